Source: an optimization exercise on an open RTL-to-GDS flow (aim: small area). Production flows keep margins and buffers that such runs may drop. Where RTL was checked, it was by simulation tests only, not by an equivalence proof against the original. The runs stand in the order in which they began. Some may have run side by side, so a run need not build on the results above it, and the first need not be the original design. Some runs may be left out. An edit can pass the tests and still lose a function that they never use. For runs 3 to 10 and 12 to 14, only the layout was checked, not whether the RTL still works. Power is estimated from default activity; no workload was simulated.

File: flow/design.v
module uart_rx #(
    parameter CLOCKS_PER_PULSE = 4 ,  
              BITS_PER_WORD = 8,  
              W_OUT = 24  
) (
    input clk,rst_n,rx,
    output reg m_valid,
    output reg [W_OUT-1:0] m_data 
);
    localparam  IDLE    = 2'b00, 
                START   = 2'b01, 
                DATA    = 2'b10, 
                STOP    = 2'b11;
  	reg [1:0] state; 
    localparam NUM_WORDS = W_OUT / BITS_PER_WORD;
    reg[$clog2(CLOCKS_PER_PULSE)-1:0] c_clocks;
    reg[$clog2(BITS_PER_WORD)-1:0] c_bits;
    reg[$clog2(NUM_WORDS)-1:0] c_words;
    always @(posedge clk or negedge rst_n) begin
        if (!rst_n) begin
            {c_words,c_bits,c_clocks,m_valid,m_data} <= 1'b0;
            state <= IDLE;
        end else begin
            m_valid <= 0;
            case(state)
                IDLE: if(rx == 0)
                    state <= START;
                START: if(c_clocks == CLOCKS_PER_PULSE/2 - 1) begin
                        c_clocks <= 0;
                        state <= DATA;
                    end else begin
                        c_clocks <= c_clocks + 1;
                    end
              DATA:   if(c_clocks == CLOCKS_PER_PULSE-1)begin
                            c_clocks <= 0;
                            m_data <= {rx, m_data[W_OUT-1:1]};  
                            if(c_bits == BITS_PER_WORD-1) begin
                                c_bits <= 0;
                                state <= STOP;  
                                if(c_words == NUM_WORDS - 1) begin
                                    m_valid <= 1;  
                                    c_words <= 0;  
                                end else c_words <= c_words + 1;  
                            end else c_bits <= c_bits + 1;  
                        end else c_clocks <= c_clocks + 1;  
                STOP: if(c_clocks == CLOCKS_PER_PULSE - 1) begin
                        c_clocks <= 0;
                        state <= IDLE;  
                    end else c_clocks <= c_clocks + 1;
            endcase
        end
    end        
endmodule
module pwm_9ch #(
    parameter RESOLUTION = 16
)(
    input  wire                 clk,
    input  wire                 rst_n,
    input  wire [RESOLUTION-1:0] duty0,
    input  wire [RESOLUTION-1:0] duty1,
    input  wire [RESOLUTION-1:0] duty2,
    input  wire [RESOLUTION-1:0] duty3,
    input  wire [RESOLUTION-1:0] duty4,
    input  wire [RESOLUTION-1:0] duty5,
    input  wire [RESOLUTION-1:0] duty6,
    input  wire [RESOLUTION-1:0] duty7,
    input  wire [RESOLUTION-1:0] duty8,
    output reg  [8:0]           pwm_out
);
    reg [RESOLUTION-1:0] counter;
    always @(posedge clk or negedge rst_n) begin
        if (!rst_n)
            counter <= {RESOLUTION{1'b0}};
        else
            counter <= counter + 1;
    end
    always @(posedge clk or negedge rst_n) begin
        if (!rst_n) begin
            pwm_out <= 9'b0;
        end else begin
            pwm_out[0] <= (counter < duty0);
            pwm_out[1] <= (counter < duty1);
            pwm_out[2] <= (counter < duty2);
            pwm_out[3] <= (counter < duty3);
            pwm_out[4] <= (counter < duty4);
            pwm_out[5] <= (counter < duty5);
            pwm_out[6] <= (counter < duty6);
            pwm_out[7] <= (counter < duty7);
            pwm_out[8] <= (counter < duty8);
        end
    end
endmodule
module sev_seg_decorder(
    input [3:0] digit,
    output reg [6:0] seg
);
    always @(*)begin
        case(digit)
           4'd0: seg  = 7'b1000000;  
            4'd1: seg  = 7'b1111001;  
            4'd2: seg  = 7'b0100100;  
            4'd3: seg  = 7'b0110000;  
            4'd4: seg  = 7'b0011001;  
            4'd5: seg  = 7'b0010010;  
            4'd6: seg  = 7'b0000010;  
            4'd7: seg  = 7'b1111000;  
            4'd8: seg  = 7'b0000000;  
            4'd9: seg  = 7'b0010000;  
            4'd10: seg = 7'b0001000;  
            4'd11: seg = 7'b0000011;  
            4'd12: seg = 7'b1000110;  
            4'd13: seg = 7'b0100001;  
            4'd14: seg = 7'b0000110;  
            4'd15: seg = 7'b0001110;  
            default: seg = 7'b0111111;  
        endcase 
        end
endmodule
module uart_pwm_data_store #(
    parameter WIDTH = 16,
    parameter CHANNELS = 9
)(
    input  wire              clk,
    input  wire              rst_n,
    input  wire              rx_valid,
    input  wire [WIDTH-1:0]  rx_data,
    output reg  [3:0]        pkt_count,
    output reg [WIDTH-1:0] duty0,
    output reg [WIDTH-1:0] duty1,
    output reg [WIDTH-1:0] duty2,
    output reg [WIDTH-1:0] duty3,
    output reg [WIDTH-1:0] duty4,
    output reg [WIDTH-1:0] duty5,
    output reg [WIDTH-1:0] duty6,
    output reg [WIDTH-1:0] duty7,
    output reg [WIDTH-1:0] duty8
);
    reg [WIDTH-1:0] duty_reg [0:CHANNELS-1];
    integer k;
    always @(posedge clk or negedge rst_n) begin
        if (!rst_n) begin
            pkt_count <= 4'd0;
            for (k = 0; k < CHANNELS; k = k + 1)
                duty_reg[k] <= {WIDTH{1'b0}};
            duty0 <= 0; duty1 <= 0; duty2 <= 0;
            duty3 <= 0; duty4 <= 0; duty5 <= 0;
            duty6 <= 0; duty7 <= 0; duty8 <= 0;
        end else if (rx_valid) begin
            duty_reg[pkt_count] <= rx_data;
            duty0 <= duty_reg[0];
            duty1 <= duty_reg[1];
            duty2 <= duty_reg[2];
            duty3 <= duty_reg[3];
            duty4 <= duty_reg[4];
            duty5 <= duty_reg[5];
            duty6 <= duty_reg[6];
            duty7 <= duty_reg[7];
            duty8 <= duty_reg[8];
            if (pkt_count == CHANNELS-1)
                pkt_count <= 4'd0;
            else
                pkt_count <= pkt_count + 1;
        end
    end
endmodule
module uart_pwm_top (
    input  wire        clk,         
    input  wire        rst_n,       
    input  wire        uart_rx,     
    output wire [8:0]  pwm_out,     
    output wire [6:0] seg0,
    output wire [6:0] seg1,
    output wire [6:0] seg2,
    output wire [6:0] seg3,
    output wire [3:0] pkt_count
);
    wire        rx_valid;
    wire [15:0] rx_data;
    uart_rx #(.CLOCKS_PER_PULSE(434),  
              .BITS_PER_WORD(8), 
              .W_OUT(16) 
    ) uart_rx_inst (
        .clk(clk),
        .rst_n(rst_n),
        .rx(uart_rx),
        .m_data(rx_data),
        .m_valid(rx_valid)
    );
    wire [15:0] duty0, duty1, duty2, duty3, duty4, duty5, duty6, duty7, duty8;
    uart_pwm_data_store #(
        .WIDTH(16),
        .CHANNELS(9)
    ) data_store_inst (
        .clk(clk),
        .rst_n(rst_n),
        .rx_valid(rx_valid),
        .rx_data(rx_data),
        .pkt_count(pkt_count),
        .duty0(duty0), .duty1(duty1), .duty2(duty2),
        .duty3(duty3), .duty4(duty4), .duty5(duty5),
        .duty6(duty6), .duty7(duty7), .duty8(duty8)
    );
    pwm_9ch #(
        .RESOLUTION(16)
    ) pwm_inst (
        .clk(clk),
        .rst_n(rst_n),
        .duty0(duty0),
        .duty1(duty1),
        .duty2(duty2),
        .duty3(duty3),
        .duty4(duty4),
        .duty5(duty5),
        .duty6(duty6),
        .duty7(duty7),
        .duty8(duty8),
        .pwm_out(pwm_out)
    );
    wire [3:0] digit0 = rx_data[3:0];     
    wire [3:0] digit1 = rx_data[7:4];
    wire [3:0] digit2 = rx_data[11:8];
    wire [3:0] digit3 = rx_data[15:12];   
    sev_seg_decorder seg_inst0 (.digit(digit0), .seg(seg0));
    sev_seg_decorder seg_inst1 (.digit(digit1), .seg(seg1));
    sev_seg_decorder seg_inst2 (.digit(digit2), .seg(seg2));
    sev_seg_decorder seg_inst3 (.digit(digit3), .seg(seg3));
endmodule
File: flow/run.sh
#!/bin/bash
# synth_recipe.tcl (not shown) runs the flow's synth.tcl, then flattens the netlist and writes it again
# the make line also repeats each setting of config.mk as NAME=value (left out here)
make -C /OpenROAD-flow-scripts/flow DESIGN_CONFIG=/design/flow/config.mk WORK_HOME=/design/flow/orfs CLKGATE_MAP_FILE= SYNTH_SCRIPT=/design/flow/synth_recipe.tcl finish
File: flow/config.mk
export PLATFORM = sky130hd
export DESIGN_NAME = uart_pwm_top
export DESIGN_NICKNAME = uart_pwm_top
export VERILOG_FILES = /design/flow/design.v
export SDC_FILE = /design/flow/constraint.sdc
export NUM_CORES = 4
export LEC_CHECK = 0
export CAP_MARGIN = 20
export CORE_MARGIN = 2
export CORE_UTILIZATION = 40
export SLEW_MARGIN = 20
File: flow/constraint.sdc
create_clock -name core_clock -period 20.0 [get_ports {clk}]
set_input_delay 4.0000 -clock core_clock [delete_from_list [all_inputs] [get_ports {clk}]]
set_output_delay 4.0000 -clock core_clock [all_outputs]
set_load 0.01 [all_outputs]
==> impl_metrics.prom, run 1 <==
# TYPE chip_impl_metric gauge
chip_impl_info{name="run_status",value="no timing/DRC/antenna violations"} 1
chip_impl_metric{name="internal-power",unit="µW"} 1170
chip_impl_metric{name="total_global_routing_track_utilization",unit="%"} 19.8
chip_impl_metric{name="fin_worst_hold_slack",unit="ps"} 478
chip_impl_metric{name="grt_antenna_before_repair",unit=""} 0
chip_impl_info{name="timing.critical_path.from_type",value="flop"} 1
chip_impl_metric{name="die_h",unit="µm"} 212
chip_impl_metric{name="ioPinCount",unit=""} 44
chip_impl_metric{name="antenna-diode-count",unit=""} 0
chip_impl_metric{name="ys_warn_count",unit=""} 5
chip_impl_info{name="worstHoldPathType",value="flop to flop"} 1
chip_impl_metric{name="postSynth.asyncResetShare",unit="%"} 100
chip_impl_metric{name="combPwrFrac",unit="%"} 4.4
chip_impl_metric{name="dpl.hpwl",unit="µm"} 28600
chip_impl_metric{name="cts_made_buffers",unit=""} 39
chip_impl_metric{name="insertion_delay",unit="ps"} 530
chip_impl_metric{name="ir_worst_vdd",unit="mV"} 0.0551
chip_impl_metric{name="die_x",unit="µm"} 212
chip_impl_metric{name="postCtsResizedCells",unit=""} 0
chip_impl_metric{name="power_switching_share",unit="%"} 22.0
chip_impl_metric{name="nets_in_the_synthesized_netlist",unit=""} 1840
chip_impl_info{name="worst_setup_path_category",value="flop to primary output"} 1
chip_impl_metric{name="placer_congestion_estimate",unit=""} 0.794
chip_impl_metric{name="fraction_of_synthesized_cell_area_in_xor_and_xnor_cells",unit="%"} 1.00
chip_impl_metric{name="gr-total-overflow",unit=""} 0
chip_impl_metric{name="worst_slew_margin_rel",unit="%"} 32.6
chip_impl_metric{name="layout-drive-gt1-share",unit="%"} 10.9
chip_impl_info{name="ordered_cell_list_for_the_critical_path",value="clkinv_1 -> ha_1 -> mux2i_1 -> o21ai_0 -> clkdlybuf4s50_1"} 1
chip_impl_metric{name="wl",unit="µm"} 42600
chip_impl_metric{name="share_clk_of_total_power",unit="%"} 47.0
chip_impl_metric{name="depth_of_the_cts_h_tree",unit=""} 2
chip_impl_metric{name="largest_reg_flops",unit=""} 144
chip_impl_metric{name="netSwitchingPower",unit="µW"} 330
chip_impl_metric{name="dpl-instance-area",unit="µm²"} 18200
chip_impl_metric{name="fillCellCount",unit=""} 3992
chip_impl_metric{name="cpPeakStageDelay",unit="ps"} 660
chip_impl_metric{name="syn_inst",unit=""} 1664
chip_impl_metric{name="worst-path-max-fanout",unit=""} 12
chip_impl_metric{name="initial_utilization",unit="%"} 40.4
chip_impl_metric{name="synth.area.mux_share",unit="%"} 7.74
chip_impl_info{name="largest_family_of_logic_cells_by_synthesized_area",value="adder cells"} 1
chip_impl_metric{name="cts.path.max_buffers",unit=""} 3
chip_impl_metric{name="buffer_ports.inserted",unit=""} 43
chip_impl_metric{name="drt_first_pass_iters",unit=""} 5
chip_impl_metric{name="routed_via_density",unit=""} 5.19
chip_impl_metric{name="design.core.area",unit="µm²"} 42900
chip_impl_metric{name="grt_max_degree",unit=""} 240
chip_impl_metric{name="violation_count_after_the_first_detailed_routing_iteration",unit=""} 894
chip_impl_metric{name="synthesis.area",unit="µm²"} 17300
chip_impl_metric{name="cts_hold_buffers",unit=""} 0
chip_impl_metric{name="sequential_power_share",unit="%"} 48.6
chip_impl_metric{name="worst-slew-pin-transition",unit="ps"} 1010
chip_impl_metric{name="path_clk_slew",unit="ps"} 60
chip_impl_metric{name="worst-endpoint-arrival",unit="ps"} 3070
chip_impl_info{name="cts_tree",value="done"} 1
chip_impl_info{name="worst_setup_path_end_kind",value="primary output"} 1
chip_impl_metric{name="synthDistinctLibCells",unit=""} 56
chip_impl_info{name="worst_path_dominant_cell_family",value="buffers and inverters"} 1
chip_impl_metric{name="worst_clock_skew",unit="ps"} 11.0
chip_impl_info{name="clockRootBuffer",value="sky130_fd_sc_hd__clkbuf_16"} 1
chip_impl_metric{name="syn_area_per_cell",unit="µm²"} 10.4
chip_impl_metric{name="finalInstanceArea",unit="µm²"} 19500
chip_impl_metric{name="syn_to_final_growth",unit="%"} 12.7
chip_impl_info{name="worst_path_max_delay_cell",value="sky130_fd_sc_hd__clkdlybuf4s50_1"} 1
chip_impl_metric{name="period_minus_slack",unit="ps"} 7070
chip_impl_metric{name="fp.dieArea",unit="µm²"} 45000
chip_impl_metric{name="ant_nets",unit=""} 0
chip_impl_metric{name="clkSinkCount",unit=""} 349
chip_impl_metric{name="yosys.area_share.adder",unit="%"} 12.5
chip_impl_metric{name="cp_data_required_time",unit="ps"} 16000
chip_impl_metric{name="setup-tns-final",unit="ps"} 0
chip_impl_metric{name="detail_route.wl_per_cell",unit="µm"} 18.6
chip_impl_metric{name="post_route_drc_violation_count",unit=""} 0
chip_impl_metric{name="post_cts.repair.setup_buffers",unit=""} 0
chip_impl_metric{name="postSynthRegisterBits",unit=""} 349
chip_impl_info{name="synth_ff_type",value="sky130_fd_sc_hd__dfrtp_1"} 1
chip_impl_metric{name="portion_of_the_clock_cycle_consumed_by_the_worst_path_in_the_final_layout",unit="%"} 35.4
chip_impl_metric{name="sequential_element_share_of_the_synthesized_area",unit="%"} 50.4
chip_impl_metric{name="final_nets",unit=""} 1860
chip_impl_metric{name="report.final.hold_viol_count",unit=""} 0
chip_impl_info{name="grt_setup_unrepaired",value="false"} 1
chip_impl_metric{name="post_synth_and_or_nand_nor_area_fraction",unit="%"} 10.6
chip_impl_metric{name="total_leakage_power",unit="µW"} 0.00933
chip_impl_metric{name="max_freq",unit="GHz"} 0.141
chip_impl_metric{name="reg2reg_setup_slack",unit="ps"} 17510
chip_impl_metric{name="floorplan.rows",unit=""} 76
chip_impl_metric{name="vias",unit=""} 11900
chip_impl_metric{name="first_pass_grt_wire_length",unit="µm"} 68300
chip_impl_metric{name="synth_edf_count",unit=""} 0
chip_impl_metric{name="timing.critical_path.buf_inv",unit=""} 2
chip_impl_metric{name="timing.final.setup_violations",unit=""} 0
chip_impl_metric{name="synth_compound_gate_area_share",unit="%"} 12.3
chip_impl_metric{name="report.final.slew_viol_count",unit=""} 0
chip_impl_metric{name="power_per_standard_cell_area",unit="nW/µm²"} 76.8
chip_impl_metric{name="max_cap_viol_count",unit=""} 0
chip_impl_metric{name="first_global_vias",unit=""} 11900
final timing paths:
kind	from	to	depth (start not counted)
min in group asynchronous	rst_n	pwm_inst.pwm_out[3]	1
max in group asynchronous	rst_n	uart_rx_inst.m_valid	3
worst max register to register	pwm_inst.counter[1]	pwm_inst.pwm_out[5]	5
worst max-delay path	uart_rx_inst.m_data[8]	seg2[1]	5
worst min register to register	data_store_inst.duty_reg[5][5]	data_store_inst.duty_reg[5][5]	2
worst min-delay path	data_store_inst.duty_reg[5][5]	data_store_inst.duty_reg[5][5]	2
synthesized netlist by cell type (all sizes together) (10+ instances only):
cell / number / area, µm²
nor3: 32 / 160
a21oi: 49 / 245
a21o: 56 / 420
nor2: 38 / 145
mux2i: 10 / 113
buf: 24 / 159
nand3: 12 / 60.1
nand4: 35 / 219
dfrtp: 349 / 8730
clkbuf: 51 / 191
inv: 157 / 589
nand2b: 16 / 103
ha: 173 / 2160
o21ai: 226 / 1130
nor2b: 10 / 62.6
mux2: 99 / 1140
nand2: 240 / 918
xnor2: 12 / 113
per-stage QoR:
stage               cells  power (µW)  setup WS [ps]  utilization, %
detailed placement   2228         807          13550            42.5
global placement     2228         805          13580            42.5
CTS                  2293        1520          12970            45.5
global route         2293        1560          12810            45.5
finish               2293        1500          12930            45.5
floorplan            1664         781          14470               -
power by group through the flow:
stage               registers, µW  clock network (µW)  logic (µW)
finish                        729                 705        65.3
global route                  730                 752        76.8
CTS                           729                 721        66.2
detailed placement            741                   0        65.9
global placement              741                   0        64.2
floorplan                     737                   0        43.3
final cells by class:
cell class	instances	area [µm²]	area share [%]
sequential	349	8740	44.8
multi-input combinational	1080	7640	39.1
clock buffer	60	1250	6.39
tap	585	732	3.75
inverter	160	601	3.08
timing repair buffer	54	534	2.74
clock inverter	5	27.5	0.141
worst register-to-register path: cells and delay by family (launching register included):
kind | cells | cell delay (ps)
AND/OR/NAND/NOR | 1 | 420
AO/OA/AOI/OAI | 3 | 880
adder cells (fa/ha/maj) | 1 | 350
flip-flops | 1 | 690
routing by layer:
layer	track usage (%)	vias up	wire, µm	share of wire (%)
li1	-	5714	-	-
met1	28.5	5863	20600	48
met2	30.7	251	19000	44
met3	3.19	64	1930	4.5
met4	6.41	0	1180	2.8
met5	0	-	0	0
kinds of logic after synthesis:
| kind of cell | after synthesis |
|---|---|
| adders and majority gates | 173 |
| DFF | 349 |
| AOI/OAI and AO/OA | 371 |
| and+or+nand+nor | 404 |
| xor gates and xnor gates | 19 |
| buffers and inverters | 235 |
| muxes | 113 |
cell usage in the layout (no fill, tap or decap), drive strengths merged, types with 8 or more instances in the layout:
| cell | n |
|---|---|
| nor2 | 38 |
| clkdlybuf4s50 | 42 |
| mux2i | 10 |
| xnor2 | 12 |
| nor3 | 32 |
| clkbuf | 60 |
| mux2 | 99 |
| a21o | 56 |
| nand4 | 35 |
| nor2b | 10 |
| a21oi | 49 |
| o22ai | 8 |
| ha | 173 |
| nand2 | 240 |
| a221o | 9 |
| dfrtp | 349 |
| buf | 12 |
| nand3 | 12 |
| o21ai | 226 |
| inv | 157 |
| nand2b | 16 |
==> inputs of run 2 (changes only) <==
==> flow/design.v (replaced) <==
module uart_rx #(
    parameter CLOCKS_PER_PULSE = 4 ,  
              BITS_PER_WORD = 8,  
              W_OUT = 24  
) (
    input clk,rst_n,rx,
    output reg m_valid,
    output reg [W_OUT-1:0] m_data 
);
    localparam  IDLE    = 2'b00, 
                START   = 2'b01, 
                DATA    = 2'b10, 
                STOP    = 2'b11;
  	reg [1:0] state; 
    localparam NUM_WORDS = W_OUT / BITS_PER_WORD;
    reg[$clog2(CLOCKS_PER_PULSE)-1:0] c_clocks;
    reg[$clog2(BITS_PER_WORD)-1:0] c_bits;
    reg[$clog2(NUM_WORDS)-1:0] c_words;
    always @(posedge clk or negedge rst_n) begin
        if (!rst_n) begin
            {c_words,c_bits,c_clocks,m_valid,m_data} <= 1'b0;
            state <= IDLE;
        end else begin
            m_valid <= 0;
            case(state)
                IDLE: if(rx == 0)
                    state <= START;
                START: if(c_clocks == CLOCKS_PER_PULSE/2 - 1) begin
                        c_clocks <= 0;
                        state <= DATA;
                    end else begin
                        c_clocks <= c_clocks + 1;
                    end
              DATA:   if(c_clocks == CLOCKS_PER_PULSE-1)begin
                            c_clocks <= 0;
                            m_data <= {rx, m_data[W_OUT-1:1]};  
                            if(c_bits == BITS_PER_WORD-1) begin
                                c_bits <= 0;
                                state <= STOP;  
                                if(c_words == NUM_WORDS - 1) begin
                                    m_valid <= 1;  
                                    c_words <= 0;  
                                end else c_words <= c_words + 1;  
                            end else c_bits <= c_bits + 1;  
                        end else c_clocks <= c_clocks + 1;  
                STOP: if(c_clocks == CLOCKS_PER_PULSE - 1) begin
                        c_clocks <= 0;
                        state <= IDLE;  
                    end else c_clocks <= c_clocks + 1;
            endcase
        end
    end        
endmodule
module pwm_9ch (
    input  wire        clk,
    input  wire        rst_n,
    input  wire        rx_valid,
    input  wire [15:0] rx_data,
    output reg  [3:0]  pkt_count,
    output reg  [8:0]  pwm_out
);
    reg [15:0] counter;
    reg [15:0] pend;
    reg [15:0] duty [0:8];
    reg        f1, f2, upd;
    always @(posedge clk or negedge rst_n) begin
        if (!rst_n) begin
            counter   <= 16'd0;
            pkt_count <= 4'd0;
            f1        <= 1'b1;
            f2        <= 1'b1;
            upd       <= 1'b0;
        end else begin
            counter <= counter + 16'd1;
            upd     <= rx_valid;
            if (rx_valid) begin
                if (pkt_count == 4'd8) begin
                    pkt_count <= 4'd0;
                    f1        <= 1'b0;
                end else begin
                    pkt_count <= pkt_count + 4'd1;
                end
                if (!f1 && pkt_count == 4'd0)
                    f2 <= 1'b0;
            end
        end
    end
    always @(posedge clk)
        if (upd)
            pend <= rx_data;
    wire cnt_zero = (counter == 16'd0);
    wire lt_pend  = (counter < pend);
    genvar k;
    generate
        for (k = 0; k < 9; k = k + 1) begin : ch
            wire load = rx_valid && (pkt_count == ((k + 1) % 9));
            wire fix  = upd && (pkt_count == ((k + 2) % 9));
            wire zero;
            if (k == 8) begin : z8
                assign zero = f2;
            end else begin : zk
                assign zero = f1 && (pkt_count < (k + 2));
            end
            always @(posedge clk)
                if (load)
                    duty[k] <= pend;
            always @(posedge clk or negedge rst_n) begin
                if (!rst_n)
                    pwm_out[k] <= 1'b0;
                else if (fix)
                    pwm_out[k] <= !zero && lt_pend;
                else
                    pwm_out[k] <= !zero && (cnt_zero || pwm_out[k]) && (counter != duty[k]);
            end
        end
    endgenerate
endmodule
module sev_seg_decorder(
    input [3:0] digit,
    output reg [6:0] seg
);
    always @(*)begin
        case(digit)
           4'd0: seg  = 7'b1000000;  
            4'd1: seg  = 7'b1111001;  
            4'd2: seg  = 7'b0100100;  
            4'd3: seg  = 7'b0110000;  
            4'd4: seg  = 7'b0011001;  
            4'd5: seg  = 7'b0010010;  
            4'd6: seg  = 7'b0000010;  
            4'd7: seg  = 7'b1111000;  
            4'd8: seg  = 7'b0000000;  
            4'd9: seg  = 7'b0010000;  
            4'd10: seg = 7'b0001000;  
            4'd11: seg = 7'b0000011;  
            4'd12: seg = 7'b1000110;  
            4'd13: seg = 7'b0100001;  
            4'd14: seg = 7'b0000110;  
            4'd15: seg = 7'b0001110;  
            default: seg = 7'b0111111;  
        endcase 
        end
endmodule
module uart_pwm_top (
    input  wire       clk,
    input  wire       rst_n,
    input  wire       uart_rx,
    output wire [8:0] pwm_out,
    output wire [6:0] seg0,
    output wire [6:0] seg1,
    output wire [6:0] seg2,
    output wire [6:0] seg3,
    output wire [3:0] pkt_count
);
    wire        rx_valid;
    wire [15:0] rx_data;
    uart_rx #(.CLOCKS_PER_PULSE(434), .BITS_PER_WORD(8), .W_OUT(16)) uart_rx_inst (
        .clk(clk), .rst_n(rst_n), .rx(uart_rx),
        .m_data(rx_data), .m_valid(rx_valid)
    );
    pwm_9ch pwm_inst (
        .clk(clk), .rst_n(rst_n),
        .rx_valid(rx_valid), .rx_data(rx_data),
        .pkt_count(pkt_count), .pwm_out(pwm_out)
    );
    sev_seg_decorder seg_inst0 (.digit(rx_data[3:0]),   .seg(seg0));
    sev_seg_decorder seg_inst1 (.digit(rx_data[7:4]),   .seg(seg1));
    sev_seg_decorder seg_inst2 (.digit(rx_data[11:8]),  .seg(seg2));
    sev_seg_decorder seg_inst3 (.digit(rx_data[15:12]), .seg(seg3));
endmodule
==> run 2 against run 1 <==
  * Final cell count shrank 45%
  * Via count shrank 44%
  * Global-route usage shrank 1.4 points
  * Synthesized cell count shrank 48%
  * Still clean
  * Count of clock-buffer cells in the layout shrank 28
  * Fmax grew 9.5%
  * Die area shrank 36%
  * Hold slack lost 14 ps
  * Sequential share of layout area grew 6.2 points
  * Worst setup slack gained 620 ps
==> impl_metrics.prom, run 2 <==
# TYPE chip_impl_metric gauge
chip_impl_metric{name="multi_input_gate_area",unit="µm²"} 4210
chip_impl_info{name="worst_setup_path_end_kind",value="primary output"} 1
chip_impl_metric{name="fillCellCount",unit=""} 2389
chip_impl_metric{name="cp_data_required_time",unit="ps"} 16000
chip_impl_metric{name="cpPeakStageDelay",unit="ps"} 540
chip_impl_info{name="clockRootBuffer",value="sky130_fd_sc_hd__clkbuf_16"} 1
chip_impl_metric{name="synthDistinctLibCells",unit=""} 58
chip_impl_metric{name="first_pass_grt_wire_length",unit="µm"} 39700
chip_impl_metric{name="floorplan.rows",unit=""} 60
chip_impl_metric{name="timing.final.setup_violations",unit=""} 0
chip_impl_info{name="ordered_cell_list_for_the_critical_path",value="inv_1 -> ha_1 -> nor2b_1 -> or3b_1 -> o21ai_1 -> clkdlybuf4s50_1"} 1
chip_impl_metric{name="sequential_element_share_of_the_synthesized_area",unit="%"} 58.6
chip_impl_metric{name="report.final.hold_viol_count",unit=""} 0
chip_impl_metric{name="worst-path-max-fanout",unit=""} 7
chip_impl_info{name="netlist_top_cells_area",value="sky130_fd_sc_hd__edfxtp_1 44%, sky130_fd_sc_hd__dfrtp_1 14%, sky130_fd_sc_hd__xnor2_1 7.1%"} 1
chip_impl_metric{name="postSynthRegisterBits",unit=""} 224
chip_impl_info{name="worstHoldPathType",value="flop to flop"} 1
chip_impl_metric{name="initial_utilization",unit="%"} 40.7
chip_impl_info{name="mostFrequentLayoutCells",value="160 x sky130_fd_sc_hd__edfxtp_1, 89 x sky130_fd_sc_hd__xnor2_1, 72 x sky130_fd_sc_hd__xor2_1"} 1
chip_impl_metric{name="largest_reg_flops",unit=""} 144
chip_impl_metric{name="vias",unit=""} 6711
chip_impl_info{name="run_status",value="no timing/DRC/antenna violations"} 1
chip_impl_metric{name="die_x",unit="µm"} 169
chip_impl_metric{name="ant_nets",unit=""} 0
chip_impl_metric{name="post_route_drc_violation_count",unit=""} 0
chip_impl_metric{name="layout-drive-gt1-share",unit="%"} 6.79
chip_impl_metric{name="path_clk_slew",unit="ps"} 60
chip_impl_metric{name="portion_of_the_clock_cycle_consumed_by_the_worst_path_in_the_final_layout",unit="%"} 32.3
chip_impl_metric{name="grt_antenna_before_repair",unit=""} 0
chip_impl_metric{name="post_cts.repair.setup_buffers",unit=""} 0
chip_impl_metric{name="insertion_delay",unit="ps"} 520
chip_impl_metric{name="routed_via_density",unit=""} 5.29
chip_impl_metric{name="max_cap_viol_count",unit=""} 0
chip_impl_metric{name="synth_largest_type_area_fraction",unit="%"} 43.9
chip_impl_info{name="worst_path_max_delay_cell",value="sky130_fd_sc_hd__clkdlybuf4s50_1"} 1
chip_impl_metric{name="worst_clock_skew",unit="ps"} 17.3
chip_impl_metric{name="cp_num_cells",unit=""} 6
chip_impl_info{name="synth_most_common_cell",value="sky130_fd_sc_hd__edfxtp_1"} 1
chip_impl_info{name="netlist.top_cell.by_area",value="sky130_fd_sc_hd__edfxtp_1"} 1
chip_impl_metric{name="clkSinkCount",unit=""} 224
chip_impl_metric{name="grt_max_degree",unit=""} 65
chip_impl_metric{name="depth_of_the_cts_h_tree",unit=""} 1
chip_impl_metric{name="syn_area_per_cell",unit="µm²"} 12.7
chip_impl_metric{name="ioPinCount",unit=""} 44
chip_impl_metric{name="min_path_cells",unit=""} 1
chip_impl_metric{name="worst-slew-pin-transition",unit="ps"} 1100
chip_impl_info{name="grt_setup_unrepaired",value="false"} 1
chip_impl_info{name="timing.critical_path.from_type",value="flop"} 1
chip_impl_metric{name="detail_route.wl_per_cell",unit="µm"} 20.4
chip_impl_metric{name="rr_worst_depth",unit=""} 6
chip_impl_metric{name="buffer_ports.inserted",unit=""} 43
chip_impl_metric{name="fp.dieArea",unit="µm²"} 28700
chip_impl_metric{name="place.detailed.instances",unit=""} 1225
chip_impl_metric{name="postSynth.asyncResetShare",unit="%"} 28.6
chip_impl_metric{name="max_freq",unit="GHz"} 0.155
chip_impl_metric{name="final_std_cells_w_o_fill",unit=""} 1269
chip_impl_metric{name="antenna-diode-count",unit=""} 0
chip_impl_metric{name="synth_edf_count",unit=""} 160
chip_impl_metric{name="area.sequential",unit="µm²"} 6410
chip_impl_metric{name="syn_inst",unit=""} 864
chip_impl_metric{name="nets_in_the_synthesized_netlist",unit=""} 921
chip_impl_metric{name="worst_slew_margin_rel",unit="%"} 26.4
chip_impl_metric{name="design.core.area",unit="µm²"} 26900
chip_impl_metric{name="die_h",unit="µm"} 169
chip_impl_metric{name="setup-tns-final",unit="ps"} 0
chip_impl_metric{name="gr-total-overflow",unit=""} 0
chip_impl_metric{name="violation_count_after_the_first_detailed_routing_iteration",unit=""} 529
chip_impl_info{name="worst_path_dominant_cell_family",value="buffers and inverters"} 1
chip_impl_metric{name="cts.path.max_buffers",unit=""} 3
chip_impl_metric{name="drt_first_pass_iters",unit=""} 5
chip_impl_metric{name="synthesis.area",unit="µm²"} 10900
chip_impl_metric{name="cts_made_buffers",unit=""} 24
chip_impl_info{name="synth.cells.most_frequent",value="160 x sky130_fd_sc_hd__edfxtp_1, 89 x sky130_fd_sc_hd__xnor2_1, 72 x sky130_fd_sc_hd__xor2_1"} 1
chip_impl_metric{name="report.final.slew_viol_count",unit=""} 0
chip_impl_metric{name="first_global_vias",unit=""} 6565
chip_impl_metric{name="total_global_routing_track_utilization",unit="%"} 18.4
chip_impl_metric{name="pre_cts_slack",unit="ps"} 14070
chip_impl_metric{name="placer_congestion_estimate",unit=""} 0.770
chip_impl_metric{name="final_nets",unit=""} 967
chip_impl_metric{name="period_minus_slack",unit="ps"} 6460
chip_impl_metric{name="dpl.hpwl",unit="µm"} 16100
chip_impl_metric{name="cts_hold_buffers",unit=""} 0
chip_impl_metric{name="syn_to_final_growth",unit="%"} 15.0
chip_impl_metric{name="ys_warn_count",unit=""} 4
chip_impl_metric{name="post-route-worst-setup-slack",unit="ps"} 13540
chip_impl_metric{name="wl",unit="µm"} 25900
chip_impl_info{name="cts_tree",value="done"} 1
chip_impl_info{name="worst_setup_path_category",value="flop to primary output"} 1
chip_impl_info{name="mostFrequentLayoutCell",value="sky130_fd_sc_hd__edfxtp_1"} 1
chip_impl_metric{name="postCtsResizedCells",unit=""} 0
chip_impl_info{name="synth_ff_type",value="sky130_fd_sc_hd__edfxtp_1"} 1
chip_impl_metric{name="worst-endpoint-arrival",unit="ps"} 2460
chip_impl_metric{name="timing.critical_path.buf_inv",unit=""} 2
## run 2: cell count changes after synthesis, moves of 52 or more
cell	change
sky130_fd_sc_hd__a21o_1	-52
sky130_fd_sc_hd__dfrtp_1	-287
sky130_fd_sc_hd__edfxtp_1	+160
sky130_fd_sc_hd__ha_1	-119
sky130_fd_sc_hd__inv_1	-114
sky130_fd_sc_hd__mux2_2	-83
sky130_fd_sc_hd__nand2_1	-182
sky130_fd_sc_hd__o21ai_0	-191
sky130_fd_sc_hd__xnor2_1	+78
sky130_fd_sc_hd__xor2_1	+65
## run 2: path summary, 6_finish.rpt
| kind | startpoint | endpoint | slack [ps] |
|---|---|---|---|
| max in group asynchronous | rst_n | pwm_inst.pwm_out[3] | 15790 |
| min reg2reg | uart_rx_inst.c_words | uart_rx_inst.c_words | 460 |
| min in group asynchronous | rst_n | pwm_inst.counter[9] | 3590 |
| max | uart_rx_inst.m_data[1] | seg0[0] | 13540 |
| min | uart_rx_inst.c_words | uart_rx_inst.c_words | 460 |
| max reg2reg | pwm_inst.counter[14] | pwm_inst.pwm_out[8] | 17160 |
## run 2: logic make-up (layout without fill, tap and decap cells)
| kind of cell | after synthesis | after routing | synth area share (%) |
|---|---|---|---|
| buffers and inverters | 84 | 148 | 2.94 |
| flip-flops | 224 | 224 | 58.6 |
| adder cells (fa/ha/maj) | 54 | 54 | 6.18 |
| AO/OA/AOI/OAI | 103 | 103 | 6.27 |
| multiplexers | 26 | 26 | 2.90 |
| AND/OR/NAND/NOR | 212 | 212 | 10.2 |
| XOR/XNOR | 161 | 161 | 12.9 |
## run 2: metal layers
layer  global-route usage, %  share of wire (%)
met1                    26.1                 45
met2                    29.6                 47
met3                    2.68                5.1
met4                    5.17                2.2
met5                       0                  0
## run 2: final cells by class
class | instances | area share [%]
multi-input cells | 556 | 33.5
clock inverters | 12 | 1.30
repair buffers | 60 | 4.42
flip-flops and latches | 224 | 50.9
well taps | 341 | 3.39
clock buffers | 32 | 5.17
inverters | 44 | 1.31
## run 2: per-stage QoR
step | util (%) | hold slack, ps | instance area [µm²]
final | 46.8 | 464 | 12600
after global routing | 46.8 | 498 | 12600
after CTS | 46.8 | 467 | 12600
after detailed placement | 43.8 | 454 | 11800
after global placement | 43.8 | 452 | 11800
after floorplan | - | 410 | 10900
Power of run 2 is not shown: the default activity estimate is doubtful for this run.
==> inputs of run 3 (changes only) <==
==> flow/design.v (replaced) <==
module uart_rx (
    input  wire        clk,
    input  wire        rst_n,
    input  wire        rx,
    output wire        m_valid,
    output reg  [15:0] m_data
);
    localparam IDLE = 2'b00, START = 2'b01, DATA = 2'b10, STOP = 2'b11;
    reg [1:0] state;
    reg [8:0] c_clocks;
    reg [2:0] c_bits;
    reg       c_words;
    wire c_zero = (c_clocks == 9'd0);
    always @(posedge clk or negedge rst_n) begin
        if (!rst_n) begin
            state    <= IDLE;
            c_clocks <= 9'd0;
            c_bits   <= 3'd0;
            c_words  <= 1'b0;
            m_data   <= 16'd0;
        end else begin
            case (state)
                IDLE: if (!rx) begin
                        state    <= START;
                        c_clocks <= 9'd216;
                    end
                START: if (c_zero) begin
                        state    <= DATA;
                        c_clocks <= 9'd433;
                    end else c_clocks <= c_clocks - 9'd1;
                DATA: if (c_zero) begin
                        c_clocks <= 9'd433;
                        m_data   <= {rx, m_data[15:1]};
                        c_bits   <= c_bits + 3'd1;
                        if (c_bits == 3'd7) begin
                            state   <= STOP;
                            c_words <= !c_words;
                        end
                    end else c_clocks <= c_clocks - 9'd1;
                STOP: if (c_zero) state <= IDLE;
                      else c_clocks <= c_clocks - 9'd1;
            endcase
        end
    end
    assign m_valid = (state == STOP) && (c_clocks == 9'd433) && !c_words;
endmodule
module pwm_9ch (
    input  wire        clk,
    input  wire        rst_n,
    input  wire        rx_valid,
    input  wire [15:0] rx_data,
    output reg  [3:0]  pkt_count,
    output reg  [8:0]  pwm_out
);
    reg [15:0] counter;
    reg [15:0] pend;
    reg [15:0] slot [0:8];
    reg [3:0]  ph;
    reg        f1, f2, ip;
    wire [8:0] phs, qs;
    genvar j;
    generate
        for (j = 0; j < 9; j = j + 1) begin : dec
            assign phs[j] = (ph == j);
            assign qs[j]  = (pkt_count == ((j + 2) % 9));
        end
    endgenerate
    wire inj = ip && |(phs & {qs[0], qs[1], qs[2], qs[3], qs[4], qs[5], qs[6], qs[7], qs[8]});
    always @(posedge clk or negedge rst_n) begin
        if (!rst_n) begin
            counter   <= 16'd0;
            pkt_count <= 4'd0;
            f1        <= 1'b1;
            f2        <= 1'b1;
            ip        <= 1'b0;
        end else begin
            counter <= counter + 16'd1;
            if (rx_valid) begin
                ip <= 1'b1;
                if (pkt_count == 4'd8) begin
                    pkt_count <= 4'd0;
                    f1        <= 1'b0;
                end else begin
                    pkt_count <= pkt_count + 4'd1;
                end
                if (!f1 && pkt_count == 4'd0)
                    f2 <= 1'b0;
            end else if (inj) begin
                ip <= 1'b0;
            end
        end
    end
    always @(posedge clk)
        ph <= (ph == 4'd8) ? 4'd0 : ph + 4'd1;
    always @(posedge clk) begin
        slot[0] <= inj ? pend : slot[8];
        if (inj)
            pend <= rx_data;
    end
    genvar s;
    generate
        for (s = 1; s < 9; s = s + 1) begin : ring
            always @(posedge clk)
                slot[s] <= slot[s - 1];
        end
    endgenerate
    wire [8:0] eq;
    generate
        for (s = 0; s < 9; s = s + 1) begin : cmp
            assign eq[s] = (counter == slot[s]);
        end
    endgenerate
    wire cnt_zero = (counter == 16'd0);
    wire lt_pend  = (counter < pend);
    genvar k;
    generate
        for (k = 0; k < 9; k = k + 1) begin : ch
            wire win = ip && qs[k];
            wire zero;
            if (k == 8) begin : z8
                assign zero = f2;
            end else begin : zk
                assign zero = f1 && (pkt_count < (k + 2));
            end
            wire [8:0] eqr = {eq, eq} >> k;
            wire hit = |(phs & eqr);
            always @(posedge clk or negedge rst_n) begin
                if (!rst_n)
                    pwm_out[k] <= 1'b0;
                else if (win)
                    pwm_out[k] <= !zero && lt_pend;
                else
                    pwm_out[k] <= !zero && (cnt_zero || pwm_out[k]) && !hit;
            end
        end
    endgenerate
endmodule
module sev_seg_decorder(
    input [3:0] digit,
    output reg [6:0] seg
);
    always @(*)begin
        case(digit)
           4'd0: seg  = 7'b1000000;  
            4'd1: seg  = 7'b1111001;  
            4'd2: seg  = 7'b0100100;  
            4'd3: seg  = 7'b0110000;  
            4'd4: seg  = 7'b0011001;  
            4'd5: seg  = 7'b0010010;  
            4'd6: seg  = 7'b0000010;  
            4'd7: seg  = 7'b1111000;  
            4'd8: seg  = 7'b0000000;  
            4'd9: seg  = 7'b0010000;  
            4'd10: seg = 7'b0001000;  
            4'd11: seg = 7'b0000011;  
            4'd12: seg = 7'b1000110;  
            4'd13: seg = 7'b0100001;  
            4'd14: seg = 7'b0000110;  
            4'd15: seg = 7'b0001110;  
            default: seg = 7'b0111111;  
        endcase 
        end
endmodule
module uart_pwm_top (
    input  wire       clk,
    input  wire       rst_n,
    input  wire       uart_rx,
    output wire [8:0] pwm_out,
    output wire [6:0] seg0,
    output wire [6:0] seg1,
    output wire [6:0] seg2,
    output wire [6:0] seg3,
    output wire [3:0] pkt_count
);
    wire        rx_valid;
    wire [15:0] rx_data;
    uart_rx uart_rx_inst (
        .clk(clk), .rst_n(rst_n), .rx(uart_rx),
        .m_data(rx_data), .m_valid(rx_valid)
    );
    pwm_9ch pwm_inst (
        .clk(clk), .rst_n(rst_n),
        .rx_valid(rx_valid), .rx_data(rx_data),
        .pkt_count(pkt_count), .pwm_out(pwm_out)
    );
    sev_seg_decorder seg_inst0 (.digit(rx_data[3:0]),   .seg(seg0));
    sev_seg_decorder seg_inst1 (.digit(rx_data[7:4]),   .seg(seg1));
    sev_seg_decorder seg_inst2 (.digit(rx_data[11:8]),  .seg(seg2));
    sev_seg_decorder seg_inst3 (.digit(rx_data[15:12]), .seg(seg3));
endmodule
==> run 3 against run 2 <==
  * Utilization shrank 0.57 points
  * Cell area shrank 4.2%
  * Wire length shrank 8.0%
  * Fmax shrank 3.5%
  * Non-clock buffer count shrank 12
  * Still clean on timing, DRC and antenna
  * Final cell count grew 7.8%
  * Flip-flop and latch count grew 3
==> impl_metrics.prom, run 3 <==
# TYPE chip_impl_metric gauge
chip_impl_info{name="run_status",value="no timing/DRC/antenna violations"} 1
chip_impl_metric{name="multi_input_gate_area",unit="µm²"} 5130
chip_impl_metric{name="reg2reg_setup_slack",unit="ps"} 15890
chip_impl_info{name="worst_path_max_delay_cell",value="sky130_fd_sc_hd__clkdlybuf4s50_1"} 1
chip_impl_info{name="mostFrequentLayoutCells",value="158 x sky130_fd_sc_hd__xnor2_1, 148 x sky130_fd_sc_hd__dfxtp_1, 61 x sky130_fd_sc_hd__dfrtp_1"} 1
chip_impl_info{name="synth_most_common_cell",value="sky130_fd_sc_hd__xnor2_1"} 1
chip_impl_metric{name="gr-total-overflow",unit=""} 0
chip_impl_metric{name="synth_largest_type_area_fraction",unit="%"} 27.9
chip_impl_metric{name="synthesis.area",unit="µm²"} 10600
chip_impl_metric{name="syn_inst",unit=""} 998
chip_impl_metric{name="largest_reg_flops",unit=""} 144
chip_impl_metric{name="buffer_ports.inserted",unit=""} 43
chip_impl_metric{name="path_clk_slew",unit="ps"} 60
chip_impl_metric{name="ioPinCount",unit=""} 44
chip_impl_metric{name="postSynthRegisterBits",unit=""} 227
chip_impl_metric{name="period_minus_slack",unit="ps"} 6690
chip_impl_info{name="critical_path.reg2reg.startpoint",value="pwm_inst.ph[2]"} 1
chip_impl_metric{name="worst-path-max-fanout",unit=""} 7
chip_impl_metric{name="ys_warn_count",unit=""} 4
chip_impl_metric{name="max_freq",unit="GHz"} 0.150
chip_impl_metric{name="setup-tns-final",unit="ps"} 0
chip_impl_metric{name="cts.path.max_buffers",unit=""} 3
chip_impl_metric{name="die_x",unit="µm"} 167
chip_impl_info{name="timing.critical_path.from_type",value="flop"} 1
chip_impl_metric{name="worst_clock_skew",unit="ps"} 10.3
chip_impl_metric{name="report.final.hold_viol_count",unit=""} 0
chip_impl_metric{name="postCtsResizedCells",unit=""} 0
chip_impl_metric{name="design.core.area",unit="µm²"} 26100
chip_impl_metric{name="sequential_element_share_of_the_synthesized_area",unit="%"} 47.2
chip_impl_metric{name="area.sequential",unit="µm²"} 5020
chip_impl_metric{name="ant_nets",unit=""} 0
chip_impl_metric{name="portion_of_the_clock_cycle_consumed_by_the_worst_path_in_the_final_layout",unit="%"} 33.4
chip_impl_metric{name="rr_worst_depth",unit=""} 7
chip_impl_metric{name="initial_utilization",unit="%"} 40.8
chip_impl_metric{name="max_cap_viol_count",unit=""} 0
chip_impl_metric{name="first_pass_grt_wire_length",unit="µm"} 39400
chip_impl_info{name="ordered_cell_list_for_the_critical_path",value="inv_1 -> ha_1 -> nor2b_1 -> or3b_2 -> o21ai_0 -> clkdlybuf4s50_1"} 1
chip_impl_metric{name="worst-slew-pin-transition",unit="ps"} 1110
chip_impl_metric{name="post_cts.repair.setup_buffers",unit=""} 0
chip_impl_metric{name="vias",unit=""} 7132
chip_impl_metric{name="depth_of_the_cts_h_tree",unit=""} 1
chip_impl_metric{name="nets_in_the_synthesized_netlist",unit=""} 1060
chip_impl_info{name="worst_setup_path_end_kind",value="primary output"} 1
chip_impl_metric{name="grt_max_degree",unit=""} 64
chip_impl_metric{name="worst_slew_margin_rel",unit="%"} 25.4
chip_impl_metric{name="min_path_cells",unit=""} 0
chip_impl_metric{name="fp.dieArea",unit="µm²"} 27900
chip_impl_metric{name="layout-drive-gt1-share",unit="%"} 9.59
chip_impl_metric{name="cpPeakStageDelay",unit="ps"} 610
chip_impl_metric{name="postSynth.asyncResetShare",unit="%"} 27.8
chip_impl_metric{name="clkSinkCount",unit=""} 227
chip_impl_metric{name="cp_data_required_time",unit="ps"} 16000
chip_impl_metric{name="cts_hold_buffers",unit=""} 0
chip_impl_metric{name="first_global_vias",unit=""} 7287
chip_impl_info{name="holdPathEnd",value="pwm_inst.slot[2][13]"} 1
chip_impl_metric{name="die_h",unit="µm"} 167
chip_impl_info{name="netlist_top_cells_area",value="sky130_fd_sc_hd__dfxtp_1 28%, sky130_fd_sc_hd__dfrtp_1 14%, sky130_fd_sc_hd__xnor2_1 13%"} 1
chip_impl_metric{name="insertion_delay",unit="ps"} 520
chip_impl_info{name="worstHoldPathType",value="flop to flop"} 1
chip_impl_metric{name="wl",unit="µm"} 23800
chip_impl_info{name="cts_tree",value="done"} 1
chip_impl_info{name="clockRootBuffer",value="sky130_fd_sc_hd__clkbuf_16"} 1
chip_impl_info{name="worst_setup_path_category",value="flop to primary output"} 1
chip_impl_info{name="netlist.top_cell.by_area",value="sky130_fd_sc_hd__dfxtp_1"} 1
chip_impl_metric{name="placer_congestion_estimate",unit=""} 0.826
chip_impl_metric{name="syn_area_per_cell",unit="µm²"} 10.7
chip_impl_metric{name="routed_via_density",unit=""} 5.21
chip_impl_metric{name="synth_edf_count",unit=""} 16
chip_impl_metric{name="violation_count_after_the_first_detailed_routing_iteration",unit=""} 574
chip_impl_metric{name="fillCellCount",unit=""} 2395
chip_impl_metric{name="drt_first_pass_iters",unit=""} 5
chip_impl_metric{name="dpl.hpwl",unit="µm"} 16800
chip_impl_metric{name="syn_to_final_growth",unit="%"} 13.3
chip_impl_info{name="mostFrequentLayoutCell",value="sky130_fd_sc_hd__xnor2_1"} 1
chip_impl_metric{name="detail_route.wl_per_cell",unit="µm"} 17.4
chip_impl_metric{name="final_nets",unit=""} 1075
chip_impl_metric{name="post_route_drc_violation_count",unit=""} 0
chip_impl_metric{name="cts_made_buffers",unit=""} 25
chip_impl_metric{name="timing.final.setup_violations",unit=""} 0
chip_impl_info{name="source_of_the_worst_hold_timing_path",value="pwm_inst.slot[1][13]"} 1
chip_impl_metric{name="synthDistinctLibCells",unit=""} 65
chip_impl_info{name="grt_setup_unrepaired",value="false"} 1
chip_impl_metric{name="report.final.slew_viol_count",unit=""} 0
chip_impl_info{name="synth_ff_type",value="sky130_fd_sc_hd__dfxtp_1"} 1
chip_impl_metric{name="floorplan.rows",unit=""} 59
chip_impl_info{name="reg2reg_to",value="pwm_inst.pend[2]"} 1
chip_impl_metric{name="total_global_routing_track_utilization",unit="%"} 17.4
chip_impl_metric{name="fin_worst_hold_slack",unit="ps"} 359
chip_impl_metric{name="grt_antenna_before_repair",unit=""} 1
chip_impl_info{name="synth.cells.most_frequent",value="158 x sky130_fd_sc_hd__xnor2_1, 148 x sky130_fd_sc_hd__dfxtp_1, 61 x sky130_fd_sc_hd__dfrtp_1"} 1
chip_impl_metric{name="worst-endpoint-arrival",unit="ps"} 2690
==> run 3: final cells by class <==
cell class | count | area share, %
diodes | 1 | 0.0208
clock buffers | 36 | 5.78
clock inverters | 10 | 1.13
inverters | 47 | 1.46
multi-input cells | 664 | 42.6
flip-flops and latches | 227 | 41.7
well taps | 335 | 3.48
repair buffers | 48 | 3.84
==> run 3: critical path: cells and delay by family (launching register included) <==
kind	cells	cell delay (ps)
AO/OA/AOI/OAI	1	160
adder cells (fa/ha/maj)	1	260
buffers and inverters	2	780
flip-flops	1	450
AND/OR/NAND/NOR	2	530
==> run 3: routing by layer <==
| layer | GRT usage (%) | vias up | part of all wire [%] |
|---|---|---|---|
| li1 | - | 3526 | - |
| met1 | 24.9 | 3412 | 49 |
| met4 | 4.84 | 0 | 2.9 |
| met3 | 2.35 | 45 | 3.7 |
| met5 | 0 | - | 0 |
| met2 | 27.6 | 149 | 45 |
==> run 3: worst max path at each step <==
stage | to | startpoint | cells after the start | slack, ps
floorplan | seg1[0] | uart_rx_inst.m_data[5] | 5 | 14590
global placement | seg3[0] | uart_rx_inst.m_data[13] | 6 | 13870
CTS | seg3[0] | uart_rx_inst.m_data[13] | 6 | 13280
detailed placement | seg3[0] | uart_rx_inst.m_data[13] | 6 | 13840
global route | seg3[0] | uart_rx_inst.m_data[13] | 6 | 13150
finish | seg3[0] | uart_rx_inst.m_data[13] | 6 | 13310
==> run 3: metrics by stage <==
stage                     worst slack (ps)  std cells  utilization, %  area, µm²
after CTS                            13280       1367            46.2      12000
after global routing                 13150       1367            46.2      12000
after floorplan                      14590        998               -      10600
after detailed placement             13840       1321            43.0      11200
after global placement               13870       1321            43.0      11200
final                                13310       1368            46.2      12000
==> run 3: cell families after synthesis <==
logic type                 count (synthesis)  share of synthesized area (%)
AOI/OAI and AO/OA                        161                           10.4
adders and majority gates                 59                           6.94
and+or+nand+nor                          230                           11.8
buffers and inverters                    107                           4.51
xor gates and xnor gates                 161                           13.3
muxes                                     53                           5.81
DFF                                      227                           47.2
Power of run 3 is not shown: the default activity estimate is doubtful for this run.
==> inputs of run 4 (changes only) <==
--- a/flow/design.v
+++ b/flow/design.v
@@ -137,28 +137,14 @@
 endmodule
 module sev_seg_decorder(
-    input [3:0] digit,
-    output reg [6:0] seg
+    input  [3:0] digit,
+    output [6:0] seg
 );
-    always @(*)begin
-        case(digit)
-           4'd0: seg  = 7'b1000000;  
-            4'd1: seg  = 7'b1111001;  
-            4'd2: seg  = 7'b0100100;  
-            4'd3: seg  = 7'b0110000;  
-            4'd4: seg  = 7'b0011001;  
-            4'd5: seg  = 7'b0010010;  
-            4'd6: seg  = 7'b0000010;  
-            4'd7: seg  = 7'b1111000;  
-            4'd8: seg  = 7'b0000000;  
-            4'd9: seg  = 7'b0010000;  
-            4'd10: seg = 7'b0001000;  
-            4'd11: seg = 7'b0000011;  
-            4'd12: seg = 7'b1000110;  
-            4'd13: seg = 7'b0100001;  
-            4'd14: seg = 7'b0000110;  
-            4'd15: seg = 7'b0001110;  
-            default: seg = 7'b0111111;  
-        endcase 
-        end
+  assign seg[0] = (~digit[3]&~digit[2]&~digit[1]&digit[0]) | (~digit[3]&digit[2]&~digit[1]&~digit[0]) | (digit[3]&digit[2]&~digit[1]&digit[0]) | (digit[3]&~digit[2]&digit[1]&digit[0]);
+  assign seg[1] = (~digit[3]&digit[2]&~digit[1]&digit[0]) | (digit[3]&digit[2]&~digit[0]) | (digit[2]&digit[1]&~digit[0]) | (digit[3]&digit[1]&digit[0]);
+  assign seg[2] = (digit[3]&digit[2]&digit[1]) | (~digit[3]&~digit[2]&digit[1]&~digit[0]) | (digit[3]&digit[2]&~digit[0]);
+  assign seg[3] = (~digit[3]&~digit[2]&~digit[1]&digit[0]) | (~digit[3]&digit[2]&~digit[1]&~digit[0]) | (digit[3]&~digit[2]&digit[1]&~digit[0]) | (digit[2]&digit[1]&digit[0]);
+  assign seg[4] = (~digit[3]&digit[0]) | (~digit[2]&~digit[1]&digit[0]) | (~digit[3]&digit[2]&~digit[1]);
+  assign seg[5] = (~digit[3]&~digit[2]&digit[0]) | (~digit[3]&~digit[2]&digit[1]) | (digit[3]&digit[2]&~digit[1]&digit[0]) | (~digit[3]&digit[1]&digit[0]);
+  assign seg[6] = (~digit[3]&~digit[2]&~digit[1]) | (digit[3]&digit[2]&~digit[1]&~digit[0]) | (~digit[3]&digit[2]&digit[1]&digit[0]);
 endmodule
 module uart_pwm_top (
==> run 4 against run 3 <==
  * Still clean on timing, DRC and antenna
  * Cell area shrank 0.86%
  * Count of clock-buffer cells in the layout shrank 4
  * Highest routed layer unchanged
  * Sequential share of layout area grew 0.36 points
  * Hold slack lost 21 ps
==> impl_metrics.prom, run 4 <==
# TYPE chip_impl_metric gauge
chip_impl_info{name="run_status",value="no timing/DRC/antenna violations"} 1
chip_impl_metric{name="wl",unit="µm"} 23700
chip_impl_metric{name="worst_slew_margin_rel",unit="%"} 36.8
chip_impl_metric{name="buffer_ports.inserted",unit=""} 43
chip_impl_info{name="synth_most_common_cell",value="sky130_fd_sc_hd__dfxtp_1"} 1
chip_impl_info{name="mostFrequentLayoutCells",value="148 x sky130_fd_sc_hd__dfxtp_1, 141 x sky130_fd_sc_hd__xnor2_1, 67 x sky130_fd_sc_hd__nand2_1"} 1
chip_impl_metric{name="worst-path-max-fanout",unit=""} 16
chip_impl_metric{name="routed_via_density",unit=""} 5.24
chip_impl_metric{name="clkSinkCount",unit=""} 227
chip_impl_metric{name="post_route_drc_violation_count",unit=""} 0
chip_impl_info{name="worst_setup_path_end_kind",value="primary output"} 1
chip_impl_metric{name="sequential_element_share_of_the_synthesized_area",unit="%"} 47.3
chip_impl_metric{name="cts_made_buffers",unit=""} 25
chip_impl_metric{name="ant_nets",unit=""} 0
chip_impl_info{name="synth_ff_type",value="sky130_fd_sc_hd__dfxtp_1"} 1
chip_impl_info{name="timing.critical_path.from_type",value="flop"} 1
chip_impl_metric{name="post_cts.repair.setup_buffers",unit=""} 0
chip_impl_metric{name="grt_max_degree",unit=""} 64
chip_impl_metric{name="design.core.area",unit="µm²"} 26100
chip_impl_metric{name="cp_data_required_time",unit="ps"} 16000
chip_impl_metric{name="dpl.hpwl",unit="µm"} 16600
chip_impl_metric{name="layout-drive-gt1-share",unit="%"} 9.32
chip_impl_info{name="cts_tree",value="done"} 1
chip_impl_metric{name="synthesis.area",unit="µm²"} 10600
chip_impl_metric{name="ys_warn_count",unit=""} 3
chip_impl_metric{name="first_pass_grt_wire_length",unit="µm"} 38500
chip_impl_metric{name="drt_first_pass_iters",unit=""} 5
chip_impl_metric{name="depth_of_the_cts_h_tree",unit=""} 1
chip_impl_metric{name="max_cap_viol_count",unit=""} 0
chip_impl_metric{name="die_x",unit="µm"} 167
chip_impl_metric{name="largest_reg_flops",unit=""} 144
chip_impl_metric{name="synthDistinctLibCells",unit=""} 73
chip_impl_metric{name="synth_largest_type_area_fraction",unit="%"} 27.9
chip_impl_metric{name="gr-total-overflow",unit=""} 0
chip_impl_metric{name="syn_to_final_growth",unit="%"} 12.5
chip_impl_metric{name="worst-endpoint-arrival",unit="ps"} 2420
chip_impl_metric{name="synth_edf_count",unit=""} 16
chip_impl_info{name="clockRootBuffer",value="sky130_fd_sc_hd__clkbuf_16"} 1
chip_impl_info{name="mostFrequentLayoutCell",value="sky130_fd_sc_hd__dfxtp_1"} 1
chip_impl_metric{name="max_freq",unit="GHz"} 0.156
chip_impl_metric{name="report.final.hold_viol_count",unit=""} 0
chip_impl_metric{name="violation_count_after_the_first_detailed_routing_iteration",unit=""} 542
chip_impl_metric{name="worst-slew-pin-transition",unit="ps"} 946
chip_impl_metric{name="cpPeakStageDelay",unit="ps"} 620
chip_impl_metric{name="report.final.slew_viol_count",unit=""} 0
chip_impl_metric{name="fp.dieArea",unit="µm²"} 27900
chip_impl_metric{name="postCtsResizedCells",unit=""} 0
chip_impl_metric{name="syn_area_per_cell",unit="µm²"} 10.3
chip_impl_metric{name="ioPinCount",unit=""} 44
chip_impl_info{name="ordered_cell_list_for_the_critical_path",value="inv_1 -> or3_1 -> o21ai_0 -> a22o_1 -> clkdlybuf4s50_1"} 1
chip_impl_metric{name="die_h",unit="µm"} 167
chip_impl_metric{name="grt_antenna_before_repair",unit=""} 0
chip_impl_metric{name="nets_in_the_synthesized_netlist",unit=""} 1064
chip_impl_metric{name="timing.critical_path.buf_inv",unit=""} 2
chip_impl_metric{name="postSynth.asyncResetShare",unit="%"} 27.8
chip_impl_info{name="netlist.top_cell.by_area",value="sky130_fd_sc_hd__dfxtp_1"} 1
chip_impl_metric{name="placer_congestion_estimate",unit=""} 0.870
chip_impl_metric{name="timing.final.setup_violations",unit=""} 0
chip_impl_info{name="synth.cells.most_frequent",value="148 x sky130_fd_sc_hd__dfxtp_1, 141 x sky130_fd_sc_hd__xnor2_1, 67 x sky130_fd_sc_hd__nand2_1"} 1
chip_impl_metric{name="worst_clock_skew",unit="ps"} 27.2
chip_impl_info{name="netlist_top_cells_area",value="sky130_fd_sc_hd__dfxtp_1 28%, sky130_fd_sc_hd__dfrtp_1 14%, sky130_fd_sc_hd__xnor2_1 12%"} 1
chip_impl_info{name="worst_setup_path_category",value="flop to primary output"} 1
chip_impl_metric{name="final_nets",unit=""} 1070
chip_impl_info{name="worst_path_dominant_cell_family",value="buffers and inverters"} 1
chip_impl_metric{name="portion_of_the_clock_cycle_consumed_by_the_worst_path_in_the_final_layout",unit="%"} 32.1
chip_impl_metric{name="cts.path.max_buffers",unit=""} 3
chip_impl_metric{name="postSynthRegisterBits",unit=""} 227
chip_impl_metric{name="period_minus_slack",unit="ps"} 6420
chip_impl_info{name="grt_setup_unrepaired",value="false"} 1
chip_impl_metric{name="detail_route.wl_per_cell",unit="µm"} 17.1
chip_impl_metric{name="syn_inst",unit=""} 1027
chip_impl_metric{name="first_global_vias",unit=""} 7204
chip_impl_metric{name="vias",unit=""} 7269
chip_impl_metric{name="initial_utilization",unit="%"} 40.8
chip_impl_metric{name="path_clk_slew",unit="ps"} 60
chip_impl_metric{name="cts_hold_buffers",unit=""} 0
chip_impl_info{name="worst_path_max_delay_cell",value="sky130_fd_sc_hd__dfrtp_1"} 1
chip_impl_metric{name="floorplan.rows",unit=""} 59
chip_impl_metric{name="insertion_delay",unit="ps"} 540
chip_impl_info{name="worstHoldPathType",value="flop to flop"} 1
chip_impl_metric{name="total_global_routing_track_utilization",unit="%"} 17.1
chip_impl_metric{name="setup-tns-final",unit="ps"} 0
run 4: cell types whose count changed in the layout (fill, tap and decap cells not counted), sizes merged, moves of 15 or more:
cell,before,now
mux2i,19,4
xor2,3,22
o21ai,36,64
a21oi,30,48
nand2,48,67
ha,59,34
run 4: cells by family (layout without fill, tap and decap cells):
family,after synthesis,in the layout,share of synthesized area [%]
xor gates and xnor gates,166,166,13.9
other,0,1,0
buffers and inverters,114,138,5.71
AOI/OAI and AO/OA,207,207,12.5
DFF,227,227,47.3
adders and majority gates,34,34,4.01
muxes,33,33,3.77
and+or+nand+nor,246,246,12.8
run 4: final cells by class:
| type | count | area [µm²] |
|---|---|---|
| antenna | 1 | 2.50 |
| inverter | 47 | 176 |
| fill | 2463 | 14100 |
| timing repair buffer | 46 | 445 |
| clock buffer | 32 | 723 |
| clock inverter | 13 | 164 |
| tap | 335 | 419 |
| sequential | 227 | 5020 |
| multi-input combinational | 686 | 4990 |
run 4: through the flow:
step	hold WS (ps)	worst slack (ps)	utilization, %	area [µm²]	cells
2_1_floorplan	349	14720	-	10600	1027
3_3_place_gp	352	14190	42.4	11100	1340
6_report	338	13580	45.8	11900	1387
5_1_grt	350	13420	45.8	11900	1386
4_1_cts	339	13590	45.8	11900	1385
3_5_place_dp	354	14150	42.4	11100	1340
run 4: final timing paths:
check / from / cells past startpoint / slack, ps / end
min in group asynchronous: rst_n / 2 / 3660 / pwm_inst.pwm_out[1]
worst max register to register: pwm_inst.ph[2] / 7 / 16810 / pwm_inst.slot[0][15]
max in group asynchronous: rst_n / 2 / 15760 / pwm_inst.counter[15]
worst min-delay path: pwm_inst.slot[0][11] / 0 / 340 / pwm_inst.slot[1][11]
worst max-delay path: uart_rx_inst.m_data[15] / 5 / 13580 / seg3[0]
worst min register to register: pwm_inst.slot[0][11] / 0 / 340 / pwm_inst.slot[1][11]
run 4: metal layers:
metal | global-route usage [%] | up-vias | part of all wire [%]
met5 | 0 | - | 0
met2 | 27.2 | 193 | 46
met1 | 23.9 | 3443 | 48
met3 | 2.26 | 45 | 4.1
met4 | 5.62 | 0 | 2.6
li1 | - | 3588 | -
Power of run 4 is not shown: the default activity estimate is doubtful for this run.
==> inputs of run 5 (changes only) <==
--- a/flow/config.mk
+++ b/flow/config.mk
@@ -9,3 +9,4 @@
 export CORE_MARGIN = 2
 export CORE_UTILIZATION = 40
+export CTS_BUF_LIST = sky130_fd_sc_hd__clkbuf_2
 export SLEW_MARGIN = 20
==> run 5 against run 4 <==
  * Cell area down 3.0%
  * Hold slack worse by 57 ps
  * Clock skew up 74 ps
  * Register-to-register slack barely moved
  * First-iteration DRC count decreased by 4.6%
  * Utilization fell by 1.4 points
  * Critical path depth stayed put
  * Sequential share of layout area grew 1.3 points
  * Area after synthesis stayed put
  * Count of clock-buffer cells in the layout is 57 higher
  * Critical path type unchanged
==> impl_metrics.prom, run 5 <==
# TYPE chip_impl_metric gauge
chip_impl_info{name="run_status",value="no timing/DRC/antenna violations"} 1
chip_impl_metric{name="die_h",unit="µm"} 167
chip_impl_metric{name="report.final.hold_viol_count",unit=""} 0
chip_impl_metric{name="worst_slew_margin_rel",unit="%"} 35.1
chip_impl_info{name="grt_setup_unrepaired",value="false"} 1
chip_impl_metric{name="pre_cts_slack",unit="ps"} 14150
chip_impl_metric{name="worst_clock_skew",unit="ps"} 101
chip_impl_metric{name="ant_nets",unit=""} 0
chip_impl_metric{name="portion_of_the_clock_cycle_consumed_by_the_worst_path_in_the_final_layout",unit="%"} 33.7
chip_impl_info{name="mostFrequentLayoutCell",value="sky130_fd_sc_hd__dfxtp_1"} 1
chip_impl_metric{name="grt_max_degree",unit=""} 64
chip_impl_metric{name="cp_data_required_time",unit="ps"} 16000
chip_impl_metric{name="postSynth.asyncResetShare",unit="%"} 27.8
chip_impl_info{name="netlist_top_cells_area",value="sky130_fd_sc_hd__dfxtp_1 28%, sky130_fd_sc_hd__dfrtp_1 14%, sky130_fd_sc_hd__xnor2_1 12%"} 1
chip_impl_metric{name="postSynthRegisterBits",unit=""} 227
chip_impl_info{name="synth.cells.most_frequent",value="148 x sky130_fd_sc_hd__dfxtp_1, 141 x sky130_fd_sc_hd__xnor2_1, 67 x sky130_fd_sc_hd__nand2_1"} 1
chip_impl_metric{name="post-route-worst-setup-slack",unit="ps"} 13260
chip_impl_metric{name="fp.dieArea",unit="µm²"} 27900
chip_impl_info{name="reg2reg_to",value="pwm_inst.slot[0][15]"} 1
chip_impl_metric{name="setup-tns-final",unit="ps"} 0
chip_impl_info{name="critical_path.reg2reg.startpoint",value="pwm_inst.ph[2]"} 1
chip_impl_metric{name="initial_utilization",unit="%"} 40.8
chip_impl_info{name="worstHoldPathType",value="flop to flop"} 1
chip_impl_info{name="netlist.top_cell.by_area",value="sky130_fd_sc_hd__dfxtp_1"} 1
chip_impl_metric{name="design.core.area",unit="µm²"} 26100
chip_impl_metric{name="violation_count_after_the_first_detailed_routing_iteration",unit=""} 517
chip_impl_metric{name="cts_made_buffers",unit=""} 56
chip_impl_metric{name="gr-total-overflow",unit=""} 0
chip_impl_metric{name="max_freq",unit="GHz"} 0.148
chip_impl_metric{name="synth.area.mux_share",unit="%"} 3.77
chip_impl_info{name="mostFrequentLayoutCells",value="148 x sky130_fd_sc_hd__dfxtp_1, 141 x sky130_fd_sc_hd__xnor2_1, 89 x sky130_fd_sc_hd__clkbuf_2"} 1
chip_impl_metric{name="yosys.area_share.adder",unit="%"} 4.01
chip_impl_metric{name="synth_largest_type_area_fraction",unit="%"} 27.9
chip_impl_metric{name="syn_area_per_cell",unit="µm²"} 10.3
chip_impl_info{name="largest_family_of_logic_cells_by_synthesized_area",value="XOR/XNOR gates"} 1
chip_impl_metric{name="detail_route.wl_per_cell",unit="µm"} 16.5
chip_impl_metric{name="syn_to_final_growth",unit="%"} 9.10
chip_impl_metric{name="syn_inst",unit=""} 1027
chip_impl_info{name="cts_tree",value="done"} 1
chip_impl_metric{name="post_route_drc_violation_count",unit=""} 0
chip_impl_metric{name="synthDistinctLibCells",unit=""} 73
chip_impl_metric{name="final_core_util",unit="%"} 44.5
chip_impl_metric{name="post_cts.repair.setup_buffers",unit=""} 0
chip_impl_metric{name="synth_compound_gate_area_share",unit="%"} 12.5
chip_impl_metric{name="first_global_vias",unit=""} 7467
chip_impl_info{name="synth_most_common_cell",value="sky130_fd_sc_hd__dfxtp_1"} 1
chip_impl_metric{name="fillCellCount",unit=""} 2545
chip_impl_metric{name="dpl-instance-area",unit="µm²"} 11100
chip_impl_metric{name="reg2reg_setup_slack",unit="ps"} 16800
chip_impl_metric{name="synth_edf_count",unit=""} 16
chip_impl_metric{name="floorplan.rows",unit=""} 59
chip_impl_metric{name="worst-endpoint-arrival",unit="ps"} 2740
chip_impl_metric{name="synthesis.area",unit="µm²"} 10600
chip_impl_metric{name="routed_via_density",unit=""} 5.18
chip_impl_metric{name="finalInstanceArea",unit="µm²"} 11600
chip_impl_info{name="source_of_the_worst_hold_timing_path",value="pwm_inst.slot[2][11]"} 1
chip_impl_metric{name="sequential_element_share_of_the_synthesized_area",unit="%"} 47.3
chip_impl_info{name="worst_setup_path_end_kind",value="primary output"} 1
chip_impl_metric{name="dpl.hpwl",unit="µm"} 16600
chip_impl_metric{name="nets_in_the_synthesized_netlist",unit=""} 1064
chip_impl_metric{name="insertion_delay",unit="ps"} 900
chip_impl_metric{name="ioPinCount",unit=""} 44
chip_impl_metric{name="depth_of_the_cts_h_tree",unit=""} 2
chip_impl_metric{name="layout-drive-gt1-share",unit="%"} 13.4
chip_impl_metric{name="final_nets",unit=""} 1101
chip_impl_info{name="clockRootBuffer",value="sky130_fd_sc_hd__clkbuf_2"} 1
chip_impl_metric{name="min_path_cells",unit=""} 0
chip_impl_info{name="holdPathEnd",value="pwm_inst.slot[3][11]"} 1
chip_impl_info{name="synth_ff_type",value="sky130_fd_sc_hd__dfxtp_1"} 1
chip_impl_metric{name="post_synth_and_or_nand_nor_area_fraction",unit="%"} 12.8
chip_impl_metric{name="vias",unit=""} 7485
chip_impl_metric{name="worst-path-max-fanout",unit=""} 16
chip_impl_metric{name="buffer_ports.inserted",unit=""} 43
chip_impl_metric{name="clkSinkCount",unit=""} 227
chip_impl_metric{name="grt_antenna_before_repair",unit=""} 1
chip_impl_metric{name="report.final.slew_viol_count",unit=""} 0
chip_impl_metric{name="rr_worst_depth",unit=""} 7
chip_impl_info{name="timing.critical_path.from_type",value="flop"} 1
chip_impl_metric{name="total_global_routing_track_utilization",unit="%"} 17.3
chip_impl_metric{name="drt_first_pass_iters",unit=""} 5
chip_impl_metric{name="largest_reg_flops",unit=""} 144
chip_impl_metric{name="period_minus_slack",unit="ps"} 6740
chip_impl_metric{name="fraction_of_synthesized_cell_area_in_xor_and_xnor_cells",unit="%"} 13.9
chip_impl_metric{name="first_pass_grt_wire_length",unit="µm"} 38900
chip_impl_metric{name="worst-slew-pin-transition",unit="ps"} 971
chip_impl_info{name="worst_setup_path_category",value="flop to primary output"} 1
chip_impl_metric{name="wl",unit="µm"} 23800
chip_impl_metric{name="timing.final.setup_violations",unit=""} 0
chip_impl_metric{name="cts.path.max_buffers",unit=""} 3
chip_impl_metric{name="max_cap_viol_count",unit=""} 0
chip_impl_metric{name="postCtsResizedCells",unit=""} 0
chip_impl_metric{name="die_x",unit="µm"} 167
chip_impl_metric{name="path_clk_slew",unit="ps"} 120
chip_impl_metric{name="cts_hold_buffers",unit=""} 0
chip_impl_metric{name="placer_congestion_estimate",unit=""} 0.870
chip_impl_metric{name="ys_warn_count",unit=""} 3
==> run 5: cell count changes in the layout (fill, tap and decap cells not counted), moves of 2 or more <==
cell,change
sky130_fd_sc_hd__clkinv_1,+9
sky130_fd_sc_hd__bufinv_16,-3
sky130_fd_sc_hd__clkbuf_8,-5
sky130_fd_sc_hd__clkinv_2,-2
sky130_fd_sc_hd__clkbuf_2,+89
sky130_fd_sc_hd__inv_4,-2
sky130_fd_sc_hd__clkbuf_16,-26
==> run 5: cell type report <==
type                            count  area (µm²)  share of cell area (%)
Clock buffer                       89         445                    3.84
Tap cell                          335         419                    3.62
Clock inverter                     15        82.6                   0.713
Inverter                           47         176                    1.52
Antenna cell                        1        2.50                  0.0216
Multi-Input combinational cell    686        4990                    43.1
Timing Repair Buffer               46         445                    3.84
Sequential cell                   227        5020                    43.3
==> run 5: worst max path at each step <==
stage	from	end	slack (ps)	cells past startpoint
2_1_floorplan	uart_rx_inst.m_data[1]	seg0[0]	14720	5
3_3_place_gp	uart_rx_inst.m_data[7]	seg1[0]	14190	5
3_5_place_dp	uart_rx_inst.m_data[15]	seg3[0]	14150	5
4_1_cts	uart_rx_inst.m_data[3]	seg0[0]	13170	5
5_1_grt	uart_rx_inst.m_data[7]	seg1[0]	13010	5
6_report	uart_rx_inst.m_data[3]	seg0[0]	13260	5
==> run 5: cell families (layout without fill, tap and decap cells) <==
kind of cell	Yosys count	after routing
AO/OA/AOI/OAI	207	207
XOR/XNOR	166	166
multiplexers	33	33
other	0	1
AND/OR/NAND/NOR	246	246
buffers and inverters	114	197
flip-flops	227	227
adder cells (fa/ha/maj)	34	34
==> run 5: worst max-delay path, stage by stage, from the launching register on <==
cell                              delay [ps]
sky130_fd_sc_hd__dfrtp_1                 640
sky130_fd_sc_hd__inv_1                   130
sky130_fd_sc_hd__or3_1                   350
sky130_fd_sc_hd__o21ai_0                  80
sky130_fd_sc_hd__a22o_1                  150
sky130_fd_sc_hd__clkdlybuf4s50_1         520
==> run 5: through the flow <==
stage | std cells | hold WS [ps]
after floorplan | 1027 | 349
after global placement | 1340 | 352
after detailed placement | 1340 | 354
after CTS | 1444 | 290
after global routing | 1446 | 296
final | 1446 | 282
==> run 5: routing by layer <==
metal  share of wire, %  routed length, µm  up-vias  track usage [%]
met4                2.5                602        0             6.97
met5                  0                  0        -                0
li1                   -                  -     3689                -
met2                 46              10900      216             27.2
met3                4.2               1010       48             3.28
met1                 47              11300     3532             23.5
Power of run 5 is not shown: the default activity estimate is doubtful for this run.
==> inputs of run 6 (changes only) <==
==> flow/flow/run.sh (new file) <==
#!/bin/bash
# Layout flow: the standard flow (standard.sh), with two changes.
#  1. Synthesis runs ORFS's own scripts, except that ABC maps for area
#     (flow/abc_area.script in place of abc_speed.script) and Yosys's
#     adder extraction is off (ADDER_MAP_FILE empty), so ABC sees all the
#     logic. Registers are mapped before ABC, exactly as in the standard
#     synthesis.
#  2. Ports are buffered with sky130_fd_sc_hd__buf_1.
# Each step's full output goes to its own log file in this folder.
set -euo pipefail
W=$(pwd)

mkdir -p "$W/scripts_area"
for f in "$FLOW_HOME"/scripts/*; do
  ln -sf "$f" "$W/scripts_area/"
done
rm -f "$W/scripts_area/abc_speed.script"
cp "$W/flow/abc_area.script" "$W/scripts_area/abc_speed.script"

bash standard.sh "SCRIPTS_DIR=$W/scripts_area" "ADDER_MAP_FILE=" synth > "$W/synth.log" 2>&1

bash standard.sh "BUFFER_PORTS_ARGS=-buffer_cell sky130_fd_sc_hd__buf_1" finish > "$W/layout.log" 2>&1
==> flow/flow/abc_area.script (new file) <==
&get -n
&st
&dch
&nf -a -R 1000
&put
topo
dnsize
==> flow/standard.sh (new file) <==
#!/bin/bash
# synth_recipe.tcl (not shown) runs the flow's synth.tcl, then flattens the netlist and writes it again
# the make line also repeats each setting of config.mk as NAME=value (left out here)
make -C /OpenROAD-flow-scripts/flow DESIGN_CONFIG=/design/flow/config.mk WORK_HOME=/design/flow/orfs CLKGATE_MAP_FILE= SYNTH_SCRIPT=/design/flow/synth_recipe.tcl "${@:-finish}"
--- a/flow/config.mk
+++ b/flow/config.mk
@@ -9,4 +9,3 @@
 export CORE_MARGIN = 2
 export CORE_UTILIZATION = 40
-export CTS_BUF_LIST = sky130_fd_sc_hd__clkbuf_2
 export SLEW_MARGIN = 20
removed: flow/run.sh
==> run 6 against run 5 <==
  * Cell area is 6.1% lower
  * Global-route usage decreased by 0.37 points
  * Wire length shrank 14%
  * Fmax rose by 11%
  * First-iteration DRC count shrank 17%
  * Via count is 8.9% lower
  * Largest cell class unchanged
  * Highest routed layer unchanged
==> impl_metrics.prom, run 6 <==
# TYPE chip_impl_metric gauge
chip_impl_metric{name="post_cts.repair.setup_buffers",unit=""} 0
chip_impl_metric{name="clkSinkCount",unit=""} 227
chip_impl_metric{name="max_cap_viol_count",unit=""} 0
chip_impl_metric{name="synth_compound_gate_area_share",unit="%"} 10.4
chip_impl_metric{name="final_nets",unit=""} 989
chip_impl_metric{name="max_freq",unit="GHz"} 0.164
chip_impl_metric{name="worst-path-max-fanout",unit=""} 12
chip_impl_metric{name="design.core.area",unit="µm²"} 22800
chip_impl_metric{name="synthDistinctLibCells",unit=""} 48
chip_impl_metric{name="postSynthRegisterBits",unit=""} 227
chip_impl_metric{name="worst_clock_skew",unit="ps"} 6.41
chip_impl_metric{name="grt_max_degree",unit=""} 64
chip_impl_metric{name="first_global_vias",unit=""} 6432
chip_impl_metric{name="ioPinCount",unit=""} 44
chip_impl_metric{name="synth_largest_type_area_fraction",unit="%"} 31.7
chip_impl_metric{name="cts.path.max_buffers",unit=""} 3
chip_impl_metric{name="timing.final.setup_violations",unit=""} 0
chip_impl_metric{name="finalInstanceArea",unit="µm²"} 10900
chip_impl_metric{name="depth_of_the_cts_h_tree",unit=""} 1
chip_impl_metric{name="postSynth.asyncResetShare",unit="%"} 27.8
chip_impl_metric{name="cts_made_buffers",unit=""} 24
chip_impl_metric{name="syn_to_final_growth",unit="%"} 16.6
chip_impl_info{name="largest_family_of_logic_cells_by_synthesized_area",value="XOR/XNOR gates"} 1
chip_impl_metric{name="setup-tns-final",unit="ps"} 0
chip_impl_info{name="netlist.top_cell.by_area",value="sky130_fd_sc_hd__dfxtp_1"} 1
chip_impl_info{name="crit_start",value="uart_rx_inst.m_data[14]"} 1
chip_impl_metric{name="grt_antenna_before_repair",unit=""} 0
chip_impl_metric{name="synth_edf_count",unit=""} 16
chip_impl_metric{name="worst-endpoint-arrival",unit="ps"} 2090
chip_impl_metric{name="period_minus_slack",unit="ps"} 6090
chip_impl_metric{name="fraction_of_synthesized_cell_area_in_xor_and_xnor_cells",unit="%"} 16.5
chip_impl_metric{name="insertion_delay",unit="ps"} 510
chip_impl_info{name="netlist_top_cells_area",value="sky130_fd_sc_hd__dfxtp_1 32%, sky130_fd_sc_hd__dfrtp_1 16%, sky130_fd_sc_hd__xnor2_1 11%"} 1
chip_impl_info{name="synth_most_common_cell",value="sky130_fd_sc_hd__dfxtp_1"} 1
chip_impl_info{name="worst_setup_path_end_kind",value="primary output"} 1
chip_impl_info{name="mostFrequentLayoutCell",value="sky130_fd_sc_hd__dfxtp_1"} 1
chip_impl_metric{name="wl",unit="µm"} 20600
chip_impl_metric{name="buffer_ports.inserted",unit=""} 43
chip_impl_metric{name="yosys.area_share.adder",unit="%"} 0.107
chip_impl_metric{name="synth.area.mux_share",unit="%"} 2.17
chip_impl_info{name="synth.cells.most_frequent",value="148 x sky130_fd_sc_hd__dfxtp_1, 122 x sky130_fd_sc_hd__xnor2_1, 109 x sky130_fd_sc_hd__nand2_1"} 1
chip_impl_info{name="reg2reg_to",value="pwm_inst.pwm_out[1]"} 1
chip_impl_metric{name="largest_reg_flops",unit=""} 144
chip_impl_metric{name="initial_utilization",unit="%"} 41.0
chip_impl_info{name="synth_ff_type",value="sky130_fd_sc_hd__dfxtp_1"} 1
chip_impl_metric{name="antenna-diode-count",unit=""} 0
chip_impl_metric{name="total_global_routing_track_utilization",unit="%"} 17.0
chip_impl_metric{name="ant_nets",unit=""} 0
chip_impl_info{name="clockRootBuffer",value="sky130_fd_sc_hd__clkbuf_16"} 1
chip_impl_metric{name="postCtsResizedCells",unit=""} 0
chip_impl_metric{name="die_x",unit="µm"} 157
chip_impl_info{name="mostFrequentLayoutCells",value="148 x sky130_fd_sc_hd__dfxtp_1, 122 x sky130_fd_sc_hd__xnor2_1, 109 x sky130_fd_sc_hd__nand2_1"} 1
chip_impl_metric{name="report.final.slew_viol_count",unit=""} 0
chip_impl_metric{name="reg2reg_setup_slack",unit="ps"} 16720
chip_impl_metric{name="fp.dieArea",unit="µm²"} 24600
chip_impl_metric{name="dpl.hpwl",unit="µm"} 14100
chip_impl_info{name="source_of_the_worst_hold_timing_path",value="pwm_inst.slot[1][5]"} 1
chip_impl_metric{name="violation_count_after_the_first_detailed_routing_iteration",unit=""} 430
chip_impl_info{name="run_status",value="no timing/DRC/antenna violations"} 1
chip_impl_metric{name="syn_area_per_cell",unit="µm²"} 10.3
chip_impl_metric{name="drt_first_pass_iters",unit=""} 5
chip_impl_metric{name="portion_of_the_clock_cycle_consumed_by_the_worst_path_in_the_final_layout",unit="%"} 30.5
chip_impl_metric{name="nets_in_the_synthesized_netlist",unit=""} 907
chip_impl_info{name="cts_tree",value="done"} 1
chip_impl_info{name="timing.critical_path.from_type",value="flop"} 1
chip_impl_metric{name="dpl-instance-area",unit="µm²"} 9990
chip_impl_metric{name="worst-slew-pin-transition",unit="ps"} 1190
chip_impl_info{name="holdPathEnd",value="pwm_inst.slot[2][5]"} 1
chip_impl_metric{name="layout-drive-gt1-share",unit="%"} 5.78
chip_impl_info{name="grt_setup_unrepaired",value="false"} 1
chip_impl_metric{name="gr-total-overflow",unit=""} 0
chip_impl_metric{name="path_clk_slew",unit="ps"} 60
chip_impl_info{name="worstHoldPathType",value="flop to flop"} 1
chip_impl_metric{name="sequential_element_share_of_the_synthesized_area",unit="%"} 53.8
chip_impl_metric{name="min_path_cells",unit=""} 0
chip_impl_metric{name="placer_congestion_estimate",unit=""} 0.837
chip_impl_metric{name="post_route_drc_violation_count",unit=""} 0
chip_impl_metric{name="rr_worst_depth",unit=""} 9
chip_impl_metric{name="cts_hold_buffers",unit=""} 0
chip_impl_metric{name="post_synth_and_or_nand_nor_area_fraction",unit="%"} 16.2
chip_impl_metric{name="synthesis.area",unit="µm²"} 9330
chip_impl_metric{name="syn_inst",unit=""} 904
chip_impl_metric{name="report.final.hold_viol_count",unit=""} 0
chip_impl_metric{name="detail_route.wl_per_cell",unit="µm"} 15.6
chip_impl_metric{name="first_pass_grt_wire_length",unit="µm"} 33300
chip_impl_info{name="worst_setup_path_category",value="flop to primary output"} 1
chip_impl_metric{name="ys_warn_count",unit=""} 3
chip_impl_metric{name="floorplan.rows",unit=""} 55
chip_impl_metric{name="cp_data_required_time",unit="ps"} 16000
chip_impl_info{name="critical_path.reg2reg.startpoint",value="pwm_inst.counter[13]"} 1
chip_impl_metric{name="routed_via_density",unit=""} 5.18
chip_impl_metric{name="vias",unit=""} 6817
chip_impl_metric{name="worst_slew_margin_rel",unit="%"} 19.7
chip_impl_metric{name="die_h",unit="µm"} 157
==> run 6: cell count changes in the layout (fill, tap and decap cells not counted), sizes merged, moves of 18 or more <==
cell / delta
a21oi: -18
nor2: +22
o21ai: -25
buf: +52
clkbuf: -52
clkdlybuf4s50: -42
xor2: +32
xnor2: -22
nand2: +42
inv: -47
ha: -34
==> run 6: how the worst max path moves through the flow <==
| stage | to | slack [ps] | depth (start not counted) |
|---|---|---|---|
| 6_report | seg3[3] | 13910 | 5 |
| 5_1_grt | seg3[3] | 13750 | 5 |
| 4_1_cts | seg3[3] | 13880 | 5 |
| 3_5_place_dp | seg3[3] | 14440 | 5 |
| 3_3_place_gp | seg0[3] | 14500 | 5 |
| 2_1_floorplan | seg1[3] | 14680 | 4 |
==> run 6: layout make-up <==
type | instances | area (µm²)
Clock buffer | 37 | 806
Clock inverter | 7 | 90.1
Fill cell | 2153 | 11900
Inverter | 18 | 67.6
Multi-Input combinational cell | 659 | 4250
Sequential cell | 227 | 5020
Tap cell | 313 | 392
Timing Repair Buffer | 56 | 260
==> run 6: critical path, stage by stage, from the launching register on <==
cell	delay, ps
sky130_fd_sc_hd__dfrtp_1	530
sky130_fd_sc_hd__or3b_1	420
sky130_fd_sc_hd__nor2b_1	170
sky130_fd_sc_hd__a21o_1	190
sky130_fd_sc_hd__o311ai_0	80
sky130_fd_sc_hd__buf_1	190
==> run 6: cell families (layout without fill, tap and decap cells) <==
group | Yosys count | after routing
simple gates | 317 | 317
flops | 227 | 227
xor+xnor | 176 | 176
compound gates | 147 | 147
mux | 18 | 18
buf+inv | 18 | 118
fa+ha+maj | 1 | 1
==> run 6: per-layer routing <==
metal	part of all wire, %	GRT usage (%)	up-vias
li1	-	-	3397
met1	48	23.9	3258
met2	46	27.1	134
met3	4.3	2.60	28
met4	1.8	4.67	0
met5	0	0	-
==> run 6: stage by stage <==
| stage | hold WS, ps | instances | utilization (%) | setup slack (ps) |
|---|---|---|---|---|
| finish | 360 | 1317 | 47.8 | 13910 |
| global route | 363 | 1317 | 47.8 | 13750 |
| CTS | 352 | 1317 | 47.8 | 13880 |
| detailed placement | 354 | 1273 | 43.8 | 14440 |
| global placement | 351 | 1273 | 43.8 | 14500 |
| floorplan | 349 | 904 | - | 14680 |
Power of run 6 is not shown: the default activity estimate is doubtful for this run.
==> inputs of run 7 (changes only) <==
--- a/flow/flow/run.sh
+++ b/flow/flow/run.sh
@@ -20,3 +20,4 @@
 bash standard.sh "SCRIPTS_DIR=$W/scripts_area" "ADDER_MAP_FILE=" synth > "$W/synth.log" 2>&1
 
-bash standard.sh "BUFFER_PORTS_ARGS=-buffer_cell sky130_fd_sc_hd__buf_1" finish > "$W/layout.log" 2>&1
+bash standard.sh "BUFFER_PORTS_ARGS=-buffer_cell sky130_fd_sc_hd__buf_1" \
+  "CTS_ARGS=-sink_clustering_enable -repair_clock_nets -buf_list sky130_fd_sc_hd__clkbuf_4 -dont_use_dummy_load" finish > "$W/layout.log" 2>&1
==> run 7 against run 6 <==
  * Still clean
  * Clock skew up 86 ps
  * Flip-flop and latch count did not move
  * Critical path depth unchanged
  * Hold slack got worse by 75 ps
  * Critical endpoint unchanged
  * Largest cell class unchanged
==> impl_metrics.prom, run 7 <==
# TYPE chip_impl_metric gauge
chip_impl_info{name="run_status",value="no timing/DRC/antenna violations"} 1
chip_impl_info{name="mostFrequentLayoutCell",value="sky130_fd_sc_hd__dfxtp_1"} 1
chip_impl_metric{name="worst-endpoint-arrival",unit="ps"} 2240
chip_impl_metric{name="report.final.slew_viol_count",unit=""} 0
chip_impl_metric{name="drt_first_pass_iters",unit=""} 5
chip_impl_metric{name="fp.dieArea",unit="µm²"} 24600
chip_impl_metric{name="worst_slew_margin_rel",unit="%"} 23.0
chip_impl_metric{name="final_nets",unit=""} 1023
chip_impl_metric{name="post_cts.repair.setup_buffers",unit=""} 0
chip_impl_metric{name="postSynth.asyncResetShare",unit="%"} 27.8
chip_impl_metric{name="routed-wl-met2",unit="µm"} 9510
chip_impl_metric{name="path_clk_slew",unit="ps"} 60
chip_impl_info{name="clockRootBuffer",value="sky130_fd_sc_hd__clkbuf_4"} 1
chip_impl_info{name="synth.cells.most_frequent",value="148 x sky130_fd_sc_hd__dfxtp_1, 122 x sky130_fd_sc_hd__xnor2_1, 109 x sky130_fd_sc_hd__nand2_1"} 1
chip_impl_metric{name="ioPinCount",unit=""} 44
chip_impl_metric{name="design.core.area",unit="µm²"} 22800
chip_impl_metric{name="layout-drive-gt1-share",unit="%"} 7.37
chip_impl_metric{name="cts_hold_buffers",unit=""} 0
chip_impl_metric{name="floorplan.rows",unit=""} 55
chip_impl_metric{name="die_h",unit="µm"} 157
chip_impl_metric{name="grt_max_degree",unit=""} 64
chip_impl_info{name="netlist_top_cells_area",value="sky130_fd_sc_hd__dfxtp_1 32%, sky130_fd_sc_hd__dfrtp_1 16%, sky130_fd_sc_hd__xnor2_1 11%"} 1
chip_impl_metric{name="max_cap_viol_count",unit=""} 0
chip_impl_metric{name="postSynthRegisterBits",unit=""} 227
chip_impl_info{name="top_routing_layer_in_use",value="met4"} 1
chip_impl_metric{name="fillCellCount",unit=""} 2227
chip_impl_metric{name="violation_count_after_the_first_detailed_routing_iteration",unit=""} 406
chip_impl_metric{name="multi_input_gate_area",unit="µm²"} 4250
chip_impl_metric{name="fin_worst_hold_slack",unit="ps"} 285
chip_impl_metric{name="routed_via_density",unit=""} 5.20
chip_impl_info{name="grt_setup_unrepaired",value="false"} 1
chip_impl_metric{name="postCtsResizedCells",unit=""} 0
chip_impl_metric{name="gr-total-overflow",unit=""} 0
chip_impl_metric{name="largest_reg_flops",unit=""} 144
chip_impl_metric{name="dpl-instance-area",unit="µm²"} 9990
chip_impl_metric{name="buffer_ports.inserted",unit=""} 43
chip_impl_metric{name="dpl.hpwl",unit="µm"} 14100
chip_impl_metric{name="met3WireLength",unit="µm"} 970
chip_impl_metric{name="synthDistinctLibCells",unit=""} 48
chip_impl_metric{name="worst-path-max-fanout",unit=""} 12
chip_impl_metric{name="synthesis.area",unit="µm²"} 9330
chip_impl_metric{name="period_minus_slack",unit="ps"} 6240
chip_impl_metric{name="first_pass_grt_wire_length",unit="µm"} 33300
chip_impl_info{name="cts_tree",value="done"} 1
chip_impl_metric{name="initial_utilization",unit="%"} 41.0
chip_impl_metric{name="timing.final.setup_violations",unit=""} 0
chip_impl_metric{name="report.final.hold_viol_count",unit=""} 0
chip_impl_info{name="netlist.top_cell.by_area",value="sky130_fd_sc_hd__dfxtp_1"} 1
chip_impl_metric{name="first_global_vias",unit=""} 6640
chip_impl_info{name="worst_setup_path_category",value="flop to primary output"} 1
chip_impl_metric{name="worst-slew-pin-transition",unit="ps"} 1150
chip_impl_metric{name="setup-tns-final",unit="ps"} 0
chip_impl_metric{name="total_global_routing_track_utilization",unit="%"} 17.1
chip_impl_info{name="timing.critical_path.from_type",value="flop"} 1
chip_impl_info{name="synth_ff_type",value="sky130_fd_sc_hd__dfxtp_1"} 1
chip_impl_info{name="worstHoldPathType",value="flop to flop"} 1
chip_impl_info{name="synth_most_common_cell",value="sky130_fd_sc_hd__dfxtp_1"} 1
chip_impl_metric{name="cp_data_required_time",unit="ps"} 16000
chip_impl_metric{name="grt_antenna_before_repair",unit=""} 1
chip_impl_metric{name="area.sequential",unit="µm²"} 5020
chip_impl_metric{name="max_freq",unit="GHz"} 0.160
chip_impl_metric{name="detail_route.wl_per_cell",unit="µm"} 15.4
chip_impl_metric{name="clkSinkCount",unit=""} 227
chip_impl_metric{name="syn_area_per_cell",unit="µm²"} 10.3
chip_impl_metric{name="portion_of_the_clock_cycle_consumed_by_the_worst_path_in_the_final_layout",unit="%"} 31.2
chip_impl_metric{name="syn_inst",unit=""} 904
chip_impl_metric{name="die_x",unit="µm"} 157
chip_impl_metric{name="synth_largest_type_area_fraction",unit="%"} 31.7
chip_impl_info{name="mostFrequentLayoutCells",value="148 x sky130_fd_sc_hd__dfxtp_1, 122 x sky130_fd_sc_hd__xnor2_1, 109 x sky130_fd_sc_hd__nand2_1"} 1
chip_impl_metric{name="placer_congestion_estimate",unit=""} 0.837
chip_impl_metric{name="insertion_delay",unit="ps"} 690
chip_impl_info{name="worst_setup_path_end_kind",value="primary output"} 1
chip_impl_metric{name="ant_nets",unit=""} 0
chip_impl_metric{name="finalInstanceArea",unit="µm²"} 10400
chip_impl_metric{name="vias",unit=""} 6920
chip_impl_metric{name="nets_in_the_synthesized_netlist",unit=""} 907
chip_impl_metric{name="cpPeakStageDelay",unit="ps"} 520
chip_impl_info{name="worst_path_max_delay_cell",value="sky130_fd_sc_hd__dfrtp_1"} 1
chip_impl_metric{name="sequential_element_share_of_the_synthesized_area",unit="%"} 53.8
chip_impl_metric{name="syn_to_final_growth",unit="%"} 11.7
chip_impl_metric{name="m1WireLength",unit="µm"} 9610
chip_impl_metric{name="cts.path.max_buffers",unit=""} 3
chip_impl_metric{name="wl",unit="µm"} 20500
chip_impl_info{name="ordered_cell_list_for_the_critical_path",value="or3b_1 -> nor2b_1 -> a21o_1 -> o311ai_0 -> buf_1"} 1
chip_impl_metric{name="reg2reg_setup_slack",unit="ps"} 16710
chip_impl_metric{name="ys_warn_count",unit=""} 3
chip_impl_metric{name="post_route_drc_violation_count",unit=""} 0
chip_impl_metric{name="synth_edf_count",unit=""} 16
chip_impl_metric{name="worst_clock_skew",unit="ps"} 92.2
chip_impl_metric{name="depth_of_the_cts_h_tree",unit=""} 2
chip_impl_metric{name="cts_made_buffers",unit=""} 58
run 7: cell counts after synthesis:
No cell type changed its count.
run 7: worst paths after layout:
kind / from / endpoint / depth (start not counted)
max in group asynchronous: rst_n / pwm_inst.counter[0] / 2
min: pwm_inst.slot[0][0] / pwm_inst.slot[1][0] / 0
max reg2reg: pwm_inst.counter[13] / pwm_inst.pwm_out[5] / 9
max: uart_rx_inst.m_data[14] / seg3[3] / 5
min in group asynchronous: rst_n / pwm_inst.counter[1] / 2
min reg2reg: pwm_inst.slot[0][0] / pwm_inst.slot[1][0] / 0
run 7: critical path, delay by kind of cell, from the launching register on:
family | cells | cell delay [ps]
buf+inv | 1 | 190
simple gates | 2 | 590
flops | 1 | 520
compound gates | 2 | 270
run 7: area by class of cell:
cell class	count	share of cell area, %
Antenna cell	1	0.0240
Sequential cell	227	48.2
Inverter	18	0.648
Clock buffer	58	4.18
Tap cell	313	3.76
Multi-Input combinational cell	659	40.7
Timing Repair Buffer	56	2.50
run 7: metrics by stage:
stage / util (%) / cells / setup WS, ps
detailed placement: 43.8 / 1273 / 14440
global placement: 43.8 / 1273 / 14500
global route: 45.8 / 1332 / 13580
CTS: 45.8 / 1331 / 13690
floorplan: - / 904 / 14680
finish: 45.8 / 1332 / 13760
run 7: kinds of logic after synthesis:
kind of cell | count (synthesis) | synth area share [%]
AO/OA/AOI/OAI | 147 | 10.4
XOR/XNOR | 176 | 16.5
adder cells (fa/ha/maj) | 1 | 0.107
buffers and inverters | 18 | 0.724
flip-flops | 227 | 53.8
multiplexers | 18 | 2.17
AND/OR/NAND/NOR | 317 | 16.2
run 7: per-layer routing:
layer  track usage [%]  vias to the layer above
li1                  -                     3461
met1              23.2                     3266
met2              27.1                      157
met3              3.57                       36
met4              5.99                        0
met5                 0                        -
Power of run 7 is not shown: the default activity estimate is doubtful for this run.
==> inputs of run 8 (changes only) <==
--- a/flow/flow/run.sh
+++ b/flow/flow/run.sh
@@ -21,3 +21,3 @@
 
 bash standard.sh "BUFFER_PORTS_ARGS=-buffer_cell sky130_fd_sc_hd__buf_1" \
-  "CTS_ARGS=-sink_clustering_enable -repair_clock_nets -buf_list sky130_fd_sc_hd__clkbuf_4 -dont_use_dummy_load" finish > "$W/layout.log" 2>&1
+  "CTS_ARGS=-sink_clustering_enable -repair_clock_nets -buf_list sky130_fd_sc_hd__clkbuf_2 -dont_use_dummy_load" finish > "$W/layout.log" 2>&1
==> run 8 against run 7 <==
  * Still clean on timing, DRC and antenna
  * Via count shrank 0.46%
  * First-iteration DRC count down 3.0%
  * Critical path depth unchanged
  * Synthesized cell count did not move
  * Cell area decreased by 1.4%
  * Flip-flop and latch count unchanged
  * Die area unchanged
  * Register-to-register slack lost 70 ps
  * Hold slack worse by 41 ps
  * Clock skew up 52 ps
  * Final cell count unchanged
  * Critical path type unchanged
  * Critical endpoint unchanged
==> impl_metrics.prom, run 8 <==
# TYPE chip_impl_metric gauge
chip_impl_metric{name="report.final.slew_viol_count",unit=""} 0
chip_impl_metric{name="insertion_delay",unit="ps"} 850
chip_impl_metric{name="ys_warn_count",unit=""} 3
chip_impl_metric{name="synthDistinctLibCells",unit=""} 48
chip_impl_metric{name="setup-tns-final",unit="ps"} 0
chip_impl_metric{name="floorplan.rows",unit=""} 55
chip_impl_metric{name="yosys.area_share.adder",unit="%"} 0.107
chip_impl_metric{name="worst_slew_margin_rel",unit="%"} 19.7
chip_impl_metric{name="synth_edf_count",unit=""} 16
chip_impl_metric{name="pre_cts_slack",unit="ps"} 14440
chip_impl_metric{name="largest_reg_flops",unit=""} 144
chip_impl_metric{name="routed_via_density",unit=""} 5.17
chip_impl_info{name="mostFrequentLayoutCell",value="sky130_fd_sc_hd__dfxtp_1"} 1
chip_impl_metric{name="syn_area_per_cell",unit="µm²"} 10.3
chip_impl_info{name="reg2reg_to",value="pwm_inst.pwm_out[5]"} 1
chip_impl_metric{name="wl",unit="µm"} 20500
chip_impl_info{name="grt_setup_unrepaired",value="false"} 1
chip_impl_metric{name="worst_clock_skew",unit="ps"} 144
chip_impl_metric{name="sequential_element_share_of_the_synthesized_area",unit="%"} 53.8
chip_impl_metric{name="nets_in_the_synthesized_netlist",unit=""} 907
chip_impl_metric{name="final_nets",unit=""} 1023
chip_impl_metric{name="clkSinkCount",unit=""} 227
chip_impl_metric{name="period_minus_slack",unit="ps"} 6420
chip_impl_metric{name="vias",unit=""} 6888
chip_impl_metric{name="worst-slew-pin-transition",unit="ps"} 1200
chip_impl_metric{name="dpl.hpwl",unit="µm"} 14100
chip_impl_metric{name="max_cap_viol_count",unit=""} 0
chip_impl_metric{name="fraction_of_synthesized_cell_area_in_xor_and_xnor_cells",unit="%"} 16.5
chip_impl_info{name="synth_ff_type",value="sky130_fd_sc_hd__dfxtp_1"} 1
chip_impl_metric{name="rr_worst_depth",unit=""} 9
chip_impl_metric{name="syn_inst",unit=""} 904
chip_impl_info{name="crit_start",value="uart_rx_inst.m_data[14]"} 1
chip_impl_info{name="critical_path.reg2reg.startpoint",value="pwm_inst.counter[13]"} 1
chip_impl_metric{name="first_pass_grt_wire_length",unit="µm"} 33300
chip_impl_metric{name="post_cts.repair.setup_buffers",unit=""} 0
chip_impl_info{name="grt_busiest_layer",value="met2"} 1
chip_impl_metric{name="synth_largest_type_area_fraction",unit="%"} 31.7
chip_impl_info{name="source_of_the_worst_hold_timing_path",value="pwm_inst.slot[0][0]"} 1
chip_impl_info{name="holdPathEnd",value="pwm_inst.slot[1][0]"} 1
chip_impl_metric{name="violation_count_after_the_first_detailed_routing_iteration",unit=""} 394
chip_impl_metric{name="post_route_drc_violation_count",unit=""} 0
chip_impl_metric{name="total_global_routing_track_utilization",unit="%"} 17.1
chip_impl_metric{name="final_core_util",unit="%"} 45.1
chip_impl_metric{name="layout-drive-gt1-share",unit="%"} 7.37
chip_impl_metric{name="worst-path-max-fanout",unit=""} 12
chip_impl_info{name="worst_setup_path_end_kind",value="primary output"} 1
chip_impl_metric{name="grt_max_degree",unit=""} 64
chip_impl_metric{name="placer_congestion_estimate",unit=""} 0.837
chip_impl_metric{name="drt_first_pass_iters",unit=""} 5
chip_impl_info{name="synth.cells.most_frequent",value="148 x sky130_fd_sc_hd__dfxtp_1, 122 x sky130_fd_sc_hd__xnor2_1, 109 x sky130_fd_sc_hd__nand2_1"} 1
chip_impl_metric{name="postSynth.asyncResetShare",unit="%"} 27.8
chip_impl_metric{name="postCtsResizedCells",unit=""} 0
chip_impl_info{name="largest_family_of_logic_cells_by_synthesized_area",value="XOR/XNOR gates"} 1
chip_impl_metric{name="initial_utilization",unit="%"} 41.0
chip_impl_metric{name="final_std_cells_w_o_fill",unit=""} 1332
chip_impl_metric{name="met2_usage",unit="%"} 27.1
chip_impl_metric{name="fp.dieArea",unit="µm²"} 24600
chip_impl_metric{name="cts_hold_buffers",unit=""} 0
chip_impl_metric{name="detail_route.wl_per_cell",unit="µm"} 15.4
chip_impl_metric{name="groute.layer.met3.usage",unit="%"} 3.57
chip_impl_metric{name="max_freq",unit="GHz"} 0.156
chip_impl_info{name="worstHoldPathType",value="flop to flop"} 1
chip_impl_metric{name="synth.area.mux_share",unit="%"} 2.17
chip_impl_metric{name="use_met1",unit="%"} 23.2
chip_impl_metric{name="synthesis.area",unit="µm²"} 9330
chip_impl_metric{name="place.detailed.instances",unit=""} 1273
chip_impl_metric{name="portion_of_the_clock_cycle_consumed_by_the_worst_path_in_the_final_layout",unit="%"} 32.1
chip_impl_info{name="cts_tree",value="done"} 1
chip_impl_metric{name="die_x",unit="µm"} 157
chip_impl_info{name="run_status",value="no timing/DRC/antenna violations"} 1
chip_impl_metric{name="depth_of_the_cts_h_tree",unit=""} 2
chip_impl_metric{name="postSynthRegisterBits",unit=""} 227
chip_impl_metric{name="gr-total-overflow",unit=""} 0
chip_impl_metric{name="cp_data_required_time",unit="ps"} 16000
chip_impl_metric{name="path_clk_slew",unit="ps"} 80
chip_impl_metric{name="report.final.hold_viol_count",unit=""} 0
chip_impl_metric{name="grt_antenna_before_repair",unit=""} 1
chip_impl_metric{name="post_synth_and_or_nand_nor_area_fraction",unit="%"} 16.2
chip_impl_metric{name="first_global_vias",unit=""} 6628
chip_impl_metric{name="design.core.area",unit="µm²"} 22800
chip_impl_metric{name="post-route-worst-setup-slack",unit="ps"} 13580
chip_impl_metric{name="ioPinCount",unit=""} 44
chip_impl_metric{name="worst-endpoint-arrival",unit="ps"} 2420
chip_impl_metric{name="syn_to_final_growth",unit="%"} 10.1
chip_impl_metric{name="die_h",unit="µm"} 157
chip_impl_metric{name="cts.path.max_buffers",unit=""} 3
chip_impl_info{name="mostFrequentLayoutCells",value="148 x sky130_fd_sc_hd__dfxtp_1, 122 x sky130_fd_sc_hd__xnor2_1, 109 x sky130_fd_sc_hd__nand2_1"} 1
chip_impl_metric{name="reg2reg_setup_slack",unit="ps"} 16640
chip_impl_info{name="netlist_top_cells_area",value="sky130_fd_sc_hd__dfxtp_1 32%, sky130_fd_sc_hd__dfrtp_1 16%, sky130_fd_sc_hd__xnor2_1 11%"} 1
chip_impl_metric{name="buffer_ports.inserted",unit=""} 43
chip_impl_info{name="netlist.top_cell.by_area",value="sky130_fd_sc_hd__dfxtp_1"} 1
chip_impl_metric{name="cts_made_buffers",unit=""} 58
chip_impl_info{name="worst_setup_path_category",value="flop to primary output"} 1
chip_impl_metric{name="ant_nets",unit=""} 0
chip_impl_metric{name="synth_compound_gate_area_share",unit="%"} 10.4
chip_impl_info{name="clockRootBuffer",value="sky130_fd_sc_hd__clkbuf_2"} 1
chip_impl_info{name="synth_most_common_cell",value="sky130_fd_sc_hd__dfxtp_1"} 1
chip_impl_metric{name="timing.final.setup_violations",unit=""} 0
chip_impl_info{name="timing.critical_path.from_type",value="flop"} 1
chip_impl_metric{name="min_path_cells",unit=""} 0
==> run 8: cell counts after synthesis <==
Identical to the previous run, type by type.
==> run 8: cell type report <==
cell class | count | area (µm²)
antenna | 1 | 2.50
clock buffer | 58 | 290
fill | 2241 | 12500
inverter | 18 | 67.6
multi-input combinational | 659 | 4250
sequential | 227 | 5020
tap | 313 | 392
timing repair buffer | 56 | 260
==> run 8: logic make-up after synthesis <==
kind of cell / after synthesis
adders and majority gates: 1
AOI/OAI and AO/OA: 147
and+or+nand+nor: 317
xor gates and xnor gates: 176
buffers and inverters: 18
muxes: 18
DFF: 227
==> run 8: worst max path at each step <==
| stage | end | cells after the start |
|---|---|---|
| 5_1_grt | seg3[3] | 5 |
| 3_5_place_dp | seg3[3] | 5 |
| 2_1_floorplan | seg1[3] | 4 |
| 3_3_place_gp | seg0[3] | 5 |
| 6_report | seg3[3] | 5 |
| 4_1_cts | seg3[3] | 5 |
==> run 8: routing by layer <==
layer  routed length (µm)  part of all wire (%)  vias to the layer above
li1                     -                     -                     3460
met2                 9490                    46                      146
met5                    0                     0                        -
met3                  908                   4.4                       36
met1                 9680                    47                     3246
met4                  424                   2.1                        0
==> run 8: stage by stage <==
| stage | hold WS [ps] | instance area (µm²) |
|---|---|---|
| finish | 245 | 10300 |
| global route | 231 | 10300 |
| CTS | 233 | 10300 |
| detailed placement | 354 | 9990 |
| global placement | 351 | 9990 |
| floorplan | 349 | 9330 |
==> run 8: worst max-delay path, stage by stage, from the launching register on <==
cell                       delay (ps)
sky130_fd_sc_hd__dfrtp_1          530
sky130_fd_sc_hd__or3b_1           420
sky130_fd_sc_hd__nor2b_1          170
sky130_fd_sc_hd__a21o_1           190
sky130_fd_sc_hd__o311ai_0          80
sky130_fd_sc_hd__buf_1            190
Power of run 8 is not shown: the default activity estimate is doubtful for this run.
==> inputs of run 9 (changes only) <==
--- a/flow/design.v
+++ b/flow/design.v
@@ -6,42 +6,34 @@
     output reg  [15:0] m_data
 );
-    localparam IDLE = 2'b00, START = 2'b01, DATA = 2'b10, STOP = 2'b11;
-    reg [1:0] state;
+    reg [3:0] phase;
     reg [8:0] c_clocks;
-    reg [2:0] c_bits;
     reg       c_words;
+    wire idle   = (phase == 4'b0001);
     wire c_zero = (c_clocks == 9'd0);
     always @(posedge clk or negedge rst_n) begin
         if (!rst_n) begin
-            state    <= IDLE;
-            c_clocks <= 9'd0;
-            c_bits   <= 3'd0;
-            c_words  <= 1'b0;
-            m_data   <= 16'd0;
-        end else begin
-            case (state)
-                IDLE: if (!rx) begin
-                        state    <= START;
-                        c_clocks <= 9'd216;
-                    end
-                START: if (c_zero) begin
-                        state    <= DATA;
-                        c_clocks <= 9'd433;
-                    end else c_clocks <= c_clocks - 9'd1;
-                DATA: if (c_zero) begin
-                        c_clocks <= 9'd433;
-                        m_data   <= {rx, m_data[15:1]};
-                        c_bits   <= c_bits + 3'd1;
-                        if (c_bits == 3'd7) begin
-                            state   <= STOP;
-                            c_words <= !c_words;
-                        end
-                    end else c_clocks <= c_clocks - 9'd1;
-                STOP: if (c_zero) state <= IDLE;
-                      else c_clocks <= c_clocks - 9'd1;
-            endcase
+            phase   <= 4'b0001;
+            c_words <= 1'b0;
+            m_data  <= 16'd0;
+        end else if (idle) begin
+            if (!rx)
+                phase <= 4'b0111;
+        end else if (c_zero) begin
+            phase <= phase + 4'd1;
+            if (phase[3])
+                m_data <= {rx, m_data[15:1]};
+            if (phase == 4'b1111)
+                c_words <= !c_words;
         end
     end
-    assign m_valid = (state == STOP) && (c_clocks == 9'd433) && !c_words;
+    always @(posedge clk) begin
+        if (idle)
+            c_clocks <= 9'd216;
+        else if (c_zero)
+            c_clocks <= 9'd433;
+        else
+            c_clocks <= c_clocks - 9'd1;
+    end
+    assign m_valid = (phase == 4'b0000) && (c_clocks == 9'd433) && !c_words;
 endmodule
 module pwm_9ch (
--- a/flow/flow/run.sh
+++ b/flow/flow/run.sh
@@ -21,3 +21,3 @@
 
 bash standard.sh "BUFFER_PORTS_ARGS=-buffer_cell sky130_fd_sc_hd__buf_1" \
-  "CTS_ARGS=-sink_clustering_enable -repair_clock_nets -buf_list sky130_fd_sc_hd__clkbuf_2 -dont_use_dummy_load" finish > "$W/layout.log" 2>&1
+  "CTS_ARGS=-sink_clustering_enable -repair_clock_nets -buf_list sky130_fd_sc_hd__clkbuf_8 -dont_use_dummy_load -sink_clustering_size 20 -sink_clustering_max_diameter 80" finish > "$W/layout.log" 2>&1
==> run 9 against run 8 <==
  * Largest cell class unchanged
  * Non-clock buffer count grew 4
  * Global-route usage shrank 0.55 points
  * Wire length shrank 4.2%
  * Utilization shrank 0.69 points
  * Still clean
  * Area after synthesis shrank 1.3%
  * Critical path depth is the same
==> impl_metrics.prom, run 9 <==
# TYPE chip_impl_metric gauge
chip_impl_info{name="crit_start",value="uart_rx_inst.m_data[6]"} 1
chip_impl_metric{name="worst_clock_skew",unit="ps"} 65.1
chip_impl_metric{name="routed_via_density",unit=""} 5.19
chip_impl_metric{name="worst-slew-pin-transition",unit="ps"} 851
chip_impl_metric{name="syn_area_per_cell",unit="µm²"} 10.3
chip_impl_metric{name="clkSinkCount",unit=""} 226
chip_impl_metric{name="cts.path.max_buffers",unit=""} 3
chip_impl_metric{name="floorplan.rows",unit=""} 55
chip_impl_metric{name="first_global_vias",unit=""} 6272
chip_impl_metric{name="dpl.hpwl",unit="µm"} 13700
chip_impl_metric{name="fillCellCount",unit=""} 2104
chip_impl_metric{name="depth_of_the_cts_h_tree",unit=""} 1
chip_impl_metric{name="detail_route.wl_per_cell",unit="µm"} 15.7
chip_impl_metric{name="max_cap_viol_count",unit=""} 0
chip_impl_info{name="worstHoldPathType",value="flop to flop"} 1
chip_impl_info{name="clockRootBuffer",value="sky130_fd_sc_hd__clkbuf_8"} 1
chip_impl_metric{name="layout-drive-gt1-share",unit="%"} 3.73
chip_impl_metric{name="violation_count_after_the_first_detailed_routing_iteration",unit=""} 416
chip_impl_info{name="synth_ff_type",value="sky130_fd_sc_hd__dfxtp_1"} 1
chip_impl_metric{name="die_x",unit="µm"} 156
chip_impl_metric{name="max_freq",unit="GHz"} 0.164
chip_impl_metric{name="drt_first_pass_iters",unit=""} 5
chip_impl_metric{name="area.sequential",unit="µm²"} 4950
chip_impl_info{name="grt_setup_unrepaired",value="false"} 1
chip_impl_metric{name="cpPeakStageDelay",unit="ps"} 550
chip_impl_metric{name="vias",unit=""} 6494
chip_impl_metric{name="postSynth.asyncResetShare",unit="%"} 23.5
chip_impl_info{name="worst_path_max_delay_cell",value="sky130_fd_sc_hd__dfrtp_1"} 1
chip_impl_metric{name="postCtsResizedCells",unit=""} 0
chip_impl_metric{name="cp_data_required_time",unit="ps"} 16000
chip_impl_info{name="netlist_top_cells_area",value="sky130_fd_sc_hd__dfxtp_1 34%, sky130_fd_sc_hd__dfrtp_1 14%, sky130_fd_sc_hd__xnor2_1 13%"} 1
chip_impl_info{name="source_of_the_worst_hold_timing_path",value="pwm_inst.slot[1][13]"} 1
chip_impl_metric{name="synth_largest_type_area_fraction",unit="%"} 34.1
chip_impl_info{name="ordered_cell_list_for_the_critical_path",value="or3b_1 -> nor2b_1 -> a21o_1 -> o311ai_0 -> buf_1"} 1
chip_impl_metric{name="worst-path-max-fanout",unit=""} 12
chip_impl_metric{name="gr-total-overflow",unit=""} 0
chip_impl_metric{name="die_h",unit="µm"} 156
chip_impl_info{name="timing.critical_path.from_type",value="flop"} 1
chip_impl_metric{name="first_pass_grt_wire_length",unit="µm"} 32700
chip_impl_info{name="mostFrequentLayoutCell",value="sky130_fd_sc_hd__dfxtp_1"} 1
chip_impl_metric{name="largest_reg_flops",unit=""} 144
chip_impl_metric{name="grt_antenna_before_repair",unit=""} 0
chip_impl_metric{name="worst_slew_margin_rel",unit="%"} 42.9
chip_impl_metric{name="fp.dieArea",unit="µm²"} 24200
chip_impl_metric{name="insertion_delay",unit="ps"} 510
chip_impl_metric{name="grt_max_degree",unit=""} 54
chip_impl_metric{name="buffer_ports.inserted",unit=""} 43
chip_impl_metric{name="path_clk_slew",unit="ps"} 110
chip_impl_metric{name="sequential_element_share_of_the_synthesized_area",unit="%"} 53.8
chip_impl_metric{name="portion_of_the_clock_cycle_consumed_by_the_worst_path_in_the_final_layout",unit="%"} 30.5
chip_impl_metric{name="cts_made_buffers",unit=""} 15
chip_impl_metric{name="period_minus_slack",unit="ps"} 6090
chip_impl_info{name="mostFrequentLayoutCells",value="157 x sky130_fd_sc_hd__dfxtp_1, 136 x sky130_fd_sc_hd__xnor2_1, 109 x sky130_fd_sc_hd__nand2_1"} 1
chip_impl_info{name="worst_setup_path_category",value="flop to primary output"} 1
chip_impl_metric{name="report.final.hold_viol_count",unit=""} 0
chip_impl_metric{name="final_nets",unit=""} 971
chip_impl_metric{name="wl",unit="µm"} 19600
chip_impl_metric{name="postSynthRegisterBits",unit=""} 226
chip_impl_info{name="netlist.top_cell.by_area",value="sky130_fd_sc_hd__dfxtp_1"} 1
chip_impl_info{name="synth_most_common_cell",value="sky130_fd_sc_hd__dfxtp_1"} 1
chip_impl_metric{name="placer_congestion_estimate",unit=""} 0.836
chip_impl_metric{name="initial_utilization",unit="%"} 40.7
chip_impl_metric{name="syn_to_final_growth",unit="%"} 9.27
chip_impl_metric{name="ant_nets",unit=""} 0
chip_impl_metric{name="multi_input_gate_area",unit="µm²"} 4190
chip_impl_metric{name="ys_warn_count",unit=""} 3
chip_impl_metric{name="post_route_drc_violation_count",unit=""} 0
chip_impl_metric{name="design.core.area",unit="µm²"} 22600
chip_impl_metric{name="nets_in_the_synthesized_netlist",unit=""} 894
chip_impl_metric{name="ioPinCount",unit=""} 44
chip_impl_info{name="cts_tree",value="done"} 1
chip_impl_metric{name="synth_edf_count",unit=""} 16
chip_impl_metric{name="synthesis.area",unit="µm²"} 9210
chip_impl_metric{name="syn_inst",unit=""} 891
chip_impl_metric{name="post_cts.repair.setup_buffers",unit=""} 0
chip_impl_metric{name="setup-tns-final",unit="ps"} 0
chip_impl_metric{name="worst-endpoint-arrival",unit="ps"} 2090
chip_impl_metric{name="timing.final.setup_violations",unit=""} 0
chip_impl_metric{name="total_global_routing_track_utilization",unit="%"} 16.5
chip_impl_info{name="run_status",value="no timing/DRC/antenna violations"} 1
chip_impl_info{name="critical_path.reg2reg.startpoint",value="pwm_inst.ph[0]"} 1
chip_impl_metric{name="cts_hold_buffers",unit=""} 0
chip_impl_metric{name="antenna-diode-count",unit=""} 0
chip_impl_metric{name="synthDistinctLibCells",unit=""} 47
chip_impl_info{name="worst_setup_path_end_kind",value="primary output"} 1
chip_impl_info{name="synth.cells.most_frequent",value="157 x sky130_fd_sc_hd__dfxtp_1, 136 x sky130_fd_sc_hd__xnor2_1, 109 x sky130_fd_sc_hd__nand2_1"} 1
chip_impl_metric{name="report.final.slew_viol_count",unit=""} 0
-- run 9: cell types whose count changed in the layout (fill, tap and decap cells not counted), moves of 9 or more --
cell,change
sky130_fd_sc_hd__dfxtp_1,+9
sky130_fd_sc_hd__clkbuf_8,+15
sky130_fd_sc_hd__clkbuf_2,-57
sky130_fd_sc_hd__dfrtp_1,-11
sky130_fd_sc_hd__xor2_1,-16
sky130_fd_sc_hd__xnor2_1,+14
-- run 9: metrics by stage --
| step | hold slack [ps] | util, % | cells | setup slack, ps | instance area [µm²] |
|---|---|---|---|---|---|
| 6_report | 358 | 44.4 | 1251 | 13910 | 10100 |
| 5_1_grt | 356 | 44.4 | 1251 | 13750 | 10100 |
| 4_1_cts | 361 | 44.4 | 1251 | 13860 | 10100 |
| 3_5_place_dp | 354 | 43.5 | 1236 | 14440 | 9850 |
| 3_3_place_gp | 352 | 43.5 | 1236 | 14480 | 9850 |
| 2_1_floorplan | 349 | - | 891 | 14680 | 9210 |
-- run 9: final cells by class --
class                      count  share of cell area [%]
timing repair buffer          60                    2.89
sequential                   226                    49.2
inverter                      16                   0.597
multi-input combinational    649                    41.7
clock buffer                  15                    2.05
tap                          285                    3.54
-- run 9: metal layers --
layer | wire length [µm] | vias up | share of wire (%) | track usage [%]
li1 | - | 3306 | - | -
met1 | 9800 | 3038 | 50 | 24.1
met5 | 0 | - | 0 | 0
met4 | 328 | 0 | 1.7 | 4.33
met3 | 678 | 26 | 3.5 | 1.61
met2 | 8840 | 124 | 45 | 26.4
-- run 9: final timing paths --
kind | to | slack, ps | depth (start not counted)
max | seg1[3] | 13910 | 5
min | pwm_inst.slot[2][13] | 360 | 0
max reg2reg | pwm_inst.pend[9] | 16900 | 9
min reg2reg | pwm_inst.slot[2][13] | 360 | 0
max in group asynchronous | pwm_inst.pwm_out[7] | 15840 | 2
min in group asynchronous | pwm_inst.pkt_count[2] | 3620 | 2
-- run 9: critical path: cells and delay by family (launching register included) --
family	cells	cell delay, ps
and+or+nand+nor	2	580
buffers and inverters	1	190
DFF	1	550
AOI/OAI and AO/OA	2	260
-- run 9: cell families (layout without fill, tap and decap cells) --
family	count (synthesis)	in the layout	synth area share, %
compound gates	141	141	10.0
xor+xnor	174	174	16.6
buf+inv	16	91	0.652
flops	226	226	53.8
mux	21	21	2.54
simple gates	313	313	16.4
Power of run 9 is not shown: the default activity estimate is doubtful for this run.
==> inputs of run 10 (changes only) <==
--- a/flow/flow/run.sh
+++ b/flow/flow/run.sh
@@ -21,3 +21,3 @@
 
 bash standard.sh "BUFFER_PORTS_ARGS=-buffer_cell sky130_fd_sc_hd__buf_1" \
-  "CTS_ARGS=-sink_clustering_enable -repair_clock_nets -buf_list sky130_fd_sc_hd__clkbuf_8 -dont_use_dummy_load -sink_clustering_size 20 -sink_clustering_max_diameter 80" finish > "$W/layout.log" 2>&1
+  "CTS_ARGS=-sink_clustering_enable -repair_clock_nets -buf_list sky130_fd_sc_hd__clkbuf_4 -dont_use_dummy_load -sink_clustering_size 10 -sink_clustering_max_diameter 60" finish > "$W/layout.log" 2>&1
==> run 10 against run 9 <==
  * Critical path depth unchanged
  * Global-route usage increased by 0.13 points
  * Worst setup slack got worse by 140 ps
  * Die area unchanged
  * Non-clock buffer count unchanged
==> impl_metrics.prom, run 10 <==
# TYPE chip_impl_metric gauge
chip_impl_metric{name="worst-endpoint-arrival",unit="ps"} 2230
chip_impl_info{name="grt_setup_unrepaired",value="false"} 1
chip_impl_info{name="holdPathEnd",value="pwm_inst.slot[2][13]"} 1
chip_impl_metric{name="post_cts.repair.setup_buffers",unit=""} 0
chip_impl_metric{name="cts.path.max_buffers",unit=""} 3
chip_impl_metric{name="nets_in_the_synthesized_netlist",unit=""} 894
chip_impl_metric{name="cts_hold_buffers",unit=""} 0
chip_impl_metric{name="wl",unit="µm"} 19800
chip_impl_metric{name="max_cap_viol_count",unit=""} 0
chip_impl_metric{name="finalInstanceArea",unit="µm²"} 10100
chip_impl_metric{name="synthesis.area",unit="µm²"} 9210
chip_impl_metric{name="period_minus_slack",unit="ps"} 6230
chip_impl_metric{name="cp_data_required_time",unit="ps"} 16000
chip_impl_metric{name="report.final.slew_viol_count",unit=""} 0
chip_impl_metric{name="layout-drive-gt1-share",unit="%"} 4.81
chip_impl_metric{name="syn_to_final_growth",unit="%"} 9.17
chip_impl_metric{name="placer_congestion_estimate",unit=""} 0.836
chip_impl_metric{name="fp.dieArea",unit="µm²"} 24200
chip_impl_metric{name="first_pass_grt_wire_length",unit="µm"} 32900
chip_impl_metric{name="ant_nets",unit=""} 0
chip_impl_metric{name="violation_count_after_the_first_detailed_routing_iteration",unit=""} 465
chip_impl_info{name="run_status",value="no timing/DRC/antenna violations"} 1
chip_impl_metric{name="grt_max_degree",unit=""} 54
chip_impl_metric{name="worst-path-max-fanout",unit=""} 12
chip_impl_metric{name="insertion_delay",unit="ps"} 650
chip_impl_metric{name="synth_edf_count",unit=""} 16
chip_impl_metric{name="initial_utilization",unit="%"} 40.7
chip_impl_metric{name="die_x",unit="µm"} 156
chip_impl_metric{name="die_h",unit="µm"} 156
chip_impl_metric{name="rr_worst_depth",unit=""} 9
chip_impl_metric{name="setup-tns-final",unit="ps"} 0
chip_impl_info{name="netlist.top_cell.by_area",value="sky130_fd_sc_hd__dfxtp_1"} 1
chip_impl_metric{name="ys_warn_count",unit=""} 3
chip_impl_metric{name="worst-slew-pin-transition",unit="ps"} 848
chip_impl_metric{name="postSynth.asyncResetShare",unit="%"} 23.5
chip_impl_metric{name="portion_of_the_clock_cycle_consumed_by_the_worst_path_in_the_final_layout",unit="%"} 31.1
chip_impl_info{name="clockRootBuffer",value="sky130_fd_sc_hd__clkbuf_4"} 1
chip_impl_info{name="reg2reg_to",value="pwm_inst.pend[10]"} 1
chip_impl_metric{name="buffer_ports.inserted",unit=""} 43
chip_impl_metric{name="syn_inst",unit=""} 891
chip_impl_metric{name="largest_reg_flops",unit=""} 144
chip_impl_metric{name="min_path_cells",unit=""} 0
chip_impl_metric{name="max_freq",unit="GHz"} 0.161
chip_impl_info{name="worstHoldPathType",value="flop to flop"} 1
chip_impl_info{name="cts_tree",value="done"} 1
chip_impl_metric{name="grt_antenna_before_repair",unit=""} 1
chip_impl_info{name="source_of_the_worst_hold_timing_path",value="pwm_inst.slot[1][13]"} 1
chip_impl_metric{name="worst_slew_margin_rel",unit="%"} 43.1
chip_impl_metric{name="syn_area_per_cell",unit="µm²"} 10.3
chip_impl_metric{name="design.core.area",unit="µm²"} 22600
chip_impl_metric{name="floorplan.rows",unit=""} 55
chip_impl_info{name="timing.critical_path.from_type",value="flop"} 1
chip_impl_metric{name="postCtsResizedCells",unit=""} 0
chip_impl_metric{name="vias",unit=""} 6648
chip_impl_info{name="synth_ff_type",value="sky130_fd_sc_hd__dfxtp_1"} 1
chip_impl_metric{name="total_global_routing_track_utilization",unit="%"} 16.7
chip_impl_metric{name="cts_made_buffers",unit=""} 26
chip_impl_metric{name="sequential_element_share_of_the_synthesized_area",unit="%"} 53.8
chip_impl_info{name="mostFrequentLayoutCells",value="157 x sky130_fd_sc_hd__dfxtp_1, 136 x sky130_fd_sc_hd__xnor2_1, 109 x sky130_fd_sc_hd__nand2_1"} 1
chip_impl_metric{name="gr-total-overflow",unit=""} 0
chip_impl_metric{name="final_nets",unit=""} 982
chip_impl_metric{name="fillCellCount",unit=""} 2108
chip_impl_metric{name="first_global_vias",unit=""} 6378
chip_impl_metric{name="dpl.hpwl",unit="µm"} 13700
chip_impl_metric{name="postSynthRegisterBits",unit=""} 226
chip_impl_info{name="critical_path.reg2reg.startpoint",value="pwm_inst.ph[0]"} 1
chip_impl_metric{name="depth_of_the_cts_h_tree",unit=""} 1
chip_impl_info{name="worst_setup_path_category",value="flop to primary output"} 1
chip_impl_info{name="worst_setup_path_end_kind",value="primary output"} 1
chip_impl_info{name="synth_most_common_cell",value="sky130_fd_sc_hd__dfxtp_1"} 1
chip_impl_info{name="synth.cells.most_frequent",value="157 x sky130_fd_sc_hd__dfxtp_1, 136 x sky130_fd_sc_hd__xnor2_1, 109 x sky130_fd_sc_hd__nand2_1"} 1
chip_impl_metric{name="routed_via_density",unit=""} 5.26
chip_impl_metric{name="reg2reg_setup_slack",unit="ps"} 16900
chip_impl_info{name="mostFrequentLayoutCell",value="sky130_fd_sc_hd__dfxtp_1"} 1
chip_impl_metric{name="report.final.hold_viol_count",unit=""} 0
chip_impl_metric{name="detail_route.wl_per_cell",unit="µm"} 15.7
chip_impl_metric{name="ioPinCount",unit=""} 44
chip_impl_metric{name="synthDistinctLibCells",unit=""} 47
chip_impl_metric{name="timing.final.setup_violations",unit=""} 0
chip_impl_metric{name="synth_largest_type_area_fraction",unit="%"} 34.1
chip_impl_info{name="netlist_top_cells_area",value="sky130_fd_sc_hd__dfxtp_1 34%, sky130_fd_sc_hd__dfrtp_1 14%, sky130_fd_sc_hd__xnor2_1 13%"} 1
chip_impl_metric{name="post_route_drc_violation_count",unit=""} 0
chip_impl_metric{name="drt_first_pass_iters",unit=""} 5
chip_impl_metric{name="worst_clock_skew",unit="ps"} 52.4
chip_impl_metric{name="dpl-instance-area",unit="µm²"} 9850
chip_impl_metric{name="clkSinkCount",unit=""} 226
chip_impl_metric{name="path_clk_slew",unit="ps"} 100
-- run 10: cell counts after synthesis --
No cell type changed its count.
-- run 10: worst max-delay path by stage --
stage,from,end,slack (ps),cells past startpoint
2_1_floorplan,uart_rx_inst.m_data[5],seg1[3],14680,4
3_3_place_gp,uart_rx_inst.m_data[14],seg3[3],14480,5
3_5_place_dp,uart_rx_inst.m_data[6],seg1[3],14440,5
4_1_cts,uart_rx_inst.m_data[6],seg1[3],13700,5
5_1_grt,uart_rx_inst.m_data[6],seg1[3],13600,5
6_report,uart_rx_inst.m_data[6],seg1[3],13770,5
-- run 10: kinds of logic after synthesis --
family | count (synthesis) | synth area share [%]
AOI/OAI and AO/OA | 141 | 10.0
xor gates and xnor gates | 174 | 16.6
buffers and inverters | 16 | 0.652
DFF | 226 | 53.8
muxes | 21 | 2.54
and+or+nand+nor | 313 | 16.4
-- run 10: worst max-delay path: stages (launching register included) --
cell and delay [ps]:
sky130_fd_sc_hd__dfrtp_1 550, sky130_fd_sc_hd__or3b_1 420, sky130_fd_sc_hd__nor2b_1 160, sky130_fd_sc_hd__a21o_1 180
sky130_fd_sc_hd__o311ai_0 80, sky130_fd_sc_hd__buf_1 190
-- run 10: cell type report --
type / instances / area, µm² / share of cell area (%)
Antenna cell: 1 / 2.50 / 0.0249
Clock buffer: 26 / 195 / 1.94
Inverter: 16 / 60.1 / 0.597
Multi-Input combinational cell: 649 / 4190 / 41.7
Sequential cell: 226 / 4950 / 49.3
Tap cell: 285 / 357 / 3.55
Timing Repair Buffer: 60 / 290 / 2.89
-- run 10: per-layer routing --
layer | routed length [µm] | share of wire [%] | up-vias | GRT usage [%]
met5 | 0 | 0 | - | 0
met4 | 338 | 1.7 | 0 | 4.72
met3 | 843 | 4.3 | 31 | 2.31
met2 | 8900 | 45 | 152 | 26.4
met1 | 9730 | 49 | 3123 | 24.0
li1 | - | - | 3342 | -
-- run 10: metrics by stage --
| step | hold slack (ps) | instances | utilization, % | setup WS, ps |
|---|---|---|---|---|
| after CTS | 335 | 1262 | 44.4 | 13700 |
| after detailed placement | 354 | 1236 | 43.5 | 14440 |
| after global placement | 352 | 1236 | 43.5 | 14480 |
| after floorplan | 349 | 891 | - | 14680 |
| final | 344 | 1263 | 44.4 | 13770 |
| after global routing | 350 | 1263 | 44.4 | 13600 |
Power of run 10 is not shown: the default activity estimate is doubtful for this run.
==> inputs of run 11 (changes only) <==
--- a/flow/design.v
+++ b/flow/design.v
@@ -85,6 +85,8 @@
     always @(posedge clk)
         ph <= (ph == 4'd8) ? 4'd0 : ph + 4'd1;
+    wire [16:0] pdiff   = {1'b0, pend} + {1'b0, ~counter};
+    wire        lt_pend = pdiff[16];
     always @(posedge clk) begin
-        slot[0] <= inj ? pend : slot[8];
+        slot[0] <= inj ? pdiff[15:0] : slot[8] - 16'd9;
         if (inj)
             pend <= rx_data;
@@ -100,9 +102,8 @@
     generate
         for (s = 0; s < 9; s = s + 1) begin : cmp
-            assign eq[s] = (counter == slot[s]);
+            assign eq[s] = (slot[s] == s);
         end
     endgenerate
     wire cnt_zero = (counter == 16'd0);
-    wire lt_pend  = (counter < pend);
     genvar k;
     generate
==> flow/flow/abc_area.script (replaced) <==
&get -n
&st
&dc2
&b -a
&dch
&nf -a -R 1000
&st
&dc2
&dch
&nf -a -R 1000
&put
topo
dnsize
==> run 11 against run 10 <==
  * Worst setup slack gained 200 ps
  * Flip-flop and latch count unchanged
  * Global-route usage is 1.3 points lower
  * Still clean
  * Die area fell by 8.8%
  * Synthesized cell count shrank 9.1%
  * Utilization is 0.42 points higher
  * Cell area down 9.2%
  * First-iteration DRC count is 16% lower
  * Via count decreased by 8.4%
  * Count of clock-buffer cells in the layout rose by 1
  * Largest cell class unchanged
  * Register-to-register slack worse by 640 ps
  * Non-clock buffer count fell by 11
==> impl_metrics.prom, run 11 <==
# TYPE chip_impl_metric gauge
chip_impl_metric{name="timing.final.setup_violations",unit=""} 0
chip_impl_metric{name="buffer_ports.inserted",unit=""} 43
chip_impl_metric{name="initial_utilization",unit="%"} 41.1
chip_impl_metric{name="cts_hold_buffers",unit=""} 0
chip_impl_metric{name="placer_congestion_estimate",unit=""} 0.892
chip_impl_metric{name="syn_area_per_cell",unit="µm²"} 10.3
chip_impl_info{name="clockRootBuffer",value="sky130_fd_sc_hd__clkbuf_4"} 1
chip_impl_metric{name="ant_nets",unit=""} 0
chip_impl_metric{name="m1WireLength",unit="µm"} 8000
chip_impl_metric{name="portion_of_the_clock_cycle_consumed_by_the_worst_path_in_the_final_layout",unit="%"} 30.2
chip_impl_metric{name="sequential_element_share_of_the_synthesized_area",unit="%"} 59.1
chip_impl_metric{name="period_minus_slack",unit="ps"} 6030
chip_impl_metric{name="worst_clock_skew",unit="ps"} 70.3
chip_impl_info{name="source_of_the_worst_hold_timing_path",value="pwm_inst.slot[2][10]"} 1
chip_impl_metric{name="postCtsResizedCells",unit=""} 0
chip_impl_metric{name="dpl.hpwl",unit="µm"} 11900
chip_impl_metric{name="layout-drive-gt1-share",unit="%"} 4.18
chip_impl_metric{name="worst-slew-pin-transition",unit="ps"} 903
chip_impl_info{name="cts_tree",value="done"} 1
chip_impl_info{name="largest_family_of_logic_cells_by_synthesized_area",value="simple AND/OR/NAND/NOR gates"} 1
chip_impl_metric{name="ys_warn_count",unit=""} 3
chip_impl_metric{name="synth.area.mux_share",unit="%"} 2.00
chip_impl_metric{name="total_global_routing_track_utilization",unit="%"} 15.3
chip_impl_metric{name="syn_inst",unit=""} 810
chip_impl_metric{name="worst_slew_margin_rel",unit="%"} 39.4
chip_impl_info{name="worstHoldPathType",value="flop to flop"} 1
chip_impl_metric{name="grt_antenna_before_repair",unit=""} 1
chip_impl_metric{name="vias",unit=""} 6090
chip_impl_metric{name="cpPeakStageDelay",unit="ps"} 490
chip_impl_metric{name="insertion_delay",unit="ps"} 660
chip_impl_info{name="top_routing_layer_in_use",value="met4"} 1
chip_impl_info{name="holdPathEnd",value="pwm_inst.slot[3][10]"} 1
chip_impl_metric{name="ioPinCount",unit=""} 44
chip_impl_metric{name="gr-total-overflow",unit=""} 0
chip_impl_metric{name="worst-endpoint-arrival",unit="ps"} 2030
chip_impl_metric{name="nets_in_the_synthesized_netlist",unit=""} 813
chip_impl_metric{name="fp.dieArea",unit="µm²"} 22100
chip_impl_info{name="worst_setup_path_end_kind",value="primary output"} 1
chip_impl_metric{name="cp_data_required_time",unit="ps"} 16000
chip_impl_info{name="grt_setup_unrepaired",value="false"} 1
chip_impl_info{name="worst_path_dominant_cell_family",value="flip-flops"} 1
chip_impl_info{name="netlist_top_cells_area",value="sky130_fd_sc_hd__dfxtp_1 38%, sky130_fd_sc_hd__dfrtp_1 15%, sky130_fd_sc_hd__edfxtp_1 5.7%"} 1
chip_impl_metric{name="first_global_vias",unit=""} 5706
chip_impl_metric{name="drt_first_pass_iters",unit=""} 5
chip_impl_metric{name="final_nets",unit=""} 891
chip_impl_metric{name="setup-tns-final",unit="ps"} 0
chip_impl_metric{name="design.core.area",unit="µm²"} 20400
chip_impl_metric{name="synth_compound_gate_area_share",unit="%"} 13.4
chip_impl_metric{name="violation_count_after_the_first_detailed_routing_iteration",unit=""} 390
chip_impl_metric{name="cts_made_buffers",unit=""} 27
chip_impl_metric{name="detail_route.wl_per_cell",unit="µm"} 14.5
chip_impl_info{name="netlist.top_cell.by_area",value="sky130_fd_sc_hd__dfxtp_1"} 1
chip_impl_metric{name="grt_max_degree",unit=""} 54
chip_impl_metric{name="worst-path-max-fanout",unit=""} 11
chip_impl_metric{name="fraction_of_synthesized_cell_area_in_xor_and_xnor_cells",unit="%"} 5.02
chip_impl_metric{name="depth_of_the_cts_h_tree",unit=""} 1
chip_impl_metric{name="syn_to_final_growth",unit="%"} 8.96
chip_impl_metric{name="timing.critical_path.buf_inv",unit=""} 1
chip_impl_metric{name="rr_worst_depth",unit=""} 13
chip_impl_metric{name="path_clk_slew",unit="ps"} 100
chip_impl_metric{name="floorplan.rows",unit=""} 52
chip_impl_info{name="mostFrequentLayoutCell",value="sky130_fd_sc_hd__dfxtp_1"} 1
chip_impl_metric{name="die_h",unit="µm"} 149
chip_impl_metric{name="max_cap_viol_count",unit=""} 0
chip_impl_metric{name="postSynth.asyncResetShare",unit="%"} 23.5
chip_impl_metric{name="synth_largest_type_area_fraction",unit="%"} 37.5
chip_impl_info{name="run_status",value="no timing/DRC/antenna violations"} 1
chip_impl_info{name="synth.cells.most_frequent",value="157 x sky130_fd_sc_hd__dfxtp_1, 81 x sky130_fd_sc_hd__nand2_1, 76 x sky130_fd_sc_hd__nor2_1"} 1
chip_impl_metric{name="clkSinkCount",unit=""} 226
chip_impl_metric{name="reg2reg_setup_slack",unit="ps"} 16260
chip_impl_metric{name="synth_edf_count",unit=""} 16
chip_impl_metric{name="die_x",unit="µm"} 149
chip_impl_metric{name="synthDistinctLibCells",unit=""} 49
chip_impl_metric{name="routed-wl-met2",unit="µm"} 7620
chip_impl_info{name="synth_ff_type",value="sky130_fd_sc_hd__dfxtp_1"} 1
chip_impl_metric{name="postSynthRegisterBits",unit=""} 226
chip_impl_metric{name="max_freq",unit="GHz"} 0.166
chip_impl_info{name="mostFrequentLayoutCells",value="157 x sky130_fd_sc_hd__dfxtp_1, 81 x sky130_fd_sc_hd__nand2_1, 76 x sky130_fd_sc_hd__nor2_1"} 1
chip_impl_metric{name="report.final.hold_viol_count",unit=""} 0
chip_impl_info{name="worst_path_max_delay_cell",value="sky130_fd_sc_hd__dfrtp_1"} 1
chip_impl_metric{name="cts.path.max_buffers",unit=""} 3
chip_impl_metric{name="routed_via_density",unit=""} 5.26
chip_impl_metric{name="min_path_cells",unit=""} 0
chip_impl_info{name="worst_setup_path_category",value="flop to primary output"} 1
chip_impl_metric{name="report.final.slew_viol_count",unit=""} 0
chip_impl_info{name="reg2reg_to",value="pwm_inst.pwm_out[5]"} 1
chip_impl_metric{name="synthesis.area",unit="µm²"} 8380
chip_impl_metric{name="first_pass_grt_wire_length",unit="µm"} 27800
chip_impl_info{name="timing.critical_path.from_type",value="flop"} 1
chip_impl_metric{name="post_cts.repair.setup_buffers",unit=""} 0
chip_impl_metric{name="post_synth_and_or_nand_nor_area_fraction",unit="%"} 19.3
chip_impl_info{name="critical_path.reg2reg.startpoint",value="pwm_inst.counter[0]"} 1
chip_impl_info{name="synth_most_common_cell",value="sky130_fd_sc_hd__dfxtp_1"} 1
chip_impl_metric{name="post_route_drc_violation_count",unit=""} 0
chip_impl_metric{name="yosys.area_share.adder",unit="%"} 0.358
chip_impl_metric{name="met3WireLength",unit="µm"} 825
chip_impl_metric{name="largest_reg_flops",unit=""} 144
chip_impl_metric{name="wl",unit="µm"} 16800
chip_impl_info{name="ordered_cell_list_for_the_critical_path",value="or3_1 -> a21o_1 -> o311ai_0 -> buf_1"} 1
## run 11: changes by cell type after synthesis, sizes merged, moves of 8 or more
cell   before  now
a21oi      28   48
nand2     109   81
nand3      25   34
nand4      38    7
nor2       58   76
nor2b      13   21
nor4       20   33
o22ai       3   13
xnor2     136   25
xor2       38   23
## run 11: cell families after synthesis
group                    count (synthesis)
flip-flops                             226
XOR/XNOR                                48
adder cells (fa/ha/maj)                  3
multiplexers                            15
AND/OR/NAND/NOR                        323
AO/OA/AOI/OAI                          177
buffers and inverters                   18
## run 11: cell type report
| type | count | area, µm² |
|---|---|---|
| repair buffers | 49 | 208 |
| inverters | 18 | 67.6 |
| well taps | 270 | 338 |
| diodes | 1 | 2.50 |
| flip-flops and latches | 226 | 4950 |
| clock buffers | 27 | 203 |
| fillers | 1963 | 11200 |
| multi-input cells | 566 | 3360 |
## run 11: routing by layer
metal,global-route usage (%),vias to the layer above
met2,25.1,151
li1,-,3118
met4,4.38,0
met1,21.0,2783
met5,0,-
met3,2.67,38
## run 11: worst max-delay path by stage
stage / start / end / slack (ps) / depth (start not counted)
floorplan: uart_rx_inst.m_data[1] / seg0[3] / 14840 / 3
global placement: uart_rx_inst.m_data[13] / seg3[3] / 14670 / 4
detailed placement: uart_rx_inst.m_data[5] / seg1[3] / 14660 / 4
CTS: uart_rx_inst.m_data[5] / seg1[3] / 13880 / 4
global route: uart_rx_inst.m_data[9] / seg2[3] / 13810 / 5
finish: uart_rx_inst.m_data[5] / seg1[3] / 13970 / 4
## run 11: worst register-to-register path, stage by stage, from the launching register on
cell and delay [ps]:
sky130_fd_sc_hd__dfrtp_1 520, sky130_fd_sc_hd__nor2b_1 130, sky130_fd_sc_hd__maj3_1 400, sky130_fd_sc_hd__maj3_1 400, sky130_fd_sc_hd__o21a_1 220, sky130_fd_sc_hd__nand3_1 70, sky130_fd_sc_hd__nand3_1 100, sky130_fd_sc_hd__and3_1 200
sky130_fd_sc_hd__o31ai_1 380, sky130_fd_sc_hd__o31ai_1 190, sky130_fd_sc_hd__a31oi_1 250, sky130_fd_sc_hd__o21ai_1 320, sky130_fd_sc_hd__o31ai_1 340, sky130_fd_sc_hd__a21oi_1 70
## run 11: through the flow
stage          instance area, µm²  setup slack (ps)  hold slack, ps  util [%]  instances
2_1_floorplan                8380             14840             323         -        810
3_3_place_gp                 8920             14670             332      43.8       1129
3_5_place_dp                 8920             14660             335      43.8       1129
4_1_cts                      9130             13880             290      44.8       1156
5_1_grt                      9130             13810             312      44.8       1157
6_report                     9130             13970             315      44.8       1157
Power of run 11 is not shown: the default activity estimate is doubtful for this run.
==> inputs of run 12 (changes only) <==
--- a/flow/design.v
+++ b/flow/design.v
@@ -85,8 +85,11 @@
     always @(posedge clk)
         ph <= (ph == 4'd8) ? 4'd0 : ph + 4'd1;
+    wire [15:0] add_a = inj ? pend : slot[8];
+    wire [15:0] add_b = inj ? ~counter : 16'hfff7;
+    wire [16:0] sum   = {1'b0, add_a} + {1'b0, add_b};
     wire [16:0] pdiff   = {1'b0, pend} + {1'b0, ~counter};
     wire        lt_pend = pdiff[16];
     always @(posedge clk) begin
-        slot[0] <= inj ? pdiff[15:0] : slot[8] - 16'd9;
+        slot[0] <= sum[15:0];
         if (inj)
             pend <= rx_data;
==> run 12 against run 11 <==
  * Still clean on timing, DRC and antenna
  * Final cell count down 2.8%
  * Global-route usage up 1.3 points
  * Worst setup slack worse by 0.60 ps
  * Fmax about the same
  * Register-to-register slack worse by 2000 ps
  * Via count up 0.23%
  * Synthesized cell count down 3.6%
  * Flip-flop and latch count unchanged
  * Count of clock-buffer cells in the layout unchanged
  * Clock skew about the same
  * Critical path depth unchanged
  * Non-clock buffer count down 3
  * Critical endpoint is now seg0[3]
==> impl_metrics.prom, run 12 <==
# TYPE chip_impl_metric gauge
chip_impl_info{name="run_status",value="no timing/DRC/antenna violations"} 1
chip_impl_metric{name="internal-power",unit="µW"} 545
chip_impl_metric{name="violation_count_after_the_first_detailed_routing_iteration",unit=""} 513
chip_impl_info{name="synth.cells.most_frequent",value="157 x sky130_fd_sc_hd__dfxtp_1, 69 x sky130_fd_sc_hd__nand2_1, 67 x sky130_fd_sc_hd__nor2_1"} 1
chip_impl_metric{name="cts.path.max_buffers",unit=""} 3
chip_impl_metric{name="rr_worst_depth",unit=""} 21
chip_impl_metric{name="use_met1",unit="%"} 23.9
chip_impl_metric{name="max_cap_viol_count",unit=""} 0
chip_impl_metric{name="sequential_element_share_of_the_synthesized_area",unit="%"} 60.1
chip_impl_metric{name="reg2reg_setup_slack",unit="ps"} 14310
chip_impl_metric{name="final_nets",unit=""} 859
chip_impl_metric{name="syn_inst",unit=""} 781
chip_impl_metric{name="largest_reg_flops",unit=""} 144
chip_impl_info{name="source_of_the_worst_hold_timing_path",value="pwm_inst.slot[2][0]"} 1
chip_impl_metric{name="cp_num_cells",unit=""} 4
chip_impl_metric{name="share_clk_of_total_power",unit="%"} 27.9
chip_impl_metric{name="portion_of_the_clock_cycle_consumed_by_the_worst_path_in_the_final_layout",unit="%"} 30.2
chip_impl_metric{name="vias",unit=""} 6104
chip_impl_metric{name="worst-path-max-fanout",unit=""} 11
chip_impl_metric{name="depth_of_the_cts_h_tree",unit=""} 1
chip_impl_info{name="synth_most_common_cell",value="sky130_fd_sc_hd__dfxtp_1"} 1
chip_impl_metric{name="gr-total-overflow",unit=""} 0
chip_impl_metric{name="finalInstanceArea",unit="µm²"} 8970
chip_impl_metric{name="timing.final.setup_violations",unit=""} 0
chip_impl_metric{name="fp.dieArea",unit="µm²"} 21800
chip_impl_metric{name="post_cts.repair.setup_buffers",unit=""} 0
chip_impl_info{name="holdPathEnd",value="pwm_inst.slot[3][0]"} 1
chip_impl_metric{name="ys_warn_count",unit=""} 3
chip_impl_metric{name="syn_to_final_growth",unit="%"} 8.90
chip_impl_metric{name="synthDistinctLibCells",unit=""} 54
chip_impl_metric{name="sequential_power_share",unit="%"} 68.1
chip_impl_metric{name="fillCellCount",unit=""} 1934
chip_impl_metric{name="drt_first_pass_iters",unit=""} 6
chip_impl_info{name="crit_start",value="uart_rx_inst.m_data[1]"} 1
chip_impl_metric{name="ir_worst_vdd",unit="mV"} 0.0411
chip_impl_info{name="timing.critical_path.from_type",value="flop"} 1
chip_impl_metric{name="power_per_standard_cell_area",unit="nW/µm²"} 78.8
chip_impl_metric{name="floorplan.rows",unit=""} 52
chip_impl_metric{name="max_freq",unit="GHz"} 0.166
chip_impl_metric{name="postSynth.asyncResetShare",unit="%"} 23.5
chip_impl_metric{name="worst_clock_skew",unit="ps"} 70.2
chip_impl_info{name="mostFrequentLayoutCells",value="157 x sky130_fd_sc_hd__dfxtp_1, 69 x sky130_fd_sc_hd__nand2_1, 67 x sky130_fd_sc_hd__nor2_1"} 1
chip_impl_metric{name="cp_data_required_time",unit="ps"} 16000
chip_impl_info{name="cts_tree",value="done"} 1
chip_impl_metric{name="dpl.hpwl",unit="µm"} 12500
chip_impl_metric{name="setup-tns-final",unit="ps"} 0
chip_impl_info{name="worst_path_max_delay_cell",value="sky130_fd_sc_hd__dfrtp_1"} 1
chip_impl_metric{name="fin_worst_hold_slack",unit="ps"} 328
chip_impl_metric{name="postSynthRegisterBits",unit=""} 226
chip_impl_metric{name="report.final.hold_viol_count",unit=""} 0
chip_impl_metric{name="nets_in_the_synthesized_netlist",unit=""} 784
chip_impl_metric{name="postCtsResizedCells",unit=""} 0
chip_impl_info{name="worstHoldPathType",value="flop to flop"} 1
chip_impl_metric{name="design.core.area",unit="µm²"} 20200
chip_impl_info{name="reg2reg_to",value="pwm_inst.slot[0][14]"} 1
chip_impl_metric{name="worst-endpoint-arrival",unit="ps"} 2030
chip_impl_metric{name="layout-drive-gt1-share",unit="%"} 4.10
chip_impl_metric{name="dpl-instance-area",unit="µm²"} 8770
chip_impl_metric{name="ioPinCount",unit=""} 44
chip_impl_metric{name="detail_route.wl_per_cell",unit="µm"} 16.0
chip_impl_metric{name="timing.critical_path.buf_inv",unit=""} 1
chip_impl_metric{name="cts_made_buffers",unit=""} 27
chip_impl_metric{name="ant_nets",unit=""} 0
chip_impl_metric{name="power_switching_share",unit="%"} 23.0
chip_impl_info{name="ordered_cell_list_for_the_critical_path",value="or3_1 -> a21o_1 -> o311ai_0 -> buf_1"} 1
chip_impl_metric{name="first_pass_grt_wire_length",unit="µm"} 29700
chip_impl_info{name="netlist_top_cells_area",value="sky130_fd_sc_hd__dfxtp_1 38%, sky130_fd_sc_hd__dfrtp_1 15%, sky130_fd_sc_hd__edfxtp_1 5.8%"} 1
chip_impl_metric{name="grt_max_degree",unit=""} 54
chip_impl_metric{name="synth_largest_type_area_fraction",unit="%"} 38.1
chip_impl_metric{name="post_route_drc_violation_count",unit=""} 0
chip_impl_metric{name="report.final.slew_viol_count",unit=""} 0
chip_impl_metric{name="placer_congestion_estimate",unit=""} 0.872
chip_impl_info{name="worst_setup_path_end_kind",value="primary output"} 1
chip_impl_metric{name="buffer_ports.inserted",unit=""} 43
chip_impl_metric{name="period_minus_slack",unit="ps"} 6030
chip_impl_metric{name="path_clk_slew",unit="ps"} 120
chip_impl_info{name="mostFrequentLayoutCell",value="sky130_fd_sc_hd__dfxtp_1"} 1
chip_impl_metric{name="worst-slew-pin-transition",unit="ps"} 930
chip_impl_info{name="critical_path.reg2reg.startpoint",value="pwm_inst.ph[2]"} 1
chip_impl_info{name="clockRootBuffer",value="sky130_fd_sc_hd__clkbuf_4"} 1
chip_impl_metric{name="syn_area_per_cell",unit="µm²"} 10.5
chip_impl_info{name="worst_path_dominant_cell_family",value="flip-flops"} 1
chip_impl_metric{name="combPwrFrac",unit="%"} 4.0
chip_impl_metric{name="wl",unit="µm"} 18100
chip_impl_metric{name="synthesis.area",unit="µm²"} 8240
chip_impl_metric{name="total_global_routing_track_utilization",unit="%"} 16.7
chip_impl_metric{name="min_path_cells",unit=""} 0
chip_impl_metric{name="netSwitchingPower",unit="µW"} 162
chip_impl_info{name="synth_ff_type",value="sky130_fd_sc_hd__dfxtp_1"} 1
chip_impl_metric{name="grt_antenna_before_repair",unit=""} 1
chip_impl_metric{name="synth_edf_count",unit=""} 16
chip_impl_metric{name="groute.layer.met3.usage",unit="%"} 3.21
chip_impl_metric{name="die_h",unit="µm"} 148
chip_impl_info{name="grt_busiest_layer",value="met2"} 1
chip_impl_metric{name="met2_usage",unit="%"} 25.5
chip_impl_info{name="grt_setup_unrepaired",value="false"} 1
chip_impl_info{name="netlist.top_cell.by_area",value="sky130_fd_sc_hd__dfxtp_1"} 1
chip_impl_metric{name="cpPeakStageDelay",unit="ps"} 500
chip_impl_metric{name="die_x",unit="µm"} 148
chip_impl_metric{name="initial_utilization",unit="%"} 40.7
chip_impl_metric{name="insertion_delay",unit="ps"} 640
chip_impl_metric{name="first_global_vias",unit=""} 5813
chip_impl_metric{name="place.detailed.instances",unit=""} 1097
chip_impl_metric{name="total_leakage_power",unit="µW"} 0.00346
chip_impl_metric{name="worst_slew_margin_rel",unit="%"} 37.9
chip_impl_metric{name="final_std_cells_w_o_fill",unit=""} 1125
chip_impl_metric{name="routed_via_density",unit=""} 5.43
chip_impl_info{name="worst_setup_path_category",value="flop to primary output"} 1
chip_impl_metric{name="cts_hold_buffers",unit=""} 0
chip_impl_metric{name="clkSinkCount",unit=""} 226
## run 12: changes by cell type in the layout (fill, tap and decap cells not counted), sizes merged, moves of 9 or more
cell and change:
o22ai +17, a221oi -14, a22oi -12, nand2 -12
o211ai +11, xnor2 -10, nor2 -9
## run 12: worst max-delay path by stage
stage               slack, ps                   end
detailed placement      14360  pwm_inst.slot[0][14]
floorplan               14560  pwm_inst.slot[0][14]
CTS                     13910               seg0[3]
global placement        14480  pwm_inst.slot[0][14]
finish                  13970               seg0[3]
global route            13470  pwm_inst.slot[0][14]
## run 12: kinds of logic (layout without fill, tap and decap cells)
logic type	count (synthesis)	in the layout	synth area share, %
other	0	1	0
XOR/XNOR	36	36	3.83
flip-flops	226	226	60.1
adder cells (fa/ha/maj)	1	1	0.121
AND/OR/NAND/NOR	306	306	19.0
AO/OA/AOI/OAI	183	183	14.2
buffers and inverters	13	86	0.592
multiplexers	16	16	2.17
## run 12: stage by stage
step                total power (µW)  util (%)  setup WS, ps
global placement                 519      43.3         14480
floorplan                        512         -         14560
CTS                              715      44.3         13910
finish                           707      44.3         13970
detailed placement               520      43.3         14360
global route                     741      44.3         13470
## run 12: routing by layer
layer  share of wire, %  wire [µm]  vias to the layer above
li1                   -          -                     3054
met1                 47       8490                     2787
met2                 44       8020                      231
met3                6.5       1180                       32
met4                2.0        360                        0
met5                  0          0                        -
## run 12: layout make-up
type	instances	area (µm²)	area share [%]
sequential	226	4950	55.2
clock buffer	27	203	2.26
tap	270	338	3.77
inverter	13	48.8	0.544
multi-input combinational	542	3240	36.1
timing repair buffer	46	185	2.06
antenna	1	2.50	0.0279
## run 12: power by group through the flow
stage	clock network (µW)	logic, µW	registers, µW
final	197	28.1	482
after global routing	223	33.5	484
after CTS	205	28.9	481
after detailed placement	0	29.0	491
after global placement	0	28.2	491
after floorplan	0	23.0	489
==> inputs of run 13 (changes only) <==
--- a/flow/flow/run.sh
+++ b/flow/flow/run.sh
@@ -21,3 +21,3 @@
 
 bash standard.sh "BUFFER_PORTS_ARGS=-buffer_cell sky130_fd_sc_hd__buf_1" \
-  "CTS_ARGS=-sink_clustering_enable -repair_clock_nets -buf_list sky130_fd_sc_hd__clkbuf_4 -dont_use_dummy_load -sink_clustering_size 10 -sink_clustering_max_diameter 60" finish > "$W/layout.log" 2>&1
+  "CTS_ARGS=-sink_clustering_enable -repair_clock_nets -buf_list sky130_fd_sc_hd__clkbuf_4 -dont_use_dummy_load -sink_clustering_size 8 -sink_clustering_max_diameter 50" finish > "$W/layout.log" 2>&1
==> run 13 against run 12 <==
  * Power grew 3.4%
  * Highest routed layer unchanged
  * Count of clock-buffer cells in the layout grew 9
  * Largest power group unchanged
  * Flip-flop and latch count is the same
==> impl_metrics.prom, run 13 <==
# TYPE chip_impl_metric gauge
chip_impl_info{name="run_status",value="no timing/DRC/antenna violations"} 1
chip_impl_metric{name="fp.dieArea",unit="µm²"} 21800
chip_impl_metric{name="pre_cts_slack",unit="ps"} 14360
chip_impl_metric{name="fin_worst_hold_slack",unit="ps"} 298
chip_impl_info{name="worst_setup_path_category",value="flop to primary output"} 1
chip_impl_metric{name="insertion_delay",unit="ps"} 610
chip_impl_metric{name="worst_clock_skew",unit="ps"} 77.3
chip_impl_metric{name="cts_made_buffers",unit=""} 36
chip_impl_metric{name="first_global_vias",unit=""} 5884
chip_impl_metric{name="combPwrFrac",unit="%"} 3.9
chip_impl_metric{name="postSynth.asyncResetShare",unit="%"} 23.5
chip_impl_metric{name="postCtsResizedCells",unit=""} 0
chip_impl_info{name="ordered_cell_list_for_the_critical_path",value="or3_1 -> a21o_1 -> o311ai_0 -> buf_1"} 1
chip_impl_metric{name="syn_area_per_cell",unit="µm²"} 10.5
chip_impl_info{name="netlist_top_cells_area",value="sky130_fd_sc_hd__dfxtp_1 38%, sky130_fd_sc_hd__dfrtp_1 15%, sky130_fd_sc_hd__edfxtp_1 5.8%"} 1
chip_impl_metric{name="design.core.area",unit="µm²"} 20200
chip_impl_metric{name="place.detailed.instances",unit=""} 1097
chip_impl_metric{name="detail_route.wl_per_cell",unit="µm"} 16.0
chip_impl_info{name="mostFrequentLayoutCells",value="157 x sky130_fd_sc_hd__dfxtp_1, 69 x sky130_fd_sc_hd__nand2_1, 67 x sky130_fd_sc_hd__nor2_1"} 1
chip_impl_metric{name="synth_edf_count",unit=""} 16
chip_impl_metric{name="sequential_power_share",unit="%"} 65.8
chip_impl_metric{name="share_clk_of_total_power",unit="%"} 30.3
chip_impl_metric{name="layout-drive-gt1-share",unit="%"} 5.10
chip_impl_info{name="synth.cells.most_frequent",value="157 x sky130_fd_sc_hd__dfxtp_1, 69 x sky130_fd_sc_hd__nand2_1, 67 x sky130_fd_sc_hd__nor2_1"} 1
chip_impl_metric{name="post_route_drc_violation_count",unit=""} 0
chip_impl_metric{name="clkSinkCount",unit=""} 226
chip_impl_metric{name="first_pass_grt_wire_length",unit="µm"} 29700
chip_impl_metric{name="ioPinCount",unit=""} 44
chip_impl_metric{name="routed_via_density",unit=""} 5.40
chip_impl_info{name="timing.critical_path.from_type",value="flop"} 1
chip_impl_metric{name="max_freq",unit="GHz"} 0.168
chip_impl_metric{name="buffer_ports.inserted",unit=""} 43
chip_impl_metric{name="violation_count_after_the_first_detailed_routing_iteration",unit=""} 542
chip_impl_metric{name="power_per_standard_cell_area",unit="nW/µm²"} 80.9
chip_impl_metric{name="final_nets",unit=""} 868
chip_impl_metric{name="synthesis.area",unit="µm²"} 8240
chip_impl_metric{name="cp_data_required_time",unit="ps"} 16000
chip_impl_metric{name="ys_warn_count",unit=""} 3
chip_impl_info{name="synth_ff_type",value="sky130_fd_sc_hd__dfxtp_1"} 1
chip_impl_metric{name="total_leakage_power",unit="µW"} 0.00350
chip_impl_metric{name="ir_worst_vdd",unit="mV"} 0.0309
chip_impl_info{name="grt_setup_unrepaired",value="false"} 1
chip_impl_metric{name="max_cap_viol_count",unit=""} 0
chip_impl_metric{name="netSwitchingPower",unit="µW"} 166
chip_impl_metric{name="ant_nets",unit=""} 0
chip_impl_metric{name="synthDistinctLibCells",unit=""} 54
chip_impl_metric{name="worst-path-max-fanout",unit=""} 11
chip_impl_info{name="clockRootBuffer",value="sky130_fd_sc_hd__clkbuf_4"} 1
chip_impl_metric{name="total_power",unit="µW"} 731
chip_impl_metric{name="nets_in_the_synthesized_netlist",unit=""} 784
chip_impl_metric{name="largest_reg_flops",unit=""} 144
chip_impl_metric{name="cts_hold_buffers",unit=""} 0
chip_impl_metric{name="final_std_cells_w_o_fill",unit=""} 1134
chip_impl_metric{name="postSynthRegisterBits",unit=""} 226
chip_impl_metric{name="cts.path.max_buffers",unit=""} 3
chip_impl_metric{name="initial_utilization",unit="%"} 40.7
chip_impl_info{name="netlist.top_cell.by_area",value="sky130_fd_sc_hd__dfxtp_1"} 1
chip_impl_metric{name="post_cts.repair.setup_buffers",unit=""} 0
chip_impl_info{name="mostFrequentLayoutCell",value="sky130_fd_sc_hd__dfxtp_1"} 1
chip_impl_metric{name="worst-slew-pin-transition",unit="ps"} 979
chip_impl_metric{name="report.final.slew_viol_count",unit=""} 0
chip_impl_metric{name="power_switching_share",unit="%"} 22.6
chip_impl_metric{name="period_minus_slack",unit="ps"} 5970
chip_impl_metric{name="grt_antenna_before_repair",unit=""} 1
chip_impl_metric{name="die_x",unit="µm"} 148
chip_impl_metric{name="total_global_routing_track_utilization",unit="%"} 16.8
chip_impl_info{name="worst_path_dominant_cell_family",value="flip-flops"} 1
chip_impl_info{name="synth_most_common_cell",value="sky130_fd_sc_hd__dfxtp_1"} 1
chip_impl_info{name="worst_setup_path_end_kind",value="primary output"} 1
chip_impl_metric{name="portion_of_the_clock_cycle_consumed_by_the_worst_path_in_the_final_layout",unit="%"} 29.8
chip_impl_info{name="worst_path_max_delay_cell",value="sky130_fd_sc_hd__dfrtp_1"} 1
chip_impl_metric{name="path_clk_slew",unit="ps"} 80
chip_impl_metric{name="dpl.hpwl",unit="µm"} 12500
chip_impl_metric{name="timing.final.setup_violations",unit=""} 0
chip_impl_metric{name="wl",unit="µm"} 18100
chip_impl_metric{name="gr-total-overflow",unit=""} 0
chip_impl_info{name="cts_tree",value="done"} 1
chip_impl_metric{name="setup-tns-final",unit="ps"} 0
chip_impl_metric{name="worst-endpoint-arrival",unit="ps"} 1970
chip_impl_metric{name="internal-power",unit="µW"} 566
chip_impl_metric{name="die_h",unit="µm"} 148
chip_impl_metric{name="timing.critical_path.buf_inv",unit=""} 1
chip_impl_metric{name="syn_inst",unit=""} 781
chip_impl_info{name="worstHoldPathType",value="flop to flop"} 1
chip_impl_metric{name="sequential_element_share_of_the_synthesized_area",unit="%"} 60.1
chip_impl_metric{name="post-route-worst-setup-slack",unit="ps"} 14030
chip_impl_metric{name="depth_of_the_cts_h_tree",unit=""} 2
chip_impl_metric{name="grt_max_degree",unit=""} 54
chip_impl_metric{name="synth_largest_type_area_fraction",unit="%"} 38.1
chip_impl_metric{name="drt_first_pass_iters",unit=""} 8
chip_impl_metric{name="placer_congestion_estimate",unit=""} 0.872
chip_impl_metric{name="worst_slew_margin_rel",unit="%"} 34.6
chip_impl_metric{name="floorplan.rows",unit=""} 52
chip_impl_metric{name="vias",unit=""} 6123
chip_impl_metric{name="report.final.hold_viol_count",unit=""} 0
chip_impl_metric{name="cpPeakStageDelay",unit="ps"} 490
chip_impl_metric{name="syn_to_final_growth",unit="%"} 9.72
==> run 13: kinds of logic (layout without fill, tap and decap cells) <==
group | after synthesis | count (layout) | share of synthesized area, %
simple gates | 306 | 306 | 19.0
fa+ha+maj | 1 | 1 | 0.121
flops | 226 | 226 | 60.1
mux | 16 | 16 | 2.17
compound gates | 183 | 183 | 14.2
xor+xnor | 36 | 36 | 3.83
buf+inv | 13 | 95 | 0.592
other cells | 0 | 1 | 0
==> run 13: worst paths after layout <==
kind	to	slack, ps	startpoint	cells after the start
max in group asynchronous	pwm_inst.counter[0]	15980	rst_n	2
hold / removal	pwm_inst.slot[1][5]	300	pwm_inst.slot[0][5]	0
setup / recovery	seg1[3]	14030	uart_rx_inst.m_data[5]	4
setup reg to reg	pwm_inst.slot[0][14]	14280	pwm_inst.ph[2]	21
hold reg to reg	pwm_inst.slot[1][5]	300	pwm_inst.slot[0][5]	0
min in group asynchronous	pwm_inst.pwm_out[3]	3530	rst_n	2
==> run 13: layout make-up <==
type	count	area (µm²)
diodes	1	2.50
clock buffers	36	270
fillers	1936	11200
inverters	13	48.8
multi-input cells	542	3240
flip-flops and latches	226	4950
well taps	270	338
repair buffers	46	185
==> run 13: power groups by stage <==
stage / sequential [µW] / combinational (µW) / clock, µW
floorplan: 489 / 23.0 / 0
global placement: 491 / 28.2 / 0
detailed placement: 491 / 29.0 / 0
CTS: 481 / 28.9 / 232
global route: 484 / 33.4 / 250
finish: 481 / 28.3 / 222
==> run 13: through the flow <==
step,area (µm²),util (%)
after floorplan,8240,-
after global placement,8770,43.3
after detailed placement,8770,43.3
after CTS,9040,44.7
after global routing,9040,44.7
final,9040,44.7
==> run 13: per-layer routing <==
metal,vias up,share of wire (%),global-route usage (%)
met5,-,0,0
met4,0,1.9,6.20
li1,3068,-,-
met1,2828,48,23.5
met2,196,44,25.5
met3,31,6.0,3.86
==> inputs of run 14 (changes only) <==
--- a/flow/flow/run.sh
+++ b/flow/flow/run.sh
@@ -21,3 +21,3 @@
 
 bash standard.sh "BUFFER_PORTS_ARGS=-buffer_cell sky130_fd_sc_hd__buf_1" \
-  "CTS_ARGS=-sink_clustering_enable -repair_clock_nets -buf_list sky130_fd_sc_hd__clkbuf_4 -dont_use_dummy_load -sink_clustering_size 8 -sink_clustering_max_diameter 50" finish > "$W/layout.log" 2>&1
+  "CTS_ARGS=-sink_clustering_enable -repair_clock_nets -buf_list {sky130_fd_sc_hd__clkbuf_4 sky130_fd_sc_hd__clkbuf_8} -dont_use_dummy_load -sink_clustering_size 12 -sink_clustering_max_diameter 60" finish > "$W/layout.log" 2>&1
==> run 14 against run 13 <==
  * Clock power rose by 9%
  * Die area did not move
  * Worst setup slack improved by 76 ps
  * Combinational power barely moved
  * Still clean
  * Synthesized cell count did not move
  * Largest power group unchanged
  * Global-route usage fell by 0.19 points
  * Hold slack improved by 27 ps
  * Via count fell by 0.64%
  * Utilization rose by 0.22 points
  * Cell area rose by 0.48%
  * Critical path type unchanged
  * Non-clock buffer count did not move
  * Fmax rose by 1.3%
==> impl_metrics.prom, run 14 <==
# TYPE chip_impl_metric gauge
chip_impl_info{name="mostFrequentLayoutCell",value="sky130_fd_sc_hd__dfxtp_1"} 1
chip_impl_metric{name="layout-drive-gt1-share",unit="%"} 3.65
chip_impl_metric{name="path_clk_slew",unit="ps"} 70
chip_impl_metric{name="syn_inst",unit=""} 781
chip_impl_info{name="run_status",value="no timing/DRC/antenna violations"} 1
chip_impl_metric{name="reg2reg_setup_slack",unit="ps"} 14300
chip_impl_metric{name="initial_utilization",unit="%"} 40.7
chip_impl_metric{name="sequential_element_share_of_the_synthesized_area",unit="%"} 60.1
chip_impl_metric{name="buffer_ports.inserted",unit=""} 43
chip_impl_metric{name="postSynthRegisterBits",unit=""} 226
chip_impl_metric{name="cts_hold_buffers",unit=""} 0
chip_impl_metric{name="first_global_vias",unit=""} 5773
chip_impl_metric{name="worst-slew-pin-transition",unit="ps"} 950
chip_impl_metric{name="syn_area_per_cell",unit="µm²"} 10.5
chip_impl_info{name="worst_setup_path_category",value="flop to primary output"} 1
chip_impl_metric{name="pre_cts_slack",unit="ps"} 14360
chip_impl_metric{name="portion_of_the_clock_cycle_consumed_by_the_worst_path_in_the_final_layout",unit="%"} 29.5
chip_impl_info{name="synth_ff_type",value="sky130_fd_sc_hd__dfxtp_1"} 1
chip_impl_metric{name="sequential_power_share",unit="%"} 64.1
chip_impl_metric{name="cp_data_required_time",unit="ps"} 16000
chip_impl_info{name="clockRootBuffer",value="sky130_fd_sc_hd__clkbuf_8"} 1
chip_impl_metric{name="area.sequential",unit="µm²"} 4950
chip_impl_metric{name="die_x",unit="µm"} 148
chip_impl_metric{name="insertion_delay",unit="ps"} 510
chip_impl_info{name="worst_setup_path_end_kind",value="primary output"} 1
chip_impl_metric{name="antenna-diode-count",unit=""} 0
chip_impl_metric{name="worst_clock_skew",unit="ps"} 37.8
chip_impl_metric{name="postCtsResizedCells",unit=""} 0
chip_impl_metric{name="netSwitchingPower",unit="µW"} 166
chip_impl_info{name="synth.cells.most_frequent",value="157 x sky130_fd_sc_hd__dfxtp_1, 69 x sky130_fd_sc_hd__nand2_1, 67 x sky130_fd_sc_hd__nor2_1"} 1
chip_impl_metric{name="fillCellCount",unit=""} 1912
chip_impl_metric{name="ys_warn_count",unit=""} 3
chip_impl_metric{name="multi_input_gate_area",unit="µm²"} 3240
chip_impl_metric{name="grt_max_degree",unit=""} 54
chip_impl_metric{name="synthesis.area",unit="µm²"} 8240
chip_impl_metric{name="period_minus_slack",unit="ps"} 5890
chip_impl_metric{name="ant_nets",unit=""} 0
chip_impl_info{name="netlist.top_cell.by_area",value="sky130_fd_sc_hd__dfxtp_1"} 1
chip_impl_metric{name="post_cts.repair.setup_buffers",unit=""} 0
chip_impl_info{name="synth_most_common_cell",value="sky130_fd_sc_hd__dfxtp_1"} 1
chip_impl_info{name="source_of_the_worst_hold_timing_path",value="pwm_inst.slot[0][10]"} 1
chip_impl_metric{name="synthDistinctLibCells",unit=""} 54
chip_impl_info{name="worstHoldPathType",value="flop to flop"} 1
chip_impl_metric{name="fp.dieArea",unit="µm²"} 21800
chip_impl_metric{name="placer_congestion_estimate",unit=""} 0.872
chip_impl_info{name="netlist_top_cells_area",value="sky130_fd_sc_hd__dfxtp_1 38%, sky130_fd_sc_hd__dfrtp_1 15%, sky130_fd_sc_hd__edfxtp_1 5.8%"} 1
chip_impl_metric{name="violation_count_after_the_first_detailed_routing_iteration",unit=""} 545
chip_impl_metric{name="report.final.hold_viol_count",unit=""} 0
chip_impl_metric{name="routed_via_density",unit=""} 5.43
chip_impl_info{name="mostFrequentLayoutCells",value="157 x sky130_fd_sc_hd__dfxtp_1, 69 x sky130_fd_sc_hd__nand2_1, 67 x sky130_fd_sc_hd__nor2_1"} 1
chip_impl_info{name="cts_tree",value="done"} 1
chip_impl_info{name="grt_setup_unrepaired",value="false"} 1
chip_impl_metric{name="dpl.hpwl",unit="µm"} 12500
chip_impl_metric{name="wl",unit="µm"} 18100
chip_impl_metric{name="post_route_drc_violation_count",unit=""} 0
chip_impl_metric{name="total_leakage_power",unit="µW"} 0.00350
chip_impl_metric{name="ir_worst_vdd",unit="mV"} 0.0413
chip_impl_metric{name="synth_largest_type_area_fraction",unit="%"} 38.1
chip_impl_metric{name="worst-endpoint-arrival",unit="ps"} 1890
chip_impl_metric{name="grt_antenna_before_repair",unit=""} 0
chip_impl_metric{name="final_std_cells_w_o_fill",unit=""} 1120
chip_impl_metric{name="depth_of_the_cts_h_tree",unit=""} 1
chip_impl_metric{name="die_h",unit="µm"} 148
chip_impl_metric{name="syn_to_final_growth",unit="%"} 10.3
chip_impl_metric{name="drt_first_pass_iters",unit=""} 6
chip_impl_metric{name="final_nets",unit=""} 855
chip_impl_metric{name="clkSinkCount",unit=""} 226
chip_impl_metric{name="first_pass_grt_wire_length",unit="µm"} 29600
chip_impl_metric{name="cts.path.max_buffers",unit=""} 3
chip_impl_metric{name="gr-total-overflow",unit=""} 0
chip_impl_metric{name="place.detailed.instances",unit=""} 1097
chip_impl_metric{name="worst-path-max-fanout",unit=""} 11
chip_impl_metric{name="internal-power",unit="µW"} 585
chip_impl_metric{name="total_global_routing_track_utilization",unit="%"} 16.6
chip_impl_metric{name="combPwrFrac",unit="%"} 3.7
chip_impl_metric{name="postSynth.asyncResetShare",unit="%"} 23.5
chip_impl_metric{name="worst_slew_margin_rel",unit="%"} 36.5
chip_impl_metric{name="share_clk_of_total_power",unit="%"} 32.1
chip_impl_info{name="holdPathEnd",value="pwm_inst.slot[1][10]"} 1
chip_impl_metric{name="floorplan.rows",unit=""} 52
chip_impl_metric{name="timing.final.setup_violations",unit=""} 0
chip_impl_metric{name="max_cap_viol_count",unit=""} 0
chip_impl_metric{name="rr_worst_depth",unit=""} 21
chip_impl_metric{name="min_path_cells",unit=""} 0
chip_impl_metric{name="largest_reg_flops",unit=""} 144
chip_impl_metric{name="fin_worst_hold_slack",unit="ps"} 326
chip_impl_metric{name="design.core.area",unit="µm²"} 20200
chip_impl_metric{name="vias",unit=""} 6084
chip_impl_metric{name="post-route-worst-setup-slack",unit="ps"} 14110
chip_impl_metric{name="total_power",unit="µW"} 751
chip_impl_metric{name="power_per_standard_cell_area",unit="nW/µm²"} 82.6
chip_impl_metric{name="ioPinCount",unit=""} 44
chip_impl_metric{name="max_freq",unit="GHz"} 0.170
chip_impl_metric{name="synth_edf_count",unit=""} 16
chip_impl_metric{name="detail_route.wl_per_cell",unit="µm"} 16.1
chip_impl_info{name="timing.critical_path.from_type",value="flop"} 1
chip_impl_info{name="critical_path.reg2reg.startpoint",value="pwm_inst.ph[2]"} 1
chip_impl_metric{name="report.final.slew_viol_count",unit=""} 0
chip_impl_metric{name="nets_in_the_synthesized_netlist",unit=""} 784
chip_impl_metric{name="cts_made_buffers",unit=""} 23
chip_impl_info{name="reg2reg_to",value="pwm_inst.slot[0][14]"} 1
chip_impl_metric{name="setup-tns-final",unit="ps"} 0
chip_impl_metric{name="power_switching_share",unit="%"} 22.1
## run 14: changes by cell type in the layout (fill, tap and decap cells not counted)
cell / previous run / this run
sky130_fd_sc_hd__clkbuf_4: 36 / 0
sky130_fd_sc_hd__clkbuf_8: 0 / 23
sky130_fd_sc_hd__diode_2: 1 / 0
## run 14: cells by family (layout without fill, tap and decap cells)
family	Yosys count	after routing	synth area share [%]
compound gates	183	183	14.2
xor+xnor	36	36	3.83
fa+ha+maj	1	1	0.121
buf+inv	13	82	0.592
flops	226	226	60.1
mux	16	16	2.17
simple gates	306	306	19.0
## run 14: worst max path at each step
| stage | startpoint | end | slack, ps | cells past startpoint |
|---|---|---|---|---|
| floorplan | pwm_inst.pkt_count[0] | pwm_inst.slot[0][14] | 14560 | 20 |
| global placement | pwm_inst.ph[2] | pwm_inst.slot[0][14] | 14480 | 21 |
| detailed placement | pwm_inst.ph[2] | pwm_inst.slot[0][14] | 14360 | 21 |
| CTS | uart_rx_inst.m_data[5] | seg1[3] | 14070 | 4 |
| global route | pwm_inst.ph[2] | pwm_inst.slot[0][14] | 13450 | 21 |
| finish | uart_rx_inst.m_data[5] | seg1[3] | 14110 | 4 |
## run 14: through the flow
step | cell area, µm² | utilization (%)
3_3_place_gp | 8770 | 43.3
6_report | 9080 | 44.9
5_1_grt | 9080 | 44.9
3_5_place_dp | 8770 | 43.3
4_1_cts | 9080 | 44.9
2_1_floorplan | 8240 | -
## run 14: critical path: stages (launching register included)
cell	delay (ps)
sky130_fd_sc_hd__dfrtp_1	490
sky130_fd_sc_hd__or3_1	430
sky130_fd_sc_hd__a21o_1	200
sky130_fd_sc_hd__o311ai_0	80
sky130_fd_sc_hd__buf_1	190
## run 14: layer usage
| metal | part of all wire, % | wire length, µm | up-vias | global-route usage (%) |
|---|---|---|---|---|
| met5 | 0 | 0 | - | 0 |
| met4 | 2.5 | 448 | 0 | 4.71 |
| met3 | 6.2 | 1130 | 44 | 3.40 |
| met2 | 44 | 7910 | 222 | 25.5 |
| met1 | 48 | 8580 | 2791 | 23.9 |
| li1 | - | - | 3027 | - |
## run 14: area by class of cell
type,count,share of cell area (%)
clock buffer,23,3.48
sequential,226,54.5
multi-input combinational,542,35.7
timing repair buffer,46,2.04
inverter,13,0.537
tap,270,3.72
## run 14: power groups by stage
stage                     logic [µW]  clock network [µW]  registers, µW
after floorplan                 23.0                   0            489
after global placement          28.2                   0            491
after detailed placement        29.0                   0            491
after CTS                       28.9                 250            481
after global routing            33.5                 267            484
final                           28.1                 241            481
==> inputs of run 15 (changes only) <==
--- a/flow/design.v
+++ b/flow/design.v
@@ -6,9 +6,12 @@
     output reg  [15:0] m_data
 );
+    localparam [8:0] T_END   = 9'h1ff;   
+    localparam [8:0] T_START = 9'd418;   
+    localparam [8:0] T_BIT   = 9'd197;   
     reg [3:0] phase;
-    reg [8:0] c_clocks;
+    reg [8:0] timer;
     reg       c_words;
-    wire idle   = (phase == 4'b0001);
-    wire c_zero = (c_clocks == 9'd0);
+    wire idle    = (phase == 4'b0001);
+    wire t_end   = (timer == T_END);
     always @(posedge clk or negedge rst_n) begin
         if (!rst_n) begin
@@ -19,5 +22,5 @@
             if (!rx)
                 phase <= 4'b0111;
-        end else if (c_zero) begin
+        end else if (t_end) begin
             phase <= phase + 4'd1;
             if (phase[3])
@@ -29,11 +32,11 @@
     always @(posedge clk) begin
         if (idle)
-            c_clocks <= 9'd216;
-        else if (c_zero)
-            c_clocks <= 9'd433;
+            timer <= T_START;
+        else if (t_end)
+            timer <= T_BIT;
         else
-            c_clocks <= c_clocks - 9'd1;
+            timer <= {timer[7:0], timer[8] ^ timer[4]};
     end
-    assign m_valid = (phase == 4'b0000) && (c_clocks == 9'd433) && !c_words;
+    assign m_valid = (phase == 4'b0000) && (timer == T_BIT) && !c_words;
 endmodule
 module pwm_9ch (
@@ -50,12 +53,12 @@
     reg [3:0]  ph;
     reg        f1, f2, ip;
-    wire [8:0] phs, qs;
-    genvar j;
-    generate
-        for (j = 0; j < 9; j = j + 1) begin : dec
-            assign phs[j] = (ph == j);
-            assign qs[j]  = (pkt_count == ((j + 2) % 9));
-        end
-    endgenerate
+    function automatic [8:0] dec9(input [3:0] v);
+        dec9 = {v[3],
+                v[2:0] == 3'd7, v[2:0] == 3'd6, v[2:0] == 3'd5, v[2:0] == 3'd4,
+                v[2:0] == 3'd3, v[2:0] == 3'd2, v[2:0] == 3'd1, v == 4'd0};
+    endfunction
+    wire [8:0] phs = dec9(ph);
+    wire [8:0] pks = dec9(pkt_count);
+    wire [8:0] qs  = {pks[1:0], pks[8:2]};
     wire inj = ip && |(phs & {qs[0], qs[1], qs[2], qs[3], qs[4], qs[5], qs[6], qs[7], qs[8]});
     always @(posedge clk or negedge rst_n) begin
@@ -70,5 +73,5 @@
             if (rx_valid) begin
                 ip <= 1'b1;
-                if (pkt_count == 4'd8) begin
+                if (pkt_count[3]) begin
                     pkt_count <= 4'd0;
                     f1        <= 1'b0;
@@ -76,5 +79,5 @@
                     pkt_count <= pkt_count + 4'd1;
                 end
-                if (!f1 && pkt_count == 4'd0)
+                if (!f1 && pks[0])
                     f2 <= 1'b0;
             end else if (inj) begin
@@ -84,5 +87,5 @@
     end
     always @(posedge clk)
-        ph <= (ph == 4'd8) ? 4'd0 : ph + 4'd1;
+        ph <= ph[3] ? 4'd0 : ph + 4'd1;
     wire [15:0] add_a = inj ? pend : slot[8];
     wire [15:0] add_b = inj ? ~counter : 16'hfff7;
--- a/flow/flow/run.sh
+++ b/flow/flow/run.sh
@@ -21,3 +21,3 @@
 
 bash standard.sh "BUFFER_PORTS_ARGS=-buffer_cell sky130_fd_sc_hd__buf_1" \
-  "CTS_ARGS=-sink_clustering_enable -repair_clock_nets -buf_list {sky130_fd_sc_hd__clkbuf_4 sky130_fd_sc_hd__clkbuf_8} -dont_use_dummy_load -sink_clustering_size 12 -sink_clustering_max_diameter 60" finish > "$W/layout.log" 2>&1
+  "CTS_ARGS=-sink_clustering_enable -repair_clock_nets -buf_list sky130_fd_sc_hd__clkbuf_4 -dont_use_dummy_load -sink_clustering_size 9 -sink_clustering_max_diameter 55" finish > "$W/layout.log" 2>&1
==> flow/flow/abc_area.script (replaced) <==
&get -n
&st
&dc2
&b -a
&st
&dc2
&dch
&nf -a -R 1000
&st
&dc2
&dch
&nf -a -R 1000
&st
&deepsyn -T 60
&nf -a -R 1000
&put
topo
dnsize
==> run 15 against run 14 <==
  * Still clean
  * Wire length decreased by 11%
  * Utilization decreased by 0.27 points
  * Fmax decreased by 10%
  * Sequential share of layout area increased by 2.1 points
  * Area after synthesis decreased by 2.7%
  * Cell area decreased by 3.8%
  * Via count decreased by 7.7%
  * Global-route usage decreased by 1.6 points
  * First-iteration DRC count decreased by 33%
  * Die area decreased by 2.7%
  * Flip-flop and latch count unchanged
  * Final cell count decreased by 4.0%
  * Largest cell class unchanged
  * Highest routed layer is now met5
==> impl_metrics.prom, run 15 <==
# TYPE chip_impl_metric gauge
chip_impl_info{name="run_status",value="no timing/DRC/antenna violations"} 1
chip_impl_metric{name="final_nets",unit=""} 814
chip_impl_metric{name="buffer_ports.inserted",unit=""} 43
chip_impl_metric{name="die_h",unit="µm"} 146
chip_impl_metric{name="sequential_element_share_of_the_synthesized_area",unit="%"} 61.8
chip_impl_metric{name="fillCellCount",unit=""} 1916
chip_impl_metric{name="ant_nets",unit=""} 0
chip_impl_metric{name="violation_count_after_the_first_detailed_routing_iteration",unit=""} 367
chip_impl_metric{name="die_x",unit="µm"} 146
chip_impl_metric{name="worst_slew_margin_rel",unit="%"} 39.7
chip_impl_info{name="source_of_the_worst_hold_timing_path",value="pwm_inst.slot[2][11]"} 1
chip_impl_metric{name="reg2reg_setup_slack",unit="ps"} 14840
chip_impl_metric{name="final_std_cells_w_o_fill",unit=""} 1075
chip_impl_info{name="netlist_top_cells_area",value="sky130_fd_sc_hd__dfxtp_1 39%, sky130_fd_sc_hd__dfrtp_1 16%, sky130_fd_sc_hd__edfxtp_1 6.0%"} 1
chip_impl_metric{name="syn_area_per_cell",unit="µm²"} 10.9
chip_impl_metric{name="gr-total-overflow",unit=""} 0
chip_impl_metric{name="cts_hold_buffers",unit=""} 0
chip_impl_metric{name="initial_utilization",unit="%"} 40.9
chip_impl_metric{name="postSynth.asyncResetShare",unit="%"} 23.5
chip_impl_metric{name="insertion_delay",unit="ps"} 640
chip_impl_metric{name="grt_max_degree",unit=""} 54
chip_impl_info{name="reg2reg_to",value="pwm_inst.pwm_out[4]"} 1
chip_impl_info{name="critical_path.reg2reg.startpoint",value="pwm_inst.counter[1]"} 1
chip_impl_metric{name="report.final.hold_viol_count",unit=""} 0
chip_impl_metric{name="detail_route.wl_per_cell",unit="µm"} 14.9
chip_impl_metric{name="placer_congestion_estimate",unit=""} 0.894
chip_impl_metric{name="dpl.hpwl",unit="µm"} 11200
chip_impl_info{name="timing.critical_path.from_type",value="flop"} 1
chip_impl_metric{name="cts_made_buffers",unit=""} 29
chip_impl_metric{name="synthDistinctLibCells",unit=""} 49
chip_impl_metric{name="ys_warn_count",unit=""} 3
chip_impl_metric{name="vias",unit=""} 5618
chip_impl_info{name="netlist.top_cell.by_area",value="sky130_fd_sc_hd__dfxtp_1"} 1
chip_impl_metric{name="post_route_drc_violation_count",unit=""} 0
chip_impl_metric{name="max_cap_viol_count",unit=""} 0
chip_impl_metric{name="syn_inst",unit=""} 735
chip_impl_metric{name="first_pass_grt_wire_length",unit="µm"} 26300
chip_impl_metric{name="setup-tns-final",unit="ps"} 0
chip_impl_info{name="mostFrequentLayoutCell",value="sky130_fd_sc_hd__dfxtp_1"} 1
chip_impl_metric{name="depth_of_the_cts_h_tree",unit=""} 1
chip_impl_metric{name="drt_first_pass_iters",unit=""} 5
chip_impl_metric{name="floorplan.rows",unit=""} 51
chip_impl_info{name="clockRootBuffer",value="sky130_fd_sc_hd__clkbuf_4"} 1
chip_impl_metric{name="timing.final.setup_violations",unit=""} 0
chip_impl_metric{name="worst-slew-pin-transition",unit="ps"} 898
chip_impl_metric{name="path_clk_slew",unit="ps"} 90
chip_impl_metric{name="worst-endpoint-arrival",unit="ps"} 2580
chip_impl_metric{name="largest_reg_flops",unit=""} 144
chip_impl_info{name="worst_setup_path_end_kind",value="primary output"} 1
chip_impl_metric{name="clkSinkCount",unit=""} 226
chip_impl_metric{name="first_global_vias",unit=""} 5370
chip_impl_metric{name="rr_worst_depth",unit=""} 27
chip_impl_metric{name="synthesis.area",unit="µm²"} 8010
chip_impl_metric{name="layout-drive-gt1-share",unit="%"} 4.33
chip_impl_metric{name="period_minus_slack",unit="ps"} 6580
chip_impl_metric{name="place.detailed.instances",unit=""} 1045
chip_impl_metric{name="cts.path.max_buffers",unit=""} 3
chip_impl_info{name="grt_setup_unrepaired",value="false"} 1
chip_impl_info{name="crit_end",value="seg3[3]"} 1
chip_impl_metric{name="cp_data_required_time",unit="ps"} 16000
chip_impl_metric{name="postSynthRegisterBits",unit=""} 226
chip_impl_metric{name="total_global_routing_track_utilization",unit="%"} 15.0
chip_impl_metric{name="synth_edf_count",unit=""} 16
chip_impl_metric{name="report.final.slew_viol_count",unit=""} 0
chip_impl_metric{name="fp.dieArea",unit="µm²"} 21200
chip_impl_info{name="worst_setup_path_category",value="flop to primary output"} 1
chip_impl_info{name="crit_start",value="uart_rx_inst.m_data[14]"} 1
chip_impl_metric{name="wl",unit="µm"} 16100
chip_impl_metric{name="synth_largest_type_area_fraction",unit="%"} 39.2
chip_impl_info{name="synth.cells.most_frequent",value="157 x sky130_fd_sc_hd__dfxtp_1, 66 x sky130_fd_sc_hd__nand2_1, 50 x sky130_fd_sc_hd__dfrtp_1"} 1
chip_impl_metric{name="nets_in_the_synthesized_netlist",unit=""} 738
chip_impl_metric{name="grt_antenna_before_repair",unit=""} 2
chip_impl_metric{name="routed_via_density",unit=""} 5.23
chip_impl_metric{name="worst_clock_skew",unit="ps"} 45.4
chip_impl_metric{name="ioPinCount",unit=""} 44
chip_impl_info{name="mostFrequentLayoutCells",value="157 x sky130_fd_sc_hd__dfxtp_1, 66 x sky130_fd_sc_hd__nand2_1, 50 x sky130_fd_sc_hd__dfrtp_1"} 1
chip_impl_metric{name="portion_of_the_clock_cycle_consumed_by_the_worst_path_in_the_final_layout",unit="%"} 32.9
chip_impl_metric{name="syn_to_final_growth",unit="%"} 9.10
chip_impl_metric{name="post_cts.repair.setup_buffers",unit=""} 0
chip_impl_info{name="synth_ff_type",value="sky130_fd_sc_hd__dfxtp_1"} 1
chip_impl_info{name="synth_most_common_cell",value="sky130_fd_sc_hd__dfxtp_1"} 1
chip_impl_metric{name="worst-path-max-fanout",unit=""} 9
chip_impl_metric{name="postCtsResizedCells",unit=""} 0
chip_impl_info{name="worstHoldPathType",value="flop to flop"} 1
chip_impl_info{name="cts_tree",value="done"} 1
chip_impl_metric{name="design.core.area",unit="µm²"} 19600
chip_impl_metric{name="max_freq",unit="GHz"} 0.152
-- run 15: changes by cell type after synthesis, sizes merged, moves of 6 or more --
cell / previous run / this run
o21ai: 41 / 35
o22ai: 30 / 19
nor2: 67 / 42
xnor2: 15 / 26
a21oi: 41 / 33
nand3: 34 / 21
o22a: 7 / 0
o221ai: 3 / 13
or2: 2 / 11
o211ai: 13 / 5
or3: 6 / 13
nand3b: 6 / 0
clkinv: 13 / 24
-- run 15: cell families (layout without fill, tap and decap cells) --
family          Yosys count  count (layout)  synth area share [%]
compound gates          156             156                  12.5
xor+xnor                 43              43                  4.70
buf+inv                  24              98                  1.12
flops                   226             226                  61.8
mux                      16              16                  2.25
other cells               0               1                     0
simple gates            270             270                  17.6
-- run 15: worst max-delay path: stages (launching register included) --
cell	delay, ps
sky130_fd_sc_hd__dfrtp_1	530
sky130_fd_sc_hd__clkinv_1	210
sky130_fd_sc_hd__o21ai_0	390
sky130_fd_sc_hd__nand4_1	170
sky130_fd_sc_hd__o211ai_1	140
sky130_fd_sc_hd__o21ai_0	160
sky130_fd_sc_hd__o221ai_1	190
sky130_fd_sc_hd__buf_1	180
-- run 15: metrics by stage --
step	hold slack [ps]	util, %	setup WS, ps	instance area [µm²]
floorplan	323	-	14190	8010
finish	338	44.6	13420	8740
global route	342	44.6	13100	8740
detailed placement	330	43.5	14090	8520
CTS	311	44.6	13350	8740
global placement	331	43.5	14190	8520
-- run 15: layout make-up --
type	count	area (µm²)	share of cell area, %
Antenna cell	1	2.50	0.0286
Clock buffer	29	218	2.49
Inverter	24	90.1	1.03
Multi-Input combinational cell	485	2970	34.0
Sequential cell	226	4950	56.7
Tap cell	265	332	3.79
Timing Repair Buffer	45	178	2.03
-- run 15: how the worst min path moves through the flow --
stage | to | slack, ps | cells past startpoint
5_1_grt | pwm_inst.slot[4][8] | 340 | 0
3_5_place_dp | pwm_inst.slot[5][2] | 330 | 0
6_report | pwm_inst.slot[3][11] | 340 | 0
4_1_cts | pwm_inst.slot[3][11] | 310 | 0
2_1_floorplan | pwm_inst.slot[6][0] | 320 | 0
3_3_place_gp | pwm_inst.slot[6][0] | 330 | 0
-- run 15: layer usage --
metal	wire length, µm	global-route usage, %	vias up
li1	-	-	2836
met1	7530	20.6	2529
met2	7070	23.8	199
met3	996	2.82	52
met4	459	5.49	2
met5	12	0	-
Power of run 15 is not shown: the default activity estimate is doubtful for this run.
==> inputs of run 16 (changes only) <==
--- a/flow/design.v
+++ b/flow/design.v
@@ -86,6 +86,9 @@
         end
     end
-    always @(posedge clk)
-        ph <= ph[3] ? 4'd0 : ph + 4'd1;
+    always @(posedge clk or negedge rst_n)
+        if (!rst_n)
+            ph <= 4'd0;
+        else
+            ph <= ph[3] ? 4'd0 : ph + 4'd1;
     wire [15:0] add_a = inj ? pend : slot[8];
     wire [15:0] add_b = inj ? ~counter : 16'hfff7;
==> flow/flow/abc_area.script (replaced) <==
&get -n
&st
&deepsyn -T 40
&nf -a -R 1000
&put
topo
dnsize
==> run 16 against run 15 <==
  * Sequential share of layout area grew 1.0 points
  * Utilization shrank 0.16 points
  * Still clean
  * Cell area shrank 1.3%
  * Area after synthesis shrank 1.5%
  * Via count shrank 3.4%
  * Critical path type unchanged
  * Global-route usage grew 0.35 points
  * Clock skew grew 20 ps
  * Highest routed layer is now met4
  * Non-clock buffer count is the same
  * Wire length shrank 4.2%
  * Final cell count shrank 1.3%
  * Fmax grew 1.7%
==> impl_metrics.prom, run 16 <==
# TYPE chip_impl_metric gauge
chip_impl_info{name="run_status",value="no timing/DRC/antenna violations"} 1
chip_impl_metric{name="ioPinCount",unit=""} 44
chip_impl_info{name="netlist_top_cells_area",value="sky130_fd_sc_hd__dfxtp_1 39%, sky130_fd_sc_hd__dfrtp_1 17%, sky130_fd_sc_hd__edfxtp_1 6.1%"} 1
chip_impl_info{name="cts_tree",value="done"} 1
chip_impl_info{name="critical_path.reg2reg.startpoint",value="pwm_inst.counter[1]"} 1
chip_impl_metric{name="final_std_cells_w_o_fill",unit=""} 1061
chip_impl_info{name="grt_busiest_layer",value="met2"} 1
chip_impl_metric{name="placer_congestion_estimate",unit=""} 0.891
chip_impl_metric{name="dpl.hpwl",unit="µm"} 10800
chip_impl_metric{name="syn_area_per_cell",unit="µm²"} 11.0
chip_impl_metric{name="sequential_element_share_of_the_synthesized_area",unit="%"} 63.0
chip_impl_metric{name="synth_edf_count",unit=""} 16
chip_impl_metric{name="insertion_delay",unit="ps"} 650
chip_impl_metric{name="design.core.area",unit="µm²"} 19400
chip_impl_metric{name="fillCellCount",unit=""} 1876
chip_impl_metric{name="report.final.slew_viol_count",unit=""} 0
chip_impl_metric{name="cts_made_buffers",unit=""} 29
chip_impl_info{name="crit_start",value="uart_rx_inst.m_data[6]"} 1
chip_impl_info{name="worst_setup_path_end_kind",value="primary output"} 1
chip_impl_info{name="synth.cells.most_frequent",value="153 x sky130_fd_sc_hd__dfxtp_1, 75 x sky130_fd_sc_hd__nand2_1, 54 x sky130_fd_sc_hd__dfrtp_1"} 1
chip_impl_metric{name="total_global_routing_track_utilization",unit="%"} 15.4
chip_impl_metric{name="multi_input_gate_area",unit="µm²"} 2820
chip_impl_metric{name="buffer_ports.inserted",unit=""} 43
chip_impl_metric{name="vias",unit=""} 5425
chip_impl_info{name="worst_setup_path_category",value="flop to primary output"} 1
chip_impl_info{name="mostFrequentLayoutCells",value="153 x sky130_fd_sc_hd__dfxtp_1, 75 x sky130_fd_sc_hd__nand2_1, 54 x sky130_fd_sc_hd__dfrtp_1"} 1
chip_impl_metric{name="postCtsResizedCells",unit=""} 0
chip_impl_metric{name="layout-drive-gt1-share",unit="%"} 4.40
chip_impl_metric{name="path_clk_slew",unit="ps"} 90
chip_impl_metric{name="worst-path-max-fanout",unit=""} 9
chip_impl_metric{name="initial_utilization",unit="%"} 40.7
chip_impl_metric{name="grt_max_degree",unit=""} 58
chip_impl_metric{name="postSynth.asyncResetShare",unit="%"} 25.2
chip_impl_metric{name="met2_usage",unit="%"} 24.4
chip_impl_info{name="worstHoldPathType",value="flop to flop"} 1
chip_impl_metric{name="drt_first_pass_iters",unit=""} 7
chip_impl_metric{name="worst_clock_skew",unit="ps"} 65.5
chip_impl_metric{name="setup-tns-final",unit="ps"} 0
chip_impl_metric{name="synth_largest_type_area_fraction",unit="%"} 38.8
chip_impl_metric{name="violation_count_after_the_first_detailed_routing_iteration",unit=""} 324
chip_impl_metric{name="worst-endpoint-arrival",unit="ps"} 2470
chip_impl_metric{name="detail_route.wl_per_cell",unit="µm"} 14.5
chip_impl_metric{name="worst-slew-pin-transition",unit="ps"} 1020
chip_impl_metric{name="synthesis.area",unit="µm²"} 7900
chip_impl_metric{name="syn_to_final_growth",unit="%"} 9.24
chip_impl_metric{name="largest_reg_flops",unit=""} 144
chip_impl_metric{name="period_minus_slack",unit="ps"} 6470
chip_impl_metric{name="post_route_drc_violation_count",unit=""} 0
chip_impl_metric{name="postSynthRegisterBits",unit=""} 226
chip_impl_metric{name="portion_of_the_clock_cycle_consumed_by_the_worst_path_in_the_final_layout",unit="%"} 32.4
chip_impl_metric{name="floorplan.rows",unit=""} 51
chip_impl_metric{name="first_global_vias",unit=""} 5272
chip_impl_metric{name="area.sequential",unit="µm²"} 4970
chip_impl_metric{name="clkSinkCount",unit=""} 226
chip_impl_metric{name="timing.final.setup_violations",unit=""} 0
chip_impl_metric{name="fp.dieArea",unit="µm²"} 20900
chip_impl_info{name="timing.critical_path.from_type",value="flop"} 1
chip_impl_metric{name="synthDistinctLibCells",unit=""} 51
chip_impl_metric{name="syn_inst",unit=""} 721
chip_impl_metric{name="max_freq",unit="GHz"} 0.155
chip_impl_metric{name="ant_nets",unit=""} 0
chip_impl_metric{name="report.final.hold_viol_count",unit=""} 0
chip_impl_metric{name="reg2reg_setup_slack",unit="ps"} 14430
chip_impl_metric{name="gr-total-overflow",unit=""} 0
chip_impl_metric{name="place.detailed.instances",unit=""} 1031
chip_impl_metric{name="cp_data_required_time",unit="ps"} 16000
chip_impl_metric{name="first_pass_grt_wire_length",unit="µm"} 25700
chip_impl_metric{name="wl",unit="µm"} 15400
chip_impl_metric{name="post_cts.repair.setup_buffers",unit=""} 0
chip_impl_metric{name="groute.layer.met3.usage",unit="%"} 2.55
chip_impl_info{name="source_of_the_worst_hold_timing_path",value="pwm_inst.slot[3][10]"} 1
chip_impl_metric{name="use_met1",unit="%"} 21.6
chip_impl_info{name="grt_setup_unrepaired",value="false"} 1
chip_impl_metric{name="die_x",unit="µm"} 145
chip_impl_info{name="clockRootBuffer",value="sky130_fd_sc_hd__clkbuf_4"} 1
chip_impl_metric{name="cts.path.max_buffers",unit=""} 3
chip_impl_info{name="netlist.top_cell.by_area",value="sky130_fd_sc_hd__dfxtp_1"} 1
chip_impl_metric{name="nets_in_the_synthesized_netlist",unit=""} 724
chip_impl_metric{name="die_h",unit="µm"} 145
chip_impl_metric{name="final_nets",unit=""} 800
chip_impl_info{name="synth_ff_type",value="sky130_fd_sc_hd__dfxtp_1"} 1
chip_impl_metric{name="worst_slew_margin_rel",unit="%"} 31.4
chip_impl_metric{name="cts_hold_buffers",unit=""} 0
chip_impl_metric{name="ys_warn_count",unit=""} 3
chip_impl_metric{name="routed_via_density",unit=""} 5.11
chip_impl_info{name="synth_most_common_cell",value="sky130_fd_sc_hd__dfxtp_1"} 1
chip_impl_metric{name="grt_antenna_before_repair",unit=""} 1
chip_impl_metric{name="max_cap_viol_count",unit=""} 0
chip_impl_info{name="mostFrequentLayoutCell",value="sky130_fd_sc_hd__dfxtp_1"} 1
chip_impl_metric{name="depth_of_the_cts_h_tree",unit=""} 1
==> run 16: cell types whose count changed after synthesis, sizes merged, moves of 6 or more <==
cell	before	now
a21oi	33	41
o22ai	19	9
nand2	66	75
mux2i	0	6
mux2	16	10
nand2b	18	10
a22oi	3	10
o221ai	13	5
==> run 16: per-layer routing <==
metal	part of all wire, %	wire length, µm
met4	1.7	268
met1	48	7360
met3	4.8	733
met2	46	7030
met5	0	0
==> run 16: worst paths after layout <==
kind	end	depth (start not counted)
min in group asynchronous	uart_rx_inst.m_data[8]	2
max	seg1[3]	7
min	pwm_inst.slot[4][10]	0
max in group asynchronous	uart_rx_inst.m_data[0]	2
max reg2reg	pwm_inst.pwm_out[7]	23
min reg2reg	pwm_inst.slot[4][10]	0
==> run 16: final cells by class <==
cell class	instances	share of cell area (%)
flip-flops and latches	226	57.7
well taps	265	3.84
multi-input cells	467	32.7
diodes	1	0.0290
repair buffers	45	2.06
clock buffers	29	2.52
inverters	28	1.22
==> run 16: stage by stage <==
stage | utilization, % | setup WS (ps) | hold WS, ps | instance area, µm²
floorplan | - | 14220 | 323 | 7900
global placement | 43.3 | 14270 | 328 | 8410
detailed placement | 43.3 | 14220 | 331 | 8410
CTS | 44.5 | 13480 | 295 | 8620
global route | 44.5 | 13300 | 291 | 8630
finish | 44.5 | 13530 | 299 | 8630
==> run 16: critical path, cell delays in order, from the launching register on <==
cell                       delay (ps)
sky130_fd_sc_hd__dfrtp_1          470
sky130_fd_sc_hd__nand2b_1         210
sky130_fd_sc_hd__and2_0           180
sky130_fd_sc_hd__or3_1            330
sky130_fd_sc_hd__o211ai_1         130
sky130_fd_sc_hd__o22ai_1          160
sky130_fd_sc_hd__o211ai_1         180
sky130_fd_sc_hd__buf_1            170
==> run 16: kinds of logic (layout without fill, tap and decap cells) <==
logic type,Yosys count,after routing,synth area share (%)
AOI/OAI and AO/OA,159,159,12.8
xor gates and xnor gates,34,34,3.77
adders and majority gates,5,5,0.634
buffers and inverters,28,102,1.33
DFF,226,226,63.0
muxes,16,16,2.19
other,0,1,0
and+or+nand+nor,253,253,16.3
Power of run 16 is not shown: the default activity estimate is doubtful for this run.
==> inputs of run 17 (changes only) <==
--- a/flow/config.mk
+++ b/flow/config.mk
@@ -8,4 +8,5 @@
 export CAP_MARGIN = 20
 export CORE_MARGIN = 2
-export CORE_UTILIZATION = 40
+export CORE_UTILIZATION = 65
+export PLACE_DENSITY = 0.75
 export SLEW_MARGIN = 20
==> run 17 against run 16 <==
  * Still clean on timing, DRC and antenna
  * Non-clock buffer count is 1 lower
  * Fmax about the same
  * Wire length up 2.3%
  * Hold slack improved by 5.1 ps
  * Worst setup slack better by 4.7 ps
  * Largest cell class unchanged
==> impl_metrics.prom, run 17 <==
# TYPE chip_impl_metric gauge
chip_impl_info{name="run_status",value="no timing/DRC/antenna violations"} 1
chip_impl_metric{name="vias",unit=""} 5620
chip_impl_metric{name="first_global_vias",unit=""} 5422
chip_impl_metric{name="setup-tns-final",unit="ps"} 0
chip_impl_metric{name="postSynthRegisterBits",unit=""} 226
chip_impl_metric{name="layout-drive-gt1-share",unit="%"} 4.41
chip_impl_metric{name="worst_clock_skew",unit="ps"} 60.8
chip_impl_metric{name="worst-endpoint-arrival",unit="ps"} 2470
chip_impl_info{name="netlist.top_cell.by_area",value="sky130_fd_sc_hd__dfxtp_1"} 1
chip_impl_metric{name="synthDistinctLibCells",unit=""} 51
chip_impl_metric{name="fillCellCount",unit=""} 942
chip_impl_info{name="source_of_the_worst_hold_timing_path",value="pwm_inst.slot[2][10]"} 1
chip_impl_metric{name="worst-path-max-fanout",unit=""} 9
chip_impl_info{name="clockRootBuffer",value="sky130_fd_sc_hd__clkbuf_4"} 1
chip_impl_metric{name="syn_area_per_cell",unit="µm²"} 11.0
chip_impl_metric{name="final_nets",unit=""} 799
chip_impl_info{name="cpMostUsedCell",value="sky130_fd_sc_hd__o211ai_1"} 1
chip_impl_info{name="mostFrequentLayoutCells",value="153 x sky130_fd_sc_hd__dfxtp_1, 75 x sky130_fd_sc_hd__nand2_1, 54 x sky130_fd_sc_hd__dfrtp_1"} 1
chip_impl_metric{name="nets_in_the_synthesized_netlist",unit=""} 724
chip_impl_metric{name="synth_largest_type_area_fraction",unit="%"} 38.8
chip_impl_metric{name="drt_first_pass_iters",unit=""} 5
chip_impl_metric{name="synth_edf_count",unit=""} 16
chip_impl_metric{name="timing.final.setup_violations",unit=""} 0
chip_impl_metric{name="worst-slew-pin-transition",unit="ps"} 889
chip_impl_metric{name="ys_warn_count",unit=""} 3
chip_impl_metric{name="clkSinkCount",unit=""} 226
chip_impl_metric{name="wl",unit="µm"} 15700
chip_impl_metric{name="report.final.slew_viol_count",unit=""} 0
chip_impl_metric{name="insertion_delay",unit="ps"} 610
chip_impl_metric{name="report.final.hold_viol_count",unit=""} 0
chip_impl_metric{name="postCtsResizedCells",unit=""} 0
chip_impl_metric{name="grt_antenna_before_repair",unit=""} 0
chip_impl_metric{name="violation_count_after_the_first_detailed_routing_iteration",unit=""} 420
chip_impl_metric{name="cp_data_required_time",unit="ps"} 16000
chip_impl_metric{name="first_pass_grt_wire_length",unit="µm"} 25900
chip_impl_info{name="netlist_top_cells_area",value="sky130_fd_sc_hd__dfxtp_1 39%, sky130_fd_sc_hd__dfrtp_1 17%, sky130_fd_sc_hd__edfxtp_1 6.1%"} 1
chip_impl_metric{name="buffer_ports.inserted",unit=""} 43
chip_impl_info{name="mostFrequentLayoutCell",value="sky130_fd_sc_hd__dfxtp_1"} 1
chip_impl_metric{name="cts_hold_buffers",unit=""} 0
chip_impl_metric{name="antenna-diode-count",unit=""} 0
chip_impl_metric{name="path_clk_slew",unit="ps"} 90
chip_impl_metric{name="largest_reg_flops",unit=""} 144
chip_impl_metric{name="ioPinCount",unit=""} 44
chip_impl_metric{name="max_cap_viol_count",unit=""} 0
chip_impl_metric{name="reg2reg_setup_slack",unit="ps"} 14570
chip_impl_metric{name="synthesis.area",unit="µm²"} 7900
chip_impl_info{name="ordered_cell_list_for_the_critical_path",value="nand2b_1 -> and2_0 -> or3_1 -> o211ai_1 -> o22ai_1 -> o211ai_1 -> buf_1"} 1
chip_impl_info{name="critical_path.reg2reg.startpoint",value="pwm_inst.counter[1]"} 1
chip_impl_metric{name="total_global_routing_track_utilization",unit="%"} 24.6
chip_impl_metric{name="worst_slew_margin_rel",unit="%"} 40.4
chip_impl_metric{name="initial_utilization",unit="%"} 66.3
chip_impl_metric{name="max_freq",unit="GHz"} 0.155
chip_impl_info{name="crit_start",value="uart_rx_inst.m_data[14]"} 1
chip_impl_metric{name="syn_to_final_growth",unit="%"} 7.30
chip_impl_metric{name="portion_of_the_clock_cycle_consumed_by_the_worst_path_in_the_final_layout",unit="%"} 32.3
chip_impl_metric{name="min_path_cells",unit=""} 0
chip_impl_metric{name="die_h",unit="µm"} 114
chip_impl_metric{name="die_x",unit="µm"} 114
chip_impl_metric{name="floorplan.rows",unit=""} 40
chip_impl_info{name="synth_ff_type",value="sky130_fd_sc_hd__dfxtp_1"} 1
chip_impl_info{name="worstHoldPathType",value="flop to flop"} 1
chip_impl_info{name="cts_tree",value="done"} 1
chip_impl_metric{name="post_route_drc_violation_count",unit=""} 0
chip_impl_metric{name="grt_max_degree",unit=""} 52
chip_impl_info{name="grt_setup_unrepaired",value="false"} 1
chip_impl_metric{name="cpPeakStageDelay",unit="ps"} 470
chip_impl_info{name="worst_setup_path_end_kind",value="primary output"} 1
chip_impl_metric{name="sequential_element_share_of_the_synthesized_area",unit="%"} 63.0
chip_impl_info{name="reg2reg_to",value="pwm_inst.pwm_out[1]"} 1
chip_impl_info{name="worst_setup_path_category",value="flop to primary output"} 1
chip_impl_metric{name="depth_of_the_cts_h_tree",unit=""} 1
chip_impl_metric{name="detail_route.wl_per_cell",unit="µm"} 16.7
chip_impl_metric{name="post_cts.repair.setup_buffers",unit=""} 0
chip_impl_metric{name="placer_congestion_estimate",unit=""} 0.970
chip_impl_info{name="worst_path_max_delay_cell",value="sky130_fd_sc_hd__dfrtp_1"} 1
chip_impl_metric{name="postSynth.asyncResetShare",unit="%"} 25.2
chip_impl_metric{name="design.core.area",unit="µm²"} 11900
chip_impl_info{name="synth.cells.most_frequent",value="153 x sky130_fd_sc_hd__dfxtp_1, 75 x sky130_fd_sc_hd__nand2_1, 54 x sky130_fd_sc_hd__dfrtp_1"} 1
chip_impl_metric{name="routed_via_density",unit=""} 5.97
chip_impl_metric{name="dpl.hpwl",unit="µm"} 11100
chip_impl_metric{name="fp.dieArea",unit="µm²"} 13000
chip_impl_metric{name="cts.path.max_buffers",unit=""} 3
chip_impl_metric{name="syn_inst",unit=""} 721
chip_impl_metric{name="cts_made_buffers",unit=""} 29
chip_impl_metric{name="gr-total-overflow",unit=""} 0
chip_impl_metric{name="period_minus_slack",unit="ps"} 6470
chip_impl_metric{name="ant_nets",unit=""} 0
chip_impl_info{name="synth_most_common_cell",value="sky130_fd_sc_hd__dfxtp_1"} 1
chip_impl_metric{name="rr_worst_depth",unit=""} 23
chip_impl_info{name="timing.critical_path.from_type",value="flop"} 1
chip_impl_info{name="holdPathEnd",value="pwm_inst.slot[3][10]"} 1
==> run 17: cell counts after synthesis <==
No cell type changed its count.
==> run 17: cell type report <==
cell class              instances  area (µm²)  area share (%)
inverters                      28         105            1.24
multi-input cells             467        2820            33.3
repair buffers                 44         170            2.01
flip-flops and latches        226        4970            58.7
well taps                     147         184            2.17
clock buffers                  29         218            2.57
==> run 17: worst max path at each step <==
stage	endpoint	slack (ps)	depth (start not counted)
after global routing	seg1[3]	13360	7
after CTS	seg3[3]	13500	7
after floorplan	seg1[3]	14220	6
after global placement	seg3[3]	14300	7
after detailed placement	seg0[3]	14170	7
final	seg3[3]	13530	7
==> run 17: cells by family (layout without fill, tap and decap cells) <==
kind of cell,after synthesis,after routing,synth area share [%]
compound gates,159,159,12.8
xor+xnor,34,34,3.77
fa+ha+maj,5,5,0.634
buf+inv,28,101,1.33
flops,226,226,63.0
mux,16,16,2.19
simple gates,253,253,16.3
==> run 17: layer usage <==
metal | wire, µm | part of all wire [%] | GRT usage [%]
met5 | 0 | 0 | 0
met4 | 307 | 1.9 | 7.24
met3 | 758 | 4.8 | 3.92
met2 | 7490 | 48 | 40.3
met1 | 7190 | 46 | 34.3
==> run 17: through the flow <==
step           hold WS [ps]  cells  utilization (%)  instance area, µm²  worst slack [ps]
4_1_cts                 316    941             71.1                8470             13500
2_1_floorplan           323    721                -                7900             14220
6_report                304    941             71.1                8470             13530
5_1_grt                 317    941             71.1                8470             13360
3_3_place_gp            328    912             69.3                8250             14300
3_5_place_dp            331    912             69.3                8250             14170
==> run 17: critical path, delay by kind of cell, from the launching register on <==
family                 cells  cell delay [ps]
AOI/OAI and AO/OA          3              490
DFF                        1              470
and+or+nand+nor            3              750
buffers and inverters      1              170
Power of run 17 is not shown: the default activity estimate is doubtful for this run.

[static timing again, ports no longer ideal]
The results above use ideal ports. As a check the final layouts listed here were re-extracted and re-timed, cells and wires unchanged. Step 1 sets driving cells, clkbuf_16 on the clock port and buf_2 on the other inputs (assumed; they add their load-dependent delay and slew). Step 2 also shifts input and output timing later by t, the mid clock arrival at the registers, as if the neighbouring blocks saw the same clock. a / b / c = ideal / step 1 / step 2; a / b = the first two.
run	shift t [ns]	setup slack, ns	hold WS [ns]	worst register clock-pin slew, ns	cell pins on the clock port's net
run 1	0.581	12.926 / 12.870 / 13.452	0.478 / 0.478 / 0.478	0.06 / 0.06	1
run 2	0.564	13.543 / 13.490 / 14.054	0.464 / 0.464 / 0.464	0.07 / 0.07	1
run 3	0.563	13.312 / 13.266 / 13.829	0.359 / 0.359 / 0.359	0.06 / 0.06	1
run 4	0.569	13.581 / 13.534 / 14.103	0.338 / 0.338 / 0.338	0.07 / 0.07	1
run 5	0.886	13.255 / 13.216 / 14.102	0.282 / 0.282 / 0.282	0.12 / 0.12	1
run 6	0.556	13.910 / 13.864 / 14.420	0.360 / 0.360 / 0.360	0.06 / 0.06	1
run 7	0.681	13.761 / 13.723 / 14.404	0.285 / 0.285 / 0.285	0.07 / 0.07	1
run 8	0.815	13.583 / 13.545 / 14.360	0.245 / 0.245 / 0.245	0.10 / 0.10	1
run 9	0.512	13.908 / 13.873 / 14.385	0.358 / 0.358 / 0.358	0.12 / 0.12	1
run 10	0.665	13.771 / 13.733 / 14.398	0.344 / 0.344 / 0.344	0.11 / 0.11	1
run 11	0.662	13.968 / 13.932 / 14.594	0.315 / 0.315 / 0.315	0.11 / 0.11	1
run 12	0.648	13.968 / 13.932 / 14.314	0.328 / 0.328 / 0.328	0.12 / 0.12	1
run 13	0.605	14.031 / 13.996 / 14.280	0.298 / 0.298 / 0.298	0.09 / 0.09	1
run 14	0.541	14.107 / 14.069 / 14.300	0.326 / 0.326 / 0.326	0.08 / 0.08	1
run 15	0.649	13.417 / 13.383 / 14.032	0.338 / 0.338 / 0.338	0.10 / 0.10	1
run 16	0.650	13.529 / 13.491 / 14.141	0.299 / 0.299 / 0.299	0.11 / 0.11	1
run 17	0.619	13.534 / 13.499 / 14.118	0.304 / 0.304 / 0.304	0.10 / 0.10	1
After both steps every run listed still meets setup and hold.
